From an optimization exercise on the open Yosys and OpenROAD flow, aimed at small area, a short achievable clock period and few clock cycles; shortcuts taken in it are not production practice. Only simulation tests tie the RTL to the original design; equivalence was not proved. Runs are listed by start time; runs that overlapped did not see each other's results, and the first one shown may already differ from the original design. Some runs may be left out. An edit can pass the tests and still lose a function that they never use. Power figures rest on the tool's default switching activity, not on a simulated workload.

## flow/config.mk

```make
export PLATFORM = sky130hd
export DESIGN_NAME = datapath
export DESIGN_NICKNAME = datapath
export VERILOG_FILES = /design/flow/design.v
export SDC_FILE = /design/flow/constraint.sdc
export NUM_CORES = 4
export LEC_CHECK = 0
export CAP_MARGIN = 20
export CORE_MARGIN = 2
export CORE_UTILIZATION = 35
export PLACE_DENSITY = 0.5
export SLEW_MARGIN = 20
```

## flow/constraint.sdc

```tcl
create_clock -name core_clock -period 8.0 [get_ports {clk}]
set_input_delay 1.6000 -clock core_clock [delete_from_list [all_inputs] [get_ports {clk}]]
set_output_delay 1.6000 -clock core_clock [all_outputs]
set_load 0.01 [all_outputs]
```

## flow/design.v

```verilog
`timescale 1ns / 1ps
module reg_param #(parameter SIZE = 4) (
    input wire clk,
    input wire en,
    input wire rst,
    input wire [SIZE-1:0] din,
    output reg [SIZE-1:0] dout
);
always @(posedge clk) begin
    if (rst)
        dout <= 'b0;
    else if (en)
        dout <= din;
end
endmodule
`timescale 1ns / 1ps
module Decoder(
    input  [16-1:0] Instr_in,
    output [6-1:0] Rm, Rn,
    output [3:0] op,
    output jump_flag,
    output [12-1:0] imm
    );
    localparam [3:0] op_jmp  = 4'b0010; 
    localparam [3:0] op_jne  = 4'b0011; 
    localparam [3:0] op_je   = 4'b0100;    
    assign op = Instr_in[15:12];
    assign Rn = Instr_in[11:06];
    assign Rm = Instr_in[05:00];
    assign imm = Instr_in[11:0];
    assign jump_flag = (op==op_jmp||op==op_je||op==op_jne) ? 1'b1 : 1'b0;
endmodule
`timescale 1ns / 1ps
module Fetch_unit(
    input wire clk, en, rst,
    input wire [16-1:0] PC_in, inst_in,
    input wire [12-1:0] imm_in,
    input wire jump_flag, ctrl_jump, ctrl_ap_start,
    output wire [16-1:0] inst_out, PC_out,
    output wire PC_en
    );
    reg [1:0] stall_cs, stall_ns;
    always @(*) begin
        case (stall_cs)
            2'b00: stall_ns = (jump_flag) ? 2'b01 : 2'b00;
            2'b01: stall_ns = 2'b10;  
            2'b10: stall_ns = 2'b00;  
            default: stall_ns = 2'b00;
        endcase
    end
    always @(posedge clk)
        if (rst)
            stall_cs <= 2'b00;
        else if (en)
            stall_cs <= stall_ns;
    wire ctrl_nop;
    assign ctrl_nop = (!ctrl_ap_start || (|stall_ns) || (|stall_cs));
    assign inst_out = (ctrl_nop) ? 16'b1111_110000_110000 : inst_in;
    assign PC_out = (rst) ? 31 : ((|stall_ns) ? PC_in : ((ctrl_jump) ? {{4{1'b0}}, imm_in} : ((|stall_cs) ? PC_in : PC_in + 1)));
    assign PC_en = (ctrl_ap_start) ? 1'b1 : 1'b0;
endmodule
`timescale 1ns / 1ps
module Register_file(RS1, RS2, disp_RS, WS, WD, WE, RD1, RD2, disp_RD, PC_IN, PC_EN, PC_OUT, RF_OUT, clk, en, rst);
    parameter REGSIZE = 7;  
    input [6-1:0] RS1, RS2, WS, disp_RS;
    input [16-1:0] WD, PC_IN;
    input WE, PC_EN;
    output reg [16-1:0] RD1, RD2, PC_OUT, disp_RD;
    output wire [16*6-1:0] RF_OUT;
    input clk, en, rst;
    reg [16-1:0] reg_file [REGSIZE-1:0];    
    integer i;                                   
    assign RF_OUT = {reg_file[5],reg_file[4],reg_file[3],reg_file[2],reg_file[1],reg_file[0]};
    always @(*)
        begin
            RD1 = (RS1 == WS && WE) ? WD : ((RS1 < REGSIZE) ? reg_file[RS1] : 'b0);  
        end
    always @(*)
        begin
            RD2 = (RS2 == WS && WE) ? WD : ((RS2 < REGSIZE) ? reg_file[RS2] : 'b0);  
        end
    always @(*)
        begin
            PC_OUT = reg_file[6];
        end
    always @(*)
        begin
            disp_RD = (disp_RS < REGSIZE) ? reg_file[disp_RS] : 'b0;
        end
    always @(posedge clk)
    begin
        if (rst) begin
            for (i=0; i<REGSIZE-1; i=i+1) 
                reg_file[i] <= 'b0;  
            reg_file[6] <= 31;
        end
        else if (en)
        begin
            if (WE && WS < 6)
                reg_file[WS] <= WD;  
            if (PC_EN)
                reg_file[6] <= PC_IN;
        end
    end
endmodule
`timescale 1ns / 1ps
module ALU(
    input wire clk, en,
    input wire [3:0] op,
    input wire [16-1:0] din0,  
    input wire [16-1:0] din1,  
    input wire [6-1:0] Rm_in,  
    input wire [16-1:0] mem_in,  
    input wire [12-1:0] imm_in,  
    input wire rst,
    output wire [16-1:0] dout,
    output wire jump, halt
    );
    reg cmp_flag, jump_t, halt_t;
    reg [16-1:0] dout_t;
    localparam [3:0] op_add  = 4'b0101; 
    localparam [3:0] op_sub  = 4'b0110; 
    localparam [3:0] op_inc  = 4'b0001; 
    localparam [3:0] op_xor  = 4'b0111; 
    localparam [3:0] op_cmp  = 4'b1000; 
    localparam [3:0] op_mov0 = 4'b1001;  
    localparam [3:0] op_mov1 = 4'b1010;  
    localparam [3:0] op_mov2 = 4'b1011;  
    localparam [3:0] op_mov3 = 4'b1100;  
    localparam [3:0] op_mov4 = 4'b1101;  
    localparam [3:0] op_sadd = 4'b1110; 
    localparam [3:0] op_jmp  = 4'b0010; 
    localparam [3:0] op_jne  = 4'b0011; 
    localparam [3:0] op_je   = 4'b0100;    
    localparam [3:0] op_nop  = 4'b1111; 
    localparam [3:0] op_halt = 4'b0000; 
    always @(*) begin
        case (op)
            op_add : dout_t = din0+din1;                             
            op_sub : dout_t = din0-din1;                             
            op_inc : dout_t = din0+16'b1;                            
            op_xor : dout_t = din0^din1;                             
            op_cmp : dout_t = 0;                                     
            op_mov0: dout_t = {{(16-6){1'b0}},Rm_in};      
            op_mov1: dout_t = din1;                                  
            op_mov2: dout_t = din1;                                  
            op_mov3: dout_t = mem_in;                                
            op_mov4: dout_t = mem_in;                                
            op_sadd: dout_t = ((|din0[15:6]==0)?{{10{din0[5]}},din0[5:0]}:din0) + ((|din1[15:6]==0)?{{10{din1[5]}},din1[5:0]}:din1);                             
            op_jmp : dout_t = {{(16-12){1'b0}},imm_in};     
            op_jne : dout_t = {{(16-12){1'b0}},imm_in};     
            op_je  : dout_t = {{(16-12){1'b0}},imm_in};     
            op_nop : dout_t = 0;                                     
            op_halt: dout_t = 0;                                     
            default: dout_t = 0;                                     
        endcase
        halt_t = (op == op_halt) ? 1'b1 : 1'b0;
        case (op)
            op_jmp: jump_t = 1'b1;                  
            op_jne: jump_t = !cmp_flag;             
            op_je : jump_t = cmp_flag;              
            default: jump_t = 1'b0;                 
        endcase
    end
    always @(posedge clk) begin
        if (rst)
            cmp_flag <= 1'b0;
        else if (en && op == op_cmp)
            cmp_flag <= (din0 == din1);
    end
    assign dout = dout_t;
    assign jump = jump_t;
    assign halt = halt_t;
endmodule
`timescale 1ns / 1ps
module memory(
    input clk,
    input en,
	input wen,
	input rst,
	input load_Mem,
    input [16-1:0] din,
    input [12-1:0] raddr_i,  
    input [12-1:0] raddr_d,  
    input [12-1:0] waddr,
    output [16-1:0] iout,
    output [16-1:0] dout,
    output [16*12-1:0] MEM_OUT
    );
    reg [16-1:0] mem [0:127];  
    integer i;
    always @(posedge clk) begin
        if (rst) begin
            for (i = 0; i < 128; i=i+1) begin
                mem[i] <= 0;
            end
        end 
        else if (load_Mem) begin
            mem[7'h1E] <= 16'h1E;  
            mem[7'h1F] <= 16'h1F;  
            mem[7'h20] <= 16'h20;  
            mem[7'h22] <= 16'h22;  
            mem[7'h24] <= 16'h24;  
            mem[7'h26] <= 16'h26;  
        end else if (wen && en) begin
            mem[waddr[6:0]] <= din;
        end
    end    
    assign iout = mem[raddr_i[6:0]];
    assign dout = (raddr_d[6:0] == waddr[6:0] && wen) ? din : mem[raddr_d[6:0]];
    assign MEM_OUT = {mem[7'h29],mem[7'h28],mem[7'h27],mem[7'h26],mem[7'h25],mem[7'h24],mem[7'h23],mem[7'h22],mem[7'h21],mem[7'h20],mem[7'h1F],mem[7'h1E]};
endmodule
`timescale 1ns / 1ps
module datapath (
    input wire clk,
    input wire rst,
    input wire load_Mem,
    input wire [16-1:0] user_inst_write,
    input wire [12-1:0] user_inst_addr,
    input wire user_inst_wen,
    input wire ap_start, resume,
    output wire [16*6-1:0] rf_out,
    output wire [16*12-1:0] mem_out,
    output wire ap_start_debug,
    output wire halt
);
    localparam op_add  = 4'b0101; 
    localparam op_sub  = 4'b0110; 
    localparam op_inc  = 4'b0001; 
    localparam op_xor  = 4'b0111; 
    localparam op_cmp  = 4'b1000; 
    localparam op_mov0 = 4'b1001;  
    localparam op_mov1 = 4'b1010;  
    localparam op_mov2 = 4'b1011;  
    localparam op_mov3 = 4'b1100;  
    localparam op_mov4 = 4'b1101;  
    localparam op_sadd = 4'b1110; 
    localparam op_jmp  = 4'b0010; 
    localparam op_jne  = 4'b0011; 
    localparam op_je   = 4'b0100;    
    localparam op_nop  = 4'b1111; 
    localparam op_halt = 4'b0000; 
    reg ap_start_cs, ap_start_ns;
    always @(*) begin
        case (ap_start_cs)
            1'b0: ap_start_ns = (ap_start) ? 1'b1 : 1'b0;
            1'b1: ap_start_ns = (rst) ? 1'b0 : 1'b1;
        endcase
    end
    always @(posedge clk)
        ap_start_cs <= (rst) ? 1'b0 : ap_start_ns;
    assign ap_start_debug = ap_start_cs;
    wire clk_local, halt_flag;
    reg clk_sel;
    assign clk_local = clk;
    reg [1:0] halt_cs, halt_ns;
    always @(*) begin
        case(halt_cs)
            2'b00 : begin  
                halt_ns = (halt_flag && ap_start_cs) ? 2'b01 : 2'b00;
                clk_sel = 1;  
            end
            2'b01 : begin  
                halt_ns = (resume) ? 2'b10 : halt_cs;
                clk_sel = 0;  
            end
            2'b10 : begin  
                clk_sel = 1;
                halt_ns = (halt_flag && ap_start_cs) ? 2'b01 : 2'b00;  
            end
            default : begin  
                clk_sel = 1;
                halt_ns = 0;
            end
        endcase
    end
    always @(posedge clk)
        halt_cs <= (rst) ? 2'b00 : halt_ns;
    assign halt = (halt_cs == 2'b01);
    wire [16-1:0] INST_next, INST_curr, INST_read;
    wire [16-1:0] PC_next, PC_curr;
    wire PC_en;
    wire [6-1:0]  RN_ID, RM_ID;
    wire [6-1:0]  RN_EX, RM_EX;
    wire [6-1:0]  RN_WB, RM_WB;
    wire [3:0] OP_ID;
    wire [3:0] OP_EX;
    wire [3:0] OP_WB;
    wire [16-1:0] RF_D1_ID, RF_D2_ID, MEM_D_ID;
    wire [16-1:0] RF_D1_EX, RF_D2_EX, MEM_D_EX;
    wire [16-1:0] RF_D1_WB;  
    wire [12-1:0] imm_ID, imm_EX;
    wire [16-1:0] RES_EX, RES_WB;
    wire JUMP_EX, JUMP_WB, jump_flag;
    Fetch_unit fetch_0(
        .clk(clk_local),
        .en(clk_sel),
        .rst(rst),
        .PC_in(PC_curr),
        .inst_in(INST_read),
        .imm_in(RES_WB[12-1:0]),
        .jump_flag(jump_flag),  
        .ctrl_jump(JUMP_WB),
        .ctrl_ap_start(ap_start_cs),
        .inst_out(INST_next),
        .PC_out(PC_next),
        .PC_en(PC_en)
    );
    reg_param  #(.SIZE(16)) reg0 (
        .clk(clk_local),
        .en(clk_sel),
        .rst(rst),
        .din(INST_next),
        .dout(INST_curr)
    );
    Decoder decoder_0(
        .Instr_in(INST_curr),
        .Rm(RM_ID),
        .Rn(RN_ID),
        .op(OP_ID),
        .imm(imm_ID),
        .jump_flag(jump_flag)
    );
    wire RF_WE;
    assign RF_WE = (OP_WB != op_cmp) && (OP_WB != op_mov2) && (OP_WB != op_mov4) && (OP_WB != op_jmp) && (OP_WB != op_je) && (OP_WB != op_jne) && (OP_WB != op_nop) && (OP_WB != op_halt);
    Register_file rf_0(
        .clk(clk_local),
        .en(clk_sel),
        .rst(rst),
        .RS1(RN_ID),
        .RS2((OP_ID == op_mov0 || OP_ID == op_nop) ? 6'b0 : RM_ID),  
        .disp_RS(6'b0),  
        .WS(RN_WB),
        .WD(RES_WB),
        .WE(RF_WE),
        .PC_IN(PC_next),
        .PC_EN(PC_en),
        .RD1(RF_D1_ID),
        .RD2(RF_D2_ID),  
        .disp_RD(),
        .RF_OUT(rf_out),
        .PC_OUT(PC_curr)
    );
    wire MEM_WE;
    assign MEM_WE = (OP_WB == op_mov2) || (OP_WB == op_mov4);
    memory mem_0(
        .clk(clk_local),
        .en(clk_sel),
        .rst(rst),
        .load_Mem(load_Mem),
        .raddr_i(PC_curr[12-1:0]),
        .raddr_d(RF_D2_ID[12-1:0]),
        .waddr((ap_start_cs == 1'b0) ? user_inst_addr : RF_D1_WB[12-1:0]),
        .din((ap_start_cs == 1'b0) ? user_inst_write : RES_WB),
        .wen((ap_start_cs == 1'b0) ? user_inst_wen : MEM_WE),
        .iout(INST_read),
        .dout(MEM_D_ID),
        .MEM_OUT(mem_out)
    );
    reg_param #(.SIZE(2*6+4+3*16+12)) reg1 (
        .clk(clk_local),
        .en(clk_sel),
        .rst(rst),
        .din({RN_ID, RM_ID, OP_ID, RF_D1_ID, RF_D2_ID, MEM_D_ID, imm_ID}),
        .dout({RN_EX, RM_EX, OP_EX, RF_D1_EX, RF_D2_EX, MEM_D_EX, imm_EX})
    );
    ALU alu_0(
        .clk(clk_local),
        .en(clk_sel),
        .rst(rst),
        .op(OP_EX),
        .din0((RN_EX==RN_WB && RF_WE) ? RES_WB : RF_D1_EX),  
        .din1((RM_EX==RN_WB && RF_WE) ? RES_WB : RF_D2_EX),  
        .Rm_in(RM_EX),
        .mem_in((RF_D2_EX == RF_D1_WB && MEM_WE) ? RES_WB : MEM_D_EX),  
        .imm_in(imm_EX),
        .dout(RES_EX),
        .jump(JUMP_EX),
        .halt(halt_flag)
    );
    reg_param #(.SIZE(2*6+4+2*16+1)) reg2 (
        .clk(clk_local),
        .en(clk_sel),
        .rst(rst),
        .din({RN_EX, RM_EX, OP_EX, RF_D1_EX, RES_EX, JUMP_EX}),
        .dout({RN_WB, RM_WB, OP_WB, RF_D1_WB, RES_WB, JUMP_WB})
    );
endmodule
```

## flow/run.sh

```bash
#!/bin/bash
# synth_recipe.tcl (not shown) runs the flow's synth.tcl, then flattens the netlist and writes it again
# the make line also repeats each setting of config.mk as NAME=value (left out here)
make -C /OpenROAD-flow-scripts/flow DESIGN_CONFIG=/design/flow/config.mk WORK_HOME=/design/flow/orfs CLKGATE_MAP_FILE= SYNTH_SCRIPT=/design/flow/synth_recipe.tcl finish
```

==> impl_results.md, run 1 <==
- Status: timing/DRC/antenna clean
- Synth Warn #: 8
- Max IR drop VDD: approximately 0.00016 V
- Final GP Congestion: around 0.96
- Clk sinks: ~2.3k
- Critical path class: flop to flop
- DR DRC count: 0
- Final period util: 0.866
- Unrepaired setup endpoints after global routing: false
- PnR Total Power: approximately 35 mW
- WL final: roughly 570000 um
- Pwr/cell area: roughly 250 nW/um2
- Final core utilization: 0.402
- Initial Utilization: 0.351
- Yosys cell types: 89
- Initial antenna violation count: 62
- Worst r2r path cells: 14
- Layout cells sized above 1: 0.154
- Setup-failing EPs final: 0
- Slew Limit Fails: 0
- Least-Margin Pin Slew: 1.27 ns
- Area occupied by registers: just under 70000 um2
- Post-synthesis compound-gate area fraction: 0.0669
- Flops & latches, synth: about 2.3k
- Drt wl/cell: around 36 um
- Clk buf depth: 4
- Pin count of the biggest net entering global routing: between 100 and 150
- Clock Latency Late Sink: 0.93 ns
- Total GRT Usage: 0.310
- CTS hold repair buffers: 0
- CTS tree: yes
- Synth Area in Adders: 0.00528
- Via density: around 6.3
- CP startpoint kind: flop
- EDFF count, synth: 2128
- Detailed Route Iter0 Violations: approximately 14k
- Post-synth top flop: edfxtp_1
- Nets: roughly 11k
- DR vias: about 98k
- Tmin final: approximately 6.9 ns
- Mux cell area share after synthesis: 0.179
- Worst path max stage delay: approximately 1.2 ns
- CTS Buf Count: between 200 and 300
- Synthesized area per cell: ~11 um2
- Stages on the worst setup path: 14
- Post-CTS Setup Repair Bufs: 0
- Die W: roughly 600 um
- TritonRoute pass-1 iters: 6
- Final setup TNS: 0 ns
- Overflow after GRT: 0
- Post-synth top cells: nor2_1 (2284), edfxtp_1 (2128), nand2_1 (1618), mux4_2 (733), clkbuf_1 (639)
- Leading area contributor after synthesis: edfxtp_1
- Fmax: between 0.1 and 0.15 GHz
- Number of cells produced by synthesis: about 11k
- CORE AREA: 349000 um2
- H-tree Lvls: 5
- Xor/xnor share of the synthesized area: 0.00672
- Count leader, synth: nor2_1
- Die Span Y: between 500 and 600 um
- Largest cells by area after synthesis: edfxtp_1 (52%), mux4_2 (13%), nor2_1 (7.0%), nand2_1 (5.0%), mux2i_1 (4.0%)
- Layout area overhead: 14.5%
- Slowest CP cell: mux2_8
- Clock skew: around 0.057 ns
- Fraction of registers with async set/reset: 0
- CP delay by family, top: simple AND/OR/NAND/NOR gates
- Hold Crit Depth: 2
- Post-Layout Cell Count: about 16k
- Clock transition at the registers of the reported paths: about 0.060 ns
- I/O pin count: ~320
- Top-area cell type share of the netlist area: 0.522
- Post-placement cell count: between 15k and 20k
- Vias in the first global route: between 90k and 100k
- Global-route wire length before repair: slightly below 800000 um
- Port bufs: ~320
- Number of max-cap violations: 0
- Worst path arrival time: 7.66 ns
- Clk root buf: clkbuf_16
- Die Footprint: 354000 um2
- CP bufs+invs: 3
- WP data required: a little under 9 ns
- Row count: about 220
- Final hold violation count: 0
- Routed Antenna Nets: 0
- Seq/Total Area, Yosys: 0.552
- Post-cts gate resize count: 0
- Worst min path class: flop to flop
- Critical-path maximum fanout: a little over 60
- # fillers: between 30k and 40k
- Synth Area in Simple Gates: 0.153
- Post-DP HPWL: 380000 um
- Multi-input gate area: between 50000 and 60000 um2
- Cell chain of the critical path: xnor2_1, a21oi_1, o32ai_2, nand4_1, mux2_8, buf_12, buf_4, mux2i_1, o221ai_1, a21oi_1, nor4b_1, buf_4, nor4_1, a221oi_1
- Main combinational cell family by area after synthesis: multiplexers
- Critical Path End Type: flop
- Slew HR: 0.147
- Pleak: around 46 nW
- Netlist Area Pre-Place: approximately 120000 um2
[layout by cell type (no fill, tap or decap), types with 43 or more instances in the layout]
cell type        instances
o22ai_1                123
and3_1                  48
nor3_1                 133
mux2i_1                487
a211oi_1                47
xnor2_1                 47
clkbuf_1                70
a21oi_1                556
clkdlybuf4s50_1        317
nand2_1               1594
a31oi_1                 62
buf_12                  55
nor4_1                 124
edfxtp_1              2128
nor2_1                2274
inv_1                   52
o21ai_0                110
o221ai_1               110
nand3_1                269
clkinv_1                51
buf_4                  369
ha_1                    46
mux4_2                 733
mux2_2                  43
xor2_1                  45
clkbuf_16              287
dfxtp_1                176
[metrics by stage]
| step | worst slack, ns | hold slack [ns] | instance area [um2] |
|---|---|---|---|
| 3_5_place_dp | 1.38 | 0.459 | 131000 |
| 3_3_place_gp | 1.23 | 0.450 | 131000 |
| 5_1_grt | 1.03 | 0.479 | 140000 |
| 6_report | 1.08 | 0.469 | 140000 |
| 2_1_floorplan | 2.96 | 0.444 | 122000 |
| 4_1_cts | 1.35 | 0.467 | 140000 |
[layer usage]
metal / part of all wire / GRT usage
met5: 0.00069 / 0
met2: 0.44 / 0.466
met3: 0.12 / 0.0796
met1: 0.37 / 0.405
met4: 0.070 / 0.181
[cells by family after synthesis]
| logic type | Yosys count |
|---|---|
| buf+inv | 1079 |
| flops | 2308 |
| simple gates | 4622 |
| mux | 1270 |
| compound gates | 1293 |
| other cells | 1 |
| xor+xnor | 93 |
| fa+ha+maj | 50 |
[sequential cells by signal, summed over array words and instances (netlist names), named ones only]
| register | count |
|---|---|
| ap_start_cs | 1 |
| mem_0.mem | 2048 |
| reg1.dout | 64 |
| alu_0.cmp_flag | 1 |
| rf_0.reg_file | 128 |
| reg0.dout | 16 |
| fetch_0.stall_cs | 2 |
| halt_cs | 2 |
| reg2.dout | 43 |
[worst min-delay path, delay by kind of cell (launching register included)]
kind	cells	cell delay [ns]
compound gates	1	0.05
simple gates	1	0.05
flops	1	0.32
[layout make-up]
cell class | instances | share of cell area
flip-flops and latches | 2308 | 0.482
repair buffers | 747 | 0.0510
clock inverters | 117 | 0.00629
clock buffers | 367 | 0.0541
inverters | 56 | 0.00161
well taps | 4599 | 0.0411
diodes | 23 | 0.000411
multi-input cells | 7344 | 0.363
[report_power, final]
group | internal (mW) | switching, mW
clock | 6.95 | 5.34
sequential | 13.6 | 0.464
combinational | 2.81 | 6.10
total | 23.4 | 11.9
[worst paths after layout]
path / from / endpoint / slack (ns)
hold reg to reg: reg2.dout[25] / reg2.dout[25] / 0.47
hold / removal: reg2.dout[25] / reg2.dout[25] / 0.47
setup reg to reg: reg0.dout[13] / reg1.dout[23] / 1.08
setup / recovery: reg0.dout[13] / reg1.dout[23] / 1.08
Testbench counts, summed over its fixed seeds: cycles 44,125.
==> inputs of run 2 (changes only) <==
==> flow/design.v (replaced) <==
`timescale 1ns / 1ps
module datapath (
    input wire clk,
    input wire rst,
    input wire load_Mem,
    input wire [16-1:0] user_inst_write,
    input wire [12-1:0] user_inst_addr,
    input wire user_inst_wen,
    input wire ap_start, resume,
    output wire [16*6-1:0] rf_out,
    output wire [16*12-1:0] mem_out,
    output wire ap_start_debug,
    output wire halt
);
    localparam [3:0] OP_HALT = 4'h0, OP_INC = 4'h1, OP_JMP = 4'h2, OP_JNE = 4'h3,
                     OP_JE = 4'h4, OP_ADD = 4'h5, OP_SUB = 4'h6, OP_XOR = 4'h7,
                     OP_CMP = 4'h8, OP_MOV0 = 4'h9, OP_MOV1 = 4'hA, OP_MOV2 = 4'hB,
                     OP_MOV3 = 4'hC, OP_MOV4 = 4'hD, OP_SADD = 4'hE, OP_NOP = 4'hF;
    localparam [15:0] BUBBLE = 16'hF000;
    reg started, halted, flag;
    reg [6:0] pc;           
    reg [5:0] ea;           
    reg [15:0] ir;          
    reg pend;               
    reg [6:0] alt_pc;       
    reg [5:0] alt_ea;
    reg [15:0] r0, r1, r2, r3, r4, r5;
    assign ap_start_debug = started;
    assign halt = halted;
    assign rf_out = {r5, r4, r3, r2, r1, r0};
    wire [3:0] xop = ir[15:12];
    wire [5:0] xn = ir[11:6];
    wire [5:0] xm = ir[5:0];
    reg [15:0] a, b;
    always @(*) begin
        case (xn[2:0])
            3'd0: a = r0;
            3'd1: a = r1;
            3'd2: a = r2;
            3'd3: a = r3;
            3'd4: a = r4;
            3'd5: a = r5;
            default: a = 16'h0;
        endcase
        case (xm[2:0])
            3'd0: b = r0;
            3'd1: b = r1;
            3'd2: b = r2;
            3'd3: b = r3;
            3'd4: b = r4;
            3'd5: b = r5;
            default: b = 16'h0;
        endcase
    end
    wire [15:0] mrd;    
    wire [15:0] sa = (a[15:6] == 10'b0) ? {{10{a[5]}}, a[5:0]} : a;
    wire [15:0] sb = (b[15:6] == 10'b0) ? {{10{b[5]}}, b[5:0]} : b;
    wire x_eq = (a == b);
    reg [15:0] res;
    always @(*) begin
        case (xop)
            OP_INC:  res = a + 16'd1;
            OP_ADD:  res = a + b;
            OP_SUB:  res = a - b;
            OP_XOR:  res = a ^ b;
            OP_MOV0: res = {10'b0, xm};
            OP_MOV1: res = b;
            OP_MOV3: res = mrd;
            OP_SADD: res = sa + sb;
            default: res = 16'h0;
        endcase
    end
    wire x_rwe = (xop == OP_INC) || (xop == OP_ADD) || (xop == OP_SUB) || (xop == OP_XOR) ||
                 (xop == OP_MOV0) || (xop == OP_MOV1) || (xop == OP_MOV3) || (xop == OP_SADD);
    wire x_mwe = (xop == OP_MOV2) || (xop == OP_MOV4);
    wire [15:0] x_wdata = (xop == OP_MOV2) ? b : mrd;
    wire x_halt = (xop == OP_HALT);
    wire x_cmp = (xop == OP_CMP);
    wire [6:0] ua = user_inst_addr[6:0];
    wire can_start = ap_start && !load_Mem && !(user_inst_wen && (ua == 7'd31 || ua == 7'd32));
    wire hold_halt = halted && resume && x_halt;
    wire run = !rst && (started ? ((!halted || resume) && !hold_halt) : can_start);
    always @(posedge clk) begin
        if (rst) begin
            started <= 1'b0;
            halted <= 1'b0;
            flag <= 1'b0;
        end else begin
            if (ap_start) started <= 1'b1;
            if (run) halted <= x_halt;
            else if (halted && resume) halted <= 1'b0;
            if (run && x_cmp) flag <= x_eq;
        end
    end
    wire [15:0] rbus = rst ? 16'h0 : res;
    wire rw = run && x_rwe;
    always @(posedge clk) begin
        if (rst || (rw && xn == 6'd0)) r0 <= rbus;
        if (rst || (rw && xn == 6'd1)) r1 <= rbus;
        if (rst || (rw && xn == 6'd2)) r2 <= rbus;
        if (rst || (rw && xn == 6'd3)) r3 <= rbus;
        if (rst || (rw && xn == 6'd4)) r4 <= rbus;
        if (rst || (rw && xn == 6'd5)) r5 <= rbus;
    end
    wire cpu_we = started && run && x_mwe;
    wire [6:0] waddr = started ? a[6:0] : ua;
    wire wen = !load_Mem && (started ? cpu_we : user_inst_wen);
    wire [15:0] wbus = rst ? 16'h0 : (started ? x_wdata : user_inst_write);
    wire [15:0] mem [0:127];
    genvar gi;
    generate
        for (gi = 0; gi < 128; gi = gi + 1) begin : g_mem
            localparam PRESET = (gi == 30) || (gi == 31) || (gi == 32) || (gi == 34) || (gi == 36) || (gi == 38);
            reg [15:0] w;
            wire we = rst || (wen && waddr == gi) || (PRESET && load_Mem);
            wire [15:0] d;
            if (PRESET) begin : g_p
                assign d = (load_Mem && !rst) ? gi : wbus;
            end else begin : g_n
                assign d = wbus;
            end
            always @(posedge clk)
                if (we) w <= d;
            assign mem[gi] = w;
        end
    endgenerate
    assign mem_out = {mem[41], mem[40], mem[39], mem[38], mem[37], mem[36],
                      mem[35], mem[34], mem[33], mem[32], mem[31], mem[30]};
    assign mrd = mem[b[6:0]];
    wire [15:0] ev = mem[{ea, 1'b0}];
    wire [15:0] od = mem[{pc[6:1], 1'b1}];
    wire [15:0] w0 = pc[0] ? od : ev;
    wire [15:0] w1 = pc[0] ? ev : od;
    wire [3:0] op0 = w0[15:12];
    wire [3:0] op1 = w1[15:12];
    wire [6:0] imm0 = w0[6:0];
    wire [6:0] imm1 = w1[6:0];
    wire flag_cur = x_cmp ? x_eq : flag;
    wire mispred = pend && x_eq;
    wire isj0 = (op0 == OP_JMP) || (op0 == OP_JNE) || (op0 == OP_JE);
    wire isj1 = (op1 == OP_JMP) || (op1 == OP_JNE) || (op1 == OP_JE);
    wire isn0 = (op0 == OP_NOP);
    wire isn1 = (op1 == OP_NOP);
    wire norm1 = !isj1 && !isn1;
    wire tk0 = (op0 == OP_JMP) || (op0 == OP_JNE && !flag_cur) || (op0 == OP_JE && flag_cur);
    wire tk1 = (op1 == OP_JMP) || (op1 == OP_JNE && !flag_cur) || (op1 == OP_JE && flag_cur);
    wire skip0 = isn0 || (isj0 && !tk0);
    wire [6:0] pc1 = pc + 7'd1;
    wire [6:0] pc2 = pc + 7'd2;
    wire [6:0] pc3 = pc + 7'd3;
    wire [6:0] imm0p = imm0 + 7'd1;
    wire [6:0] imm1p = imm1 + 7'd1;
    always @(posedge clk) begin
        if (rst) begin
            pc <= 7'd31;
            ea <= 6'd16;
            ir <= BUBBLE;
            pend <= 1'b0;
            alt_pc <= 7'd0;
            alt_ea <= 6'd0;
        end else if (run) begin
            pend <= 1'b0;
            if (mispred) begin
                ir <= BUBBLE;
                pc <= alt_pc;
                ea <= alt_ea;
            end else if (isj0 && tk0) begin
                ir <= BUBBLE;
                pc <= imm0;
                ea <= imm0p[6:1];
            end else if (skip0) begin
                ir <= norm1 ? w1 : BUBBLE;
                if (isj1 && tk1) begin
                    pc <= imm1;
                    ea <= imm1p[6:1];
                end else begin
                    pc <= pc2;
                    ea <= pc3[6:1];
                end
            end else begin
                ir <= w0;
                if (norm1) begin
                    pc <= pc1;
                    ea <= pc2[6:1];
                end else if (isn1 || op0 != OP_CMP || op1 == OP_JMP) begin
                    if (isj1 && tk1) begin
                        pc <= imm1;
                        ea <= imm1p[6:1];
                    end else begin
                        pc <= pc2;
                        ea <= pc3[6:1];
                    end
                end else begin
                    pend <= 1'b1;
                    if (op1 == OP_JNE) begin
                        pc <= imm1;
                        ea <= imm1p[6:1];
                        alt_pc <= pc2;
                        alt_ea <= pc3[6:1];
                    end else begin
                        pc <= pc2;
                        ea <= pc3[6:1];
                        alt_pc <= imm1;
                        alt_ea <= imm1p[6:1];
                    end
                end
            end
        end
    end
endmodule
==> run 2 against run 1 <==
- the run now fails in global routing
- area after synthesis shrank 16%
- synthesized cell count is 26% lower
==> impl_results.md, run 2 <==
- Clk root buf: clkbuf_16 (unchanged)
- Row count: 198 (was 217)
- CTS Buf Count: 263 (was 277)
- I/O pin count: 324 (unchanged)
- Stop Error: [ERROR GRT-0116] Global routing finished with congestion. Check the congestion regions in the DRC Viewer.
- Synthesized area per cell: 12.9 um2 (was 11.4 um2)
- Post-cts gate resize count: 0 (unchanged)
- Initial Utilization: 0.352 (was 0.351)
- Total GRT Usage: 0.769
- Post-CTS Setup Repair Bufs: 0 (unchanged)
- H-tree Lvls: 5 (unchanged)
- Worst slack at placement: 0.689 ns (was 1.38 ns)
- EDFF count, synth: 2144 (was 2128)
- Count leader, synth: edfxtp_1 (was nor2_1)
- Pin count of the biggest net entering global routing: 90
- Die W: 545 um (was 595 um)
- CTS hold repair buffers: 0 (unchanged)
- Overflow after GRT: about 1.3k
- Number of cells produced by synthesis: 7903 (was 10.7k)
- Status: stopped before the end (was timing/DRC/antenna clean)
- Synth Warn #: 1 (was 8)
- Clk buf depth: 4 (unchanged)
- Seq/Total Area, Yosys: 0.639 (was 0.552)
- Clk sinks: 2190 (was 2308)
- Die Span Y: 545 um (was 595 um)
- Global-route wire length before repair: 1490000 um
- Vias in the first global route: approximately 120k
- Post-synth top cells: edfxtp_1 (2144), a22oi_1 (1217), clkbuf_1 (463), nand2_1 (381), and3_1 (374) (was nor2_1 (2284), edfxtp_1 (2128), nand2_1 (1618), mux4_2 (733), clkbuf_1 (639))
- DP Area: 119000 um2 (was 131000 um2)
- Post-synth top flop: edfxtp_1 (unchanged)
- Largest cells by area after synthesis: edfxtp_1 (63%), a22oi_1 (8.9%), and3_1 (2.3%), nand3_1 (1.7%), clkbuf_1 (1.7%) (was edfxtp_1 (52%), mux4_2 (13%), nor2_1 (7.0%), nand2_1 (5.0%), mux2i_1 (4.0%))
- Final GP Congestion: 1.60 (was 0.959)
- Post-DP HPWL: 723000 um (was 380000 um)
- Fraction of registers with async set/reset: 0 (unchanged)
- Netlist Area Pre-Place: 102000 um2 (was 122000 um2)
- Leading area contributor after synthesis: edfxtp_1 (unchanged)
- Port bufs: 318 (unchanged)
- Failed at: global routing
- Yosys cell types: 98 (was 89)
- Top-area cell type share of the netlist area: 0.630 (was 0.522)
- Flops & latches, synth: 2190 (was 2308)
run 2: changes by cell type after synthesis, sizes merged, moves of 175 or more:
cell / before / now
mux2i: 491 / 81
nand4: 29 / 249
mux4: 733 / 9
clkbuf: 639 / 464
buf: 384 / 134
nand2: 1620 / 381
a22oi: 11 / 1217
a21oi: 559 / 136
and3: 48 / 377
nor2: 2286 / 352
run 2: cell families after synthesis:
logic type      count (synthesis)  synth area share
flops                        2190             0.639
fa+ha+maj                      56           0.00707
buf+inv                       649            0.0263
simple gates                 2348             0.123
compound gates               2469             0.185
xor+xnor                       66           0.00565
mux                           125            0.0138
run 2: how the worst max path moves through the flow:
stage | to | slack [ns] | start
detailed placement | ea[0] | 0.69 | pc[1]
floorplan | g_mem[0].w[2] | 0.61 | ir[2]
global placement | g_mem[95].w[9] | 0.42 | ir[1]
CTS | g_mem[62].w[6] | 0.63 | ir[1]
run 2: metal layers:
layer  GRT overflow  track usage
met1             84        0.789
met2            665        0.851
met5             10        0.464
met3             93        0.706
met4            436        0.707
run 2: through the flow:
stage,hold WS [ns],instances
CTS,0.469,13000
detailed placement,0.459,12600
global placement,0.455,12600
floorplan,0.436,7903
run 2: power by group through the flow:
stage	Clock (mW)	Combinational (mW)	Sequential, mW
3_5_place_dp	0	15.3	18.6
2_1_floorplan	0	6.22	16.4
3_3_place_gp	0	15.1	18.6
4_1_cts	12.5	15.4	18.4
Testbench counts for the RTL of run 2, summed over its fixed seeds: cycles 28,513.
==> inputs of run 3 (changes only) <==
==> flow/design.v (replaced) <==
`timescale 1ns / 1ps
module datapath (
    input wire clk,
    input wire rst,
    input wire load_Mem,
    input wire [16-1:0] user_inst_write,
    input wire [12-1:0] user_inst_addr,
    input wire user_inst_wen,
    input wire ap_start, resume,
    output wire [16*6-1:0] rf_out,
    output wire [16*12-1:0] mem_out,
    output wire ap_start_debug,
    output wire halt
);
    localparam [3:0] OP_HALT = 4'h0, OP_INC = 4'h1, OP_JMP = 4'h2, OP_JNE = 4'h3,
                     OP_JE = 4'h4, OP_ADD = 4'h5, OP_SUB = 4'h6, OP_XOR = 4'h7,
                     OP_CMP = 4'h8, OP_MOV0 = 4'h9, OP_MOV1 = 4'hA, OP_MOV2 = 4'hB,
                     OP_MOV3 = 4'hC, OP_MOV4 = 4'hD, OP_SADD = 4'hE, OP_NOP = 4'hF;
    localparam [15:0] BUBBLE = 16'hF000;
    reg started, halted, flag;
    reg [6:0] pc;           
    reg [15:0] id;
    reg id_pend;            
    reg [6:0] id_alt_pc;    
    reg [15:0] ir;
    reg ir_pend;
    reg [6:0] ir_alt_pc;
    reg [5:0] sel_n, sel_m;    
    reg [15:0] ld_lo;          
    reg [7:0] ld_hi;           
    reg [6:0] ld_a;            
    reg [15:0] r0, r1, r2, r3, r4, r5;
    assign ap_start_debug = started;
    assign halt = halted;
    assign rf_out = {r5, r4, r3, r2, r1, r0};
    wire [3:0] xop = ir[15:12];
    wire [5:0] xm = ir[5:0];
    wire [15:0] a = ({16{sel_n[0]}} & r0) | ({16{sel_n[1]}} & r1) | ({16{sel_n[2]}} & r2) |
                    ({16{sel_n[3]}} & r3) | ({16{sel_n[4]}} & r4) | ({16{sel_n[5]}} & r5);
    wire [15:0] b = ({16{sel_m[0]}} & r0) | ({16{sel_m[1]}} & r1) | ({16{sel_m[2]}} & r2) |
                    ({16{sel_m[3]}} & r3) | ({16{sel_m[4]}} & r4) | ({16{sel_m[5]}} & r5);
    function [15:0] pfx_add(input [15:0] x, input [15:0] y, input ci);
        reg [4:0] s0, s1;
        reg c;
        integer k;
        begin
            c = ci;
            for (k = 0; k < 4; k = k + 1) begin
                s0 = {1'b0, x[k*4 +: 4]} + {1'b0, y[k*4 +: 4]};
                s1 = {1'b0, x[k*4 +: 4]} + {1'b0, y[k*4 +: 4]} + 5'd1;
                pfx_add[k*4 +: 4] = c ? s1[3:0] : s0[3:0];
                c = c ? s1[4] : s0[4];
            end
        end
    endfunction
    wire [15:0] mrd;    
    wire sb_fwd;
    wire [5:0] r_small = {r5[15:6] == 10'b0, r4[15:6] == 10'b0, r3[15:6] == 10'b0,
                        r2[15:6] == 10'b0, r1[15:6] == 10'b0, r0[15:6] == 10'b0};
    wire ext_a = |(sel_n & r_small) && a[5];
    wire ext_b = |(sel_m & r_small) && b[5];
    wire [15:0] sa = {a[15:6] | {10{ext_a}}, a[5:0]};
    wire [15:0] sb = {b[15:6] | {10{ext_b}}, b[5:0]};
    wire x_eq = (a == b);
    function [7:0] opdec(input [3:0] op);
        opdec = {op == OP_MOV3 || op == OP_MOV4, op == OP_SADD, op == OP_MOV1, op == OP_MOV0,
                 op == OP_XOR, op == OP_SUB, op == OP_ADD, op == OP_INC};
    endfunction
    reg [7:0] xs;
    wire s_inc = xs[0];
    wire s_add = xs[1];
    wire s_sub = xs[2];
    wire s_xor = xs[3];
    wire s_mv0 = xs[4];
    wire s_mv1 = xs[5];
    wire s_sad = xs[6];
    wire s_mem = xs[7];
    wire [15:0] add_a = s_sad ? sa : a;
    wire [15:0] add_b = ({16{s_add}} & b) | ({16{s_sub}} & ~b) | ({16{s_sad}} & sb);
    wire add_c = s_inc || s_sub;
    wire [15:0] sum = pfx_add(add_a, add_b, add_c);
    wire [15:0] res = ({16{s_inc || s_add || s_sub || s_sad}} & sum) | ({16{s_xor}} & (a ^ b)) |
                      ({16{s_mv0}} & {10'b0, xm}) | ({16{s_mv1}} & b) | mrd;
    wire x_rwe = (xop == OP_INC) || (xop == OP_ADD) || (xop == OP_SUB) || (xop == OP_XOR) ||
                 (xop == OP_MOV0) || (xop == OP_MOV1) || (xop == OP_MOV3) || (xop == OP_SADD);
    wire x_mwe = (xop == OP_MOV2) || (xop == OP_MOV4);
    wire [15:0] x_wdata = (xop == OP_MOV2) ? b : mrd;
    wire x_halt = (xop == OP_HALT);
    wire x_cmp = (xop == OP_CMP);
    wire x_sure = (ir[11:6] == ir[5:0]);    
    wire d_halt_now;
    wire mispred;
    wire [6:0] ua = user_inst_addr[6:0];
    wire [6:0] pc1;
    wire can_start = ap_start && !load_Mem && !user_inst_wen;
    wire [15:0] m31;
    wire w31_now = load_Mem || (user_inst_wen && ua == 7'd31);
    wire [6:0] idle_pc = (!w31_now && m31[15:12] == OP_JMP) ? m31[6:0] : 7'd31;
    wire hold_halt = halted && resume && x_halt;
    wire run = !rst && (started ? ((!halted || resume) && !hold_halt) : can_start);
    always @(posedge clk) begin
        if (rst) begin
            started <= 1'b0;
            halted <= 1'b0;
            flag <= 1'b0;
        end else begin
            if (ap_start) started <= 1'b1;
            if (run) halted <= x_halt || d_halt_now;
            else if (halted && resume) halted <= 1'b0;
            if (run && x_cmp) flag <= x_eq;
        end
    end
    wire [15:0] rbus = rst ? 16'h0 : res;
    wire rw = run && x_rwe;
    always @(posedge clk) begin
        if (rst || (rw && sel_n[0])) r0 <= rbus;
        if (rst || (rw && sel_n[1])) r1 <= rbus;
        if (rst || (rw && sel_n[2])) r2 <= rbus;
        if (rst || (rw && sel_n[3])) r3 <= rbus;
        if (rst || (rw && sel_n[4])) r4 <= rbus;
        if (rst || (rw && sel_n[5])) r5 <= rbus;
    end
    reg sb_v;
    reg [6:0] sb_a;
    reg [15:0] sb_d;
    always @(posedge clk) begin
        if (rst)
            sb_v <= 1'b0;
        else
            sb_v <= run && x_mwe;
        sb_a <= a[6:0];
        sb_d <= x_wdata;
    end
    assign sb_fwd = sb_v && (sb_a == ld_a);
    wire [6:0] waddr = started ? sb_a : ua;
    wire wen = !load_Mem && (started ? sb_v : user_inst_wen);
    wire [15:0] wbus = rst ? 16'h0 : (started ? sb_d : user_inst_write);
    wire [15:0] mem [0:127];
    genvar gi;
    generate
        for (gi = 0; gi < 128; gi = gi + 1) begin : g_mem
            localparam PRESET = (gi == 30) || (gi == 31) || (gi == 32) || (gi == 34) || (gi == 36) || (gi == 38);
            reg [15:0] w;
            wire we = rst || (wen && waddr == gi) || (PRESET && load_Mem);
            wire [15:0] d;
            if (PRESET) begin : g_p
                assign d = (load_Mem && !rst) ? gi : wbus;
            end else begin : g_n
                assign d = wbus;
            end
            always @(posedge clk)
                if (we) w <= d;
            assign mem[gi] = w;
        end
    endgenerate
    assign m31 = mem[31];
    assign mem_out = {mem[41], mem[40], mem[39], mem[38], mem[37], mem[36],
                      mem[35], mem[34], mem[33], mem[32], mem[31], mem[30]};
    wire [15:0] grp [0:7];
    genvar gg;
    generate
        for (gg = 0; gg < 8; gg = gg + 1) begin : g_rd
            reg [15:0] acc;
            integer k;
            always @(*) begin
                acc = 16'h0;
                for (k = 0; k < 16; k = k + 1)
                    acc = acc | ({16{ld_lo[k]}} & mem[gg * 16 + k]);
            end
            assign grp[gg] = {16{ld_hi[gg] && s_mem && !sb_fwd}} & acc;
        end
    endgenerate
    assign mrd = grp[0] | grp[1] | grp[2] | grp[3] | grp[4] | grp[5] | grp[6] | grp[7] |
                 ({16{s_mem && sb_fwd}} & sb_d);
    wire [3:0] dop = id[15:12];
    wire [5:0] dn = id[11:6];
    wire [5:0] dm = id[5:0];
    wire d_cmp = (dop == OP_CMP);
    wire d_ld = (dop == OP_MOV3) || (dop == OP_MOV4);
    wire d_sure = (dn == dm);
    assign d_halt_now = started && (dop == OP_HALT) && !halted && !x_halt && !x_mwe && !mispred;
    wire x_wr_dm = x_rwe && (dm < 6'd6) && sel_n[dm[2:0]];
    wire [6:0] fa = a[6:0];
    wire [6:0] fsa = sa[6:0];
    wire [6:0] fsb = sb[6:0];
    wire [6:0] x_lo7 = ({7{s_inc}} & (fa + 7'd1)) | ({7{s_add}} & (fa + b[6:0])) |
                       ({7{s_sub}} & (fa - b[6:0])) | ({7{s_xor}} & (fa ^ b[6:0])) |
                       ({7{s_mv0}} & {1'b0, xm}) | ({7{s_mv1}} & b[6:0]) |
                       ({7{s_sad}} & (fsa + fsb));
    reg [15:0] dv;    
    always @(*) begin
        if (x_wr_dm) dv = {9'b0, x_lo7};
        else case (dm)
            6'd0: dv = r0;
            6'd1: dv = r1;
            6'd2: dv = r2;
            6'd3: dv = r3;
            6'd4: dv = r4;
            6'd5: dv = r5;
            default: dv = 16'h0;
        endcase
    end
    wire stall_ld = d_ld && x_wr_dm && s_mem;
    function [31:0] ohx(input [6:0] x);
        reg [7:0] ol, oh, el, eh;
        begin
            ol = 8'b1 << x[3:1];
            oh = 8'b1 << x[6:4];
            el = x[0] ? {ol[6:0], ol[7]} : ol;
            eh = (x[0] && x[3:1] == 3'd7) ? {oh[6:0], oh[7]} : oh;
            ohx = {eh, el, oh, ol};
        end
    endfunction
    reg [31:0] oh;
    wire [7:0] o_lo = oh[7:0];
    wire [7:0] o_hi = oh[15:8];
    wire [7:0] e_lo = oh[23:16];
    wire [7:0] e_hi = oh[31:24];
    wire [15:0] egrp [0:7];
    wire [15:0] ogrp [0:7];
    generate
        for (gg = 0; gg < 8; gg = gg + 1) begin : g_fr
            reg [15:0] eacc, oacc;
            integer k;
            always @(*) begin
                eacc = 16'h0;
                oacc = 16'h0;
                for (k = 0; k < 8; k = k + 1) begin
                    eacc = eacc | ({16{e_lo[k]}} & mem[(gg * 8 + k) * 2]);
                    oacc = oacc | ({16{o_lo[k]}} & mem[(gg * 8 + k) * 2 + 1]);
                end
            end
            assign egrp[gg] = {16{e_hi[gg]}} & eacc;
            assign ogrp[gg] = {16{o_hi[gg]}} & oacc;
        end
    endgenerate
    wire [15:0] ev = egrp[0] | egrp[1] | egrp[2] | egrp[3] | egrp[4] | egrp[5] | egrp[6] | egrp[7];
    wire [15:0] od = ogrp[0] | ogrp[1] | ogrp[2] | ogrp[3] | ogrp[4] | ogrp[5] | ogrp[6] | ogrp[7];
    wire [15:0] w0 = pc[0] ? od : ev;
    wire [15:0] w1 = pc[0] ? ev : od;
    wire [3:0] op0 = w0[15:12];
    wire [3:0] op1 = w1[15:12];
    wire [6:0] imm0 = w0[6:0];
    wire [6:0] imm1 = w1[6:0];
    assign mispred = ir_pend && x_eq;
    wire isj0 = (op0 == OP_JMP) || (op0 == OP_JNE) || (op0 == OP_JE);
    wire isj1 = (op1 == OP_JMP) || (op1 == OP_JNE) || (op1 == OP_JE);
    wire isc0 = (op0 == OP_JNE) || (op0 == OP_JE);
    wire isc1 = (op1 == OP_JNE) || (op1 == OP_JE);
    wire isn0 = (op0 == OP_NOP);
    wire isn1 = (op1 == OP_NOP);
    wire norm0 = !isj0 && !isn0;
    wire norm1 = !isj1 && !isn1;
    wire cmp0 = (op0 == OP_CMP);
    wire y_cmp = d_cmp || x_cmp;                  
    wire y_sure = d_cmp ? d_sure : x_sure;        
    wire known = !y_cmp || y_sure;
    wire fl = y_cmp ? y_sure : flag;
    wire tk0 = (op0 == OP_JMP) || (op0 == OP_JNE && !fl) || (op0 == OP_JE && fl);
    wire tk1 = (op1 == OP_JMP) || (op1 == OP_JNE && !fl) || (op1 == OP_JE && fl);
    wire sure0 = 1'b0;    
    wire tk1c = (op1 == OP_JMP) || (op1 == OP_JNE && !sure0) || (op1 == OP_JE && sure0);
    wire skip0 = isn0 || (isj0 && !tk0);
    wire wait0 = isc0 && x_cmp && !d_cmp && !x_sure;
    wire wait1 = skip0 && isc1 && x_cmp && !d_cmp && !x_sure;
    wire f_wait = wait0 || wait1;
    wire only0 = norm0 && !cmp0 && isc1 && x_cmp && !d_cmp && !x_sure;
    assign pc1 = pc + 7'd1;
    wire [6:0] pc2 = pc + 7'd2;
    wire c_t0 = isj0 && tk0;
    wire c_s1 = !c_t0 && !skip0 && (norm1 || only0);
    wire c_t1 = !c_t0 && (skip0 ? (isj1 && tk1) : (!norm1 && !only0 && !isn1 && (cmp0 ? tk1c : tk1)));
    wire [15:0] f_ins = c_t0 ? BUBBLE : (skip0 ? (norm1 ? w1 : BUBBLE) : w0);
    wire [6:0] f_pc = c_t0 ? imm0 : (c_t1 ? imm1 : (c_s1 ? pc1 : pc2));
    wire [31:0] f_oh = c_t0 ? ohx(imm0) : (c_t1 ? ohx(imm1) : (c_s1 ? ohx(pc1) : ohx(pc2)));
    reg f_pred;
    reg [6:0] f_alt_pc;
    always @(*) begin
        f_pred = 1'b0;
        f_alt_pc = pc2;
        if (c_t0) begin
            f_pred = isc0 && !known;
            f_alt_pc = pc1;
        end else if (skip0) begin
            f_pred = isc0 && !known;
            f_alt_pc = imm0;
            if (!(isc0 && !known) && isc1 && !known) begin
                f_pred = 1'b1;
                f_alt_pc = tk1 ? pc2 : imm1;
            end
        end else if (!norm1 && !only0 && !isn1) begin
            f_pred = isc1 && (cmp0 ? !sure0 : !known);
            f_alt_pc = c_t1 ? pc2 : imm1;
        end
    end
    wire f_own = norm0 && cmp0;     
    always @(posedge clk) begin
        if (rst) begin
            pc <= 7'd31;
            oh <= ohx(7'd31);
            id <= BUBBLE;
            id_pend <= 1'b0;
            ir <= BUBBLE;
            xs <= 8'b0;
            ir_pend <= 1'b0;
            sel_n <= 6'b0;
            sel_m <= 6'b0;
        end else if (!started && !run) begin
            pc <= idle_pc;
            oh <= ohx(idle_pc);
        end else if (run) begin
            if (mispred) begin
                pc <= ir_alt_pc;
                oh <= ohx(ir_alt_pc);
                id <= BUBBLE;
                id_pend <= 1'b0;
                ir <= BUBBLE;
                xs <= 8'b0;
            xs <= 8'b0;
                ir_pend <= 1'b0;
                sel_n <= 6'b0;
            end else if (stall_ld) begin
                ir <= BUBBLE;
                xs <= 8'b0;
            xs <= 8'b0;
                ir_pend <= 1'b0;
                sel_n <= 6'b0;
            end else begin
                ir <= d_halt_now ? BUBBLE : id;
                xs <= d_halt_now ? 8'b0 : opdec(dop);
                sel_n <= (dn < 6'd6 && !d_halt_now) ? (6'b1 << dn) : 6'b0;
                sel_m <= (dm < 6'd6) ? (6'b1 << dm) : 6'b0;
                ld_a <= dv[6:0];
                ld_lo <= 16'b1 << dv[3:0];
                ld_hi <= 8'b1 << dv[6:4];
                if (!f_wait && f_pred && !f_own && !id_pend) begin
                    ir_pend <= 1'b1;
                    ir_alt_pc <= f_alt_pc;
                end else begin
                    ir_pend <= id_pend;
                    ir_alt_pc <= id_alt_pc;
                end
                if (f_wait) begin
                    id <= BUBBLE;
                    id_pend <= 1'b0;
                end else begin
                    id <= f_ins;
                    id_pend <= f_pred && f_own;
                    id_alt_pc <= f_alt_pc;
                    pc <= f_pc;
                    oh <= f_oh;
                end
            end
        end
    end
endmodule
--- a/flow/config.mk
+++ b/flow/config.mk
@@ -8,5 +8,8 @@
 export CAP_MARGIN = 20
 export CORE_MARGIN = 2
-export CORE_UTILIZATION = 35
-export PLACE_DENSITY = 0.5
+export CORE_UTILIZATION = 28
+export CTS_BUF_LIST = sky130_fd_sc_hd__clkbuf_4 sky130_fd_sc_hd__clkbuf_8
+export PLACE_DENSITY = 0.45
+export SETUP_SLACK_MARGIN = 4.0
 export SLEW_MARGIN = 20
+export TNS_END_PERCENT = 5
==> run 3 against run 2 <==
- now clean on timing, DRC and antenna
- synthesized cell count shrank 2.5%
- area after synthesis grew 2.2%
==> impl_results.md, run 3 <==
- Status: timing/DRC/antenna clean (was stopped before the end)
- Final GP Congestion: 1.00 (was 1.60)
- Initial antenna violation count: 66
- Commonest non-fill, non-tap cells in the layout: edfxtp_1 (2189), a22oi_1 (1528), buf_4 (521)
- Netlist Area Pre-Place: 105000 um2 (was 102000 um2)
- Clk sinks: 2309 (was 2190)
- Port bufs: 318 (unchanged)
- Slew Limit Fails: 0
- I/O pin count: 324 (unchanged)
- Worst path arrival time: approximately 6 ns
- Vias in the first global route: 85.9k
- Stages on the worst setup path: 14
- Biggest register: g_mem.w
- Post-DP HPWL: 401000 um (was 723000 um)
- Final hold violation count: 0
- Row count: 224 (was 198)
- Largest register FFs: between 2k and 2.5k
- Die W: 615 um (was 545 um)
- Top-area cell type share of the netlist area: 0.629 (was 0.630)
- Slew HR: 0.0302
- DR vias: roughly 92k
- Critical path class: flop to flop
- Largest cells by area after synthesis: edfxtp_1 (63%), a22oi_1 (11%), a221oi_1 (2.9%), a22o_1 (2.8%), dfxtp_1 (2.3%) (was edfxtp_1 (63%), a22oi_1 (8.9%), and3_1 (2.3%), nand3_1 (1.7%), clkbuf_1 (1.7%))
- Post-synth top flop: edfxtp_1 (unchanged)
- Tmin final: roughly 5.2 ns
- Via density: 6.71
- Routed Antenna Nets: 0
- Number of max-cap violations: 0
- Clk buf depth: 4 (unchanged)
- Slowest CP cell: nand4_1
- Critical Path End Type: flop
- Worst path max stage delay: between 0.7 and 0.8 ns
- Final period util: 0.651
- Nets: around 8.5k
- Worst r2r path cells: 14
- CORE AREA: 372000 um2
- Global-route wire length before repair: a little over 800000 um
- # fillers: ~36k
- Die Span Y: 615 um (was 545 um)
- WL final: 626000 um
- Clk root buf: clkbuf_8 (was clkbuf_16)
- Total GRT Usage: 0.316
- Max IR drop VDD: approximately 0.00022 V
- Layout area overhead: 23.9%
- WP data required: roughly 8.7 ns
- H-tree Lvls: 5 (unchanged)
- Critical-path maximum fanout: 7
- Clock Latency Late Sink: 1.10 ns
- CP delay by family, top: simple AND/OR/NAND/NOR gates
- Final worst setup slack: 2.79 ns
- Overflow after GRT: 0
- Fraction of registers with async set/reset: 0 (unchanged)
- DR DRC count: 0
- Yosys cell types: 102 (was 98)
- Pwr/cell area: about 330 nW/um2
- Fmax: between 0.15 and 0.2 GHz
- Unrepaired setup endpoints after global routing: true
- Worst min path class: flop to flop
- Hold Crit Depth: 2
- Flops & latches, synth: 2309 (was 2190)
- Leading area contributor after synthesis: edfxtp_1 (unchanged)
- TritonRoute pass-1 iters: 10
- CTS hold repair buffers: 0 (unchanged)
- Worst slack at placement: 1.50 ns (was 0.689 ns)
- Clock skew: 0.128 ns
- Most common cell after layout, fill and taps aside: edfxtp_1
- Count leader, synth: edfxtp_1 (unchanged)
- Pleak: approximately 43 nW
- Drt wl/cell: approximately 46 um
- Number of cells produced by synthesis: 7707 (was 7903)
- Synth Warn #: 1 (unchanged)
- Largest regs: g_mem.w: 2048 flops, oh: 32 flops
- CTS tree: yes
- Clock transition at the registers of the reported paths: approximately 0.080 ns
- Cell chain of the critical path: buf_12, a22oi_2, nand4_1, a2111oi_4, buf_4, nand4_1, and2_4, or4_4, o211a_4, a221oi_4, o21ai_4, mux2_4, a221o_1, mux2_4
- Post-synth top cells: edfxtp_1 (2189), a22oi_1 (1559), clkbuf_1 (459), a221oi_1 (350), a22o_1 (340) (was edfxtp_1 (2144), a22oi_1 (1217), clkbuf_1 (463), nand2_1 (381), and3_1 (374))
- Layout cells sized above 1: 0.213
- Final setup TNS: 0 ns
- Pin count of the biggest net entering global routing: between 100 and 150
- CP bufs+invs: 2
- Initial Utilization: 0.281 (was 0.352)
- CP startpoint kind: flop
- EDFF count, synth: 2189 (was 2144)
- CTS Buf Count: 391 (was 263)
- Final core utilization: 0.348
- Synthesized area per cell: 13.6 um2 (was 12.9 um2)
- Die Footprint: about 380000 um2
- Seq/Total Area, Yosys: 0.652 (was 0.639)
- Setup-failing EPs final: 0
- Detailed Route Iter0 Violations: approximately 18k
- Least-Margin Pin Slew: between 1 and 1.5 ns
-- run 3: path summary, 6_finish.rpt --
path | startpoint | end | slack (ns)
setup / recovery | oh[1] | ir_alt_pc[3] | 2.79
hold / removal | flag | flag | 0.49
setup reg to reg | oh[1] | ir_alt_pc[3] | 2.79
hold reg to reg | flag | flag | 0.49
-- run 3: area by class of cell --
| cell class | count | area (um2) | share of cell area |
|---|---|---|---|
| timing repair buffer | 1022 | 10300 | 0.0798 |
| clock inverter | 172 | 1030 | 0.00796 |
| clock buffer | 523 | 6470 | 0.0499 |
| antenna | 35 | 87.6 | 0.000676 |
| multi-input combinational | 4668 | 36900 | 0.285 |
| sequential | 2309 | 68200 | 0.527 |
| inverter | 63 | 253 | 0.00195 |
| tap | 4972 | 6220 | 0.0480 |
-- run 3: logic make-up (layout without fill, tap and decap cells) --
group,count (synthesis),after routing,share of synthesized area
other cells,0,35,0
simple gates,1264,1264,0.0638
mux,126,126,0.0127
fa+ha+maj,44,44,0.00570
flops,2309,2309,0.652
xor+xnor,92,92,0.00771
compound gates,3136,3142,0.229
buf+inv,736,1780,0.0292
-- run 3: worst reg2reg max path, delay by kind of cell, from the launching register on --
kind | cells | cell delay (ns)
simple gates | 4 | 1.74
compound gates | 6 | 1.70
mux | 2 | 0.58
flops | 1 | 0.47
buf+inv | 2 | 0.43
-- run 3: metrics by stage --
stage | hold slack, ns | cells | power, mW | instance area, um2
floorplan | 0.445 | 7707 | 22.4 | 105000
global placement | 0.461 | 12700 | 29.1 | 116000
detailed placement | 0.471 | 12700 | 29.1 | 116000
CTS | 0.482 | 13700 | 41.9 | 128000
global route | 0.505 | 13700 | 44.0 | 129000
finish | 0.485 | 13800 | 43.4 | 130000
-- run 3: power breakdown --
group          switching [mW]  internal [mW]  total, mW  leakage, nW
Sequential               1.38           15.1       16.5         23.5
Combinational            10.8           5.32       16.1         16.1
Clock                    5.21           5.55       10.8         3.97
Total                    17.4           26.0       43.4         43.5
-- run 3: what timing repair did --
item	in CTS	in global routing
setup buffers	217	49
pin swaps	157	84
cloned	12	1
endpoints found under the setup margin	1541	1779
gates resized for setup	378	134
-- run 3: per-layer routing --
layer	wire length, um	global-route usage	vias to the layer above
li1	-	-	34200
met1	230000	0.401	47200
met3	98900	0.142	1893
met4	47900	0.198	24
met2	249000	0.433	8945
met5	475	0	-
Testbench counts for the RTL of run 3, summed over its fixed seeds: cycles 28,887.
==> inputs of run 4 (changes only) <==
--- a/flow/design.v
+++ b/flow/design.v
@@ -31,6 +31,7 @@
     reg [6:0] ld_a;            
     reg [15:0] r0, r1, r2, r3, r4, r5;
-    assign ap_start_debug = started;
-    assign halt = halted;
+    reg started_o, halted_o;
+    assign ap_start_debug = started_o;
+    assign halt = halted_o;
     assign rf_out = {r5, r4, r3, r2, r1, r0};
     wire [3:0] xop = ir[15:12];
@@ -103,4 +104,6 @@
             started <= 1'b0;
             halted <= 1'b0;
+            started_o <= 1'b0;
+            halted_o <= 1'b0;
             flag <= 1'b0;
         end else begin
@@ -108,4 +111,7 @@
             if (run) halted <= x_halt || d_halt_now;
             else if (halted && resume) halted <= 1'b0;
+            if (run) halted_o <= x_halt || d_halt_now;
+            else if (halted_o && resume) halted_o <= 1'b0;
+            started_o <= started || ap_start;
             if (run && x_cmp) flag <= x_eq;
         end
--- a/flow/config.mk
+++ b/flow/config.mk
@@ -8,5 +8,5 @@
 export CAP_MARGIN = 20
 export CORE_MARGIN = 2
-export CORE_UTILIZATION = 28
+export CORE_UTILIZATION = 26
 export CTS_BUF_LIST = sky130_fd_sc_hd__clkbuf_4 sky130_fd_sc_hd__clkbuf_8
 export PLACE_DENSITY = 0.45
==> run 4 against run 3 <==
- clock power is 5% higher
- count of clock-buffer cells in the layout is 7 lower
- first-iteration DRC count is 7.1% lower
- wire length is 0.95% higher
- core utilization is 1.5 points lower
- global-route usage is 2.0 points lower
- cell area is 2.8% higher
- clock skew is 0.016 ns lower
- total power is 12% lower
- critical endpoint is now g_mem[95].w[3]
==> impl_results.md, run 4 <==
- Synth Area in Simple Gates: 0.0571 (was 0.0638)
- EDFF count, synth: 2189 (unchanged)
- Nets: 8640 (was 8533)
- Initial antenna violation count: 46 (was 66)
- Xor/xnor share of the synthesized area: 0.00807 (was 0.00771)
- WL final: 632000 um (was 626000 um)
- Synth Warn #: 1 (unchanged)
- Fmax: 0.212 GHz (was 0.192 GHz)
- CTS hold repair buffers: 0 (unchanged)
- Biggest register: g_mem.w (unchanged)
- Die Span Y: 637 um (was 615 um)
- Mux cell area share after synthesis: 0.0121 (was 0.0127)
- Fraction of registers with async set/reset: 0 (unchanged)
- WP data required: 8.68 ns (was 8.73 ns)
- Top-area cell type share of the netlist area: 0.631 (was 0.629)
- Clk buf depth: 4 (unchanged)
- Clk sinks: 2311 (was 2309)
- Cell chain of the critical path: clkdlybuf4s50_1, nand2b_1, o22ai_1, nand2_2, o21ai_4 (was buf_12, a22oi_2, nand4_1, a2111oi_4, buf_4, nand4_1, and2_4, or4_4, o211a_4, a221oi_4, o21ai_4, mux2_4, a221o_1, mux2_4)
- Drt wl/cell: 44.6 um (was 45.5 um)
- Slew HR: 0.124 (was 0.0302)
- I/O pin count: 324 (unchanged)
- Synth Area in Adders: 0.00572 (was 0.00570)
- Worst path arrival time: 5.39 ns (was 5.94 ns)
- Critical Path End Type: flop (unchanged)
- TritonRoute pass-1 iters: 7 (was 10)
- Pleak: 44.5 nW (was 43.5 nW)
- Pin count of the biggest net entering global routing: 95 (was 101)
- Most common cell after layout, fill and taps aside: edfxtp_1 (unchanged)
- CP startpoint kind: primary input (was flop)
- Critical path class: primary input to flop (was flop to flop)
- CTS tree: yes (unchanged)
- Critical-path maximum fanout: 16 (was 7)
- Row count: 232 (was 224)
- # fillers: 38.8k (was 36.1k)
- Worst min path class: flop to flop (unchanged)
- Post-synth top flop: edfxtp_1 (unchanged)
- Final period util: 0.588 (was 0.651)
- Clock transition at the registers of the reported paths: 0.06 ns (was 0.08 ns)
- Slowest CP cell: o21ai_4 (was nand4_1)
- Unrepaired setup endpoints after global routing: true (unchanged)
- DR vias: 92.6k (was 92.3k)
- PnR Total Power: 38.3 mW (was 43.4 mW)
- Pwr/cell area: 288 nW/um2 (was 335 nW/um2)
- Total GRT Usage: 0.295 (was 0.316)
- Post-DP HPWL: 393000 um (was 401000 um)
- Leading area contributor after synthesis: edfxtp_1 (unchanged)
- Flops & latches, synth: 2311 (was 2309)
- Vias in the first global route: 85.8k (was 85.9k)
- Clock skew: 0.112 ns (was 0.128 ns)
- Die Footprint: 406000 um2 (was 378000 um2)
- Final hold violation count: 0 (unchanged)
- Clock Latency Late Sink: 1.18 ns (was 1.10 ns)
- Largest register FFs: 2048 (unchanged)
- Count leader, synth: edfxtp_1 (unchanged)
- Largest cells by area after synthesis: edfxtp_1 (63%), a22oi_1 (11%), a22o_1 (2.8%), a221oi_1 (2.8%), dfxtp_1 (2.3%) (was edfxtp_1 (63%), a22oi_1 (11%), a221oi_1 (2.9%), a22o_1 (2.8%), dfxtp_1 (2.3%))
- Largest regs: g_mem.w: 2048 flops, oh: 32 flops (unchanged)
- Number of cells produced by synthesis: 7676 (was 7707)
- Global-route wire length before repair: 818000 um (was 813000 um)
- Tmin final: 4.71 ns (was 5.21 ns)
- Synthesized area per cell: 13.6 um2 (about the same)
- Final setup TNS: 0 ns (unchanged)
- Number of max-cap violations: 0 (unchanged)
- Netlist Area Pre-Place: 104000 um2 (was 105000 um2)
- Least-Margin Pin Slew: 1.31 ns (was 1.45 ns)
- Routed Antenna Nets: 0 (unchanged)
- Max IR drop VDD: 0.000160 V (was 0.000220 V)
- CORE AREA: 399000 um2 (was 372000 um2)
- Via density: 6.53 (was 6.71)
- Layout cells sized above 1: 0.244 (was 0.213)
- H-tree Lvls: 5 (unchanged)
- Main combinational cell family by area after synthesis: compound AO/OA/AOI/OAI gates (unchanged)
- DR DRC count: 0 (unchanged)
- Seq/Total Area, Yosys: 0.654 (was 0.652)
- Layout area overhead: 27.9% (was 23.9%)
- Commonest non-fill, non-tap cells in the layout: edfxtp_1 (2189), a22oi_1 (1473), buf_4 (558) (was edfxtp_1 (2189), a22oi_1 (1528), buf_4 (521))
- Yosys cell types: 95 (was 102)
- Port bufs: 318 (unchanged)
- Initial Utilization: 0.261 (was 0.281)
- Die W: 637 um (was 615 um)
- Slew Limit Fails: 0 (unchanged)
- Post-synth top cells: edfxtp_1 (2189), a22oi_1 (1542), clkbuf_1 (415), a22o_1 (337), a221oi_1 (328) (was edfxtp_1 (2189), a22oi_1 (1559), clkbuf_1 (459), a221oi_1 (350), a22o_1 (340))
- Final GP Congestion: 1.00 (about the same)
- CTS Buf Count: 397 (was 391)
- Worst path max stage delay: 1.15 ns (was 0.75 ns)
- Clk root buf: clkbuf_8 (unchanged)
- Status: timing/DRC/antenna clean (unchanged)
- Post-synthesis compound-gate area fraction: 0.233 (was 0.229)
- Setup-failing EPs final: 0 (unchanged)
- Detailed Route Iter0 Violations: 16.7k (was 17.9k)
- Overflow after GRT: 0 (unchanged)
-- run 4: cell count changes after synthesis, sizes merged, moves of 34 or more --
cell,delta
a31oi,+37
o21bai,-120
a41oi,+83
nand4,-102
nand2,+34
o21ai,+96
clkbuf,-45
nor4,+35
-- run 4: final timing paths --
kind | startpoint | end | slack (ns) | depth (start not counted)
setup / recovery | user_inst_addr[5] | g_mem[95].w[3] | 3.29 | 5
hold / removal | halted_o | halted_o | 0.47 | 1
hold reg to reg | halted_o | halted_o | 0.47 | 1
setup reg to reg | ld_lo[1] | r0[15] | 3.31 | 12
-- run 4: metrics by stage --
step	instance area [um2]	worst slack [ns]	hold WS, ns	utilization	std cells
2_1_floorplan	104000	3.36	0.446	-	7676
3_3_place_gp	117000	1.85	0.458	0.292	13000
3_5_place_dp	117000	1.90	0.469	0.292	13000
4_1_cts	131000	3.48	0.482	0.328	14100
5_1_grt	133000	3.47	0.510	0.334	14200
6_report	133000	3.29	0.468	0.334	14200
-- run 4: what timing repair did --
| action | in CTS | in global routing |
|---|---|---|
| pin swaps | 157 | 88 |
| cloned | 17 | 10 |
| buffers inserted | 267 | 85 |
| endpoints found under the setup margin | 1258 | 1729 |
| resized for setup | 667 | 208 |
-- run 4: layout make-up --
type / instances / area, um2 / share of cell area
diodes: 26 / 65.1 / 0.000488
clock buffers: 516 / 6440 / 0.0483
clock inverters: 209 / 1530 / 0.0115
inverters: 62 / 272 / 0.00204
multi-input cells: 4647 / 38000 / 0.285
flip-flops and latches: 2311 / 68300 / 0.513
well taps: 5265 / 6590 / 0.0495
repair buffers: 1143 / 12100 / 0.0905
-- run 4: worst max-delay path, delay by kind of cell --
family                 cells  cell delay (ns)
AOI/OAI and AO/OA          2             2.00
and+or+nand+nor            2             1.11
buffers and inverters      1             0.62
-- run 4: logic make-up (layout without fill, tap and decap cells) --
family,Yosys count,count (layout)
other,0,26
and+or+nand+nor,1169,1170
xor gates and xnor gates,96,96
buffers and inverters,723,1930
AOI/OAI and AO/OA,3214,3218
adders and majority gates,44,44
muxes,119,119
DFF,2311,2311
-- run 4: routing by layer --
layer  vias to the layer above  share of wire  GRT usage
met3                      2148           0.14      0.105
met5                         -        0.00036    0.00603
met2                      8887           0.41      0.422
li1                      34500              -          -
met4                        16          0.094      0.221
met1                     47100           0.36      0.365
-- run 4: where the power goes --
part | switching (mW) | total, mW | internal (mW) | leakage [nW]
sequential | 0.989 | 15.6 | 14.6 | 23.5
combinational | 7.66 | 11.4 | 3.77 | 16.8
clock | 5.37 | 11.3 | 5.88 | 4.20
total | 14.0 | 38.3 | 24.3 | 44.5
Testbench counts for the RTL of run 4, summed over its fixed seeds: cycles 28,887.
==> inputs of run 5 (changes only) <==
--- a/flow/design.v
+++ b/flow/design.v
@@ -138,7 +138,13 @@
         sb_d <= x_wdata;
     end
-    assign sb_fwd = sb_v && (sb_a == ld_a);
-    wire [6:0] waddr = started ? sb_a : ua;
-    wire wen = !load_Mem && (started ? sb_v : user_inst_wen);
+    reg fwd_q;
+    wire d_to_x = run && !mispred && !stall_ld;
+    wire [6:0] ld_a_next = d_to_x ? dv[6:0] : ld_a;
+    always @(posedge clk) fwd_q <= !rst && run && x_mwe && (a[6:0] == ld_a_next);
+    assign sb_fwd = fwd_q;
+    wire [7:0] h_lo = (8'b1 << ua[2:0]) & {8{!started && user_inst_wen && !load_Mem}};
+    wire [15:0] h_hi = 16'b1 << ua[6:3];
+    wire [7:0] c_lo = (8'b1 << sb_a[2:0]) & {8{started && sb_v && !load_Mem}};
+    wire [15:0] c_hi = 16'b1 << sb_a[6:3];
     wire [15:0] wbus = rst ? 16'h0 : (started ? sb_d : user_inst_write);
     wire [15:0] mem [0:127];
@@ -148,5 +154,6 @@
             localparam PRESET = (gi == 30) || (gi == 31) || (gi == 32) || (gi == 34) || (gi == 36) || (gi == 38);
             reg [15:0] w;
-            wire we = rst || (wen && waddr == gi) || (PRESET && load_Mem);
+            wire we = rst || (h_hi[gi / 8] && h_lo[gi % 8]) || (c_hi[gi / 8] && c_lo[gi % 8]) ||
+                      (PRESET && load_Mem);
             wire [15:0] d;
             if (PRESET) begin : g_p
@@ -268,8 +275,8 @@
     wire tk1c = (op1 == OP_JMP) || (op1 == OP_JNE && !sure0) || (op1 == OP_JE && sure0);
     wire skip0 = isn0 || (isj0 && !tk0);
-    wire wait0 = isc0 && x_cmp && !d_cmp && !x_sure;
-    wire wait1 = skip0 && isc1 && x_cmp && !d_cmp && !x_sure;
+    wire wait0 = isc0 && !known;
+    wire wait1 = skip0 && isc1 && !known;
     wire f_wait = wait0 || wait1;
-    wire only0 = norm0 && !cmp0 && isc1 && x_cmp && !d_cmp && !x_sure;
+    wire only0 = norm0 && !cmp0 && isc1 && !known;
     assign pc1 = pc + 7'd1;
     wire [6:0] pc2 = pc + 7'd2;
@@ -277,34 +284,40 @@
     wire c_s1 = !c_t0 && !skip0 && (norm1 || only0);
     wire c_t1 = !c_t0 && (skip0 ? (isj1 && tk1) : (!norm1 && !only0 && !isn1 && (cmp0 ? tk1c : tk1)));
-    wire [15:0] f_ins = c_t0 ? BUBBLE : (skip0 ? (norm1 ? w1 : BUBBLE) : w0);
-    wire [6:0] f_pc = c_t0 ? imm0 : (c_t1 ? imm1 : (c_s1 ? pc1 : pc2));
-    wire [31:0] f_oh = c_t0 ? ohx(imm0) : (c_t1 ? ohx(imm1) : (c_s1 ? ohx(pc1) : ohx(pc2)));
-    reg f_pred;
-    reg [6:0] f_alt_pc;
-    always @(*) begin
-        f_pred = 1'b0;
-        f_alt_pc = pc2;
-        if (c_t0) begin
-            f_pred = isc0 && !known;
-            f_alt_pc = pc1;
-        end else if (skip0) begin
-            f_pred = isc0 && !known;
-            f_alt_pc = imm0;
-            if (!(isc0 && !known) && isc1 && !known) begin
-                f_pred = 1'b1;
-                f_alt_pc = tk1 ? pc2 : imm1;
-            end
-        end else if (!norm1 && !only0 && !isn1) begin
-            f_pred = isc1 && (cmp0 ? !sure0 : !known);
-            f_alt_pc = c_t1 ? pc2 : imm1;
-        end
+    wire c_s2 = !c_t0 && !c_t1 && !c_s1;
+    wire i_w0 = !c_t0 && !skip0;                
+    wire i_w1 = !c_t0 && skip0 && norm1;        
+    wire f_own = norm0 && cmp0 && isc1;
+    wire [6:0] f_alt_pc = (op1 == OP_JNE) ? pc2 : imm1;
+    wire idle = !started && !run;
+    wire f_redir = rst || idle || (run && mispred);            
+    wire [6:0] redir_pc = rst ? 7'd31 : (idle ? idle_pc : ir_alt_pc);
+    wire f_adv = run && !mispred && !stall_ld;                 
+    wire f_go = f_adv && !f_wait;                              
+    wire f_keep = !f_redir && !f_go;
+    wire g_t0 = f_go && c_t0;
+    wire g_t1 = f_go && c_t1;
+    wire g_s1 = f_go && c_s1;
+    wire g_s2 = f_go && c_s2;
+    wire [6:0] pc_next = ({7{g_t0}} & imm0) | ({7{g_t1}} & imm1) | ({7{g_s1}} & pc1) |
+                         ({7{g_s2}} & pc2) | ({7{f_redir}} & redir_pc) | ({7{f_keep}} & pc);
+    wire [31:0] oh_next = ({32{g_t0}} & ohx(imm0)) | ({32{g_t1}} & ohx(imm1)) |
+                          ({32{g_s1}} & ohx(pc1)) | ({32{g_s2}} & ohx(pc2)) |
+                          ({32{f_redir}} & ohx(redir_pc)) | ({32{f_keep}} & oh);
+    wire d_w0 = f_go && i_w0;
+    wire d_w1 = f_go && i_w1;
+    wire d_keep = !rst && !(run && mispred) && !f_adv;
+    wire d_bub = !d_w0 && !d_w1 && !d_keep;
+    wire [15:0] id_next = ({16{d_w0}} & w0) | ({16{d_w1}} & w1) | ({16{d_bub}} & BUBBLE) |
+                          ({16{d_keep}} & id);
+    wire id_pend_next = (f_go && f_own) || (d_keep && id_pend);
+    always @(posedge clk) begin
+        pc <= pc_next;
+        oh <= oh_next;
+        id <= id_next;
+        id_pend <= id_pend_next;
+        if (f_go) id_alt_pc <= f_alt_pc;
     end
-    wire f_own = norm0 && cmp0;     
     always @(posedge clk) begin
         if (rst) begin
-            pc <= 7'd31;
-            oh <= ohx(7'd31);
-            id <= BUBBLE;
-            id_pend <= 1'b0;
             ir <= BUBBLE;
             xs <= 8'b0;
@@ -312,16 +325,8 @@
             sel_n <= 6'b0;
             sel_m <= 6'b0;
-        end else if (!started && !run) begin
-            pc <= idle_pc;
-            oh <= ohx(idle_pc);
         end else if (run) begin
             if (mispred) begin
-                pc <= ir_alt_pc;
-                oh <= ohx(ir_alt_pc);
-                id <= BUBBLE;
-                id_pend <= 1'b0;
                 ir <= BUBBLE;
                 xs <= 8'b0;
-            xs <= 8'b0;
                 ir_pend <= 1'b0;
                 sel_n <= 6'b0;
@@ -329,5 +334,4 @@
                 ir <= BUBBLE;
                 xs <= 8'b0;
-            xs <= 8'b0;
                 ir_pend <= 1'b0;
                 sel_n <= 6'b0;
@@ -340,21 +344,6 @@
                 ld_lo <= 16'b1 << dv[3:0];
                 ld_hi <= 8'b1 << dv[6:4];
-                if (!f_wait && f_pred && !f_own && !id_pend) begin
-                    ir_pend <= 1'b1;
-                    ir_alt_pc <= f_alt_pc;
-                end else begin
-                    ir_pend <= id_pend;
-                    ir_alt_pc <= id_alt_pc;
-                end
-                if (f_wait) begin
-                    id <= BUBBLE;
-                    id_pend <= 1'b0;
-                end else begin
-                    id <= f_ins;
-                    id_pend <= f_pred && f_own;
-                    id_alt_pc <= f_alt_pc;
-                    pc <= f_pc;
-                    oh <= f_oh;
-                end
+                ir_pend <= id_pend;
+                ir_alt_pc <= id_alt_pc;
             end
         end
==> run 5 against run 4 <==
- critical endpoint is now r4[12]
- combinational power rose by 46%
- sequential cell count rose by 1
- count of clock-buffer cells in the layout rose by 6
- sequential share of layout area rose by 2.3 points
- still clean
- worst hold slack got worse by 0.049 ns
==> impl_results.md, run 5 <==
- Total GRT Usage: 0.293 (was 0.295)
- Via density: 6.57 (was 6.53)
- Clk root buf: clkbuf_8 (unchanged)
- Global-route wire length before repair: 798000 um (was 818000 um)
- Clock transition at the registers of the reported paths: 0.07 ns (was 0.06 ns)
- Slowest CP cell: edfxtp_1 (was o21ai_4)
- CORE AREA: 396000 um2 (was 399000 um2)
- Critical Path End Type: flop (unchanged)
- Clk sinks: 2312 (was 2311)
- Post-placement cell count: 12.7k (was 13.0k)
- Worst min path class: flop to flop (unchanged)
- Seq/Total Area, Yosys: 0.660 (was 0.654)
- Fraction of registers with async set/reset: 0 (unchanged)
- Die W: 634 um (was 637 um)
- Layout area overhead: 23.4% (was 27.9%)
- Port bufs: 318 (unchanged)
- Number of max-cap violations: 0 (unchanged)
- Slew HR: 0.112 (was 0.124)
- WP data required: 8.86 ns (was 8.68 ns)
- Max IR drop VDD: 0.000262 V (was 0.000160 V)
- Routed Antenna Nets: 0 (unchanged)
- CP delay by family, top: compound AO/OA/AOI/OAI gates (unchanged)
- Slew Limit Fails: 0 (unchanged)
- Detailed Route Iter0 Violations: 17.3k (was 16.7k)
- Drt wl/cell: 44.6 um (about the same)
- Vias in the first global route: 83.7k (was 85.8k)
- Cell chain of the critical path: buf_12, a22o_1, a221oi_1, nand3_1, nor2_1, o22ai_1, nor3_1, nand3_1, a221oi_1, a21oi_4 (was clkdlybuf4s50_1, nand2b_1, o22ai_1, nand2_2, o21ai_4)
- Worst slack at placement: 1.57 ns (was 1.90 ns)
- Least-Margin Pin Slew: 1.33 ns (was 1.31 ns)
- Clock Latency Late Sink: 1.17 ns (was 1.18 ns)
- EDFF count, synth: 2189 (unchanged)
- Tmin final: 4.81 ns (was 4.71 ns)
- Die Span Y: 634 um (was 637 um)
- I/O pin count: 324 (unchanged)
- Synth Warn #: 1 (unchanged)
- Worst path max stage delay: 0.76 ns (was 1.15 ns)
- Yosys cell types: 103 (was 95)
- Final hold slack: 0.419 ns (was 0.468 ns)
- Post-synth top cells: edfxtp_1 (2189), a22oi_1 (1620), clkbuf_1 (336), a221oi_1 (327), a22o_1 (311) (was edfxtp_1 (2189), a22oi_1 (1542), clkbuf_1 (415), a22o_1 (337), a221oi_1 (328))
- Largest register FFs: 2048 (unchanged)
- Fmax: 0.208 GHz (was 0.212 GHz)
- Pleak: 42.8 nW (was 44.5 nW)
- CTS hold repair buffers: 0 (unchanged)
- Leading area contributor after synthesis: edfxtp_1 (unchanged)
- Unrepaired setup endpoints after global routing: true (unchanged)
- DR vias: 90.5k (was 92.6k)
- Nets: 8249 (was 8640)
- Top-area cell type share of the netlist area: 0.636 (was 0.631)
- H-tree Lvls: 5 (unchanged)
- Flops & latches, synth: 2312 (was 2311)
- Commonest non-fill, non-tap cells in the layout: edfxtp_1 (2189), a22oi_1 (1586), buf_4 (503) (was edfxtp_1 (2189), a22oi_1 (1473), buf_4 (558))
- Post-Layout Cell Count: 13.8k (was 14.2k)
- Pwr/cell area: 344 nW/um2 (was 288 nW/um2)
- Clock skew: 0.110 ns (was 0.112 ns)
- Critical-path maximum fanout: 53 (was 16)
- Number of cells produced by synthesis: 7413 (was 7676)
- Pin count of the biggest net entering global routing: 97 (was 95)
- PnR Total Power: 43.8 mW (was 38.3 mW)
- Critical path class: flop to flop (was primary input to flop)
- CTS tree: yes (unchanged)
- Synthesized area per cell: 13.9 um2 (was 13.6 um2)
- Most common cell after layout, fill and taps aside: edfxtp_1 (unchanged)
- Netlist Area Pre-Place: 103000 um2 (was 104000 um2)
- Final worst setup slack: 3.19 ns (was 3.29 ns)
- Initial Utilization: 0.261 (about the same)
- Initial antenna violation count: 63 (was 46)
- Largest cells by area after synthesis: edfxtp_1 (64%), a22oi_1 (12%), a221oi_1 (2.8%), a22o_1 (2.6%), dfxtp_1 (2.4%) (was edfxtp_1 (63%), a22oi_1 (11%), a22o_1 (2.8%), a221oi_1 (2.8%), dfxtp_1 (2.3%))
- Post-synth top flop: edfxtp_1 (unchanged)
- TritonRoute pass-1 iters: 9 (was 7)
- Worst path arrival time: 5.67 ns (was 5.39 ns)
- Largest regs: g_mem.w: 2048 flops, oh: 32 flops (unchanged)
- Overflow after GRT: 0 (unchanged)
- CP bufs+invs: 1 (unchanged)
- Final setup TNS: 0 ns (unchanged)
- WL final: 615000 um (was 632000 um)
- Biggest register: g_mem.w (unchanged)
- Setup-failing EPs final: 0 (unchanged)
- Count leader, synth: edfxtp_1 (unchanged)
- Post-DP HPWL: 379000 um (was 393000 um)
- Layout cells sized above 1: 0.204 (was 0.244)
- Die Footprint: 402000 um2 (was 406000 um2)
- Row count: 231 (was 232)
- Final GP Congestion: 0.974 (was 1.00)
- Final period util: 0.601 (was 0.588)
- Clk buf depth: 4 (unchanged)
- CTS Buf Count: 402 (was 397)
- DR DRC count: 0 (unchanged)
- CP startpoint kind: flop (was primary input)
- Final hold violation count: 0 (unchanged)
- Status: timing/DRC/antenna clean (unchanged)
## run 5: logic make-up (layout without fill, tap and decap cells)
| logic type | Yosys count | count (layout) | share of synthesized area |
|---|---|---|---|
| compound gates | 2995 | 2996 | 0.227 |
| flops | 2312 | 2312 | 0.660 |
| other cells | 0 | 37 | 0 |
| buf+inv | 701 | 1775 | 0.0287 |
| simple gates | 1198 | 1198 | 0.0625 |
| xor+xnor | 90 | 90 | 0.00777 |
| mux | 73 | 73 | 0.00761 |
| fa+ha+maj | 44 | 44 | 0.00577 |
## run 5: repair_timing
| action | CTS | global route |
|---|---|---|
| pin swaps | 111 | 8 |
| buffers inserted | 224 | 8 |
| gates cloned | 27 | 0 |
| resized for setup | 342 | 32 |
| setup endpoints to repair | 407 | 622 |
## run 5: stage by stage
step	utilization	instance area, um2
final	0.322	127000
after global routing	0.322	127000
after CTS	0.321	127000
after detailed placement	0.289	115000
after global placement	0.289	114000
after floorplan	-	103000
## run 5: worst paths after layout
kind	from	endpoint	slack (ns)	cells past startpoint
worst min-delay path	id_alt_pc[0]	ir_alt_pc[0]	0.42	0
worst max register to register	ld_lo[9]	r4[12]	3.19	10
worst min register to register	id_alt_pc[0]	ir_alt_pc[0]	0.42	0
worst max-delay path	ld_lo[9]	r4[12]	3.19	10
## run 5: final cells by class
type / instances / area, um2
flip-flops and latches: 2312 / 68300
inverters: 65 / 264
repair buffers: 989 / 10300
diodes: 37 / 92.6
well taps: 5242 / 6560
clock inverters: 199 / 1420
fillers: 38700 / 268000
multi-input cells: 4401 / 34000
clock buffers: 522 / 6520
## run 5: report_power, final
group | total, mW | switching, mW | internal (mW)
registers | 16.0 | 1.21 | 14.7
clock network | 11.2 | 5.38 | 5.80
logic | 16.7 | 11.9 | 4.80
## run 5: routing by layer
layer | wire length [um] | part of all wire | vias up | global-route usage
met5 | 567 | 0.00092 | - | 0.00616
met4 | 51100 | 0.083 | 38 | 0.203
met3 | 93400 | 0.15 | 1938 | 0.118
met2 | 251000 | 0.41 | 8813 | 0.415
met1 | 218000 | 0.36 | 46400 | 0.362
li1 | - | - | 33300 | -
Testbench counts for the RTL of run 5, summed over its fixed seeds: cycles 28,899.
==> inputs of run 6 (changes only) <==
--- a/flow/design.v
+++ b/flow/design.v
@@ -139,7 +139,12 @@
     end
     reg fwd_q;
-    wire d_to_x = run && !mispred && !stall_ld;
-    wire [6:0] ld_a_next = d_to_x ? dv[6:0] : ld_a;
+    wire ld_take = run && !stall_ld;
+    wire [6:0] ld_a_next = ld_take ? dv[6:0] : ld_a;
     always @(posedge clk) fwd_q <= !rst && run && x_mwe && (a[6:0] == ld_a_next);
+    always @(posedge clk) begin
+        ld_a <= ld_a_next;
+        ld_lo <= 16'b1 << ld_a_next[3:0];
+        ld_hi <= 8'b1 << ld_a_next[6:4];
+    end
     assign sb_fwd = fwd_q;
     wire [7:0] h_lo = (8'b1 << ua[2:0]) & {8{!started && user_inst_wen && !load_Mem}};
@@ -341,7 +346,4 @@
                 sel_n <= (dn < 6'd6 && !d_halt_now) ? (6'b1 << dn) : 6'b0;
                 sel_m <= (dm < 6'd6) ? (6'b1 << dm) : 6'b0;
-                ld_a <= dv[6:0];
-                ld_lo <= 16'b1 << dv[3:0];
-                ld_hi <= 8'b1 << dv[6:4];
                 ir_pend <= id_pend;
                 ir_alt_pc <= id_alt_pc;
==> run 6 against run 5 <==
- via count fell by 2.2%
- critical path depth fell by 2
- global-route usage fell by 0.58 points
- highest routed layer unchanged
- non-clock buffer count fell by 72
- core utilization barely moved
- wire length fell by 2.5%
==> impl_results.md, run 6 <==
- Clock transition at the registers of the reported paths: 0.05 ns (was 0.07 ns)
- Fmax: 0.207 GHz (was 0.208 GHz)
- Pin count of the biggest net entering global routing: 97 (unchanged)
- Final setup TNS: 0 ns (unchanged)
- Hold Crit Depth: 0 (unchanged)
- Clk root buf: clkbuf_8 (unchanged)
- Seq/Total Area, Yosys: 0.661 (was 0.660)
- Flops & latches, synth: 2312 (unchanged)
- Largest regs: g_mem.w: 2048 flops, oh: 32 flops (unchanged)
- HP Start: id_alt_pc[4] (was id_alt_pc[0])
- Slew HR: 0.0790 (was 0.112)
- Detailed Route Iter0 Violations: 16.0k (was 17.3k)
- Synth Warn #: 1 (unchanged)
- Critical path class: flop to flop (unchanged)
- Most common cell after layout, fill and taps aside: edfxtp_1 (unchanged)
- Pleak: 41.3 nW (was 42.8 nW)
- R2R Path Start: ld_lo[7] (was ld_lo[9])
- Row count: 230 (was 231)
- TritonRoute pass-1 iters: 8 (was 9)
- Worst r2r path cells: 8 (was 10)
- Worst min path class: flop to flop (unchanged)
- Largest cells by area after synthesis: edfxtp_1 (63%), a22oi_1 (11%), dfxtp_1 (3.0%), a221oi_1 (3.0%), a22o_1 (2.9%) (was edfxtp_1 (64%), a22oi_1 (12%), a221oi_1 (2.8%), a22o_1 (2.6%), dfxtp_1 (2.4%))
- CTS tree: yes (unchanged)
- Count leader, synth: edfxtp_1 (unchanged)
- Nets: 8108 (was 8249)
- Commonest non-fill, non-tap cells in the layout: edfxtp_1 (2158), a22oi_1 (1515), buf_4 (469) (was edfxtp_1 (2189), a22oi_1 (1586), buf_4 (503))
- Tmin final: 4.82 ns (was 4.81 ns)
- Reg-to-reg critical path endpoint: r3[6] (was r4[12])
- Initial antenna violation count: 59 (was 63)
- Cell chain of the critical path: buf_4, a221oi_1, and3_1, a31oi_1, a311o_1, a2111oi_2, buf_4, a31oi_1 (was buf_12, a22o_1, a221oi_1, nand3_1, nor2_1, o22ai_1, nor3_1, nand3_1, a221oi_1, a21oi_4)
- Via density: 6.50 (was 6.57)
- Unrepaired setup endpoints after global routing: true (unchanged)
- Critical Path End Type: flop (unchanged)
- CP startpoint kind: flop (unchanged)
- Fraction of registers with async set/reset: 0 (unchanged)
- Slew Limit Fails: 0 (unchanged)
- Clock Latency Late Sink: 1.21 ns (was 1.17 ns)
- H-tree Lvls: 5 (unchanged)
- Vias in the first global route: 82.5k (was 83.7k)
- Global-route wire length before repair: 782000 um (was 798000 um)
- Clk buf depth: 4 (unchanged)
- Met1 Usage GRT: 0.352 (was 0.362)
- DR vias: 88.5k (was 90.5k)
- Final core utilization: 0.322 (about the same)
- Global route hottest layer: met2 (unchanged)
- Synthesized area per cell: 14.0 um2 (was 13.9 um2)
- Post-synth top cells: edfxtp_1 (2158), a22oi_1 (1530), a221oi_1 (350), a22o_1 (344), clkbuf_1 (328) (was edfxtp_1 (2189), a22oi_1 (1620), clkbuf_1 (336), a221oi_1 (327), a22o_1 (311))
- Number of cells produced by synthesis: 7333 (was 7413)
- Die Footprint: 400000 um2 (was 402000 um2)
- Max IR drop VDD: 0.000248 V (was 0.000262 V)
- Yosys cell types: 100 (was 103)
- Layout cells sized above 1: 0.206 (was 0.204)
- DR DRC count: 0 (unchanged)
- FF-to-FF setup slack: 3.18 ns (was 3.19 ns)
- Layout area overhead: 23.2% (was 23.4%)
- Worst path max stage delay: 0.87 ns (was 0.76 ns)
- Grt met2 use: 0.420 (was 0.415)
- Drt wl/cell: 44.1 um (was 44.6 um)
- Post-DP HPWL: 376000 um (was 379000 um)
- Critical-path maximum fanout: 28 (was 53)
- Pwr/cell area: 341 nW/um2 (was 344 nW/um2)
- I/O pin count: 324 (unchanged)
- Worst Hold End: ir_alt_pc[4] (was ir_alt_pc[0])
- Largest register FFs: 2048 (unchanged)
- CORE AREA: 393000 um2 (was 396000 um2)
- Leading area contributor after synthesis: edfxtp_1 (unchanged)
- Total GRT Usage: 0.287 (was 0.293)
- GR Layer Usage met3: 0.106 (was 0.118)
- Clock skew: 0.154 ns (was 0.110 ns)
- Netlist Area Pre-Place: 103000 um2 (about the same)
- Least-Margin Pin Slew: 1.36 ns (was 1.33 ns)
- Overflow after GRT: 0 (unchanged)
- Routed Antenna Nets: 0 (unchanged)
- EDFF count, synth: 2158 (was 2189)
- Number of max-cap violations: 0 (unchanged)
- Port bufs: 318 (unchanged)
- WP data required: 8.74 ns (was 8.86 ns)
- Worst path arrival time: 5.56 ns (was 5.67 ns)
- Die Span Y: 632 um (was 634 um)
- # fillers: 38.6k (was 38.7k)
- Die W: 632 um (was 634 um)
- Setup-failing EPs final: 0 (unchanged)
- CTS Buf Count: 396 (was 402)
- Top-area cell type share of the netlist area: 0.631 (was 0.636)
- Final GP Congestion: 0.982 (was 0.974)
- Biggest register: g_mem.w (unchanged)
- Initial Utilization: 0.261 (about the same)
- Final period util: 0.603 (was 0.601)
- Post-synth top flop: edfxtp_1 (unchanged)
- Slowest CP cell: dfxtp_4 (was edfxtp_1)
- Status: timing/DRC/antenna clean (unchanged)
- Clk sinks: 2312 (unchanged)
- Final hold violation count: 0 (unchanged)
- WL final: 600000 um (was 615000 um)
==> run 6: changes by cell type in the layout (fill, tap and decap cells not counted), sizes merged, moves of 31 or more <==
cell	change
a41oi	+69
a22o	+33
and3	+38
nand3	-48
edfxtp	-31
buf	-51
dfxtp	+31
nand4	-76
a22oi	-87
==> run 6: cell families (layout without fill, tap and decap cells) <==
family,Yosys count,count (layout),share of synthesized area
flops,2312,2312,0.661
simple gates,1082,1085,0.0556
compound gates,3053,3053,0.234
xor+xnor,87,87,0.00756
fa+ha+maj,44,44,0.00580
buf+inv,677,1700,0.0269
other cells,0,28,0
mux,78,78,0.00880
==> run 6: critical path, delay by kind of cell, from the launching register on <==
family,cells,cell delay [ns]
AND/OR/NAND/NOR,1,0.20
AO/OA/AOI/OAI,5,2.31
buffers and inverters,2,0.93
flip-flops,1,0.87
==> run 6: timing repair <==
item                       4_1_cts  5_1_grt
hold buffers                     0        0
pin swaps                       59       40
cloned                           6        1
resized for setup              280       56
setup buffers                  181       44
setup endpoints to repair      284      264
==> run 6: worst max path at each step <==
stage / start / to / cells past startpoint
after floorplan: r2[9] / r0[15] / 17
after global placement: ap_start / id[7] / 12
after detailed placement: ap_start / id[7] / 12
after CTS: ld_lo[1] / r0[4] / 9
after global routing: r5[9] / r4[12] / 17
final: ld_lo[7] / r3[6] / 8
==> run 6: cell type report <==
| cell class | count | area (um2) | share of cell area |
|---|---|---|---|
| flip-flops and latches | 2312 | 68000 | 0.538 |
| inverters | 56 | 240 | 0.00190 |
| multi-input cells | 4347 | 34200 | 0.270 |
| repair buffers | 917 | 9110 | 0.0720 |
| clock inverters | 203 | 1820 | 0.0144 |
| diodes | 28 | 70.1 | 0.000554 |
| clock buffers | 524 | 6470 | 0.0511 |
| well taps | 5220 | 6530 | 0.0517 |
==> run 6: per-layer routing <==
layer,routed length (um),part of all wire,up-vias
met4,50500,0.084,48
li1,-,-,33000
met2,250000,0.42,8280
met5,378,0.00063,-
met1,214000,0.36,45200
met3,84700,0.14,1954
==> run 6: metrics by stage <==
stage          total power, mW  hold slack (ns)  cells  setup slack (ns)  cell area (um2)
3_3_place_gp              29.2            0.406  12600              1.83           114000
5_1_grt                   43.6            0.403  13600              3.32           126000
4_1_cts                   42.0            0.396  13500              3.38           126000
6_report                  43.1            0.391  13600              3.18           126000
2_1_floorplan             21.4            0.400   7333              3.78           103000
3_5_place_dp              29.1            0.405  12600              1.72           114000
==> run 6: report_power, final <==
part           switching (mW)  leakage (nW)  internal [mW]
logic                    11.3          13.5           4.42
clock network            5.40          4.36           6.24
registers                1.37          23.5           14.5
Testbench counts for the RTL of run 6, summed over its fixed seeds: cycles 28,899.
==> inputs of run 7 (changes only) <==
==> flow/flow/run.sh (new file) <==
#!/bin/bash
# The standard layout (standard.sh), with one change: the buffers that
# buffer_ports puts on every input and output port are buf_4 cells instead of
# the default choice (a slow delay buffer). Each tool's output goes to its own log.
set -euo pipefail
bash standard.sh synth > synth.log 2>&1
bash standard.sh "BUFFER_PORTS_ARGS=-buffer_cell sky130_fd_sc_hd__buf_4" finish > layout.log 2>&1
==> flow/standard.sh (new file) <==
#!/bin/bash
# synth_recipe.tcl (not shown) runs the flow's synth.tcl, then flattens the netlist and writes it again
# the make line also repeats each setting of config.mk as NAME=value (left out here)
make -C /OpenROAD-flow-scripts/flow DESIGN_CONFIG=/design/flow/config.mk WORK_HOME=/design/flow/orfs CLKGATE_MAP_FILE= SYNTH_SCRIPT=/design/flow/synth_recipe.tcl "${@:-finish}"
removed: flow/run.sh
==> run 7 against run 6 <==
- now fails the layout checks on antenna violations
- sequential power is essentially flat
- non-clock buffer count fell by 3
- count of clock-buffer cells in the layout increased by 4
- largest cell class unchanged
==> impl_results.md, run 7 <==
- Status: finished with violations (was timing/DRC/antenna clean)
- Failed Checks: antenna violations
- FF-to-FF setup slack: 3.27 ns (was 3.18 ns)
- TritonRoute pass-1 iters: 10 (was 8)
- Synthesized area per cell: 14.0 um2 (unchanged)
- Largest register FFs: 2048 (unchanged)
- Yosys cell types: 100 (unchanged)
- Slowest CP cell: nor3_1 (was dfxtp_4)
- CP bufs+invs: 1 (was 2)
- Stages on the worst setup path: 9 (was 8)
- Layout area overhead: 22.5% (was 23.2%)
- Routed Antenna Nets: 1 (was 0)
- Worst r2r path cells: 9 (was 8)
- Critical path origin: ld_lo[14] (was ld_lo[7])
- Netlist Area Pre-Place: 103000 um2 (unchanged)
- Fmax: 0.211 GHz (was 0.207 GHz)
- Commonest non-fill, non-tap cells in the layout: edfxtp_1 (2158), a22oi_1 (1519), buf_4 (759) (was edfxtp_1 (2158), a22oi_1 (1515), buf_4 (469))
- Count leader, synth: edfxtp_1 (unchanged)
- H-tree Lvls: 5 (unchanged)
- CP delay by family, top: simple AND/OR/NAND/NOR gates (was compound AO/OA/AOI/OAI gates)
- Clk root buf: clkbuf_8 (unchanged)
- Final hold violation count: 0 (unchanged)
- Slew HR: 0.0859 (was 0.0790)
- Die Footprint: 400000 um2 (unchanged)
- Post-Layout Cell Count: 13.6k (about the same)
- Port bufs: 318 (unchanged)
- Via density: 6.56 (was 6.50)
- CTS tree: yes (unchanged)
- Clk sinks: 2312 (unchanged)
- Initial Utilization: 0.261 (unchanged)
- Pwr/cell area: 341 nW/um2 (about the same)
- Vias in the first global route: 83.0k (was 82.5k)
- Detailed Route Iter0 Violations: 16.0k (about the same)
- Final setup TNS: 0 ns (unchanged)
- Seq/Total Area, Yosys: 0.661 (unchanged)
- Initial antenna violation count: 65 (was 59)
- Global-route wire length before repair: 789000 um (was 782000 um)
- DR DRC count: 0 (unchanged)
- Critical-path maximum fanout: 28 (unchanged)
- Critical Path End Type: flop (unchanged)
- Top-area cell type share of the netlist area: 0.631 (unchanged)
- Cell chain of the critical path: buf_4, a221oi_1, nand3_1, nor2_1, o22ai_1, nor3_1, nand4_1, nor2_1, nor2_1 (was buf_4, a221oi_1, and3_1, a31oi_1, a311o_1, a2111oi_2, buf_4, a31oi_1)
- Pleak: 41.7 nW (was 41.3 nW)
- Post-synth top flop: edfxtp_1 (unchanged)
- Setup-failing EPs final: 0 (unchanged)
- Clock skew: 0.136 ns (was 0.154 ns)
- Row count: 230 (unchanged)
- I/O pin count: 324 (unchanged)
- CP startpoint kind: flop (unchanged)
- Largest regs: g_mem.w: 2048 flops, oh: 32 flops (unchanged)
- Pin count of the biggest net entering global routing: 179 (was 97)
- Clk buf depth: 4 (unchanged)
- Post-DP HPWL: 376000 um (about the same)
- Overflow after GRT: 0 (unchanged)
- Post-synth top cells: edfxtp_1 (2158), a22oi_1 (1530), a221oi_1 (350), a22o_1 (344), clkbuf_1 (328) (unchanged)
- Unrepaired setup endpoints after global routing: true (unchanged)
- CTS hold repair buffers: 0 (unchanged)
- Worst path arrival time: 5.52 ns (was 5.56 ns)
- Total GRT Usage: 0.290 (was 0.287)
- Fraction of registers with async set/reset: 0 (unchanged)
- Multi-input gate area: 34300 um2 (was 34200 um2)
- Max IR drop VDD: 0.000206 V (was 0.000248 V)
- Slew Limit Fails: 0 (unchanged)
- Setup crit end: r0[1] (was r3[6])
- Layout cells sized above 1: 0.243 (was 0.206)
- Flops & latches, synth: 2312 (unchanged)
- Least-Margin Pin Slew: 1.36 ns (about the same)
- Number of cells produced by synthesis: 7333 (unchanged)
- DR vias: 89.1k (was 88.5k)
- Nets: 8108 (unchanged)
- Most common cell after layout, fill and taps aside: edfxtp_1 (unchanged)
- Post-placement cell count: 12.6k (about the same)
- Largest cells by area after synthesis: edfxtp_1 (63%), a22oi_1 (11%), dfxtp_1 (3.0%), a221oi_1 (3.0%), a22o_1 (2.9%) (unchanged)
- CTS Buf Count: 402 (was 396)
- EDFF count, synth: 2158 (unchanged)
- Area occupied by registers: 68000 um2 (about the same)
- # fillers: 38.7k (was 38.6k)
- Worst min path class: flop to flop (unchanged)
- Clock transition at the registers of the reported paths: 0.06 ns (was 0.05 ns)
- CORE AREA: 393000 um2 (unchanged)
- Final period util: 0.592 (was 0.603)
- Clock Latency Late Sink: 1.15 ns (was 1.21 ns)
- WP data required: 8.79 ns (was 8.74 ns)
- Worst path max stage delay: 1.01 ns (was 0.87 ns)
- R2R Path Start: ld_lo[14] (was ld_lo[7])
- Leading area contributor after synthesis: edfxtp_1 (unchanged)
- Biggest register: g_mem.w (unchanged)
- Die W: 632 um (unchanged)
- Synth Warn #: 1 (unchanged)
- Drt wl/cell: 44.6 um (was 44.1 um)
- Number of max-cap violations: 0 (unchanged)
- Tmin final: 4.73 ns (was 4.82 ns)
- Reg-to-reg critical path endpoint: r0[1] (was r3[6])
- Critical path class: flop to flop (unchanged)
- Most used cell, CP: nor2_1
- Die Span Y: 632 um (unchanged)
- WL final: 605000 um (was 600000 um)
- Final GP Congestion: 0.974 (was 0.982)
-- run 7: area by class of cell --
cell class	count	area share
inverters	56	0.00200
multi-input cells	4344	0.272
clock buffers	528	0.0522
repair buffers	914	0.0688
well taps	5220	0.0519
clock inverters	187	0.0112
diodes	25	0.000497
flip-flops and latches	2312	0.541
-- run 7: through the flow --
step	setup WS, ns	util	area (um2)	hold slack (ns)	power [mW]
4_1_cts	3.48	0.319	125000	0.433	41.9
6_report	3.27	0.320	126000	0.433	42.9
3_3_place_gp	2.16	0.287	113000	0.408	29.0
3_5_place_dp	2.12	0.287	113000	0.406	29.0
2_1_floorplan	3.78	-	103000	0.400	21.4
5_1_grt	3.36	0.320	126000	0.437	43.3
-- run 7: routing by layer --
layer / part of all wire / global-route usage
met5: 0.00064 / 0
met2: 0.41 / 0.416
met1: 0.36 / 0.359
met3: 0.14 / 0.102
met4: 0.089 / 0.212
-- run 7: timing repair --
item,4_1_cts,5_1_grt
gates resized for setup,345,30
endpoints found under the setup margin,272,203
setup buffers,222,12
gates cloned,10,0
pin swaps,82,22
-- run 7: logic make-up after synthesis --
group                      after synthesis  synth area share
muxes                                   78           0.00880
AOI/OAI and AO/OA                     3053             0.234
DFF                                   2312             0.661
and+or+nand+nor                       1082            0.0556
xor gates and xnor gates                87           0.00756
adders and majority gates               44           0.00580
buffers and inverters                  677            0.0269
-- run 7: worst min path at each step --
stage | start | endpoint | slack (ns) | cells after the start
3_5_place_dp | id_alt_pc[0] | ir_alt_pc[0] | 0.41 | 0
3_3_place_gp | id_alt_pc[0] | ir_alt_pc[0] | 0.41 | 0
5_1_grt | id_alt_pc[3] | ir_alt_pc[3] | 0.44 | 0
2_1_floorplan | id_alt_pc[0] | ir_alt_pc[0] | 0.40 | 0
6_report | id_alt_pc[1] | ir_alt_pc[1] | 0.43 | 0
4_1_cts | id_alt_pc[3] | ir_alt_pc[3] | 0.43 | 0
-- run 7: power breakdown --
group / switching (mW) / leakage, nW / total [mW] / internal, mW
Combinational: 11.3 / 14.0 / 15.8 / 4.51
Clock: 5.32 / 4.22 / 11.3 / 5.95
Sequential: 1.36 / 23.5 / 15.8 / 14.5
==> inputs of run 8 (changes only) <==
==> flow/flow/run.sh (replaced) <==
#!/bin/bash
# The standard layout (standard.sh), with two changes:
#  - the buffers that buffer_ports puts on every input and output port are buf_4
#    cells instead of the default choice (a slow delay buffer);
#  - timing repair may resize a cell to any drive strength, not only to cells of
#    the same footprint (MATCH_CELL_FOOTPRINT=0);
#  - antenna repair may take up to 15 rounds after global and detailed routing.
# Synthesis is the standard one. Each tool's output goes to its own log.
set -euo pipefail
bash standard.sh synth > synth.log 2>&1
bash standard.sh "BUFFER_PORTS_ARGS=-buffer_cell sky130_fd_sc_hd__buf_4" MATCH_CELL_FOOTPRINT=0 MAX_REPAIR_ANTENNAS_ITER_GRT=15 MAX_REPAIR_ANTENNAS_ITER_DRT=15 finish > layout.log 2>&1
==> run 8 against run 7 <==
- global-route usage increased by 0.36 points
- largest power group is now combinational cells
- total power about the same
- die area unchanged
- non-clock buffer count increased by 8
- clock power about the same
- fmax decreased by 3.9%
- sequential power about the same
- clock skew decreased by 0.0073 ns
- worst hold slack got worse by 0.013 ns
- now clean on timing, DRC and antenna
==> impl_results.md, run 8 <==
- Critical Path End Type: flop (unchanged)
- Number of max-cap violations: 0 (unchanged)
- Tmin final: 4.93 ns (was 4.73 ns)
- Post-synth top cells: edfxtp_1 (2158), a22oi_1 (1530), a221oi_1 (350), a22o_1 (344), clkbuf_1 (328) (unchanged)
- Row count: 230 (unchanged)
- Layout area overhead: 22.5% (about the same)
- Clock skew: 0.129 ns (was 0.136 ns)
- Sequential Power Share: 0.368 (was 0.369)
- Die W: 632 um (unchanged)
- Overflow after GRT: 0 (unchanged)
- Sw Share: 0.424 (was 0.419)
- Unrepaired setup endpoints after global routing: true (unchanged)
- Routed Antenna Nets: 0 (was 1)
- Most common cell after layout, fill and taps aside: edfxtp_1 (unchanged)
- Fmax: 0.203 GHz (was 0.211 GHz)
- Biggest register: g_mem.w (unchanged)
- Synthesized area per cell: 14.0 um2 (unchanged)
- Count leader, synth: edfxtp_1 (unchanged)
- Least-Margin Pin Slew: 1.44 ns (was 1.36 ns)
- WP data required: 8.81 ns (was 8.79 ns)
- Max IR drop VDD: 0.000198 V (was 0.000206 V)
- Slew Limit Fails: 0 (unchanged)
- I/O pin count: 324 (unchanged)
- Via density: 6.57 (was 6.56)
- Cell chain of the critical path: nor2b_4, buf_4, nand2_2, a31oi_1, nor4_4, nand3_1, nor3_1, nor2_1 (was buf_4, a221oi_1, nand3_1, nor2_1, o22ai_1, nor3_1, nand4_1, nor2_1, nor2_1)
- Logic pwr share: 0.371 (was 0.369)
- Slew HR: 0.0328 (was 0.0859)
- PnR Total Power: 42.9 mW (about the same)
- Vias in the first global route: 83.2k (was 83.0k)
- Setup crit end: r4[2] (was r0[1])
- H-tree Lvls: 5 (unchanged)
- CTS hold repair buffers: 0 (unchanged)
- Total GRT Usage: 0.294 (was 0.290)
- Drt wl/cell: 45.1 um (was 44.6 um)
- Largest regs: g_mem.w: 2048 flops, oh: 32 flops (unchanged)
- Critical-path maximum fanout: 18 (was 28)
- Top-area cell type share of the netlist area: 0.631 (unchanged)
- TritonRoute pass-1 iters: 9 (was 10)
- DR DRC count: 0 (unchanged)
- Critical path class: flop to flop (unchanged)
- Initial antenna violation count: 60 (was 65)
- Detailed Route Iter0 Violations: 17.4k (was 16.0k)
- Seq/Total Area, Yosys: 0.661 (unchanged)
- Clock Latency Late Sink: 1.18 ns (was 1.15 ns)
- Post-synth top flop: edfxtp_1 (unchanged)
- Final GP Congestion: 0.990 (was 0.974)
- CTS Buf Count: 392 (was 402)
- Reg-to-reg critical path endpoint: r4[2] (was r0[1])
- Post-DP HPWL: 373000 um (was 376000 um)
- CP startpoint kind: flop (unchanged)
- Largest cells by area after synthesis: edfxtp_1 (63%), a22oi_1 (11%), dfxtp_1 (3.0%), a221oi_1 (3.0%), a22o_1 (2.9%) (unchanged)
- CORE AREA: 393000 um2 (unchanged)
- Leading area contributor after synthesis: edfxtp_1 (unchanged)
- Slowest CP cell: a31oi_1 (was nor3_1)
- Clk sinks: 2312 (unchanged)
- Final period util: 0.616 (was 0.592)
- Die Span Y: 632 um (unchanged)
- Fraction of registers with async set/reset: 0 (unchanged)
- Worst path max stage delay: 1.07 ns (was 1.01 ns)
- Number of cells produced by synthesis: 7333 (unchanged)
- Global-route wire length before repair: 795000 um (was 789000 um)
- EDFF count, synth: 2158 (unchanged)
- Synth Warn #: 1 (unchanged)
- Initial Utilization: 0.261 (unchanged)
- Clock transition at the registers of the reported paths: 0.06 ns (about the same)
- P_sw: 18.2 mW (was 18.0 mW)
- Clk buf depth: 4 (unchanged)
- Layout cells sized above 1: 0.242 (was 0.243)
- Status: timing/DRC/antenna clean (was finished with violations)
- Worst r2r path cells: 8 (was 9)
- Pin count of the biggest net entering global routing: 124 (was 179)
- Die Footprint: 400000 um2 (unchanged)
- Flops & latches, synth: 2312 (unchanged)
- R2R Path Start: xs[7] (was ld_lo[14])
- Final hold violation count: 0 (unchanged)
- Largest register FFs: 2048 (unchanged)
- Pleak: 41.7 nW (about the same)
- FF-to-FF setup slack: 3.07 ns (was 3.27 ns)
- Worst min path class: flop to flop (unchanged)
- Setup-failing EPs final: 0 (unchanged)
- Netlist Area Pre-Place: 103000 um2 (unchanged)
- Critical path origin: xs[7] (was ld_lo[14])
- Clk root buf: clkbuf_8 (unchanged)
- WL final: 613000 um (was 605000 um)
- Nets: 8107 (was 8108)
- Final setup TNS: 0 ns (unchanged)
- Worst path arrival time: 5.73 ns (was 5.52 ns)
- Commonest non-fill, non-tap cells in the layout: edfxtp_1 (2158), a22oi_1 (1512), buf_4 (762) (was edfxtp_1 (2158), a22oi_1 (1519), buf_4 (759))
- Int Pwr: 24.7 mW (was 24.9 mW)
- Yosys cell types: 100 (unchanged)
- DR vias: 89.3k (was 89.1k)
- Port bufs: 318 (unchanged)
- CTS tree: yes (unchanged)
- Clock Power Share: 0.262 (was 0.263)
- Pwr/cell area: 341 nW/um2 (about the same)
[run 8: cell counts after synthesis]
Identical to the previous run, type by type.
[run 8: what timing repair did]
item / in CTS / in global routing
resized for setup: 348 / 25
setup buffers: 203 / 16
endpoints found under the setup margin: 249 / 201
cloned: 17 / 0
pin swaps: 68 / 20
[run 8: worst min path at each step]
stage	startpoint	to	slack (ns)	depth (start not counted)
finish	id_alt_pc[6]	ir_alt_pc[6]	0.42	0
global route	id_alt_pc[2]	ir_alt_pc[2]	0.42	0
CTS	id_alt_pc[6]	ir_alt_pc[6]	0.42	0
detailed placement	id_alt_pc[6]	ir_alt_pc[6]	0.41	0
global placement	id_alt_pc[4]	ir_alt_pc[4]	0.40	0
floorplan	id_alt_pc[0]	ir_alt_pc[0]	0.40	0
[run 8: power by group through the flow]
stage	logic [mW]	clock network (mW)	registers, mW
after floorplan	6.29	0	15.1
after global placement	12.9	0	16.2
after detailed placement	12.8	0	16.2
after CTS	14.9	11.3	15.7
after global routing	15.7	11.7	15.8
final	15.9	11.2	15.8
[run 8: final cells by class]
cell class                      count  area (um2)
Antenna cell                       38        95.1
Clock buffer                      513        6380
Clock inverter                    195        1570
Fill cell                       38800      267000
Inverter                           56         244
Multi-Input combinational cell   4345       34200
Sequential cell                  2312       68000
Tap cell                         5220        6530
Timing Repair Buffer              922        8720
[run 8: per-stage QoR]
stage	hold slack (ns)	instances	cell area, um2	worst slack, ns	utilization
after floorplan	0.400	7333	103000	3.80	-
final	0.420	13600	126000	3.07	0.320
after CTS	0.423	13500	125000	3.42	0.319
after detailed placement	0.409	12600	113000	2.26	0.288
after global routing	0.424	13600	126000	3.34	0.320
after global placement	0.405	12600	113000	2.22	0.288
[run 8: routing by layer]
metal / global-route usage / share of wire / vias up
li1: - / - / 33000
met1: 0.355 / 0.35 / 45200
met2: 0.420 / 0.41 / 8774
met3: 0.113 / 0.15 / 2203
met4: 0.221 / 0.093 / 52
met5: 0.00628 / 0.0010 / -
[run 8: cells by family after synthesis]
logic type,Yosys count,share of synthesized area
buffers and inverters,677,0.0269
AOI/OAI and AO/OA,3053,0.234
DFF,2312,0.661
xor gates and xnor gates,87,0.00756
and+or+nand+nor,1082,0.0556
adders and majority gates,44,0.00580
muxes,78,0.00880
[run 8: critical path: cells and delay by family (launching register included)]
family                 cells  cell delay [ns]
AO/OA/AOI/OAI              1             1.07
buffers and inverters      1             0.45
flip-flops                 1             0.39
AND/OR/NAND/NOR            6             2.60
==> inputs of run 9 (changes only) <==
==> flow/run.sh (new file) <==
#!/bin/bash
# synth_recipe.tcl (not shown) runs the flow's synth.tcl, then flattens the netlist and writes it again
# the make line also repeats each setting of config.mk as NAME=value (left out here)
make -C /OpenROAD-flow-scripts/flow DESIGN_CONFIG=/design/flow/config.mk WORK_HOME=/design/flow/orfs CLKGATE_MAP_FILE= SYNTH_SCRIPT=/design/flow/synth_recipe.tcl finish
--- a/flow/config.mk
+++ b/flow/config.mk
@@ -11,5 +11,5 @@
 export CTS_BUF_LIST = sky130_fd_sc_hd__clkbuf_4 sky130_fd_sc_hd__clkbuf_8
 export PLACE_DENSITY = 0.45
-export SETUP_SLACK_MARGIN = 4.0
+export SETUP_SLACK_MARGIN = 4.5
 export SLEW_MARGIN = 20
 export TNS_END_PERCENT = 5
removed: flow/flow/run.sh
removed: flow/standard.sh
==> run 9 against run 8 <==
- still clean on timing, DRC and antenna
- sequential share of layout area fell by 1.6 points
- worst hold slack lost 0.014 ns
- combinational power up 9%
- area after synthesis unchanged
- largest power group unchanged
- highest routed layer unchanged
==> impl_results.md, run 9 <==
- Status: timing/DRC/antenna clean (unchanged)
- Top-area cell type share of the netlist area: 0.631 (unchanged)
- Setup-failing EPs final: 0 (unchanged)
- Layout cells sized above 1: 0.237 (was 0.242)
- CP startpoint kind: flop (unchanged)
- Post-placement cell count: 12.6k (about the same)
- Total GRT Usage: 0.292 (was 0.294)
- DR vias: 90.7k (was 89.3k)
- Post-Layout Cell Count: 13.8k (was 13.6k)
- Clock transition at the registers of the reported paths: 0.07 ns (was 0.06 ns)
- Biggest register: g_mem.w (unchanged)
- Least-Margin Pin Slew: 1.37 ns (was 1.44 ns)
- Final hold violation count: 0 (unchanged)
- CP bufs+invs: 8 (was 1)
- H-tree Lvls: 5 (unchanged)
- Global-route wire length before repair: 793000 um (was 795000 um)
- I/O pin count: 324 (unchanged)
- Vias in the first global route: 83.8k (was 83.2k)
- Routed Antenna Nets: 0 (unchanged)
- Max IR drop VDD: 0.000227 V (was 0.000198 V)
- # fillers: 38.3k (was 38.8k)
- Port bufs: 318 (unchanged)
- Critical-path maximum fanout: 7 (was 18)
- CP delay by family, top: simple AND/OR/NAND/NOR gates (unchanged)
- CTS Buf Count: 394 (was 392)
- Largest register FFs: 2048 (unchanged)
- DP Area: 114000 um2 (was 113000 um2)
- Clock Latency Late Sink: 1.21 ns (was 1.18 ns)
- Initial antenna violation count: 81 (was 60)
- Synth Warn #: 1 (unchanged)
- Final setup TNS: 0 ns (unchanged)
- Fraction of registers with async set/reset: 0 (unchanged)
- Worst path max stage delay: 0.68 ns (was 1.07 ns)
- Netlist Area Pre-Place: 103000 um2 (unchanged)
- Commonest non-fill, non-tap cells in the layout: edfxtp_1 (2158), a22oi_1 (1490), buf_4 (561) (was edfxtp_1 (2158), a22oi_1 (1512), buf_4 (762))
- DR DRC count: 0 (unchanged)
- Row count: 230 (unchanged)
- Final GP Congestion: 0.998 (was 0.990)
- Critical path class: flop to flop (unchanged)
- Fmax: 0.215 GHz (was 0.203 GHz)
- TritonRoute pass-1 iters: 9 (unchanged)
- Final hold slack: 0.407 ns (was 0.420 ns)
- Overflow after GRT: 0 (unchanged)
- Met1 Usage GRT: 0.354 (was 0.355)
- Clk root buf: clkbuf_8 (unchanged)
- WP data required: 9.03 ns (was 8.81 ns)
- Synthesized area per cell: 14.0 um2 (unchanged)
- Number of cells produced by synthesis: 7333 (unchanged)
- Clk sinks: 2312 (unchanged)
- Seq/Total Area, Yosys: 0.661 (unchanged)
- Worst path arrival time: 5.68 ns (was 5.73 ns)
- Global route hottest layer: met2 (unchanged)
- Largest regs: g_mem.w: 2048 flops, oh: 32 flops (unchanged)
- Clock skew: 0.106 ns (was 0.129 ns)
- CORE AREA: 393000 um2 (unchanged)
- Fin area: 130000 um2 (was 126000 um2)
- Count leader, synth: edfxtp_1 (unchanged)
- Initial Utilization: 0.261 (unchanged)
- Layout area overhead: 26.2% (was 22.5%)
- Most common cell after layout, fill and taps aside: edfxtp_1 (unchanged)
- GR Layer Usage met3: 0.109 (was 0.113)
- Worst min path class: flop to flop (unchanged)
- Cell chain of the critical path: buf_12, a22oi_2, nand4_1, a2111oi_4, buf_12, nand4_1, buf_4, nand2_4, buf_12, buf_4, a311o_1, o2111ai_1, or3_4, buf_6, buf_6, buf_6, o31ai_1 (was nor2b_4, buf_4, nand2_2, a31oi_1, nor4_4, nand3_1, nor3_1, nor2_1)
- Flops & latches, synth: 2312 (unchanged)
- Clk buf depth: 4 (unchanged)
- Die Footprint: 400000 um2 (unchanged)
- Slowest CP cell: nand4_1 (was a31oi_1)
- Leading area contributor after synthesis: edfxtp_1 (unchanged)
- Slew Limit Fails: 0 (unchanged)
- Slew HR: 0.0836 (was 0.0328)
- Nets: 8281 (was 8107)
- Pwr/cell area: 343 nW/um2 (was 341 nW/um2)
- CTS tree: yes (unchanged)
- EDFF count, synth: 2158 (unchanged)
- Die Span Y: 632 um (unchanged)
- Pin count of the biggest net entering global routing: 97 (was 124)
- Post-synth top cells: edfxtp_1 (2158), a22oi_1 (1530), a221oi_1 (350), a22o_1 (344), clkbuf_1 (328) (unchanged)
- Via density: 6.58 (was 6.57)
- Tmin final: 4.65 ns (was 4.93 ns)
- Detailed Route Iter0 Violations: 17.8k (was 17.4k)
- Grt met2 use: 0.424 (was 0.420)
- Unrepaired setup endpoints after global routing: true (unchanged)
- Largest cells by area after synthesis: edfxtp_1 (63%), a22oi_1 (11%), dfxtp_1 (3.0%), a221oi_1 (3.0%), a22o_1 (2.9%) (unchanged)
- Post-synth top flop: edfxtp_1 (unchanged)
- Post-DP HPWL: 383000 um (was 373000 um)
- Yosys cell types: 100 (unchanged)
- Critical Path End Type: flop (unchanged)
- Pleak: 42.6 nW (was 41.7 nW)
- Drt wl/cell: 45.0 um (was 45.1 um)
- Final period util: 0.581 (was 0.616)
- Die W: 632 um (unchanged)
- WL final: 621000 um (was 613000 um)
- Number of max-cap violations: 0 (unchanged)
-- run 9: cell counts after synthesis --
Identical to the previous run, type by type.
-- run 9: metal layers --
layer  part of all wire  vias to the layer above
li1                   -                    33400
met1               0.35                    46000
met2               0.41                     8984
met3               0.15                     2276
met4              0.093                       66
met5            0.00083                        -
-- run 9: through the flow --
stage,power [mW],setup slack [ns],util
after floorplan,21.4,3.78,-
after global placement,29.3,1.87,0.290
after detailed placement,29.3,1.74,0.290
after CTS,42.5,3.57,0.323
after global routing,44.7,3.43,0.330
final,44.4,3.35,0.330
-- run 9: final timing paths --
| kind | start | slack, ns | depth (start not counted) | end |
|---|---|---|---|---|
| worst max register to register | oh[18] | 3.35 | 17 | oh[15] |
| worst min-delay path | id_alt_pc[4] | 0.41 | 0 | ir_alt_pc[4] |
| worst min register to register | id_alt_pc[4] | 0.41 | 0 | ir_alt_pc[4] |
| worst max-delay path | oh[18] | 3.35 | 17 | oh[15] |
-- run 9: what timing repair did --
item                                     CTS  global route
pin swaps                                114           114
endpoints found under the setup margin  1096          2100
setup buffers                            233           136
resized for setup                        428           219
cloned                                     9             6
hold buffers                               0             0
-- run 9: where the power goes --
group          switching (mW)  internal (mW)  total [mW]
clock network            5.34           6.08        11.4
registers                1.21           14.5        15.7
logic                    12.3           5.03        17.3
-- run 9: logic make-up after synthesis --
family / count (synthesis) / synth area share
multiplexers: 78 / 0.00880
XOR/XNOR: 87 / 0.00756
flip-flops: 2312 / 0.661
AO/OA/AOI/OAI: 3053 / 0.234
AND/OR/NAND/NOR: 1082 / 0.0556
buffers and inverters: 677 / 0.0269
adder cells (fa/ha/maj): 44 / 0.00580
-- run 9: cell type report --
cell class / count / area, um2 / share of cell area
tap: 5220 / 6530 / 0.0504
multi-input combinational: 4344 / 35300 / 0.272
inverter: 56 / 238 / 0.00183
sequential: 2312 / 68000 / 0.525
clock buffer: 508 / 6370 / 0.0492
antenna: 39 / 97.6 / 0.000753
timing repair buffer: 1095 / 11200 / 0.0865
clock inverter: 220 / 1780 / 0.0138
==> inputs of run 10 (changes only) <==
==> flow/flow/run.sh (new file) <==
#!/bin/bash
# The standard layout (standard.sh), with two changes:
#  - the buffers that buffer_ports puts on every input and output port are buf_4
#    cells instead of the default choice (a slow delay buffer);
#  - antenna repair may take up to 15 rounds after global and detailed routing.
# Synthesis is the standard one. Each tool's output goes to its own log.
set -euo pipefail
bash standard.sh synth > synth.log 2>&1
bash standard.sh "BUFFER_PORTS_ARGS=-buffer_cell sky130_fd_sc_hd__buf_4" MAX_REPAIR_ANTENNAS_ITER_GRT=15 MAX_REPAIR_ANTENNAS_ITER_DRT=15 finish > layout.log 2>&1
==> flow/standard.sh (new file) <==
#!/bin/bash
# synth_recipe.tcl (not shown) runs the flow's synth.tcl, then flattens the netlist and writes it again
# the make line also repeats each setting of config.mk as NAME=value (left out here)
make -C /OpenROAD-flow-scripts/flow DESIGN_CONFIG=/design/flow/config.mk WORK_HOME=/design/flow/orfs CLKGATE_MAP_FILE= SYNTH_SCRIPT=/design/flow/synth_recipe.tcl "${@:-finish}"
removed: flow/run.sh
==> run 10 against run 9 <==
- worst setup slack worse by 0.18 ns
- sequential power hardly changed
- clock skew is 0.038 ns higher
- wire length is 2.4% lower
- sequential cell count stayed put
- worst hold slack better by 0.012 ns
- synthesized cell count stayed put
- cell count is 1.2% lower
- combinational power is 8% lower
==> impl_results.md, run 10 <==
- Status: timing/DRC/antenna clean (unchanged)
- Worst min path class: flop to flop (unchanged)
- Final hold violation count: 0 (unchanged)
- Seq/Total Area, Yosys: 0.661 (unchanged)
- Most common cell after layout, fill and taps aside: edfxtp_1 (unchanged)
- Port bufs: 318 (unchanged)
- Slew HR: 0.0964 (was 0.0836)
- EDFF count, synth: 2158 (unchanged)
- DR vias: 88.8k (was 90.7k)
- Critical Path End Type: flop (unchanged)
- Unrepaired setup endpoints after global routing: true (unchanged)
- Global-route wire length before repair: 791000 um (was 793000 um)
- Tmin final: 4.83 ns (was 4.65 ns)
- Post-synth top cells: edfxtp_1 (2158), a22oi_1 (1530), a221oi_1 (350), a22o_1 (344), clkbuf_1 (328) (unchanged)
- Worst path arrival time: 5.65 ns (was 5.68 ns)
- Clk buf depth: 4 (unchanged)
- Yosys cell types: 100 (unchanged)
- Number of max-cap violations: 0 (unchanged)
- TritonRoute pass-1 iters: 9 (unchanged)
- Clock skew: 0.144 ns (was 0.106 ns)
- Logic pwr share: 0.372 (was 0.390)
- Critical-path maximum fanout: 55 (was 7)
- Synthesized area per cell: 14.0 um2 (unchanged)
- Fraction of registers with async set/reset: 0 (unchanged)
- P_sw: 18.2 mW (was 18.8 mW)
- Most used cell, CP: nor2_1
- Post-placement cell count: 12.6k (about the same)
- Commonest non-fill, non-tap cells in the layout: edfxtp_1 (2158), a22oi_1 (1519), buf_4 (783) (was edfxtp_1 (2158), a22oi_1 (1490), buf_4 (561))
- Clk sinks: 2312 (unchanged)
- WL final: 606000 um (was 621000 um)
- Initial antenna violation count: 56 (was 81)
- Clock transition at the registers of the reported paths: 0.06 ns (was 0.07 ns)
- Setup-failing EPs final: 0 (unchanged)
- Pleak: 41.8 nW (was 42.6 nW)
- Initial Utilization: 0.261 (unchanged)
- Clock Latency Late Sink: 1.23 ns (was 1.21 ns)
- # fillers: 38.7k (was 38.3k)
- Post-Layout Cell Count: 13.6k (was 13.8k)
- Nets: 8132 (was 8281)
- Post-synth top flop: edfxtp_1 (unchanged)
- Final hold slack: 0.419 ns (was 0.407 ns)
- Layout cells sized above 1: 0.248 (was 0.237)
- Final setup TNS: 0 ns (unchanged)
- Die W: 632 um (unchanged)
- Flops & latches, synth: 2312 (unchanged)
- Fin area: 126000 um2 (was 130000 um2)
- Row count: 230 (unchanged)
- Final period util: 0.604 (was 0.581)
- CTS tree: yes (unchanged)
- Largest cells by area after synthesis: edfxtp_1 (63%), a22oi_1 (11%), dfxtp_1 (3.0%), a221oi_1 (3.0%), a22o_1 (2.9%) (unchanged)
- DP Area: 113000 um2 (was 114000 um2)
- Largest register FFs: 2048 (unchanged)
- Detailed Route Iter0 Violations: 16.5k (was 17.8k)
- Sequential Power Share: 0.368 (was 0.353)
- DR DRC count: 0 (unchanged)
- Worst path max stage delay: 0.71 ns (was 0.68 ns)
- Worst slack at placement: 1.82 ns (was 1.74 ns)
- Largest regs: g_mem.w: 2048 flops, oh: 32 flops (unchanged)
- Overflow after GRT: 0 (unchanged)
- Pin count of the biggest net entering global routing: 122 (was 97)
- FF-to-FF setup slack: 3.17 ns (was 3.35 ns)
- Via density: 6.51 (was 6.58)
- I/O pin count: 324 (unchanged)
- Final worst setup slack: 3.17 ns (was 3.35 ns)
- CORE AREA: 393000 um2 (unchanged)
- Slew Limit Fails: 0 (unchanged)
- CTS hold repair buffers: 0 (unchanged)
- Fmax: 0.207 GHz (was 0.215 GHz)
- Sw Share: 0.424 (about the same)
- Biggest register: g_mem.w (unchanged)
- Total GRT Usage: 0.291 (was 0.292)
- Synth Warn #: 1 (unchanged)
- CTS Buf Count: 396 (was 394)
- Clock Power Share: 0.259 (was 0.257)
- Die Footprint: 400000 um2 (unchanged)
- Pwr/cell area: 340 nW/um2 (was 343 nW/um2)
- H-tree Lvls: 5 (unchanged)
- Count leader, synth: edfxtp_1 (unchanged)
- Critical path class: flop to flop (unchanged)
- Slowest CP cell: nor3_2 (was nand4_1)
- WP data required: 8.82 ns (was 9.03 ns)
- Post-DP HPWL: 379000 um (was 383000 um)
- Cell chain of the critical path: buf_12, a22o_1, a221oi_1, nand3_1, nor2_1, o22ai_1, nor3_2, nand4_1, nor2_1, nor2_1 (was buf_12, a22oi_2, nand4_1, a2111oi_4, buf_12, nand4_1, buf_4, nand2_4, buf_12, buf_4, a311o_1, o2111ai_1, or3_4, buf_6, buf_6, buf_6, o31ai_1)
- Routed Antenna Nets: 0 (unchanged)
- Max IR drop VDD: 0.000222 V (was 0.000227 V)
- Number of cells produced by synthesis: 7333 (unchanged)
- Top-area cell type share of the netlist area: 0.631 (unchanged)
- Int Pwr: 24.6 mW (was 25.6 mW)
- Leading area contributor after synthesis: edfxtp_1 (unchanged)
- Vias in the first global route: 83.4k (was 83.8k)
- Layout area overhead: 22.8% (was 26.2%)
- Clk root buf: clkbuf_8 (unchanged)
- Final GP Congestion: 0.996 (was 0.998)
- Least-Margin Pin Slew: 1.34 ns (was 1.37 ns)
- Drt wl/cell: 44.5 um (was 45.0 um)
- CP startpoint kind: flop (unchanged)
- Die Span Y: 632 um (unchanged)
- Netlist Area Pre-Place: 103000 um2 (unchanged)
## run 10: cell types whose count changed in the layout (fill, tap and decap cells not counted), moves of 16 or more
cell             previous run  this run
clkdlybuf4s50_1           316         0
buf_4                     561       783
buf_6                      76        42
a22oi_1                  1490      1519
a22oi_2                    48        19
buf_12                    105        88
a41oi_2                    43        59
## run 10: path summary, 6_finish.rpt
check                     from           end  cells after the start
setup / recovery      ld_lo[0]         r0[1]                     10
hold / removal    id_alt_pc[4]  ir_alt_pc[4]                      0
setup reg to reg      ld_lo[0]         r0[1]                     10
hold reg to reg   id_alt_pc[4]  ir_alt_pc[4]                      0
## run 10: power by group through the flow
| stage | Clock, mW | Combinational (mW) | Sequential [mW] |
|---|---|---|---|
| after floorplan | 0 | 6.29 | 15.1 |
| after global placement | 0 | 12.9 | 16.2 |
| after detailed placement | 0 | 12.9 | 16.2 |
| after CTS | 11.1 | 14.8 | 15.7 |
| after global routing | 11.7 | 15.8 | 15.8 |
| final | 11.1 | 15.9 | 15.8 |
## run 10: worst max-delay path, delay by kind of cell, from the launching register on
| kind | cells | cell delay (ns) |
|---|---|---|
| compound gates | 3 | 0.96 |
| buf+inv | 1 | 0.30 |
| simple gates | 6 | 2.54 |
| flops | 1 | 0.54 |
## run 10: per-layer routing
metal,part of all wire,track usage
met2,0.41,0.419
met3,0.14,0.112
met5,0.00083,0.00447
met4,0.090,0.214
met1,0.35,0.351
## run 10: layout make-up
type	count	area (um2)	area share
Multi-Input combinational cell	4346	34500	0.274
Antenna cell	27	67.6	0.000536
Sequential cell	2312	68000	0.540
Clock buffer	518	6450	0.0512
Tap cell	5220	6530	0.0518
Inverter	56	240	0.00191
Timing Repair Buffer	942	8720	0.0692
Clock inverter	205	1400	0.0111
## run 10: cell families after synthesis
kind of cell / count (synthesis) / synth area share
AO/OA/AOI/OAI: 3053 / 0.234
XOR/XNOR: 87 / 0.00756
adder cells (fa/ha/maj): 44 / 0.00580
buffers and inverters: 677 / 0.0269
flip-flops: 2312 / 0.661
multiplexers: 78 / 0.00880
AND/OR/NAND/NOR: 1082 / 0.0556
## run 10: metrics by stage
| stage | utilization | total power, mW |
|---|---|---|
| floorplan | - | 21.4 |
| global placement | 0.288 | 29.1 |
| detailed placement | 0.288 | 29.1 |
| CTS | 0.319 | 41.6 |
| global route | 0.321 | 43.2 |
| finish | 0.321 | 42.8 |
## run 10: what timing repair did
action | in CTS | in global routing
setup buffers | 215 | 29
endpoints found under the setup margin | 1221 | 1247
cloned | 8 | 0
resized for setup | 377 | 77
pin swaps | 121 | 53
hold endpoints to repair | 0 | 0
==> inputs of run 11 (changes only) <==
==> flow/run.sh (new file) <==
#!/bin/bash
# synth_recipe.tcl (not shown) runs the flow's synth.tcl, then flattens the netlist and writes it again
# the make line also repeats each setting of config.mk as NAME=value (left out here)
make -C /OpenROAD-flow-scripts/flow DESIGN_CONFIG=/design/flow/config.mk WORK_HOME=/design/flow/orfs CLKGATE_MAP_FILE= SYNTH_SCRIPT=/design/flow/synth_recipe.tcl finish
--- a/flow/config.mk
+++ b/flow/config.mk
@@ -11,5 +11,5 @@
 export CTS_BUF_LIST = sky130_fd_sc_hd__clkbuf_4 sky130_fd_sc_hd__clkbuf_8
 export PLACE_DENSITY = 0.45
-export SETUP_SLACK_MARGIN = 4.5
+export SETUP_SLACK_MARGIN = 5.0
 export SLEW_MARGIN = 20
 export TNS_END_PERCENT = 5
removed: flow/flow/run.sh
removed: flow/standard.sh
==> run 11 against run 10 <==
- register-to-register slack better by 0.23 ns
- clock skew down 0.053 ns
- global-route usage up 0.77 points
- critical path depth up 3
- core utilization up 1.5 points
- worst hold slack worse by 0.0073 ns
- sequential power about the same
- cell area up 4.6%
- clock power about the same
- via count up 3.0%
- critical path type unchanged
- cell count up 2.1%
- critical endpoint is now oh[28]
==> impl_results.md, run 11 <==
- # fillers: 38.2k (was 38.7k)
- Via density: 6.57 (was 6.51)
- DR DRC count: 0 (unchanged)
- Leading area contributor after synthesis: edfxtp_1 (unchanged)
- Synthesized area per cell: 14.0 um2 (unchanged)
- Layout area overhead: 28.3% (was 22.8%)
- Main combinational cell family by area after synthesis: compound AO/OA/AOI/OAI gates (unchanged)
- I/O pin count: 324 (unchanged)
- Vias in the first global route: 84.7k (was 83.4k)
- Post-synth top cells: edfxtp_1 (2158), a22oi_1 (1530), a221oi_1 (350), a22o_1 (344), clkbuf_1 (328) (unchanged)
- Cell chain of the critical path: buf_4, buf_4, a22oi_1, nand4_1, a2111oi_4, and3_4, mux2i_4, inv_1, nor3_1, a31o_2, a221oi_1, o21ai_0, a211o_1 (was buf_12, a22o_1, a221oi_1, nand3_1, nor2_1, o22ai_1, nor3_2, nand4_1, nor2_1, nor2_1)
- CP startpoint kind: flop (unchanged)
- CTS Buf Count: 394 (was 396)
- Int Pwr: 25.9 mW (was 24.6 mW)
- EDFF count, synth: 2158 (unchanged)
- Largest regs: g_mem.w: 2048 flops, oh: 32 flops (unchanged)
- Fraction of registers with async set/reset: 0 (unchanged)
- DP Area: 114000 um2 (was 113000 um2)
- Least-Margin Pin Slew: 1.33 ns (was 1.34 ns)
- Initial Utilization: 0.261 (unchanged)
- Port bufs: 318 (unchanged)
- Final GP Congestion: 0.998 (was 0.996)
- Worst path arrival time: 5.57 ns (was 5.65 ns)
- Nets: 8389 (was 8132)
- Critical Path End Type: flop (unchanged)
- Clock skew: 0.0917 ns (was 0.144 ns)
- Routed Antenna Nets: 0 (unchanged)
- Fin area: 132000 um2 (was 126000 um2)
- Post-DP HPWL: 383000 um (was 379000 um)
- Count leader, synth: edfxtp_1 (unchanged)
- H-tree Lvls: 5 (unchanged)
- Detailed Route Iter0 Violations: 18.0k (was 16.5k)
- Largest cells by area after synthesis: edfxtp_1 (63%), a22oi_1 (11%), dfxtp_1 (3.0%), a221oi_1 (3.0%), a22o_1 (2.9%) (unchanged)
- Clock transition at the registers of the reported paths: 0.07 ns (was 0.06 ns)
- P_sw: 19.1 mW (was 18.2 mW)
- Fmax: 0.218 GHz (was 0.207 GHz)
- Worst min path class: flop to flop (unchanged)
- Final hold violation count: 0 (unchanged)
- Synth Area in Adders: 0.00580 (unchanged)
- Mux cell area share after synthesis: 0.00880 (unchanged)
- Netlist Area Pre-Place: 103000 um2 (unchanged)
- Clk sinks: 2312 (unchanged)
- CTS hold repair buffers: 0 (unchanged)
- Final setup TNS: 0 ns (unchanged)
- Clk buf depth: 4 (unchanged)
- CTS tree: yes (unchanged)
- Pleak: 43.6 nW (was 41.8 nW)
- Critical-path maximum fanout: 18 (was 55)
- Slew HR: 0.103 (was 0.0964)
- Xor/xnor share of the synthesized area: 0.00756 (unchanged)
- Final core utilization: 0.335 (was 0.321)
- Top-area cell type share of the netlist area: 0.631 (unchanged)
- Global-route wire length before repair: 807000 um (was 791000 um)
- Most used cell, CP: buf_4 (was nor2_1)
- Sw Share: 0.425 (was 0.424)
- Yosys cell types: 100 (unchanged)
- Flops & latches, synth: 2312 (unchanged)
- PnR Total Power: 45.0 mW (was 42.8 mW)
- Seq/Total Area, Yosys: 0.661 (unchanged)
- Die Span Y: 632 um (unchanged)
- Layout cells sized above 1: 0.254 (was 0.248)
- Clk root buf: clkbuf_8 (unchanged)
- Critical path class: flop to flop (unchanged)
- Drt wl/cell: 45.3 um (was 44.5 um)
- Tmin final: 4.59 ns (was 4.83 ns)
- Pin count of the biggest net entering global routing: 97 (was 122)
- Setup-failing EPs final: 0 (unchanged)
- Number of max-cap violations: 0 (unchanged)
- Unrepaired setup endpoints after global routing: true (unchanged)
- Sequential Power Share: 0.345 (was 0.368)
- Number of cells produced by synthesis: 7333 (unchanged)
- Max IR drop VDD: 0.000214 V (was 0.000222 V)
- Row count: 230 (unchanged)
- DR vias: 91.4k (was 88.8k)
- Die W: 632 um (unchanged)
- Clock Latency Late Sink: 1.16 ns (was 1.23 ns)
- Logic pwr share: 0.401 (was 0.372)
- Final period util: 0.574 (was 0.604)
- Synth Warn #: 1 (unchanged)
- Largest register FFs: 2048 (unchanged)
- Post-synth top flop: edfxtp_1 (unchanged)
- Initial antenna violation count: 66 (was 56)
- Slowest CP cell: a2111oi_4 (was nor3_2)
- Overflow after GRT: 0 (unchanged)
- Die Footprint: 400000 um2 (unchanged)
- CORE AREA: 393000 um2 (unchanged)
- Worst path max stage delay: 0.63 ns (was 0.71 ns)
- Commonest non-fill, non-tap cells in the layout: edfxtp_1 (2158), a22oi_1 (1488), buf_4 (598) (was edfxtp_1 (2158), a22oi_1 (1519), buf_4 (783))
- Synth Area in Simple Gates: 0.0556 (unchanged)
- Status: timing/DRC/antenna clean (unchanged)
- Biggest register: g_mem.w (unchanged)
- Post-synthesis compound-gate area fraction: 0.234 (unchanged)
- TritonRoute pass-1 iters: 12 (was 9)
- Clock Power Share: 0.254 (was 0.259)
- Slew Limit Fails: 0 (unchanged)
- Pwr/cell area: 342 nW/um2 (was 340 nW/um2)
- WL final: 630000 um (was 606000 um)
- WP data required: 8.97 ns (was 8.82 ns)
- Most common cell after layout, fill and taps aside: edfxtp_1 (unchanged)
- Total GRT Usage: 0.298 (was 0.291)
## run 11: critical path, delay by kind of cell (launching register included)
| kind | cells | cell delay, ns |
|---|---|---|
| flops | 1 | 0.43 |
| compound gates | 6 | 1.80 |
| mux | 1 | 0.17 |
| buf+inv | 3 | 0.92 |
| simple gates | 3 | 1.06 |
## run 11: cells by family after synthesis
kind of cell	after synthesis
compound gates	3053
buf+inv	677
flops	2312
simple gates	1082
xor+xnor	87
mux	78
fa+ha+maj	44
## run 11: stage by stage
stage | std cells | worst slack (ns) | hold WS (ns)
final | 13900 | 3.41 | 0.412
after global routing | 13900 | 3.42 | 0.421
after CTS | 13700 | 3.59 | 0.405
after detailed placement | 12600 | 1.74 | 0.405
after global placement | 12600 | 1.87 | 0.402
after floorplan | 7333 | 3.78 | 0.400
## run 11: layer usage
metal | global-route usage | part of all wire | vias to the layer above
met5 | 0.00242 | 0.00069 | -
met4 | 0.216 | 0.092 | 50
li1 | - | - | 33600
met3 | 0.110 | 0.15 | 2289
met1 | 0.361 | 0.35 | 46500
met2 | 0.435 | 0.41 | 8990
## run 11: path summary, 6_finish.rpt
check,startpoint,slack (ns),to,cells past startpoint
setup / recovery,oh[2],3.41,oh[28],13
hold / removal,id_alt_pc[3],0.41,ir_alt_pc[3],0
setup reg to reg,oh[2],3.41,oh[28],13
hold reg to reg,id_alt_pc[3],0.41,ir_alt_pc[3],0
## run 11: power groups by stage
stage          clock network [mW]  logic (mW)  registers [mW]
2_1_floorplan                   0        6.29            15.1
3_3_place_gp                    0        13.1            16.2
3_5_place_dp                    0        13.1            16.2
4_1_cts                      11.5        16.0            15.6
5_1_grt                      12.0        17.7            15.6
6_report                     11.4        18.0            15.5
## run 11: timing repair
item / 4_1_cts / 5_1_grt
gates resized for setup: 586 / 271
pin swaps: 157 / 116
gates cloned: 19 / 11
setup endpoints to repair: 3434 / 3666
buffers inserted: 334 / 127
## run 11: final cells by class
type                       instances  area [um2]  share of cell area
tap                             5220        6530              0.0496
clock inverter                   220        1780              0.0135
timing repair buffer            1201       12800              0.0971
multi-input combinational       4346       35800               0.272
clock buffer                     508        6370              0.0484
antenna                           47         118            0.000893
inverter                          56         233             0.00177
sequential                      2312       68000               0.517

## re-timing with driven ports
How much do the figures lean on ideal ports? The routed layouts below were timed once more, with nothing changed but the port constraints.
Step 1 sets driving cells, clkbuf_16 on the clock port and buf_2 on the other inputs (assumed; they add their load-dependent delay and slew).
Step 2 also shifts input and output timing later by t, the mid clock arrival at the registers, as if the neighbouring blocks saw the same clock.
Three values: ideal ports, drivers, drivers and shift; two values: the first two.
| run | t, ns | slack for setup (ns) | latest minus earliest clock arrival (ns) | worst data-port slew with drivers (ns) | pins driven straight from the clock port |
|---|---|---|---|---|---|
| run 1 | 1.019 | 1.075 / 1.075 / 1.075 | 0.078 / 0.078 | 0.17 | 1 |
| run 3 | 1.139 | 2.792 / 2.792 / 1.779 | 0.139 / 0.139 | 0.05 | 1 |
| run 4 | 1.231 | 3.293 / 3.309 / 2.136 | 0.118 / 0.118 | 0.20 | 1 |
| run 5 | 1.229 | 3.192 / 3.192 / 2.079 | 0.116 / 0.116 | 0.15 | 1 |
| run 6 | 1.240 | 3.179 / 3.179 / 2.256 | 0.154 / 0.154 | 0.25 | 1 |
| run 7 | 1.200 | 3.265 / 3.265 / 2.569 | 0.165 / 0.165 | 0.21 | 1 |
| run 8 | 1.212 | 3.075 / 3.075 / 2.429 | 0.135 / 0.135 | 0.23 | 1 |
| run 9 | 1.248 | 3.350 / 3.350 / 2.298 | 0.108 / 0.108 | 0.27 | 1 |
| run 10 | 1.240 | 3.172 / 3.172 / 2.445 | 0.162 / 0.163 | 0.27 | 1 |
| run 11 | 1.233 | 3.406 / 3.406 / 2.189 | 0.092 / 0.092 | 0.34 | 1 |
For run 11, which loses most, drivers alone change the setup slack by 0.000 ns; drivers and shift together by -1.217 ns.
